What follows belongs to an exercise in optimizing a design on an open flow for a short achievable clock period and few clock cycles; a production flow would make more cautious choices.
At most, simulation tests tie the RTL to the original design; equivalence was not proved.
Order is by start time. A run may have started before the one above it ended, and the first run may already hold edits.
The series may have gaps, and a smaller design here may also do less where the tests do not look.
No functional check of the RTL was part of runs 6, 7, 9 to 11, 15 to 17, 20 and 21.
Power and IR drop assume default switching activity.

--- flow/config.mk ---
export PLATFORM = sky130hd
export DESIGN_NAME = cpu_top
export DESIGN_NICKNAME = cpu_top
export VERILOG_FILES = /design/flow/design.v
export SDC_FILE = /design/flow/constraint.sdc
export NUM_CORES = 4
export LEC_CHECK = 0
export CAP_MARGIN = 20
export CORE_MARGIN = 2
export CORE_UTILIZATION = 40
export SLEW_MARGIN = 20
--- flow/constraint.sdc ---
create_clock -name core_clock -period 7.5 [get_ports {Clock}]
set_input_delay 1.5000 -clock core_clock [delete_from_list [all_inputs] [get_ports {Clock}]]
set_output_delay 1.5000 -clock core_clock [all_outputs]
set_load 0.01 [all_outputs]
--- flow/design.v ---
module regn(R, Rin, Clock, Q);
	parameter n = 9;
	input wire [n-1:0] R;
	input wire Rin, Clock;
	output reg [n-1:0] Q;
	always @(posedge Clock)
		if (Rin)
			Q <= R;
endmodule
module dec3to8(W, En, Y);
	input wire [2:0] W;
	input wire En; 
	output reg [7:0] Y;
	always @(W or En) 
	begin
		if (En == 1)
			case (W)
				3'b111: Y = 8'b10000000;
				3'b110: Y = 8'b01000000;
				3'b101: Y = 8'b00100000;
				3'b100: Y = 8'b00010000;
				3'b011: Y = 8'b00001000;
				3'b010: Y = 8'b00000100;
				3'b001: Y = 8'b00000010;
				3'b000: Y = 8'b00000001; 
			endcase 
		else
			Y = 8'b00000000;
	 end
endmodule
module num_on_bits(num_in, num_of_ones);
	input wire [7:0] num_in;
	output reg [3:0] num_of_ones;
	integer i;
	always @ (num_in)
	begin
		num_of_ones = 4'b0;
		for (i = 0; i < 8; i = i+1)
			num_of_ones = num_of_ones + num_in[i];
	end
endmodule
module ALU(instruction, input_a, input_b, result);
	input wire [8:0] input_a, input_b;
	input wire [2:0] instruction;
	output reg [8:0] result;
	wire [7:0] temp_a, temp_b;
	wire sign_a, sign_b;
	wire [3:0] num_of_ones;
	assign temp_a = input_a[7:0];
	assign temp_b = input_b[7:0];
	assign sign_a = input_a[8];
	assign sign_b = input_b[8];
	num_on_bits ones (.num_in(temp_b), .num_of_ones(num_of_ones));
	parameter ADD = 3'b010, SUB = 3'b011, SLL = 3'b111, SRL = 3'b110, POS = 1'b0, NEG = 1'b1;
	always @*
	begin
		result = 9'b0;
		case(instruction)
			ADD:
			begin
				if((sign_a == POS) && (sign_b == POS))
				begin
					result = temp_a + temp_b;
					result[8] = sign_a;
				end
				else if((sign_a == POS) && (sign_b == NEG))
				begin
					if(temp_a >= temp_b)
					begin
						result = temp_a - temp_b;
						result[8] = sign_a;
					end
					else
					begin
						result = temp_b - temp_a;
						result[8] = sign_b;
					end
				end
				else if((sign_a == NEG) && (sign_b == POS))
				begin
					if(temp_a >= temp_b)
					begin
						result = temp_a - temp_b;
						result[8] = sign_b;
					end
					else
					begin
						result = temp_b - temp_a;
						result[8] = sign_a;
					end
				end
				else
				begin
					result = temp_a + temp_b;
					result[8] = sign_a;
				end
			end
			SUB:
			begin
				if((sign_a == POS) && (sign_b == POS))
				begin
					if(temp_a >= temp_b)
					begin
						result = temp_a - temp_b;
						result[8] = sign_a;
					end
					else
					begin
						result = temp_b - temp_a;
						result[8] = ~sign_a;
					end
				end
				else if((sign_a == POS) && (sign_b == NEG))
				begin
					result = temp_a + temp_b;
					result[8] = sign_a;
				end
				else if((sign_a == NEG) && (sign_b == POS))
				begin
					result = temp_b - temp_a;
					result[8] = sign_a;
				end
				else
				begin
					if(temp_a >= temp_b)
					begin
						result = temp_a - temp_b;
						result[8] = sign_b;
					end
					else
					begin
						result = temp_b - temp_a;
						result[8] = ~sign_a;
					end
				end
			end
			SLL:
			begin
				result[7:0] = temp_a << num_of_ones;
				result[8] = sign_a;
			end
			SRL:
			begin
				result[7:0] = temp_a >> (num_of_ones);  
				result[8] = sign_a;
			end
		endcase
	end
endmodule
module mux_10_to_1(DIN, R0, R1, R2, R3, R4, R5, R6, R7, G, sel, bus_out);
	input wire [8:0] DIN, R0, R1, R2, R3, R4, R5, R6, R7, G;
	input wire [9:0] sel;
	output wire [8:0] bus_out;
	parameter DIN_code = 10'b000000001, G_code = 10'b0000000010, R0_code = 10'b0000000100,
			  R1_code = 10'b0000001000, R2_code = 10'b0000010000, R3_code = 10'b0000100000,
			  R4_code = 10'b0001000000, R5_code = 10'b0010000000, R6_code = 10'b0100000000,
			  R7_code = 10'b1000000000;
	assign bus_out = (sel == DIN_code) ? DIN:
					 (sel == R0_code) ? R0:
					 (sel == R1_code) ? R1:
					 (sel == R2_code) ? R2:
					 (sel == R3_code) ? R3:
					 (sel == R4_code) ? R4:
					 (sel == R5_code) ? R5:
					 (sel == R6_code) ? R6:
					 (sel == R7_code) ? R7:
					 (sel == G_code) ? G:
					 DIN;  
endmodule
module cpu_top (DIN, Resetn, Clock, Run, Done, BusWires, debug_reg0, debug_reg1,
debug_reg2, debug_reg3, debug_reg4, debug_reg5, debug_reg6, debug_reg7);
	input wire [8:0] DIN;
	input wire Resetn, Clock, Run;
	output reg Done;
	output wire[8:0] BusWires;
	reg reset_all;
	output wire [8:0] debug_reg0, debug_reg1;
	output wire [8:0] debug_reg2, debug_reg3, debug_reg4, debug_reg5, debug_reg6, debug_reg7;
	parameter T0 = 2'b00, T1 = 2'b01, T2 = 2'b10, T3 = 2'b11,  
			  mv = 3'b000, mvi = 3'b001, add = 3'b010, sub = 3'b011,  
			  sll = 3'b111, srl = 3'b110;  
	reg [1:0] Tstep_Q, Nstep_Q;  
	wire [2:0] I;
	wire [7:0] Xreg, Yreg;
	reg [7:0] Rin;
	wire [8:0] R0, R1, R2, R3, R4, R5, R6, R7, IR, G, A;
	reg [7:0] Rout;
	reg DIN_out, Gout, IRin, Ain, Gin;
	wire [9:0] mux_10_1_sel;
	wire [8:0] ALU_out;
	assign mux_10_1_sel = {Rout, Gout, DIN_out};
	assign I = IR[8:6];
	dec3to8 decX (IR[5:3], 1'b1, Xreg); 
	dec3to8 decY (IR[2:0], 1'b1, Yreg);
	regn reg_0 (.R(BusWires), .Rin(Rin[0]), .Clock(Clock), .Q(R0));
	regn reg_1 (BusWires, Rin[1], Clock, R1);
	regn reg_2 (BusWires, Rin[2], Clock, R2);
	regn reg_3 (BusWires, Rin[3], Clock, R3);
	regn reg_4 (BusWires, Rin[4], Clock, R4);
	regn reg_5 (BusWires, Rin[5], Clock, R5);
	regn reg_6 (BusWires, Rin[6], Clock, R6);
	regn reg_7 (BusWires, Rin[7], Clock, R7);
	regn Ireg (.R(DIN), .Rin(IRin), .Clock(Clock), .Q(IR));
	regn Greg (.R(ALU_out), .Rin (Gin), .Clock(Clock), .Q(G));
	regn Areg (.R(BusWires), .Rin (Ain), .Clock(Clock), .Q(A));
	mux_10_to_1 multiplexer (.DIN(DIN), .R0(R0), .R1(R1), .R2(R2), .R3(R3),
							 .R4(R4), .R5(R5), .R6(R6), .R7(R7), .G(G), .sel(mux_10_1_sel),
							 .bus_out(BusWires));
	ALU add_sub (.instruction(I), .input_a(A), .input_b(BusWires), .result(ALU_out));
	always @(Tstep_Q, Run, Done) 
	begin
		case (Tstep_Q)
		T0:
		begin
			if(~Run)
				Nstep_Q <= T0;
			else
				Nstep_Q <= T1;
		end
		T1:
		begin
			if(Done)
				Nstep_Q <= T0;
			else
				Nstep_Q <= T2;
		end
		T2:
		begin
			if(Done)
				Nstep_Q <= T0;
			else
				Nstep_Q <= T3;
		end
		T3:
		begin
			Nstep_Q <= T0;
		end
		endcase
	end
	always @(Tstep_Q or I or Xreg or Yreg or reset_all) 
	begin
		Rout <= 8'b0;
		DIN_out <= 1'b0;
		Gout <= 1'b0;
		Rin <= 8'b0;
		Ain <= 1'b0;
		IRin <= 1'b0; 
		Gin <= 1'b0;
		Done <= 1'b0;
		case (Tstep_Q) 
			T0: 
			begin   
				IRin <= 1'b1;
				if (reset_all)
					Rin <= 8'b11111111;
			end
			T1:  
			begin
				case (I)
					mv:
					begin
						Rin <= Xreg;
						Rout <= Yreg;
						Done <= 1'b1;
					end
					mvi:
					begin
						Rin <= Xreg;
						DIN_out <= 1'b1;
						Done <= 1'b1;
					end
					add:
					begin
						Rout <= Xreg;
						Ain <= 1'b1;
					end
					sub:
					begin
						Rout <= Xreg;
						Ain <= 1'b1;
					end
					sll:
					begin
						Rout <= Xreg;
						Ain <= 1'b1;
					end
					srl:
					begin
						Rout <= Xreg;
						Ain <= 1'b1;
					end
				endcase
			end
			T2:
			begin
				case(I)
					add:
					begin
						Rout <= Yreg;
						Gin <= 1'b1;
					end
					sub:
					begin
						Rout <= Yreg;
						Gin <= 1'b1;
					end
					sll:
					begin
						Rout <= Yreg;
						Gin <= 1'b1;
					end
					srl:
					begin
						Rout <= Yreg;
						Gin <= 1'b1;
					end
				endcase
			end
			T3:
			begin
				case(I)
					add:
					begin
						Gout <= 1'b1;
						Rin <= Xreg;
						Done <= 1'b1;
					end
					sub:
					begin
						Gout <= 1'b1;
						Rin <= Xreg;
						Done <= 1'b1;
					end
					sll:
					begin
						Gout <= 1'b1;
						Rin <= Xreg;
						Done <= 1'b1;
					end
					srl:
					begin
						Gout <= 1'b1;
						Rin <= Xreg;
						Done <= 1'b1;
					end
				endcase
			end
		endcase
	end
	always @(posedge Clock, negedge Resetn) 
	begin
		if (!Resetn)
		begin
			Tstep_Q <= T0;
			reset_all <= 1'b1;
		end
		else
		begin
			Tstep_Q <= Nstep_Q;
			reset_all <= 1'b0;
		end
	end
	assign debug_reg0 = R0;
	assign debug_reg1 = R1;
	assign debug_reg2 = R2;
	assign debug_reg3 = R3;
	assign debug_reg4 = R4;
	assign debug_reg5 = R5;
	assign debug_reg6 = R6;
	assign debug_reg7 = R7;
endmodule
--- flow/run.sh ---
#!/bin/bash
# synth_recipe.tcl (not shown) runs the flow's synth.tcl, then flattens the netlist and writes it again
# the make line also repeats each setting of config.mk as NAME=value (left out here)
make -C /OpenROAD-flow-scripts/flow DESIGN_CONFIG=/design/flow/config.mk WORK_HOME=/design/flow/orfs CLKGATE_MAP_FILE= SYNTH_SCRIPT=/design/flow/synth_recipe.tcl finish
==> summary.txt, run 1 <==
Drt
  – Remaining number of nets flagged by the antenna check after routing: 0
  – Total Wirelength: about 25000 um
  – Number of detailed-routing iterations run before antenna repair: 5
  – Number of DRC violations after detailed-routing iteration 0: between 500 and 600
  – Remaining design rule violation count: 0
  – Via count of the routed design: between 6000 and 7000
  – DR WL/cell: 22.9 um
  – Drt via density: 6.03

Synthesis
  – Area share of the largest cell type after synthesis: approximately two fifths
  – Asr flop ratio synth: roughly 2.5%
  – Proportion of synthesized chip area in sequential cells: 44.3%
  – Syn Inst Count: 756
  – Count of flip-flops with a built-in enable after synthesis: slightly below 100
  – Library cell with the largest summed area after synthesis: edfxtp_1
  – Top cells by area, synth: edfxtp_1 (39%), mux2i_1 (5.3%), ha_1 (4.9%)
  – Most common flop cell mapped by yosys: edfxtp_1
  – Cell area after synthesis: 0.00760 mm^2
  – Yosys Warn Count: 5
  – Mean instance size in the synthesized netlist: ~10 um^2
  – Synth Register Bits: ~120
  – Number of distinct library cells after synthesis: 75

Clock tree
  – H-tree depth: 4
  – Buffer cell driving the clock tree root: clkbuf_16
  – Number of sinks driven by the clock tree: around 120
  – Clock latency on the worst-skew pair: between 0.4 and 0.5 ns
  – CTS Buffer Depth: 2
  – Clock transition at the register clock pins on the worst setup and hold paths after CTS: 0.06 ns
  – Post-cts resize count: 0
  – Number of CTS-inserted buffers: 17
  – CTS tree: done
  – Hold bufs inserted after CTS: 0
  – Post CTS Setup Buffer Count: 0

Die
  – Horizontal extent of the die: around 140 um
  – Area enclosed by the die boundary: slightly above 0.02 mm^2
  – Number of placed I/O pins: 94
  – Die H: roughly 140 um
  – Std cell rows: 50
  – Placeable Area: 0.0186 mm^2
  – Starting density of the core: 40.8%

Timing
  – Actual transition at the worst max-transition pin: 1.16 ns
  – Final Skew: ~0.018 ns
  – Period Utilization, post-route: slightly above 90%
  – Max Freq: 0.143 GHz
  – Setup Total Neg Slack: 0 ns
  – Setup repair after global routing missed its margin: false
  – Hold violation total from the final report: 0
  – Worst slew margin relative to its limit: a little under a quarter
  – Final-report max-slew violation count: 0
  – Minimum clock period after layout: approximately 7.0 ns
  – Final setup violating endpoints: 0

Run
  – Count of maximum capacitance violations: 0

Worst setup path
  – Worst reg-to-reg setup slack: about 0.52 ns
  – Critical path's most frequent cell: inv_1
  – Library cell contributing the largest single delay on the critical path: fa_1
  – Endpoint class of the critical path: flip-flop
  – Slowest cell delay on critical path: ~0.56 ns
  – WS Path Type: reg2reg
  – Max FO, Critical Path: 12
  – Arr. time, crit path: approximately 7.2 ns
  – Setup crit start kind: flip-flop
  – Critical path required time: 7.67 ns

Global routing
  – Number of antenna violations at the first check in global routing: 0
  – GRT Total Usage: roughly 25%
  – GRT overflow: 0
  – Vias in the first global route: 6470
  – Maximum number of pins on one net before global-route repair: 32
  – Wire length of the first global-routing pass: between 30000 and 40000 um

Cells and area
  – Final Net Count: between 900 and 1000
  – Area used by multi-input combinational logic: 0.00392 mm^2
  – Number of antenna cells inserted: 0
  – Number of filler cells placed in the layout: between 1500 and 2000
  – Layout cell share with drive strength beyond 1: between 10% and 20%
  – Post-route standard cell area excluding fillers: roughly 0.0095 mm^2
  – Non-filler instance count after layout: 1101
  – Layout overhead on the synthesized area: 25.0%
  – Sequential cell area: ~0.0034 mm^2
  – Final core utilization: 50.9%

Place
  – Hpwl dp: between 15000 and 20000 um
  – Number of cells in the design after placement: between 1000 and 1500
  – Number of port buffers: 93
  – Final Wtd Congestion: approximately 0.93
  – Placed cell area: a little under 0.009 mm^2

Status
  – Outcome: complete, no violations

Hold path
  – Worst min-delay path category: reg2reg
==> critical path: cells and delay by family (launching register included) <==
family,cells,cell delay (ns)
and+or+nand+nor,7,1.57
buffers and inverters,6,0.72
AOI/OAI and AO/OA,9,1.71
DFF,1,0.39
adders and majority gates,6,2.33
==> registers in the layout, summed over array words and instances, names as in the netlist, 2 cells and up <==
register / cells
Ireg.Q: 9
reg_0.Q: 9
reg_3.Q: 9
Greg.Q: 9
reg_4.Q: 9
Tstep_Q: 2
reg_6.Q: 9
reg_5.Q: 9
reg_1.Q: 9
Yreg: 8
Areg.Q: 9
Xreg: 8
reg_7.Q: 9
reg_2.Q: 9
==> layer usage <==
layer,GRT usage (%),vias to the layer above,routed length [um]
li1,-,3047,-
met5,0,-,0
met3,4.52,46,1390
met4,8.95,0,655
met1,32.8,3269,10800
met2,42.4,280,12400
==> stage by stage <==
stage,setup slack [ns],hold WS [ns]
floorplan,0.175,0.534
global placement,0.678,0.584
detailed placement,0.631,0.589
CTS,0.612,0.611
global route,0.264,0.662
finish,0.517,0.616
==> path summary, 6_finish.rpt <==
path / start / endpoint / cells after the start
hold / removal: Ireg.Q[5] / Xreg[6] / 2
hold reg to reg: Ireg.Q[5] / Xreg[6] / 2
max in group asynchronous: Resetn / reset_all / 1
min in group asynchronous: Resetn / Tstep_Q[0] / 1
setup / recovery: Tstep_Q[1] / Greg.Q[0] / 28
setup reg to reg: Tstep_Q[1] / Greg.Q[0] / 28
==> cells in the mapped netlist, types with 5 or more instances <==
| library cell | count |
|---|---|
| edfxtp_1 | 99 |
| nand2_1 | 72 |
| nor2_1 | 63 |
| a21oi_1 | 44 |
| inv_1 | 40 |
| mux2i_1 | 40 |
| o21ai_0 | 38 |
| ha_1 | 30 |
| clkbuf_1 | 29 |
| o211ai_1 | 29 |
| nand3_1 | 23 |
| a22o_1 | 17 |
| o21a_1 | 17 |
| dfxtp_1 | 16 |
| a31oi_1 | 11 |
| o211a_1 | 11 |
| a22oi_1 | 10 |
| nor3_1 | 8 |
| fa_1 | 7 |
| mux2_2 | 7 |
| nor2b_1 | 7 |
| nor3b_1 | 7 |
| xnor2_1 | 7 |
| a211oi_1 | 6 |
| a221o_1 | 6 |
| and2_1 | 6 |
| buf_2 | 6 |
| xor2_1 | 6 |
| a21boi_0 | 5 |
| o21bai_1 | 5 |
==> layout make-up <==
type,count,area share (%)
tap,234,3.08
inverter,40,1.58
clock buffer,17,4.48
clock inverter,15,2.03
multi-input combinational,556,41.3
timing repair buffer,121,12.0
sequential,118,35.5
==> logic make-up after synthesis <==
group / Yosys count / synth area share (%)
adder cells (fa/ha/maj): 37 / 6.78
other: 1 / 0.0494
buffers and inverters: 82 / 4.36
multiplexers: 48 / 6.50
flip-flops: 118 / 44.3
AND/OR/NAND/NOR: 221 / 14.2
AO/OA/AOI/OAI: 235 / 22.1
XOR/XNOR: 14 / 1.71
==> placed cells by master, fill, tap and decap left out, types with 8 or more instances in the layout <==
| cell type | instances |
|---|---|
| a21oi_1 | 37 |
| a22o_1 | 17 |
| a22oi_1 | 10 |
| nand3_1 | 23 |
| nor3_1 | 8 |
| o211a_1 | 11 |
| inv_1 | 40 |
| o211ai_1 | 29 |
| a31oi_1 | 11 |
| nand2_1 | 72 |
| clkdlybuf4s50_1 | 93 |
| nor2_1 | 63 |
| o21a_1 | 17 |
| edfxtp_1 | 99 |
| dfxtp_1 | 16 |
| ha_1 | 30 |
| o21ai_0 | 36 |
| buf_4 | 28 |
| mux2i_1 | 40 |
| clkbuf_16 | 17 |
Testbench counts, summed over its fixed seeds: cycles 51,014.
Power of run 1 is not shown: default switching activity piles up to over one toggle a cycle in this logic, so the estimate is an artifact.
==> run 2, diff against run 1 <==
==> flow/design.v (replaced) <==
module regn(R, Rin, Clock, Q);
	parameter n = 9;
	input wire [n-1:0] R;
	input wire Rin, Clock;
	output reg [n-1:0] Q;
	always @(posedge Clock)
		if (Rin)
			Q <= R;
endmodule
module dec3to8(W, En, Y);
	input wire [2:0] W;
	input wire En; 
	output reg [7:0] Y;
	always @(W or En) 
	begin
		if (En == 1)
			case (W)
				3'b111: Y = 8'b10000000;
				3'b110: Y = 8'b01000000;
				3'b101: Y = 8'b00100000;
				3'b100: Y = 8'b00010000;
				3'b011: Y = 8'b00001000;
				3'b010: Y = 8'b00000100;
				3'b001: Y = 8'b00000010;
				3'b000: Y = 8'b00000001; 
			endcase 
		else
			Y = 8'b00000000;
	 end
endmodule
module num_on_bits(num_in, one_hot);
	input wire [7:0] num_in;
	output wire [8:0] one_hot;
	reg [3:0] num_of_ones;
	integer i;
	always @*
	begin
		num_of_ones = 4'b0;
		for (i = 0; i < 8; i = i + 1)
			num_of_ones = num_of_ones + num_in[i];
	end
	assign one_hot = 9'b1 << num_of_ones;
endmodule
module ALU(instruction, input_a, input_b, shift_oh, result);
	input wire [8:0] input_a, input_b;
	input wire [2:0] instruction;
	input wire [8:0] shift_oh;    
	output reg [8:0] result;
	localparam MV = 3'b000, ADD = 3'b010, SUB = 3'b011, SLL = 3'b111, SRL = 3'b110;
	wire [7:0] a = input_a[7:0];
	wire [7:0] b = input_b[7:0];
	wire sa = input_a[8];
	wire sb = input_b[8];
	wire [7:0] sum = a + b;
	wire [8:0] d_ab = {1'b0, a} - {1'b0, b};
	wire [7:0] amb = d_ab[7:0];
	wire [7:0] bma = b - a;
	wire lt = d_ab[8];
	wire [7:0] absd = lt ? bma : amb;
	reg [7:0] shl, shr;
	integer j, k;
	always @*
	begin
		shl = 8'b0;
		shr = 8'b0;
		for (j = 0; j < 8; j = j + 1)
			for (k = 0; k < 8; k = k + 1)
			begin
				if (k <= j)
					shl[j] = shl[j] | (a[j-k] & shift_oh[k]);
				if (j + k < 8)
					shr[j] = shr[j] | (a[j+k] & shift_oh[k]);
			end
	end
	always @*
	begin
		result = 9'b0;
		case (instruction)
			MV:  result = input_b;
			ADD: result = (sa == sb) ? {sa, sum} : {lt, absd};
			SUB: result = (sa == sb) ? {lt ^ sa, absd} : (sa ? {1'b1, bma} : {1'b0, sum});
			SLL: result = {sa, shl};
			SRL: result = {sa, shr};
		endcase
	end
endmodule
module mux_10_to_1(DIN, R0, R1, R2, R3, R4, R5, R6, R7, G, sel, bus_out);
	input wire [8:0] DIN, R0, R1, R2, R3, R4, R5, R6, R7, G;
	input wire [9:0] sel;
	output wire [8:0] bus_out;
	parameter DIN_code = 10'b000000001, G_code = 10'b0000000010, R0_code = 10'b0000000100,
			  R1_code = 10'b0000001000, R2_code = 10'b0000010000, R3_code = 10'b0000100000,
			  R4_code = 10'b0001000000, R5_code = 10'b0010000000, R6_code = 10'b0100000000,
			  R7_code = 10'b1000000000;
	assign bus_out = (sel == DIN_code) ? DIN:
					 (sel == R0_code) ? R0:
					 (sel == R1_code) ? R1:
					 (sel == R2_code) ? R2:
					 (sel == R3_code) ? R3:
					 (sel == R4_code) ? R4:
					 (sel == R5_code) ? R5:
					 (sel == R6_code) ? R6:
					 (sel == R7_code) ? R7:
					 (sel == G_code) ? G:
					 DIN;  
endmodule
module cpu_top (DIN, Resetn, Clock, Run, Done, BusWires, debug_reg0, debug_reg1,
debug_reg2, debug_reg3, debug_reg4, debug_reg5, debug_reg6, debug_reg7);
	input wire [8:0] DIN;
	input wire Resetn, Clock, Run;
	output wire Done;
	output wire [8:0] BusWires;
	output wire [8:0] debug_reg0, debug_reg1;
	output wire [8:0] debug_reg2, debug_reg3, debug_reg4, debug_reg5, debug_reg6, debug_reg7;
	localparam mvi = 3'b001;
	reg [8:0] R [0:7];
	reg       pend;      
	reg [2:0] pend_x;    
	wire [2:0] op = DIN[8:6];
	wire [2:0] X  = DIN[5:3];
	wire [2:0] Y  = DIN[2:0];
	wire [8:0] sh_oh [0:7];
	genvar gi;
	generate
		for (gi = 0; gi < 8; gi = gi + 1) begin : g_pop
			num_on_bits pc (.num_in(R[gi][7:0]), .one_hot(sh_oh[gi]));
		end
	endgenerate
	wire [8:0] a  = R[X];
	wire [8:0] b  = R[Y];
	wire [8:0] oh = sh_oh[Y];
	wire [8:0] alu_out;
	ALU alu (.instruction(op), .input_a(a), .input_b(b), .shift_oh(oh), .result(alu_out));
	wire run_exec = Run & ~pend & (op != mvi);
	wire run_mvi  = Run & ~pend & (op == mvi);
	assign Done     = run_exec | pend;
	assign BusWires = pend ? DIN : alu_out;
	wire [2:0] wx = pend ? pend_x : X;
	integer i;
	always @(posedge Clock, negedge Resetn)
	begin
		if (!Resetn)
		begin
			pend <= 1'b0;
			pend_x <= 3'b0;
			for (i = 0; i < 8; i = i + 1)
				R[i] <= 9'b0;
		end
		else
		begin
			pend <= run_mvi;
			if (run_mvi)
				pend_x <= X;
			if (Done)
				R[wx] <= BusWires;
		end
	end
	assign debug_reg0 = R[0];
	assign debug_reg1 = R[1];
	assign debug_reg2 = R[2];
	assign debug_reg3 = R[3];
	assign debug_reg4 = R[4];
	assign debug_reg5 = R[5];
	assign debug_reg6 = R[6];
	assign debug_reg7 = R[7];
endmodule
==> run 2 against run 1 <==
  * Via count grew 27%
  * Register-to-register slack gained 1.4 ns
  * Still clean
  * First-iteration DRC count grew 31%
  * Critical path depth shrank 10
  * Count of clock-buffer cells in the layout shrank 8
  * Synthesized area grew 9.3%
  * Hold slack lost 0.064 ns
  * Worst setup slack lost 0.39 ns
  * Maximum frequency shrank 5.4%
  * Global-route usage grew 5.2 points
  * Routed wire length grew 33%
  * Sequential share of layout area shrank 18 points
==> summary.txt, run 2 <==
Cells and area
  – Final Net Count: 1237 (+37%)
  – Most used cells in the layout excluding fill and tap cells: buf_4 (146), inv_1 (118), clkdlybuf4s50_1 (84)
  – Final core utilization: 54.4% (+3.5 points)
  – Most common cell after layout, fill and taps aside: buf_4
  – Top reg by flops: R
  – Layout cell share with drive strength beyond 1: 24.5% (+14 points)
  – Number of filler cells placed in the layout: 1931 (+16%)
  – Layout overhead on the synthesized area: 33.1%
  – Post-route standard cell area excluding fillers: 0.0110 mm^2 (+16%)
  – Number of antenna cells inserted: 0 (unchanged)
  – Max reg flops: 72
  – Largest regs: R x72, pend_x x3, pend x1

Drt
  – Number of detailed-routing iterations run before antenna repair: 6 (+1)
  – Via count of the routed design: 8443 (+27%)
  – Total Wirelength: 33400 um (+33%)
  – Number of DRC violations after detailed-routing iteration 0: 769 (+31%)
  – Remaining number of nets flagged by the antenna check after routing: 0 (unchanged)
  – DR WL/cell: 23.6 um (+3.1%)
  – Drt via density: 5.95 (-1.4%)
  – Remaining design rule violation count: 0 (unchanged)

Synthesis
  – Library cell with the largest summed area after synthesis: dfrtp_1
  – Count of flip-flops with a built-in enable after synthesis: 0 (-100%)
  – Mean instance size in the synthesized netlist: 8.86 um^2 (-12%)
  – Syn Inst Count: 937 (+24%)
  – Number of distinct library cells after synthesis: 86 (+15%)
  – Cell area after synthesis: 0.00830 mm^2 (+9.3%)
  – Synth Register Bits: 76 (-36%)
  – Asr flop ratio synth: 100% (+97 points)
  – Yosys Warn Count: 5 (unchanged)
  – Most numerous cell in the Yosys netlist: inv_1
  – Area share of the largest cell type after synthesis: 22.9% (-16 points)
  – Synth cell count leaders: inv_1 (118), nor2_1 (78), dfrtp_1 (76)
  – Most common flop cell mapped by yosys: dfrtp_1
  – Proportion of synthesized chip area in sequential cells: 22.9% (-21 points)
  – Top cells by area, synth: dfrtp_1 (23%), fa_1 (8.4%), ha_1 (6.9%)

Worst setup path
  – Worst Path Buf+Inv: 6 (unchanged)
  – Max FO, Critical Path: 17 (+5)
  – Arr. time, crit path: 5.88 ns (-1.27 ns)
  – Cell type group with the largest total delay on the critical path: buffers and inverters
  – Endpoint class of the critical path: output pin
  – WS Path Type: in2out
  – Library cell contributing the largest single delay on the critical path: clkdlybuf4s50_1
  – Critical path required time: 6.00 ns (-1.67 ns)
  – Cell-by-cell listing of the critical path: clkdlybuf4s50_1 > buf_12 > inv_1 > buf_4 > mux4_2 > nand2_1 > o221ai_1 > inv_1 > ha_1 > nand2b_1 > a211o_1 > a21oi_4 > o21ai_1 > a211oi_2 > a211oi_1 > mux2_2 > a21oi_4 > clkdlybuf4s50_1
  – Slowest cell delay on critical path: 0.57 ns (about the same)
  – Setup crit start kind: input pin

Place
  – Placed cell area: 0.0105 mm^2 (+18%)
  – Number of port buffers: 93 (unchanged)
  – Pre-CTS setup slack: -0.271 ns (-0.902 ns)
  – Final Wtd Congestion: 0.963 (+3.6%)
  – Hpwl dp: 26300 um (+38%)

Die
  – Die H: 148 um (+4.4%)
  – Horizontal extent of the die: 148 um (+4.4%)
  – Starting density of the core: 40.9% (+0.14 points)
  – Std cell rows: 52 (+4.0%)
  – Number of placed I/O pins: 94 (unchanged)
  – Placeable Area: 0.0203 mm^2 (+8.9%)
  – Area enclosed by the die boundary: 0.0219 mm^2 (+9.0%)

Global routing
  – GRT Total Usage: 30.4% (+5.2 points)
  – GRT overflow: 0 (unchanged)
  – Vias in the first global route: 8396 (+30%)
  – Number of antenna violations at the first check in global routing: 0 (unchanged)
  – Maximum number of pins on one net before global-route repair: 77 (+140%)
  – Wire length of the first global-routing pass: 50500 um (+33%)

Clock tree
  – H-tree depth: 3 (-1)
  – Number of sinks driven by the clock tree: 76 (-36%)
  – Clock transition at the register clock pins on the worst setup and hold paths after CTS: 0.07 ns (about the same)
  – Number of CTS-inserted buffers: 9 (-8)
  – CTS Buffer Depth: 2 (unchanged)
  – Hold bufs inserted after CTS: 0 (unchanged)
  – Buffer cell driving the clock tree root: clkbuf_16
  – CTS tree: done
  – Clock latency on the worst-skew pair: 0.35 ns (-0.07 ns)

Timing
  – Final worst slack: 0.122 ns (-0.395 ns)
  – Worst slew margin relative to its limit: 42.6% (+20 points)
  – Minimum clock period after layout: 7.38 ns (+0.395 ns)
  – Final Skew: 0.0135 ns (-0.00463 ns)
  – Actual transition at the worst max-transition pin: 0.861 ns (-0.301 ns)
  – Max Freq: 0.136 GHz (-5.4%)
  – Worst hold slack: 0.553 ns (-0.0639 ns)
  – Final setup violating endpoints: 0 (unchanged)
  – Period Utilization, post-route: 98.4% (+5.3 points)
  – Final-report max-slew violation count: 0 (unchanged)
  – Hold violation total from the final report: 0 (unchanged)

Hold path
  – Worst min-delay path category: reg2reg

Run
  – Count of maximum capacitance violations: 0 (unchanged)

Status
  – Outcome: complete, no violations
## run 2: timing repair
action	4_1_cts	5_1_grt
pin swaps	3	9
resized for setup	19	29
buffers inserted	1	4
hold endpoints to repair	0	0
setup endpoints to repair	7	9
## run 2: cells by family (layout without fill, tap and decap cells)
family,count (synthesis),in the layout,synth area share [%]
adder cells (fa/ha/maj),81,81,15.4
multiplexers,109,109,14.8
AND/OR/NAND/NOR,242,242,14.4
XOR/XNOR,16,16,1.78
flip-flops,76,76,22.9
AO/OA/AOI/OAI,245,245,22.5
buffers and inverters,168,380,8.36
## run 2: metal layers
| metal | GRT usage (%) | part of all wire [%] | vias to the layer above |
|---|---|---|---|
| li1 | - | - | 3790 |
| met2 | 50.8 | 48 | 439 |
| met5 | 0 | 0 | - |
| met1 | 40.9 | 42 | 4125 |
| met3 | 3.68 | 6.7 | 89 |
| met4 | 10.8 | 3.8 | 0 |
## run 2: metrics by stage
stage	TNS (ns)	instances
detailed placement	-1.48	1397
floorplan	0	937
global placement	-1.45	1397
finish	0	1419
global route	-0.0410	1419
CTS	0	1414
## run 2: layout make-up
| class | instances | area, um^2 | share of cell area, % |
|---|---|---|---|
| clock buffer | 9 | 225 | 2.04 |
| multi-input combinational | 693 | 5920 | 53.6 |
| clock inverter | 7 | 80.1 | 0.725 |
| tap | 270 | 338 | 3.06 |
| inverter | 119 | 447 | 4.04 |
| timing repair buffer | 245 | 2140 | 19.3 |
| sequential | 76 | 1900 | 17.2 |
## run 2: final timing paths
check / depth (start not counted) / slack [ns] / from / endpoint
hold / removal: 2 / 0.55 / pend_x[2] / pend_x[2]
min in group asynchronous: 1 / 1.12 / Resetn / R[6][0]
setup / recovery: 18 / 0.12 / DIN[1] / BusWires[2]
hold reg to reg: 2 / 0.55 / pend_x[2] / pend_x[2]
setup reg to reg: 19 / 1.93 / R[2][0] / R[1][6]
max in group asynchronous: 2 / 5.78 / Resetn / R[1][3]
## run 2: worst register-to-register path: cells and delay by family (launching register included)
family / cells / cell delay, ns
DFF: 1 / 0.48
muxes: 1 / 0.19
buffers and inverters: 5 / 0.63
AOI/OAI and AO/OA: 7 / 1.86
and+or+nand+nor: 1 / 0.15
adders and majority gates: 5 / 2.11
Testbench counts for the RTL of run 2, summed over its fixed seeds: cycles 20,055.
Power of run 2 is not shown: the default activity estimate is doubtful for this run.
==> run 3, diff against run 2 <==
--- a/flow/config.mk
+++ b/flow/config.mk
@@ -8,4 +8,5 @@
 export CAP_MARGIN = 20
 export CORE_MARGIN = 2
 export CORE_UTILIZATION = 40
+export SETUP_SLACK_MARGIN = 2.5
 export SLEW_MARGIN = 20
==> run 3 against run 2 <==
  * Critical path depth increased by 1
  * Clock skew grew 0.0029 ns
  * Hold slack worse by 0.058 ns
  * Synthesized area stayed put
  * Synthesized cell count did not move
  * Register-to-register slack better by 0.28 ns
  * Cell count is 0.28% higher
  * Count of clock-buffer cells in the layout stayed put
  * Global-route usage increased by 0.74 points
  * Still clean on timing, DRC and antenna
  * Non-clock buffer count is 4 higher
  * Cell area grew 6.7%
  * First-iteration DRC count is 10% higher
==> summary.txt, run 3 <==
Synthesis
  – Number of distinct library cells after synthesis: 86 (unchanged)
  – Mean instance size in the synthesized netlist: 8.86 um^2 (unchanged)
  – Yosys Warn Count: 5 (unchanged)
  – Main combinational cell family by area after synthesis: compound AO/OA/AOI/OAI gates
  – Asr flop ratio synth: 100% (unchanged)
  – Most numerous cell in the Yosys netlist: inv_1
  – Most common flop cell mapped by yosys: dfrtp_1
  – Share of the synthesized netlist area taken by xor and xnor gates: 1.78% (unchanged)
  – Fraction of the mapped netlist area in adder cells: 15.4% (unchanged)
  – Library cell with the largest summed area after synthesis: dfrtp_1
  – Cell area after synthesis: 0.00830 mm^2 (unchanged)
  – Synth cell count leaders: inv_1 (118), nor2_1 (78), dfrtp_1 (76)
  – Count of flip-flops with a built-in enable after synthesis: 0 (unchanged)
  – Syn Inst Count: 937 (unchanged)
  – Area share of the largest cell type after synthesis: 22.9% (unchanged)
  – Synth Register Bits: 76 (unchanged)
  – Proportion of synthesized chip area in sequential cells: 22.9% (unchanged)
  – Area fraction in and, or, nand and nor cells after synthesis: 14.4% (unchanged)
  – Mux share of post-synthesis cell area: 14.8% (unchanged)
  – Share of the synthesized area in compound gates (AO/OA/AOI/OAI): 22.5% (unchanged)
  – Top cells by area, synth: dfrtp_1 (23%), fa_1 (8.4%), ha_1 (6.9%)

Die
  – Number of placed I/O pins: 94 (unchanged)
  – Std cell rows: 52 (unchanged)
  – Die H: 148 um (unchanged)
  – Placeable Area: 0.0203 mm^2 (unchanged)
  – Area enclosed by the die boundary: 0.0219 mm^2 (unchanged)
  – Starting density of the core: 40.9% (unchanged)
  – Horizontal extent of the die: 148 um (unchanged)

Global routing
  – Vias in the first global route: 8361 (-0.42%)
  – Wire length of the first global-routing pass: 51400 um (+1.8%)
  – GRT overflow: 0 (unchanged)
  – GRT Total Usage: 31.1% (+0.74 points)
  – Number of antenna violations at the first check in global routing: 0 (unchanged)
  – Maximum number of pins on one net before global-route repair: 77 (unchanged)

Cells and area
  – Top reg by flops: R
  – Number of antenna cells inserted: 0 (unchanged)
  – Most common cell after layout, fill and taps aside: buf_4
  – Max reg flops: 72 (unchanged)
  – Largest regs: R x72, pend_x x3, pend x1
  – Final Net Count: 1241 (+0.32%)
  – Non-filler instance count after layout: 1423 (+0.28%)
  – Layout cell share with drive strength beyond 1: 35.9% (+11 points)
  – Most used cells in the layout excluding fill and tap cells: buf_4 (127), inv_1 (101), clkdlybuf4s50_1 (77)
  – Layout overhead on the synthesized area: 42.0%

Worst setup path
  – Endpoint class of the critical path: output pin
  – Worst Path Buf+Inv: 6 (unchanged)
  – WS Path Type: reg2out
  – Arr. time, crit path: 5.25 ns (-0.63 ns)
  – Critical path required time: 6.00 ns (about the same)
  – Library cell contributing the largest single delay on the critical path: fa_2
  – Cell type group with the largest total delay on the critical path: adder cells
  – Max FO, Critical Path: 5 (-12)
  – Slowest cell delay on critical path: 0.58 ns (about the same)
  – Cell-by-cell listing of the critical path: ha_4 > inv_1 > fa_2 > fa_1 > fa_2 > inv_1 > fa_1 > a21boi_1 > a211oi_2 > o32ai_2 > buf_4 > buf_8 > nor2_4 > a22oi_2 > nor3b_1 > buf_4 > o41ai_4 > nand2_2 > buf_6
  – Setup crit start kind: flip-flop

Clock tree
  – Hold bufs inserted after CTS: 0 (unchanged)
  – CTS tree: done
  – H-tree depth: 3 (unchanged)
  – Buffer cell driving the clock tree root: clkbuf_16
  – Number of CTS-inserted buffers: 9 (unchanged)
  – CTS Buffer Depth: 2 (unchanged)
  – Clock latency on the worst-skew pair: 0.36 ns (about the same)
  – Number of sinks driven by the clock tree: 76 (unchanged)
  – Clock transition at the register clock pins on the worst setup and hold paths after CTS: 0.08 ns (about the same)

Drt
  – DR WL/cell: 24.4 um (+3.3%)
  – Via count of the routed design: 8625 (+2.2%)
  – Number of detailed-routing iterations run before antenna repair: 5 (-1)
  – Drt via density: 6.06 (+1.9%)
  – Remaining number of nets flagged by the antenna check after routing: 0 (unchanged)
  – Number of DRC violations after detailed-routing iteration 0: 848 (+10%)
  – Remaining design rule violation count: 0 (unchanged)
  – Total Wirelength: 34700 um (+3.6%)

Timing
  – Actual transition at the worst max-transition pin: 0.887 ns (+0.0265 ns)
  – Final-report max-slew violation count: 0 (unchanged)
  – Period Utilization, post-route: 90.0% (-8.3 points)
  – Final Skew: 0.0164 ns (+0.00288 ns)
  – Worst slew margin relative to its limit: 40.4% (-2.2 points)
  – Max Freq: 0.148 GHz (+9.2%)
  – Minimum clock period after layout: 6.75 ns (-0.624 ns)
  – Setup repair after global routing missed its margin: true
  – Final setup violating endpoints: 0 (unchanged)
  – Hold violation total from the final report: 0 (unchanged)

Status
  – Outcome: complete, no violations

Place
  – Hpwl dp: 26000 um (-1.0%)
  – Number of cells in the design after placement: 1341 (-4.0%)
  – Number of port buffers: 93 (unchanged)
  – Final Wtd Congestion: 0.973 (+1.0%)

Run
  – Count of maximum capacitance violations: 0 (unchanged)

Hold path
  – Worst min-delay path category: reg2reg
[run 3: cell count changes in the layout (fill, tap and decap cells not counted), sizes merged]
cell           change
dlymetal6s2s       -3
clkinvlp           +3
clkinv             -1
buf               +17
bufbuf             +1
clkdlybuf4s50      -7
dlygate4sd2        -4
inv                -1
bufinv             -1
[run 3: final timing paths]
| path | startpoint | cells past startpoint | slack [ns] | to |
|---|---|---|---|---|
| hold reg to reg | pend_x[2] | 2 | 0.49 | pend_x[2] |
| max in group asynchronous | Resetn | 2 | 5.88 | R[0][5] |
| hold / removal | pend_x[2] | 2 | 0.49 | pend_x[2] |
| setup reg to reg | R[7][1] | 22 | 2.21 | R[0][5] |
| min in group asynchronous | Resetn | 1 | 1.03 | R[7][8] |
| setup / recovery | R[7][1] | 19 | 0.75 | BusWires[1] |
[run 3: cells by family after synthesis]
kind of cell             Yosys count
adder cells (fa/ha/maj)           81
buffers and inverters            168
AND/OR/NAND/NOR                  242
multiplexers                     109
XOR/XNOR                          16
AO/OA/AOI/OAI                    245
flip-flops                        76
[run 3: final cells by class]
| class | count | area [um^2] |
|---|---|---|
| flip-flops and latches | 76 | 1920 |
| well taps | 270 | 338 |
| inverters | 119 | 457 |
| fillers | 1789 | 8510 |
| multi-input cells | 693 | 6500 |
| repair buffers | 249 | 2290 |
| clock inverters | 7 | 57.6 |
| clock buffers | 9 | 225 |
[run 3: metal layers]
metal / track usage (%) / up-vias / routed length, um
li1: - / 3788 / -
met4: 14.0 / 0 / 1780
met5: 0 / - / 0
met2: 51.7 / 479 / 16300
met1: 40.5 / 4250 / 14100
met3: 4.60 / 108 / 2510
[run 3: repair_timing]
action / CTS / global route
endpoints found under the setup margin: 82 / 74
gates cloned: 4 / 0
pin swaps: 52 / 30
gates resized for setup: 184 / 76
buffers inserted: 34 / 27
[run 3: per-stage QoR]
stage	TNS, ns	util (%)	cell area, um^2	hold WS (ns)	worst slack (ns)
after detailed placement	-0.288	50.3	10200	0.471	-0.134
after CTS	0	55.4	11200	0.497	0.817
after global placement	-0.215	50.3	10200	0.467	-0.117
after global routing	0	58.1	11800	0.511	0.715
final	0	58.1	11800	0.495	0.747
after floorplan	0	-	8580	0.445	1.16
[run 3: worst register-to-register path, cell delays in order, from the launching register on]
cell      delay (ns)
dfrtp_2         0.46
ha_4            0.28
inv_1           0.04
fa_2            0.58
fa_1            0.46
fa_2            0.45
inv_1           0.08
fa_1            0.41
a21boi_1        0.18
a211oi_2        0.08
o32ai_2         0.25
buf_4           0.17
buf_4           0.12
buf_6           0.12
buf_4           0.11
nor3_1          0.04
o31ai_2         0.26
a31oi_1         0.12
and4bb_2        0.38
nor2_4          0.07
buf_4           0.15
buf_6           0.12
mux2_2          0.25
Power of run 3 is not shown: the default activity estimate is doubtful for this run.
==> run 4, diff against run 3 <==
--- a/flow/design.v
+++ b/flow/design.v
@@ -31,32 +31,47 @@
 module num_on_bits(num_in, one_hot);
 	input wire [7:0] num_in;
 	output wire [8:0] one_hot;
-	reg [3:0] num_of_ones;
-	integer i;
+	wire [4:0] lo, hi;
+	nib_count cl (.v(num_in[3:0]), .c(lo));
+	nib_count ch (.v(num_in[7:4]), .c(hi));
+	assign one_hot[0] = lo[0] & hi[0];
+	assign one_hot[1] = (lo[1] & hi[0]) | (lo[0] & hi[1]);
+	assign one_hot[2] = (lo[2] & hi[0]) | (lo[1] & hi[1]) | (lo[0] & hi[2]);
+	assign one_hot[3] = (lo[3] & hi[0]) | (lo[2] & hi[1]) | (lo[1] & hi[2]) | (lo[0] & hi[3]);
+	assign one_hot[4] = (lo[4] & hi[0]) | (lo[3] & hi[1]) | (lo[2] & hi[2]) | (lo[1] & hi[3]) | (lo[0] & hi[4]);
+	assign one_hot[5] = (lo[4] & hi[1]) | (lo[3] & hi[2]) | (lo[2] & hi[3]) | (lo[1] & hi[4]);
+	assign one_hot[6] = (lo[4] & hi[2]) | (lo[3] & hi[3]) | (lo[2] & hi[4]);
+	assign one_hot[7] = (lo[4] & hi[3]) | (lo[3] & hi[4]);
+	assign one_hot[8] = lo[4] & hi[4];
+endmodule
+module nib_count(v, c);
+	input wire [3:0] v;
+	output reg [4:0] c;
 	always @*
-	begin
-		num_of_ones = 4'b0;
-		for (i = 0; i < 8; i = i + 1)
-			num_of_ones = num_of_ones + num_in[i];
-	end
-	assign one_hot = 9'b1 << num_of_ones;
+		case (v)
+			4'b0000: c = 5'b00001;
+			4'b0001, 4'b0010, 4'b0100, 4'b1000: c = 5'b00010;
+			4'b0011, 4'b0101, 4'b0110, 4'b1001, 4'b1010, 4'b1100: c = 5'b00100;
+			4'b1111: c = 5'b10000;
+			default: c = 5'b01000;
+		endcase
 endmodule
 module ALU(instruction, input_a, input_b, shift_oh, result);
 	input wire [8:0] input_a, input_b;
 	input wire [2:0] instruction;
 	input wire [8:0] shift_oh;    
-	output reg [8:0] result;
+	output wire [8:0] result;
 	localparam MV = 3'b000, ADD = 3'b010, SUB = 3'b011, SLL = 3'b111, SRL = 3'b110;
 	wire [7:0] a = input_a[7:0];
 	wire [7:0] b = input_b[7:0];
 	wire sa = input_a[8];
 	wire sb = input_b[8];
-	wire [7:0] sum = a + b;
-	wire [8:0] d_ab = {1'b0, a} - {1'b0, b};
-	wire [7:0] amb = d_ab[7:0];
-	wire [7:0] bma = b - a;
-	wire lt = d_ab[8];
-	wire [7:0] absd = lt ? bma : amb;
+	wire [7:0] sum, amb, bma;
+	wire c_sum, c_amb, c_bma;
+	ks_add8 u_sum (.x(a), .y(b),  .ci(1'b0), .s(sum), .co(c_sum));
+	ks_add8 u_amb (.x(a), .y(~b), .ci(1'b1), .s(amb), .co(c_amb));
+	ks_add8 u_bma (.x(b), .y(~a), .ci(1'b1), .s(bma), .co(c_bma));
+	wire lt = ~c_amb;    
 	reg [7:0] shl, shr;
 	integer j, k;
 	always @*
@@ -72,17 +87,65 @@
 					shr[j] = shr[j] | (a[j+k] & shift_oh[k]);
 			end
 	end
-	always @*
-	begin
-		result = 9'b0;
-		case (instruction)
-			MV:  result = input_b;
-			ADD: result = (sa == sb) ? {sa, sum} : {lt, absd};
-			SUB: result = (sa == sb) ? {lt ^ sa, absd} : (sa ? {1'b1, bma} : {1'b0, sum});
-			SLL: result = {sa, shl};
-			SRL: result = {sa, shr};
-		endcase
-	end
+	wire is_add = (instruction == ADD);
+	wire is_sub = (instruction == SUB);
+	wire is_sll = (instruction == SLL);
+	wire is_srl = (instruction == SRL);
+	wire is_mv  = (instruction == MV);
+	wire eq_s   = (sa == sb);
+	wire use_sum  = (is_add & eq_s) | (is_sub & ~sa & sb);
+	wire use_absd = (is_add & ~eq_s) | (is_sub & eq_s);
+	wire use_bma  = is_sub & sa & ~sb;
+	wire sel_sum = use_sum;
+	wire sel_bma = use_bma | (use_absd & lt);
+	wire sel_amb = use_absd & ~lt;
+	assign result[7:0] = ({8{sel_sum}} & sum) | ({8{sel_bma}} & bma) | ({8{sel_amb}} & amb)
+	                   | ({8{is_sll}} & shl) | ({8{is_srl}} & shr) | ({8{is_mv}} & b);
+	wire sgn_static = (is_mv & sb) | ((is_add | is_sub | is_sll | is_srl) & sa);
+	assign result[8] = use_absd ? (lt ^ (is_sub & sa)) : sgn_static;
+endmodule
+module ks_add8(x, y, ci, s, co);
+	input wire [7:0] x, y;
+	input wire ci;
+	output wire [7:0] s;
+	output wire co;
+	wire [7:0] p = x ^ y;
+	wire [7:0] g0 = x & y;
+	wire [7:0] g = {g0[7:1], g0[0] | (p[0] & ci)};
+	wire [7:0] pp = {p[7:1], 1'b0};
+	wire [7:0] g1, p1, g2, p2, g3, p3;
+	genvar i;
+	generate
+		for (i = 0; i < 8; i = i + 1) begin : l1
+			if (i >= 1) begin
+				assign g1[i] = g[i] | (pp[i] & g[i-1]);
+				assign p1[i] = pp[i] & pp[i-1];
+			end else begin
+				assign g1[i] = g[i];
+				assign p1[i] = pp[i];
+			end
+		end
+		for (i = 0; i < 8; i = i + 1) begin : l2
+			if (i >= 2) begin
+				assign g2[i] = g1[i] | (p1[i] & g1[i-2]);
+				assign p2[i] = p1[i] & p1[i-2];
+			end else begin
+				assign g2[i] = g1[i];
+				assign p2[i] = p1[i];
+			end
+		end
+		for (i = 0; i < 8; i = i + 1) begin : l3
+			if (i >= 4) begin
+				assign g3[i] = g2[i] | (p2[i] & g2[i-4]);
+				assign p3[i] = p2[i] & p2[i-4];
+			end else begin
+				assign g3[i] = g2[i];
+				assign p3[i] = p2[i];
+			end
+		end
+	endgenerate
+	assign s = p ^ {g3[6:0], ci};
+	assign co = g3[7];
 endmodule
 module mux_10_to_1(DIN, R0, R1, R2, R3, R4, R5, R6, R7, G, sel, bus_out);
 	input wire [8:0] DIN, R0, R1, R2, R3, R4, R5, R6, R7, G;
==> run 4 against run 3 <==
  * Global-route usage is 3.7 points higher
  * Largest cell class unchanged
  * Still clean
  * Die area up 20%
  * Highest routed layer unchanged
  * Critical path depth shrank 3
==> summary.txt, run 4 <==
Status
  – Outcome: complete, no violations

Timing
  – Final Skew: 0.00789 ns (-0.00846 ns)
  – Setup Total Neg Slack: 0 ns (unchanged)
  – Hold violation total from the final report: 0 (unchanged)
  – Minimum clock period after layout: 6.33 ns (-0.426 ns)
  – Worst slew margin relative to its limit: 37.7% (-2.7 points)
  – Final worst slack: 1.17 ns (+0.426 ns)
  – Period Utilization, post-route: 84.4% (-5.7 points)
  – Final-report max-slew violation count: 0 (unchanged)
  – Final setup violating endpoints: 0 (unchanged)
  – Max Freq: 0.158 GHz (+6.7%)
  – Setup repair after global routing missed its margin: true
  – Actual transition at the worst max-transition pin: 0.933 ns (+0.0459 ns)

Die
  – Std cell rows: 57 (+9.6%)
  – Die H: 162 um (+9.5%)
  – Placeable Area: 0.0245 mm^2 (+21%)
  – Horizontal extent of the die: 162 um (+9.5%)
  – Number of placed I/O pins: 94 (unchanged)
  – Area enclosed by the die boundary: 0.0263 mm^2 (+20%)
  – Starting density of the core: 40.9% (about the same)

Global routing
  – Maximum number of pins on one net before global-route repair: 77 (unchanged)
  – Number of antenna violations at the first check in global routing: 0 (unchanged)
  – Wire length of the first global-routing pass: 68600 um (+33%)
  – GRT overflow: 0 (unchanged)
  – Vias in the first global route: 10600 (+27%)
  – GRT Total Usage: 34.9% (+3.7 points)

Synthesis
  – Proportion of synthesized chip area in sequential cells: 19.0% (-3.9 points)
  – Most common flop cell mapped by yosys: dfrtp_1
  – Mean instance size in the synthesized netlist: 8.11 um^2 (-8.4%)
  – Synth cell count leaders: mux2i_1 (106), nand2_1 (100), nor2_1 (95)
  – Area share of the largest cell type after synthesis: 19.0% (-3.9 points)
  – Yosys Warn Count: 5 (unchanged)
  – Number of distinct library cells after synthesis: 87 (+1.2%)
  – Most numerous cell in the Yosys netlist: mux2i_1
  – Asr flop ratio synth: 100% (unchanged)
  – Library cell with the largest summed area after synthesis: dfrtp_1
  – Cell area after synthesis: 0.0100 mm^2 (+21%)
  – Top cells by area, synth: dfrtp_1 (19%), mux2i_1 (11%), ha_1 (9.1%)
  – Syn Inst Count: 1234 (+32%)
  – Synth Register Bits: 76 (unchanged)
  – Count of flip-flops with a built-in enable after synthesis: 0 (unchanged)

Worst setup path
  – Library cell contributing the largest single delay on the critical path: mux4_2
  – Worst reg-to-reg setup slack: 2.98 ns (+0.77 ns)
  – WS Path Type: in2out
  – Max FO, Critical Path: 6 (+1)
  – Endpoint class of the critical path: output pin
  – Worst R2R Path Depth: 13 (-41%)
  – Worst Path Buf+Inv: 4 (-2)
  – Worst flop-to-flop path endpoint: R[7][3]
  – Reg-to-reg critical path startpoint: R[3][0]
  – Arr. time, crit path: 4.83 ns (-0.42 ns)
  – Slowest cell delay on critical path: 0.51 ns (-0.07 ns)
  – Cell type group with the largest total delay on the critical path: compound AO/OA/AOI/OAI gates
  – Critical path required time: 6.00 ns (about the same)
  – Cell-by-cell listing of the critical path: buf_16 > buf_4 > mux4_2 > and2_0 > o22a_1 > ha_2 > inv_1 > o21a_1 > o21ai_0 > a21oi_1 > o41ai_1 > nor2_1 > o22ai_2 > o2bb2ai_2 > nand2_2 > buf_6
  – Setup crit start kind: input pin

Run
  – Count of maximum capacitance violations: 0 (unchanged)

Place
  – Number of cells in the design after placement: 1633 (+22%)
  – Placed cell area: 0.0118 mm^2 (+16%)
  – Final Wtd Congestion: 1.05 (+7.7%)
  – Hpwl dp: 35000 um (+35%)
  – Pre-CTS setup slack: -0.00477 ns (+0.129 ns)
  – Number of port buffers: 93 (unchanged)

Hold path
  – Cell depth of the worst min-delay path: 2 (unchanged)
  – Worst Min Path Start: pend_x[2]
  – Worst min-delay path category: reg2reg
  – Hold Path End: pend_x[2]

Drt
  – Total Wirelength: 46500 um (+34%)
  – Number of detailed-routing iterations run before antenna repair: 7 (+2)
  – DR WL/cell: 27.2 um (+12%)
  – Drt via density: 6.62 (+9.3%)
  – Via count of the routed design: 11300 (+31%)
  – Remaining number of nets flagged by the antenna check after routing: 0 (unchanged)
  – Number of DRC violations after detailed-routing iteration 0: 1358 (+60%)
  – Remaining design rule violation count: 0 (unchanged)

Cells and area
  – Post-route standard cell area excluding fillers: 0.0132 mm^2 (+12%)
  – Non-filler instance count after layout: 1709 (+20%)
  – Most used cells in the layout excluding fill and tap cells: mux2i_1 (106), buf_4 (103), nand2_1 (90)
  – Number of filler cells placed in the layout: 2299 (+29%)
  – Number of antenna cells inserted: 0 (unchanged)
  – Final Net Count: 1468 (+18%)
  – Most common cell after layout, fill and taps aside: mux2i_1
  – Max reg flops: 72 (unchanged)
  – Layout overhead on the synthesized area: 31.9%
  – Layout cell share with drive strength beyond 1: 23.8% (-12 points)
  – Top reg by flops: R
  – Largest regs: R x72, pend_x x3, pend x1

Power and ir drop
  – Peak VDD IR: approximately 0.28 mV
  – Overall power consumption: around 6.1 mW
  – Power per Cell Area: around 460 mW/mm^2
  – Leakage: between 5 and 6 nW

Clock tree
  – CTS tree: done
  – H-tree depth: 3 (unchanged)
  – Number of CTS-inserted buffers: 9 (unchanged)
  – Number of sinks driven by the clock tree: 76 (unchanged)
  – Clock latency on the worst-skew pair: 0.35 ns (about the same)
  – Buffer cell driving the clock tree root: clkbuf_16
  – Clock transition at the register clock pins on the worst setup and hold paths after CTS: 0.06 ns (-0.02 ns)
  – CTS Buffer Depth: 2 (unchanged)
## run 4: cell types whose count changed after synthesis, sizes merged, moves of 23 or more
| cell | previous run | this run |
|---|---|---|
| inv | 118 | 72 |
| mux2i | 56 | 107 |
| o22ai | 7 | 47 |
| nand2 | 59 | 100 |
| fa | 35 | 3 |
| ha | 46 | 73 |
| clkbuf | 23 | 46 |
| o21ai | 40 | 66 |
## run 4: logic make-up (layout without fill, tap and decap cells)
kind of cell / after synthesis / in the layout / synth area share (%)
adders and majority gates: 76 / 76 / 9.72
muxes: 145 / 145 / 15.5
and+or+nand+nor: 358 / 358 / 17.8
AOI/OAI and AO/OA: 412 / 412 / 30.6
DFF: 76 / 76 / 19.0
buffers and inverters: 157 / 308 / 6.51
xor gates and xnor gates: 10 / 10 / 0.875
## run 4: what timing repair did
| action | 4_1_cts | 5_1_grt |
|---|---|---|
| endpoints found under the setup margin | 73 | 10 |
| hold buffers | 0 | 0 |
| cloned | 7 | 0 |
| pin swaps | 58 | 21 |
| setup buffers | 48 | 4 |
| resized for setup | 175 | 9 |
## run 4: where the power goes
part	internal (mW)	switching, mW	total (mW)
combinational	1.98	2.37	4.35
sequential	0.584	0.728	1.31
clock	0.268	0.184	0.452
## run 4: layout make-up
cell class                      count  area [um^2]  share of cell area, %
Inverter                           73          285                   2.16
Multi-Input combinational cell   1001         8140                   61.7
Clock inverter                      5         60.1                  0.455
Tap cell                          324          405                   3.07
Timing Repair Buffer              219         2170                   16.4
Clock buffer                       11          243                   1.84
Sequential cell                    76         1900                   14.4
## run 4: worst register-to-register path: stages, from the launching register on
cell       delay (ns)
dfrtp_1          0.61
inv_1            0.21
ha_1             0.39
mux2i_1          0.21
o21a_1           0.27
nor3_1           0.08
or4_1            0.58
a2111oi_4        0.38
a21oi_1          0.27
o41ai_4          0.55
a41oi_2          0.22
buf_4            0.18
buf_4            0.16
mux2_2           0.28
## run 4: worst max path at each step
stage / startpoint / endpoint / slack [ns] / cells after the start
3_5_place_dp: DIN[1] / BusWires[5] / -0.005 / 16
3_3_place_gp: DIN[1] / BusWires[5] / -0.0009 / 16
4_1_cts: DIN[0] / BusWires[1] / 1.26 / 17
6_report: DIN[0] / BusWires[7] / 1.17 / 16
2_1_floorplan: DIN[0] / BusWires[4] / 1.50 / 17
5_1_grt: DIN[0] / BusWires[7] / 1.12 / 16
## run 4: stage by stage
stage               utilization, %  hold WS, ns
finish                        54.0        0.526
global route                  54.0        0.565
CTS                           53.6        0.520
detailed placement            48.3        0.503
global placement              48.3        0.496
floorplan                        -        0.450
## run 4: per-layer routing
metal  global-route usage, %  vias to the layer above  part of all wire (%)
li1                        -                     5014                     -
met1                    47.5                     5549                    42
met2                    56.2                      643                    45
met3                    4.42                      111                   8.6
met4                    14.2                        0                   4.4
met5                       0                        -                     0
Testbench counts for the RTL of run 4, summed over its fixed seeds: cycles 20,055.
==> run 5, diff against run 4 <==
--- a/flow/config.mk
+++ b/flow/config.mk
@@ -7,6 +7,7 @@
 export LEC_CHECK = 0
 export CAP_MARGIN = 20
 export CORE_MARGIN = 2
-export CORE_UTILIZATION = 40
-export SETUP_SLACK_MARGIN = 2.5
+export CORE_UTILIZATION = 70
+export PLACE_DENSITY = 0.85
+export SETUP_SLACK_MARGIN = 3.5
 export SLEW_MARGIN = 20
==> run 5 against run 4 <==
  * The run now fails in global routing (5_1_grt)
  * Synthesized cell count unchanged
  * Synthesized area unchanged
==> summary.txt, run 5 <==
Status
  – Outcome: aborted with a tool error
  – Last stage reached: global routing (5_1_grt)
  – Stop Error: [ERROR GRT-0116] Global routing finished with congestion. Check the congestion regions in the DRC Viewer.

Synthesis
  – Synth Register Bits: 76 (unchanged)
  – Syn Inst Count: 1234 (unchanged)
  – Most common flop cell mapped by yosys: dfrtp_1
  – Number of distinct library cells after synthesis: 87 (unchanged)
  – Area share of the largest cell type after synthesis: 19.0% (unchanged)
  – Yosys Warn Count: 5 (unchanged)
  – Count of flip-flops with a built-in enable after synthesis: 0 (unchanged)
  – Asr flop ratio synth: 100% (unchanged)
  – Library cell with the largest summed area after synthesis: dfrtp_1
  – Synth cell count leaders: mux2i_1 (106), nand2_1 (100), nor2_1 (95)
  – Mean instance size in the synthesized netlist: 8.11 um^2 (unchanged)
  – Proportion of synthesized chip area in sequential cells: 19.0% (unchanged)
  – Top cells by area, synth: dfrtp_1 (19%), mux2i_1 (11%), ha_1 (9.1%)
  – Cell area after synthesis: 0.0100 mm^2 (unchanged)
  – Most numerous cell in the Yosys netlist: mux2i_1

Global routing
  – GRT Total Usage: 84.5%
  – Wire length of the first global-routing pass: slightly below 100000 um
  – Maximum number of pins on one net before global-route repair: 77
  – Vias in the first global route: around 16000
  – GRT overflow: around 160

Die
  – Number of placed I/O pins: 94 (unchanged)
  – Die H: 124 um (-24%)
  – Starting density of the core: 71.8% (+31 points)
  – Horizontal extent of the die: 124 um (-24%)
  – Std cell rows: 43 (-25%)

Clock tree
  – CTS Buffer Depth: 2 (unchanged)
  – H-tree depth: 3 (unchanged)
  – Number of CTS-inserted buffers: 9 (unchanged)
  – Number of sinks driven by the clock tree: 76 (unchanged)
  – Hold bufs inserted after CTS: 0 (unchanged)
  – Buffer cell driving the clock tree root: clkbuf_16

Place
  – Hpwl dp: 30100 um (-14%)
  – Final Wtd Congestion: 1.15 (+10%)
  – Number of cells in the design after placement: 1478 (-9.5%)
  – Number of port buffers: 93 (unchanged)
[run 5: stage by stage]
step | setup slack [ns] | hold slack (ns) | instance area, um^2
2_1_floorplan | 1.50 | 0.450 | 10500
3_3_place_gp | 0.197 | 0.466 | 11600
3_5_place_dp | 0.146 | 0.510 | 11600
4_1_cts | 1.24 | 0.520 | 13300
[run 5: cells by family after synthesis]
| family | synth area share (%) |
|---|---|
| buffers and inverters | 6.51 |
| multiplexers | 15.5 |
| XOR/XNOR | 0.875 |
| AO/OA/AOI/OAI | 30.6 |
| flip-flops | 19.0 |
| AND/OR/NAND/NOR | 17.8 |
| adder cells (fa/ha/maj) | 9.72 |
[run 5: worst max path at each step]
| stage | endpoint | slack (ns) | cells past startpoint |
|---|---|---|---|
| after CTS | BusWires[5] | 1.24 | 19 |
| after detailed placement | BusWires[5] | 0.15 | 17 |
| after global placement | BusWires[5] | 0.20 | 17 |
| after floorplan | BusWires[4] | 1.50 | 17 |
[run 5: repair_timing]
item                       CTS
pin swaps                   68
resized for setup          234
setup buffers               74
setup endpoints to repair   82
gates cloned                 6
[run 5: metal layers]
layer  overflow  track usage, %
met1          2            83.1
met3          3            72.0
met5          0            42.0
met4         72            88.8
met2         84            97.6
==> run 6, diff against run 5 <==
--- a/flow/design.v
+++ b/flow/design.v
@@ -66,12 +66,20 @@
 	wire [7:0] b = input_b[7:0];
 	wire sa = input_a[8];
 	wire sb = input_b[8];
-	wire [7:0] sum, amb, bma;
-	wire c_sum, c_amb, c_bma;
-	ks_add8 u_sum (.x(a), .y(b),  .ci(1'b0), .s(sum), .co(c_sum));
-	ks_add8 u_amb (.x(a), .y(~b), .ci(1'b1), .s(amb), .co(c_amb));
-	ks_add8 u_bma (.x(b), .y(~a), .ci(1'b1), .s(bma), .co(c_bma));
-	wire lt = ~c_amb;    
+	wire [7:0] cs;                        
+	wire [7:0] gs_all, ps_all;
+	ks_prefix8 u_s (.g(a & b), .p(a ^ b), .G(gs_all), .P(ps_all));
+	assign cs = {gs_all[6:0], 1'b0};
+	wire [7:0] sum = (a ^ b) ^ cs;
+	wire [7:0] pd = ~(a ^ b);
+	wire [7:0] gd = a & ~b;
+	wire [7:0] Gd, Pd;
+	ks_prefix8 u_d (.g(gd), .p(pd), .G(Gd), .P(Pd));
+	wire [7:0] c0 = {Gd[6:0], 1'b0};               
+	wire [7:0] c1 = {Gd[6:0] | Pd[6:0], 1'b1};     
+	wire [7:0] amb = pd ^ c1;                      
+	wire [7:0] bma = ~(pd ^ c0);                   
+	wire lt = ~(Gd[7] | Pd[7]);                    
 	reg [7:0] shl, shr;
 	integer j, k;
 	always @*
@@ -96,33 +104,28 @@
 	wire use_sum  = (is_add & eq_s) | (is_sub & ~sa & sb);
 	wire use_absd = (is_add & ~eq_s) | (is_sub & eq_s);
 	wire use_bma  = is_sub & sa & ~sb;
-	wire sel_sum = use_sum;
-	wire sel_bma = use_bma | (use_absd & lt);
-	wire sel_amb = use_absd & ~lt;
-	assign result[7:0] = ({8{sel_sum}} & sum) | ({8{sel_bma}} & bma) | ({8{sel_amb}} & amb)
-	                   | ({8{is_sll}} & shl) | ({8{is_srl}} & shr) | ({8{is_mv}} & b);
+	wire [7:0] base = ({8{use_sum}} & sum) | ({8{use_bma}} & bma)
+	                | ({8{is_sll}} & shl) | ({8{is_srl}} & shr) | ({8{is_mv}} & b);
+	wire [7:0] m_lt = base | ({8{use_absd}} & bma);
+	wire [7:0] m_ge = base | ({8{use_absd}} & amb);
 	wire sgn_static = (is_mv & sb) | ((is_add | is_sub | is_sll | is_srl) & sa);
-	assign result[8] = use_absd ? (lt ^ (is_sub & sa)) : sgn_static;
-endmodule
-module ks_add8(x, y, ci, s, co);
-	input wire [7:0] x, y;
-	input wire ci;
-	output wire [7:0] s;
-	output wire co;
-	wire [7:0] p = x ^ y;
-	wire [7:0] g0 = x & y;
-	wire [7:0] g = {g0[7:1], g0[0] | (p[0] & ci)};
-	wire [7:0] pp = {p[7:1], 1'b0};
-	wire [7:0] g1, p1, g2, p2, g3, p3;
+	wire s_lt = use_absd ? ~(is_sub & sa) : sgn_static;
+	wire s_ge = use_absd ?  (is_sub & sa) : sgn_static;
+	assign result = lt ? {s_lt, m_lt} : {s_ge, m_ge};
+endmodule
+module ks_prefix8(g, p, G, P);
+	input wire [7:0] g, p;
+	output wire [7:0] G, P;
+	wire [7:0] g1, p1, g2, p2;
 	genvar i;
 	generate
 		for (i = 0; i < 8; i = i + 1) begin : l1
 			if (i >= 1) begin
-				assign g1[i] = g[i] | (pp[i] & g[i-1]);
-				assign p1[i] = pp[i] & pp[i-1];
+				assign g1[i] = g[i] | (p[i] & g[i-1]);
+				assign p1[i] = p[i] & p[i-1];
 			end else begin
 				assign g1[i] = g[i];
-				assign p1[i] = pp[i];
+				assign p1[i] = p[i];
 			end
 		end
 		for (i = 0; i < 8; i = i + 1) begin : l2
@@ -136,16 +139,14 @@
 		end
 		for (i = 0; i < 8; i = i + 1) begin : l3
 			if (i >= 4) begin
-				assign g3[i] = g2[i] | (p2[i] & g2[i-4]);
-				assign p3[i] = p2[i] & p2[i-4];
+				assign G[i] = g2[i] | (p2[i] & g2[i-4]);
+				assign P[i] = p2[i] & p2[i-4];
 			end else begin
-				assign g3[i] = g2[i];
-				assign p3[i] = p2[i];
+				assign G[i] = g2[i];
+				assign P[i] = p2[i];
 			end
 		end
 	endgenerate
-	assign s = p ^ {g3[6:0], ci};
-	assign co = g3[7];
 endmodule
 module mux_10_to_1(DIN, R0, R1, R2, R3, R4, R5, R6, R7, G, sel, bus_out);
 	input wire [8:0] DIN, R0, R1, R2, R3, R4, R5, R6, R7, G;
@@ -177,27 +178,37 @@
 	output wire [8:0] debug_reg2, debug_reg3, debug_reg4, debug_reg5, debug_reg6, debug_reg7;
 	localparam mvi = 3'b001;
 	reg [8:0] R [0:7];
+	reg [8:0] SH [0:7];  
 	reg       pend;      
 	reg [2:0] pend_x;    
 	wire [2:0] op = DIN[8:6];
 	wire [2:0] X  = DIN[5:3];
 	wire [2:0] Y  = DIN[2:0];
-	wire [8:0] sh_oh [0:7];
-	genvar gi;
-	generate
-		for (gi = 0; gi < 8; gi = gi + 1) begin : g_pop
-			num_on_bits pc (.num_in(R[gi][7:0]), .one_hot(sh_oh[gi]));
-		end
-	endgenerate
-	wire [8:0] a  = R[X];
-	wire [8:0] b  = R[Y];
-	wire [8:0] oh = sh_oh[Y];
+	wire [7:0] xd, yd;
+	dec3to8 decX (X, 1'b1, xd);
+	dec3to8 decY (Y, 1'b1, yd);
+	reg [8:0] a, b, oh;
+	integer n;
+	always @*
+	begin
+		a = 9'b0;
+		b = 9'b0;
+		oh = 9'b0;
+		for (n = 0; n < 8; n = n + 1)
+		begin
+			a = a | ({9{xd[n]}} & R[n]);
+			b = b | ({9{yd[n]}} & R[n]);
+			oh = oh | ({9{yd[n]}} & SH[n]);
+		end
+	end
 	wire [8:0] alu_out;
 	ALU alu (.instruction(op), .input_a(a), .input_b(b), .shift_oh(oh), .result(alu_out));
 	wire run_exec = Run & ~pend & (op != mvi);
 	wire run_mvi  = Run & ~pend & (op == mvi);
 	assign Done     = run_exec | pend;
 	assign BusWires = pend ? DIN : alu_out;
+	wire [8:0] bus_oh;
+	num_on_bits pc (.num_in(BusWires[7:0]), .one_hot(bus_oh));
 	wire [2:0] wx = pend ? pend_x : X;
 	integer i;
 	always @(posedge Clock, negedge Resetn)
@@ -207,7 +218,10 @@
 			pend <= 1'b0;
 			pend_x <= 3'b0;
 			for (i = 0; i < 8; i = i + 1)
+			begin
 				R[i] <= 9'b0;
+				SH[i] <= 9'b1;
+			end
 		end
 		else
 		begin
@@ -215,7 +229,10 @@
 			if (run_mvi)
 				pend_x <= X;
 			if (Done)
+			begin
 				R[wx] <= BusWires;
+				SH[wx] <= bus_oh;
+			end
 		end
 	end
 	assign debug_reg0 = R[0];
--- a/flow/config.mk
+++ b/flow/config.mk
@@ -7,7 +7,7 @@
 export LEC_CHECK = 0
 export CAP_MARGIN = 20
 export CORE_MARGIN = 2
-export CORE_UTILIZATION = 70
-export PLACE_DENSITY = 0.85
+export CORE_UTILIZATION = 50
+export PLACE_DENSITY = 0.7
 export SETUP_SLACK_MARGIN = 3.5
 export SLEW_MARGIN = 20
==> run 6 against run 5 <==
  * Now clean on timing, DRC and antenna
  * Synthesized area shrank 7.6%
  * Synthesized cell count decreased by 17%
==> summary.txt, run 6 <==
Status
  – Outcome: complete, no violations

Worst setup path
  – Cell type group with the largest total delay on the critical path: compound AO/OA/AOI/OAI gates
  – Critical path required time: 6.00 ns
  – Critical path's most frequent cell: buf_4
  – Setup crit start kind: input pin
  – Arr. time, crit path: 4.89 ns
  – Slowest cell delay on critical path: 0.41 ns
  – Cell-by-cell listing of the critical path: buf_12 > buf_12 > buf_4 > inv_1 > buf_4 > o22ai_1 > o2bb2ai_2 > inv_1 > ha_1 > nor4_2 > a21oi_4 > a21o_4 > buf_6 > buf_4 > a2111oi_1 > a21oi_1 > nor2_1 > a21oi_2 > inv_2 > buf_6
  – Library cell contributing the largest single delay on the critical path: a2111oi_1
  – Endpoint class of the critical path: output pin
  – Max FO, Critical Path: 5
  – WS Path Type: in2out
  – Worst Path Buf+Inv: 10

Cells and area
  – Top reg by flops: R
  – Most used cells in the layout excluding fill and tap cells: nand2_1 (183), dfrtp_1 (132), nor2_1 (104)
  – Number of antenna cells inserted: 0
  – Largest regs: R x72, SH x64, pend_x x3
  – Max reg flops: a little over 70
  – Number of filler cells placed in the layout: 1303
  – Final Net Count: 1241
  – Post-route standard cell area excluding fillers: 0.0129 mm^2
  – Non-filler instance count after layout: 1449
  – Most common cell after layout, fill and taps aside: nand2_1
  – Layout overhead on the synthesized area: 39.4%
  – Layout cell share with drive strength beyond 1: around a third

Drt
  – Number of DRC violations after detailed-routing iteration 0: about 1000
  – DR WL/cell: between 20 and 25 um
  – Number of detailed-routing iterations run before antenna repair: 6
  – Met2 routed wirelength: ~16000 um
  – Drt via density: 6.49
  – Remaining number of nets flagged by the antenna check after routing: 0
  – Highest metal used: met4
  – Total Wirelength: around 36000 um
  – Remaining design rule violation count: 0
  – Via count of the routed design: roughly 9400
  – Met3 layer wire length in the routed design: 3490 um
  – Routed length on met1: approximately 14000 um

Timing
  – Minimum clock period after layout: between 6 and 7 ns
  – Period Utilization, post-route: 85.2%
  – Worst hold slack: about 0.47 ns
  – Setup Total Neg Slack: 0 ns
  – Final-report max-slew violation count: 0
  – Hold violation total from the final report: 0
  – Actual transition at the worst max-transition pin: roughly 1.1 ns
  – Final setup violating endpoints: 0
  – Final Skew: around 0.013 ns
  – Final worst slack: 1.11 ns
  – Max Freq: between 0.15 and 0.2 GHz
  – Setup repair after global routing missed its margin: true
  – Worst slew margin relative to its limit: about a quarter

Place
  – Number of cells in the design after placement: 1331 (-9.9%)
  – Placed cell area: 0.0107 mm^2 (-7.7%)
  – Hpwl dp: 22800 um (-24%)
  – Final Wtd Congestion: 0.964 (-16%)
  – Number of port buffers: 93 (unchanged)
  – Pre-CTS setup slack: 0.209 ns (+0.0626 ns)

Die
  – Number of placed I/O pins: 94 (unchanged)
  – Horizontal extent of the die: 140 um (+13%)
  – Placeable Area: about 0.018 mm^2
  – Std cell rows: 49 (+14%)
  – Die H: 140 um (+13%)
  – Starting density of the core: 51.3% (-21 points)
  – Area enclosed by the die boundary: between 0.015 and 0.02 mm^2

Clock tree
  – Clock latency on the worst-skew pair: around 0.43 ns
  – H-tree depth: 4 (+1)
  – Hold bufs inserted after CTS: 0 (unchanged)
  – Clock transition at the register clock pins on the worst setup and hold paths after CTS: about 0.07 ns
  – CTS tree: done
  – Buffer cell driving the clock tree root: clkbuf_16
  – Number of CTS-inserted buffers: 17 (+8)
  – Number of sinks driven by the clock tree: 140 (+84%)
  – CTS Buffer Depth: 2 (unchanged)

Global routing
  – GRT Total Usage: between 30% and 40%
  – Vias in the first global route: roughly 9100
  – Number of antenna violations at the first check in global routing: 0
  – Maximum number of pins on one net before global-route repair: 80
  – Wire length of the first global-routing pass: between 50000 and 60000 um
  – GRT overflow: 0

Synthesis
  – Asr flop ratio synth: 100% (unchanged)
  – Cell area after synthesis: 0.00925 mm^2 (-7.6%)
  – Top cells by area, synth: dfrtp_1 (36%), mux4_2 (8.0%), nand2_1 (7.6%)
  – Synth cell count leaders: nand2_1 (187), dfrtp_1 (132), nor2_1 (112)
  – Synth Register Bits: 140 (+84%)
  – Library cell with the largest summed area after synthesis: dfrtp_1
  – Count of flip-flops with a built-in enable after synthesis: 0 (unchanged)
  – Yosys Warn Count: 6 (+1)
  – Area share of the largest cell type after synthesis: 35.7% (+17 points)
  – Most common flop cell mapped by yosys: dfrtp_1
  – Most numerous cell in the Yosys netlist: nand2_1
  – Syn Inst Count: 1023 (-17%)
  – Proportion of synthesized chip area in sequential cells: 38.0% (+19 points)
  – Mean instance size in the synthesized netlist: 9.04 um^2 (+11%)
  – Number of distinct library cells after synthesis: 78 (-10%)

Hold path
  – Worst min-delay path category: reg2reg

Power and ir drop
  – Peak VDD IR: ~0.29 mV
  – Power per Cell Area: 481 mW/mm^2
  – Leakage: around 5.5 nW

Run
  – Count of maximum capacitance violations: 0
run 6: metrics by stage:
| stage | power, mW | util [%] |
|---|---|---|
| after CTS | 5.80 | 69.8 |
| final | 6.21 | 71.5 |
| after global placement | 4.26 | 59.4 |
| after detailed placement | 4.28 | 59.4 |
| after floorplan | 3.19 | - |
| after global routing | 6.48 | 71.5 |
run 6: layout make-up:
| type | instances | area [um^2] | share of cell area [%] |
|---|---|---|---|
| timing repair buffer | 228 | 2370 | 18.4 |
| tap | 229 | 287 | 2.22 |
| inverter | 39 | 156 | 1.21 |
| multi-input combinational | 781 | 5950 | 46.2 |
| clock buffer | 17 | 425 | 3.30 |
| sequential | 140 | 3510 | 27.2 |
| clock inverter | 15 | 190 | 1.48 |
run 6: final timing paths:
kind / startpoint / depth (start not counted) / end / slack (ns)
setup / recovery: DIN[0] / 20 / BusWires[8] / 1.11
hold / removal: SH[0][0] / 2 / SH[0][0] / 0.47
setup reg to reg: R[4][0] / 29 / SH[1][3] / 1.96
hold reg to reg: SH[0][0] / 2 / SH[0][0] / 0.47
max in group asynchronous: Resetn / 2 / pend_x[1] / 5.32
min in group asynchronous: Resetn / 1 / SH[3][1] / 1.03
run 6: what timing repair did:
item / in CTS / in global routing
buffers inserted: 60 / 19
cloned: 7 / 0
pin swaps: 56 / 17
setup endpoints to repair: 146 / 146
endpoints found under the hold margin: 0 / 0
gates resized for setup: 252 / 33
run 6: logic make-up (layout without fill, tap and decap cells):
kind of cell | after synthesis | after routing | synth area share (%)
buf+inv | 102 | 299 | 4.55
flops | 140 | 140 | 38.0
fa+ha+maj | 22 | 22 | 3.14
mux | 85 | 85 | 14.4
xor+xnor | 11 | 11 | 1.04
simple gates | 394 | 394 | 18.7
compound gates | 269 | 269 | 20.1
run 6: power breakdown:
part           internal [mW]  leakage [nW]  switching (mW)
clock                  0.509         0.301           0.387
combinational           1.89          3.48            2.07
sequential              1.06          1.77           0.294
run 6: metal layers:
layer / up-vias / GRT usage (%)
li1: 4089 / -
met5: - / 0
met2: 577 / 55.9
met1: 4608 / 47.0
met3: 131 / 9.13
met4: 0 / 19.5
run 6: tightest hold or removal path, stage by stage (launching register included):
cell,delay [ns]
dfstp_2,0.37
nand2_1,0.05
nand2_1,0.05
==> run 7, diff against run 6 <==
--- a/flow/design.v
+++ b/flow/design.v
@@ -56,62 +56,21 @@
 			default: c = 5'b01000;
 		endcase
 endmodule
-module ALU(instruction, input_a, input_b, shift_oh, result);
-	input wire [8:0] input_a, input_b;
-	input wire [2:0] instruction;
-	input wire [8:0] shift_oh;    
-	output wire [8:0] result;
-	localparam MV = 3'b000, ADD = 3'b010, SUB = 3'b011, SLL = 3'b111, SRL = 3'b110;
-	wire [7:0] a = input_a[7:0];
-	wire [7:0] b = input_b[7:0];
-	wire sa = input_a[8];
-	wire sb = input_b[8];
-	wire [7:0] cs;                        
-	wire [7:0] gs_all, ps_all;
-	ks_prefix8 u_s (.g(a & b), .p(a ^ b), .G(gs_all), .P(ps_all));
-	assign cs = {gs_all[6:0], 1'b0};
-	wire [7:0] sum = (a ^ b) ^ cs;
+module ALU(a, b, sum, amb, bma, absd, lt, gt);
+	input wire [7:0] a, b;
+	output wire [7:0] sum, amb, bma, absd;
+	output wire lt, gt;
+	wire [7:0] Gs, Ps;
+	ks_prefix8 u_s (.g(a & b), .p(a ^ b), .G(Gs), .P(Ps));
+	assign sum = (a ^ b) ^ {Gs[6:0], 1'b0};
 	wire [7:0] pd = ~(a ^ b);
-	wire [7:0] gd = a & ~b;
 	wire [7:0] Gd, Pd;
-	ks_prefix8 u_d (.g(gd), .p(pd), .G(Gd), .P(Pd));
-	wire [7:0] c0 = {Gd[6:0], 1'b0};               
-	wire [7:0] c1 = {Gd[6:0] | Pd[6:0], 1'b1};     
-	wire [7:0] amb = pd ^ c1;                      
-	wire [7:0] bma = ~(pd ^ c0);                   
-	wire lt = ~(Gd[7] | Pd[7]);                    
-	reg [7:0] shl, shr;
-	integer j, k;
-	always @*
-	begin
-		shl = 8'b0;
-		shr = 8'b0;
-		for (j = 0; j < 8; j = j + 1)
-			for (k = 0; k < 8; k = k + 1)
-			begin
-				if (k <= j)
-					shl[j] = shl[j] | (a[j-k] & shift_oh[k]);
-				if (j + k < 8)
-					shr[j] = shr[j] | (a[j+k] & shift_oh[k]);
-			end
-	end
-	wire is_add = (instruction == ADD);
-	wire is_sub = (instruction == SUB);
-	wire is_sll = (instruction == SLL);
-	wire is_srl = (instruction == SRL);
-	wire is_mv  = (instruction == MV);
-	wire eq_s   = (sa == sb);
-	wire use_sum  = (is_add & eq_s) | (is_sub & ~sa & sb);
-	wire use_absd = (is_add & ~eq_s) | (is_sub & eq_s);
-	wire use_bma  = is_sub & sa & ~sb;
-	wire [7:0] base = ({8{use_sum}} & sum) | ({8{use_bma}} & bma)
-	                | ({8{is_sll}} & shl) | ({8{is_srl}} & shr) | ({8{is_mv}} & b);
-	wire [7:0] m_lt = base | ({8{use_absd}} & bma);
-	wire [7:0] m_ge = base | ({8{use_absd}} & amb);
-	wire sgn_static = (is_mv & sb) | ((is_add | is_sub | is_sll | is_srl) & sa);
-	wire s_lt = use_absd ? ~(is_sub & sa) : sgn_static;
-	wire s_ge = use_absd ?  (is_sub & sa) : sgn_static;
-	assign result = lt ? {s_lt, m_lt} : {s_ge, m_ge};
+	ks_prefix8 u_d (.g(a & ~b), .p(pd), .G(Gd), .P(Pd));
+	assign amb = pd ^ {Gd[6:0] | Pd[6:0], 1'b1};
+	assign bma = ~(pd ^ {Gd[6:0], 1'b0});
+	assign gt = Gd[7];
+	assign lt = ~(Gd[7] | Pd[7]);
+	assign absd = lt ? bma : amb;
 endmodule
 module ks_prefix8(g, p, G, P);
 	input wire [7:0] g, p;
@@ -176,9 +135,8 @@
 	output wire [8:0] BusWires;
 	output wire [8:0] debug_reg0, debug_reg1;
 	output wire [8:0] debug_reg2, debug_reg3, debug_reg4, debug_reg5, debug_reg6, debug_reg7;
-	localparam mvi = 3'b001;
+	localparam MV = 3'b000, MVI = 3'b001, ADD = 3'b010, SUB = 3'b011, SLL = 3'b111, SRL = 3'b110;
 	reg [8:0] R [0:7];
-	reg [8:0] SH [0:7];  
 	reg       pend;      
 	reg [2:0] pend_x;    
 	wire [2:0] op = DIN[8:6];
@@ -187,28 +145,88 @@
 	wire [7:0] xd, yd;
 	dec3to8 decX (X, 1'b1, xd);
 	dec3to8 decY (Y, 1'b1, yd);
+	wire [8:0] sh_oh [0:7];
+	wire [24:0] V [0:63];
+	genvar gi, gj;
+	generate
+		for (gi = 0; gi < 8; gi = gi + 1) begin : g_pop
+			num_on_bits pc (.num_in(R[gi][7:0]), .one_hot(sh_oh[gi]));
+		end
+		for (gi = 0; gi < 8; gi = gi + 1) begin : g_x
+			for (gj = 0; gj < 8; gj = gj + 1) begin : g_y
+				if (gi < gj) begin : g_pair
+					wire [7:0] sum, amb, bma, absd;
+					wire lt, gt;
+					ALU u (.a(R[gi][7:0]), .b(R[gj][7:0]), .sum(sum), .amb(amb), .bma(bma),
+					       .absd(absd), .lt(lt), .gt(gt));
+					assign V[gi*8+gj] = {lt, bma, absd, sum};
+					assign V[gj*8+gi] = {gt, amb, absd, sum};
+				end else if (gi == gj) begin : g_same
+					assign V[gi*8+gj] = {1'b0, 8'b0, 8'b0, R[gi][6:0], 1'b0};
+				end
+			end
+		end
+	endgenerate
+	reg [24:0] v;
 	reg [8:0] a, b, oh;
-	integer n;
+	reg [24:0] vx;
+	integer n, m;
 	always @*
 	begin
+		v = 25'b0;
 		a = 9'b0;
 		b = 9'b0;
 		oh = 9'b0;
 		for (n = 0; n < 8; n = n + 1)
 		begin
+			vx = 25'b0;
+			for (m = 0; m < 8; m = m + 1)
+				vx = vx | ({25{yd[m]}} & V[n*8+m]);
+			v = v | ({25{xd[n]}} & vx);
 			a = a | ({9{xd[n]}} & R[n]);
 			b = b | ({9{yd[n]}} & R[n]);
-			oh = oh | ({9{yd[n]}} & SH[n]);
+			oh = oh | ({9{yd[n]}} & sh_oh[n]);
 		end
 	end
-	wire [8:0] alu_out;
-	ALU alu (.instruction(op), .input_a(a), .input_b(b), .shift_oh(oh), .result(alu_out));
-	wire run_exec = Run & ~pend & (op != mvi);
-	wire run_mvi  = Run & ~pend & (op == mvi);
+	wire [7:0] v_sum  = v[7:0];
+	wire [7:0] v_absd = v[15:8];
+	wire [7:0] v_bma  = v[23:16];
+	wire       v_lt   = v[24];
+	reg [7:0] shl, shr;
+	integer j, k;
+	always @*
+	begin
+		shl = 8'b0;
+		shr = 8'b0;
+		for (j = 0; j < 8; j = j + 1)
+			for (k = 0; k < 8; k = k + 1)
+			begin
+				if (k <= j)
+					shl[j] = shl[j] | (a[j-k] & oh[k]);
+				if (j + k < 8)
+					shr[j] = shr[j] | (a[j+k] & oh[k]);
+			end
+	end
+	wire sa = a[8];
+	wire sb = b[8];
+	wire is_add = (op == ADD);
+	wire is_sub = (op == SUB);
+	wire is_sll = (op == SLL);
+	wire is_srl = (op == SRL);
+	wire is_mv  = (op == MV);
+	wire eq_s   = (sa == sb);
+	wire use_sum  = (is_add & eq_s) | (is_sub & ~sa & sb);
+	wire use_absd = (is_add & ~eq_s) | (is_sub & eq_s);
+	wire use_bma  = is_sub & sa & ~sb;
+	wire [7:0] mag = ({8{use_sum}} & v_sum) | ({8{use_absd}} & v_absd) | ({8{use_bma}} & v_bma)
+	               | ({8{is_sll}} & shl) | ({8{is_srl}} & shr) | ({8{is_mv}} & b[7:0]);
+	wire sgn_static = (is_mv & sb) | ((is_add | is_sub | is_sll | is_srl) & sa);
+	wire sgn = use_absd ? (v_lt ^ (is_sub & sa)) : sgn_static;
+	wire [8:0] alu_out = {sgn, mag};
+	wire run_exec = Run & ~pend & (op != MVI);
+	wire run_mvi  = Run & ~pend & (op == MVI);
 	assign Done     = run_exec | pend;
 	assign BusWires = pend ? DIN : alu_out;
-	wire [8:0] bus_oh;
-	num_on_bits pc (.num_in(BusWires[7:0]), .one_hot(bus_oh));
 	wire [2:0] wx = pend ? pend_x : X;
 	integer i;
 	always @(posedge Clock, negedge Resetn)
@@ -218,10 +236,7 @@
 			pend <= 1'b0;
 			pend_x <= 3'b0;
 			for (i = 0; i < 8; i = i + 1)
-			begin
 				R[i] <= 9'b0;
-				SH[i] <= 9'b1;
-			end
 		end
 		else
 		begin
@@ -229,10 +244,7 @@
 			if (run_mvi)
 				pend_x <= X;
 			if (Done)
-			begin
 				R[wx] <= BusWires;
-				SH[wx] <= bus_oh;
-			end
 		end
 	end
 	assign debug_reg0 = R[0];
==> run 7 against run 6 <==
  * The flow now stops in global routing (5_1_grt)
  * Synthesized cell count grew to 6.7 times the previous value
  * Synthesized area grew to 5.2 times the previous value
==> summary.txt, run 7 <==
Synthesis
  – Synth Register Bits: 76 (-46%)
  – Top cells by area, synth: ha_1 (13%), xnor2_1 (6.3%), a21oi_1 (6.2%)
  – Number of distinct library cells after synthesis: 114 (+46%)
  – Most numerous cell in the Yosys netlist: a21oi_1
  – Cell area after synthesis: 0.0479 mm^2 (+420%)
  – Most common flop cell mapped by yosys: dfrtp_1
  – Mean instance size in the synthesized netlist: 6.99 um^2 (-23%)
  – Asr flop ratio synth: 100% (unchanged)
  – Count of flip-flops with a built-in enable after synthesis: 0 (unchanged)
  – Proportion of synthesized chip area in sequential cells: 3.97% (-34 points)
  – Syn Inst Count: 6851 (+570%)
  – Yosys Warn Count: 5 (-1)
  – Library cell with the largest summed area after synthesis: ha_1
  – Synth cell count leaders: a21oi_1 (591), nor2_1 (510), ha_1 (480)
  – Area share of the largest cell type after synthesis: 12.5% (-23 points)

Status
  – Last stage reached: global routing (5_1_grt)
  – Outcome: aborted with a tool error
  – Stop Error: [ERROR GRT-0116] Global routing finished with congestion. Check the congestion regions in the DRC Viewer.

Global routing
  – Vias in the first global route: 76000
  – GRT overflow: between 2000 and 3000
  – GRT Total Usage: 92.2%
  – Wire length of the first global-routing pass: between 600000 and 700000 um
  – Maximum number of pins on one net before global-route repair: 77

Die
  – Std cell rows: 113 (+130%)
  – Number of placed I/O pins: 94 (unchanged)
  – Starting density of the core: 50.5% (-0.85 points)
  – Die H: 313 um (+120%)
  – Horizontal extent of the die: 313 um (+120%)

Place
  – Final Wtd Congestion: 1.53 (+59%)
  – Hpwl dp: 322000 um (+1300%)
  – Number of port buffers: 93 (unchanged)

Clock tree
  – Hold bufs inserted after CTS: 0 (unchanged)
  – CTS Buffer Depth: 2 (unchanged)
  – Number of sinks driven by the clock tree: 76 (-46%)
  – Buffer cell driving the clock tree root: clkbuf_16
  – H-tree depth: 3 (-1)
  – Number of CTS-inserted buffers: 9 (-8)
-- run 7: kinds of logic after synthesis --
group / Yosys count / share of synthesized area (%)
muxes: 369 / 8.43
and+or+nand+nor: 2115 / 22.4
AOI/OAI and AO/OA: 2425 / 33.8
adders and majority gates: 536 / 14.9
buffers and inverters: 794 / 6.72
xor gates and xnor gates: 536 / 9.81
DFF: 76 / 3.97
-- run 7: how the worst max path moves through the flow --
stage / slack, ns / depth (start not counted) / to / start
4_1_cts: 1.25 / 18 / BusWires[6] / R[2][0]
3_5_place_dp: -0.09 / 14 / BusWires[6] / DIN[1]
3_3_place_gp: -0.09 / 13 / BusWires[3] / DIN[1]
2_1_floorplan: 2.04 / 12 / BusWires[4] / R[2][1]
-- run 7: timing repair --
item / CTS
cloned: 8
setup endpoints to repair: 82
pin swaps: 123
buffers inserted: 215
resized for setup: 697
-- run 7: stage by stage --
| step | instance area [um^2] | setup WS, ns | util (%) | hold slack [ns] | cells |
|---|---|---|---|---|---|
| floorplan | 48400 | 2.04 | - | 0.450 | 6851 |
| global placement | 54400 | -0.0884 | 57.3 | 0.485 | 8382 |
| detailed placement | 54400 | -0.0946 | 57.3 | 0.485 | 8382 |
| CTS | 60000 | 1.25 | 63.3 | 0.497 | 8621 |
-- run 7: routing by layer --
layer,GRT overflow,global-route usage [%]
met5,31,69.2
met4,790,90.0
met3,164,84.0
met2,1627,103
met1,191,90.9
==> run 8, diff against run 7 <==
==> flow/design.v: back to that of run 4 <==
==> run 8 against run 7 <==
  * The run now finishes clean
  * Synthesized cell count down 82%
  * Synthesized area down 79%
==> summary.txt, run 8 <==
Worst setup path
  – Cell type group with the largest total delay on the critical path: buffers and inverters
  – Worst R2R Path Depth: 35
  – WS Path Type: in2reg
  – Critical path's most frequent cell: buf_6
  – Number of cells on the critical path: 36
  – Worst reg-to-reg setup slack: ~1.9 ns
  – Endpoint class of the critical path: flip-flop
  – First element of the critical path: DIN[5]
  – Arr. time, crit path: 6.54 ns
  – Library cell contributing the largest single delay on the critical path: a221oi_2
  – Capturing instance or port of the critical path: R[6][6]
  – Slowest cell delay on critical path: roughly 0.3 ns
  – Reg-to-reg critical path startpoint: R[5][4]
  – Max FO, Critical Path: 8
  – Setup crit start kind: input pin
  – Worst flop-to-flop path endpoint: R[6][6]
  – Worst Path Buf+Inv: 22
  – Critical path required time: a little under 8 ns

Synthesis
  – Most numerous cell in the Yosys netlist: mux2i_1
  – Area fraction in and, or, nand and nor cells after synthesis: 17.8% (-4.7 points)
  – Area share of the largest cell type after synthesis: 19.0% (+6.5 points)
  – Most common flop cell mapped by yosys: dfrtp_1
  – Proportion of synthesized chip area in sequential cells: 19.0% (+15 points)
  – Fraction of the mapped netlist area in adder cells: 9.72% (-5.2 points)
  – Share of the synthesized area in compound gates (AO/OA/AOI/OAI): 30.6% (-3.2 points)
  – Asr flop ratio synth: 100% (unchanged)
  – Yosys Warn Count: 5 (unchanged)
  – Top cells by area, synth: dfrtp_1 (19%), mux2i_1 (11%), ha_1 (9.1%)
  – Mean instance size in the synthesized netlist: 8.11 um^2 (+16%)
  – Synth cell count leaders: mux2i_1 (106), nand2_1 (100), nor2_1 (95)
  – Library cell with the largest summed area after synthesis: dfrtp_1
  – Synth Register Bits: 76 (unchanged)
  – Number of distinct library cells after synthesis: 87 (-24%)
  – Mux share of post-synthesis cell area: 15.5% (+7.1 points)
  – Count of flip-flops with a built-in enable after synthesis: 0 (unchanged)
  – Main combinational cell family by area after synthesis: compound AO/OA/AOI/OAI gates
  – Cell area after synthesis: 0.0100 mm^2 (-79%)
  – Share of the synthesized netlist area taken by xor and xnor gates: 0.875% (-8.9 points)
  – Syn Inst Count: 1234 (-82%)

Timing
  – Final Skew: 0.00746 ns
  – Final setup violating endpoints: 0
  – Worst slew margin relative to its limit: a little under a third
  – Actual transition at the worst max-transition pin: 1.01 ns
  – Hold violation total from the final report: 0
  – Minimum clock period after layout: ~6.3 ns
  – Setup Total Neg Slack: 0 ns
  – Final-report max-slew violation count: 0
  – Setup repair after global routing missed its margin: true
  – Max Freq: between 0.15 and 0.2 GHz
  – Period Utilization, post-route: approximately 84%

Cells and area
  – Final Net Count: between 1500 and 2000
  – Layout cell share with drive strength beyond 1: between 20% and 30%
  – Layout overhead on the synthesized area: 39.9%
  – Top reg by flops: R
  – Most used cells in the layout excluding fill and tap cells: buf_4 (111), mux2i_1 (104), nand2_1 (93)
  – Most common cell after layout, fill and taps aside: buf_4
  – Max reg flops: 72
  – Number of filler cells placed in the layout: around 1500
  – Largest regs: R x72, pend_x x3, pend x1
  – Non-filler instance count after layout: 1686

Power and ir drop
  – Fraction of power consumed by sequential logic: about 20%
  – Part of the power in combinational logic: 73.4%
  – Peak VDD IR: approximately 0.33 mV
  – Leakage: 5.76 nW
  – Power per Cell Area: approximately 480 mW/mm^2
  – Switching share of power: between 50% and 60%
  – Clock share of power: under 10%
  – Overall power consumption: approximately 6.7 mW
  – Net switching power of the design: 3.53 mW
  – Cell internal power dissipation: approximately 3.2 mW

Die
  – Std cell rows: 51 (-55%)
  – Die H: 146 um (-54%)
  – Horizontal extent of the die: 146 um (-54%)
  – Starting density of the core: 51.3% (+0.81 points)
  – Placeable Area: 0.0195 mm^2
  – Number of placed I/O pins: 94 (unchanged)
  – Area enclosed by the die boundary: between 0.02 and 0.025 mm^2

Clock tree
  – Number of sinks driven by the clock tree: 76 (unchanged)
  – Buffer cell driving the clock tree root: clkbuf_16
  – CTS tree: done
  – Number of CTS-inserted buffers: 9 (unchanged)
  – CTS Buffer Depth: 2 (unchanged)
  – Clock latency on the worst-skew pair: between 0.3 and 0.4 ns
  – Clock transition at the register clock pins on the worst setup and hold paths after CTS: roughly 0.060 ns
  – H-tree depth: 3 (unchanged)

Place
  – Number of port buffers: 93 (unchanged)
  – Final Wtd Congestion: 1.08 (-29%)
  – Hpwl dp: 34000 um (-89%)
  – Number of cells in the design after placement: 1571 (-81%)

Hold path
  – Worst min-delay path category: reg2reg

Drt
  – Total Wirelength: 47400 um
  – Via count of the routed design: between 10000 and 15000
  – Drt via density: about 7
  – Remaining design rule violation count: 0
  – Remaining number of nets flagged by the antenna check after routing: 0
  – DR WL/cell: about 28 um
  – Number of DRC violations after detailed-routing iteration 0: between 1500 and 2000
  – Number of detailed-routing iterations run before antenna repair: 7

Global routing
  – GRT Total Usage: between 40% and 50%
  – Wire length of the first global-routing pass: 67400 um
  – Number of antenna violations at the first check in global routing: 2
  – GRT overflow: 0
  – Vias in the first global route: between 10000 and 15000
  – Maximum number of pins on one net before global-route repair: 77

Run
  – Count of maximum capacitance violations: 0

Status
  – Outcome: complete, no violations
[run 8: cell types whose count changed after synthesis, sizes merged, moves of 146 or more]
cell,before,now
nand2,475,100
nor3,175,18
mux2i,253,107
xor2,191,3
o21ai,423,66
o22ai,220,47
ha,480,73
inv,260,72
clkbuf,308,46
nor2,512,96
buf,212,38
a21oi,597,49
xnor2,345,7
[run 8: power groups by stage]
stage / combinational [mW] / clock, mW / sequential [mW]
final: 4.92 / 0.461 / 1.33
after global routing: 5.16 / 0.474 / 1.32
after CTS: 4.31 / 0.456 / 1.26
after detailed placement: 3.93 / 0 / 1.26
after global placement: 3.90 / 0 / 1.25
after floorplan: 2.77 / 0 / 0.864
[run 8: cell families (layout without fill, tap and decap cells)]
family | count (synthesis) | in the layout
xor gates and xnor gates | 10 | 10
AOI/OAI and AO/OA | 412 | 412
adders and majority gates | 76 | 76
buffers and inverters | 157 | 342
muxes | 145 | 145
DFF | 76 | 76
other | 0 | 2
and+or+nand+nor | 358 | 358
[run 8: worst min-delay path by stage]
stage	slack, ns	to	startpoint	depth (start not counted)
detailed placement	0.49	pend_x[2]	pend_x[2]	2
finish	0.51	pend_x[2]	pend_x[2]	2
floorplan	0.45	pend_x[2]	pend_x[2]	2
global route	0.54	pend_x[2]	pend_x[2]	2
global placement	0.47	pend_x[2]	pend_x[2]	2
CTS	0.50	pend_x[2]	pend_x[2]	2
[run 8: timing repair]
action,in CTS,in global routing
endpoints found under the hold margin,0,0
pin swaps,60,20
hold buffers,0,0
gates cloned,7,2
endpoints found under the setup margin,82,82
buffers inserted,59,29
gates resized for setup,209,87
[run 8: tightest hold or removal path, stage by stage (launching register included)]
cell and delay, ns:
dfrtp_1 0.35, nand2_1 0.05, o21ai_0 0.08
[run 8: cell type report]
cell class / count / area [um^2] / area share, %
Multi-Input combinational cell: 1001 / 8610 / 61.5
Timing Repair Buffer: 253 / 2550 / 18.2
Sequential cell: 76 / 1900 / 13.6
Tap cell: 265 / 332 / 2.37
Inverter: 73 / 294 / 2.10
Clock buffer: 12 / 256 / 1.83
Clock inverter: 4 / 55.1 / 0.393
Antenna cell: 2 / 5.00 / 0.0357
[run 8: per-layer routing]
metal,GRT usage (%),routed length (um),vias up
met5,0,0,-
met4,23.8,3510,0
met3,11.7,6260,248
met2,62.3,20000,940
met1,53.3,17700,5643
li1,-,-,5077
[run 8: stage by stage]
stage	hold WS, ns	util [%]	cell area, um^2	setup slack, ns
after floorplan	0.450	-	10500	1.50
after global placement	0.468	60.2	11800	0.217
after detailed placement	0.487	60.3	11800	0.210
after CTS	0.505	68.0	13300	1.33
after global routing	0.541	71.7	14000	1.14
final	0.514	71.7	14000	1.22
Testbench counts for the RTL of run 8, summed over its fixed seeds: cycles 20,055.
==> run 9, diff against run 8 <==
==> flow/design.v: back to that of run 6 <==
--- a/flow/config.mk
+++ b/flow/config.mk
@@ -11,3 +11,5 @@
 export PLACE_DENSITY = 0.7
 export SETUP_SLACK_MARGIN = 3.5
 export SLEW_MARGIN = 20
+export SYNTH_HIERARCHICAL = 1
+export SYNTH_MINIMUM_KEEP_SIZE = 0
==> run 9 against run 8 <==
  * Critical path depth is 19 lower
  * Die area is 9.2% lower
  * Synthesized cell count is 37% lower
  * Register-to-register slack better by 0.58 ns
  * Critical path type is now in2out
==> summary.txt, run 9 <==
Drt
  – Total Wirelength: 34200 um (-28%)
  – DR WL/cell: 28.1 um (about the same)
  – Number of DRC violations after detailed-routing iteration 0: 1038 (-32%)
  – Drt via density: 6.75 (-4.4%)
  – Number of detailed-routing iterations run before antenna repair: 10 (+3)
  – Via count of the routed design: 8217 (-31%)
  – Remaining number of nets flagged by the antenna check after routing: 0 (unchanged)
  – Remaining design rule violation count: 0 (unchanged)

Die
  – Number of placed I/O pins: 94 (unchanged)
  – Std cell rows: 49 (-3.9%)
  – Horizontal extent of the die: 139 um (-4.7%)
  – Starting density of the core: 50.7% (-0.61 points)
  – Area enclosed by the die boundary: 0.0192 mm^2 (-9.2%)
  – Placeable Area: 0.0179 mm^2 (-8.3%)
  – Die H: 139 um (-4.7%)

Worst setup path
  – WS Path Type: in2out
  – Cell-by-cell listing of the critical path: buf_8 > and4bb_2 > a22oi_1 > nand4_1 > inv_2 > ha_4 > and4_4 > and3_4 > and3_4 > or2_4 > buf_4 > mux2i_2 > xnor2_1 > nand2_1 > nand2_1 > mux2_4 > buf_6
  – Setup crit start kind: input pin
  – Endpoint class of the critical path: output pin
  – Slowest cell delay on critical path: 0.50 ns (+0.20 ns)
  – Max FO, Critical Path: 9 (+1)
  – Critical path required time: 6.00 ns (-1.76 ns)
  – Arr. time, crit path: 4.67 ns (-1.87 ns)
  – Library cell contributing the largest single delay on the critical path: and4bb_2

Clock tree
  – Number of sinks driven by the clock tree: 140 (+84%)
  – Buffer cell driving the clock tree root: clkbuf_16
  – CTS Buffer Depth: 2 (unchanged)
  – Clock transition at the register clock pins on the worst setup and hold paths after CTS: 0.07 ns (about the same)
  – CTS tree: done
  – Hold bufs inserted after CTS: 0 (unchanged)
  – Clock latency on the worst-skew pair: 0.44 ns (+0.10 ns)
  – Number of CTS-inserted buffers: 17 (+8)
  – H-tree depth: 4 (+1)

Cells and area
  – Final Net Count: 1006 (-33%)
  – Final core utilization: 69.0% (-2.7 points)
  – Layout overhead on the synthesized area: 36.3%
  – Layout cell share with drive strength beyond 1: 46.4% (+17 points)
  – Most common cell after layout, fill and taps aside: dfrtp_1
  – Number of filler cells placed in the layout: 1287 (-13%)
  – Number of antenna cells inserted: 0 (-2)
  – Max reg flops: 72 (unchanged)
  – Most used cells in the layout excluding fill and tap cells: dfrtp_1 (131), a22oi_1 (109), buf_4 (96)
  – Largest regs: R x72, SH x64, pend_x x3
  – Top reg by flops: R

Timing
  – Actual transition at the worst max-transition pin: 1.01 ns (+0.00383 ns)
  – Setup repair after global routing missed its margin: true
  – Final Skew: 0.0167 ns (+0.00921 ns)
  – Minimum clock period after layout: 6.17 ns (-0.109 ns)
  – Period Utilization, post-route: 82.3% (-1.5 points)
  – Final setup violating endpoints: 0 (unchanged)
  – Final-report max-slew violation count: 0 (unchanged)
  – Max Freq: 0.162 GHz (+1.8%)
  – Worst hold slack: 0.511 ns (-0.00334 ns)
  – Worst slew margin relative to its limit: 31.9% (-0.064 points)
  – Setup Total Neg Slack: 0 ns (unchanged)
  – Hold violation total from the final report: 0 (unchanged)

Synthesis
  – Mean instance size in the synthesized netlist: 11.7 um^2 (+44%)
  – Cell area after synthesis: 0.00907 mm^2 (-9.4%)
  – Syn Inst Count: 774 (-37%)
  – Yosys Warn Count: 12 (+7)

Power and ir drop
  – Power per Cell Area: 315 mW/mm^2 (-34%)
  – Leakage: 5.59 nW (-3.0%)
  – Peak VDD IR: 0.248 mV (-24%)

Global routing
  – Wire length of the first global-routing pass: 50900 um (-24%)
  – Maximum number of pins on one net before global-route repair: 75 (-2.6%)
  – GRT overflow: 0 (unchanged)
  – GRT Total Usage: 34.7% (-6.7 points)
  – Vias in the first global route: 8294 (-24%)
  – Number of antenna violations at the first check in global routing: 0 (-2)

Run
  – Count of maximum capacitance violations: 0 (unchanged)

Hold path
  – Worst min-delay path category: reg2reg

Place
  – Final Wtd Congestion: 0.990 (-8.7%)
  – Hpwl dp: 21000 um (-38%)
  – Number of port buffers: 93 (unchanged)

Status
  – Outcome: complete, no violations
-- run 9: changes by cell type in the layout (fill, tap and decap cells not counted), sizes merged, moves of 43 or more --
cell   previous run  this run
o21ai            66        14
ha               73        19
mux2i           107        13
mux2             34       148
dfrtp            76       132
o22ai            47         4
nor2             96        15
a22oi            24       130
nand2           100        27
-- run 9: power by group --
part           internal (mW)  switching, mW
logic                   1.03          0.864
registers              0.933          0.197
clock network          0.475          0.396
-- run 9: timing repair --
item,CTS,global route
setup buffers,48,25
hold endpoints to repair,0,0
pin swaps,59,39
setup endpoints to repair,146,146
gates cloned,4,1
gates resized for setup,188,54
-- run 9: stage by stage --
stage | total power [mW] | area (um^2) | worst slack (ns) | instances
after floorplan | 1.91 | 9430 | 1.70 | 789
after global placement | 2.44 | 10500 | 0.292 | 1107
after detailed placement | 2.46 | 10500 | 0.310 | 1107
after CTS | 3.65 | 12000 | 1.39 | 1191
after global routing | 4.04 | 12400 | 1.22 | 1217
final | 3.90 | 12400 | 1.33 | 1217
-- run 9: metal layers --
metal  wire length (um)  share of wire [%]  up-vias  track usage (%)
met4               1470                4.3        0             15.0
met1              13900                 41     4156             46.7
li1                   -                  -     3407                -
met5                  0                  0        -                0
met3               3070                9.0      117             7.56
met2              15800                 46      537             54.5
-- run 9: final timing paths --
check | from | endpoint | slack [ns] | cells past startpoint
worst max-delay path | DIN[0] | BusWires[6] | 1.33 | 17
worst min-delay path | SH[6][1] | SH[6][1] | 0.51 | 1
worst max register to register | R[1][3] | SH[1][6] | 2.45 | 23
worst min register to register | SH[6][1] | SH[6][1] | 0.51 | 1
max in group asynchronous | Resetn | R[2][8] | 5.06 | 2
min in group asynchronous | Resetn | R[3][6] | 1.07 | 1
-- run 9: final cells by class --
| cell class | instances | area [um^2] | area share, % |
|---|---|---|---|
| flip-flops and latches | 140 | 3510 | 28.4 |
| repair buffers | 218 | 2050 | 16.6 |
| multi-input cells | 567 | 5790 | 46.8 |
| well taps | 229 | 287 | 2.32 |
| inverters | 31 | 119 | 0.962 |
| clock buffers | 17 | 425 | 3.44 |
| clock inverters | 15 | 174 | 1.41 |
-- run 9: worst max-delay path, delay by kind of cell --
family                   cells  cell delay (ns)
AO/OA/AOI/OAI                1             0.19
AND/OR/NAND/NOR              8             1.62
adder cells (fa/ha/maj)      1             0.28
XOR/XNOR                     1             0.10
multiplexers                 2             0.54
buffers and inverters        4             0.45
==> run 10, diff against run 9 <==
--- a/flow/design.v
+++ b/flow/design.v
@@ -56,7 +56,8 @@
 			default: c = 5'b01000;
 		endcase
 endmodule
-module ALU(instruction, input_a, input_b, shift_oh, result);
+module ALU(en, instruction, input_a, input_b, shift_oh, result);
+	input wire en;                 
 	input wire [8:0] input_a, input_b;
 	input wire [2:0] instruction;
 	input wire [8:0] shift_oh;    
@@ -95,11 +96,11 @@
 					shr[j] = shr[j] | (a[j+k] & shift_oh[k]);
 			end
 	end
-	wire is_add = (instruction == ADD);
-	wire is_sub = (instruction == SUB);
-	wire is_sll = (instruction == SLL);
-	wire is_srl = (instruction == SRL);
-	wire is_mv  = (instruction == MV);
+	wire is_add = en & (instruction == ADD);
+	wire is_sub = en & (instruction == SUB);
+	wire is_sll = en & (instruction == SLL);
+	wire is_srl = en & (instruction == SRL);
+	wire is_mv  = en & (instruction == MV);
 	wire eq_s   = (sa == sb);
 	wire use_sum  = (is_add & eq_s) | (is_sub & ~sa & sb);
 	wire use_absd = (is_add & ~eq_s) | (is_sub & eq_s);
@@ -148,25 +149,11 @@
 		end
 	endgenerate
 endmodule
-module mux_10_to_1(DIN, R0, R1, R2, R3, R4, R5, R6, R7, G, sel, bus_out);
-	input wire [8:0] DIN, R0, R1, R2, R3, R4, R5, R6, R7, G;
-	input wire [9:0] sel;
+module mux_10_to_1(DIN, alu_out, pend, bus_out);
+	input wire [8:0] DIN, alu_out;
+	input wire pend;
 	output wire [8:0] bus_out;
-	parameter DIN_code = 10'b000000001, G_code = 10'b0000000010, R0_code = 10'b0000000100,
-			  R1_code = 10'b0000001000, R2_code = 10'b0000010000, R3_code = 10'b0000100000,
-			  R4_code = 10'b0001000000, R5_code = 10'b0010000000, R6_code = 10'b0100000000,
-			  R7_code = 10'b1000000000;
-	assign bus_out = (sel == DIN_code) ? DIN:
-					 (sel == R0_code) ? R0:
-					 (sel == R1_code) ? R1:
-					 (sel == R2_code) ? R2:
-					 (sel == R3_code) ? R3:
-					 (sel == R4_code) ? R4:
-					 (sel == R5_code) ? R5:
-					 (sel == R6_code) ? R6:
-					 (sel == R7_code) ? R7:
-					 (sel == G_code) ? G:
-					 DIN;  
+	assign bus_out = alu_out | ({9{pend}} & DIN);
 endmodule
 module cpu_top (DIN, Resetn, Clock, Run, Done, BusWires, debug_reg0, debug_reg1,
 debug_reg2, debug_reg3, debug_reg4, debug_reg5, debug_reg6, debug_reg7);
@@ -184,9 +171,10 @@
 	wire [2:0] op = DIN[8:6];
 	wire [2:0] X  = DIN[5:3];
 	wire [2:0] Y  = DIN[2:0];
-	wire [7:0] xd, yd;
+	wire [7:0] xd, yd, yd2;
 	dec3to8 decX (X, 1'b1, xd);
 	dec3to8 decY (Y, 1'b1, yd);
+	dec3to8 decY2 (Y, 1'b1, yd2);
 	reg [8:0] a, b, oh;
 	integer n;
 	always @*
@@ -198,17 +186,19 @@
 		begin
 			a = a | ({9{xd[n]}} & R[n]);
 			b = b | ({9{yd[n]}} & R[n]);
-			oh = oh | ({9{yd[n]}} & SH[n]);
+			oh = oh | ({9{yd2[n]}} & SH[n]);
 		end
 	end
 	wire [8:0] alu_out;
-	ALU alu (.instruction(op), .input_a(a), .input_b(b), .shift_oh(oh), .result(alu_out));
+	ALU alu (.en(~pend), .instruction(op), .input_a(a), .input_b(b), .shift_oh(oh), .result(alu_out));
 	wire run_exec = Run & ~pend & (op != mvi);
 	wire run_mvi  = Run & ~pend & (op == mvi);
 	assign Done     = run_exec | pend;
-	assign BusWires = pend ? DIN : alu_out;
+	wire [8:0] wdata;
+	mux_10_to_1 bus_port (.DIN(DIN), .alu_out(alu_out), .pend(pend), .bus_out(BusWires));
+	mux_10_to_1 bus_write (.DIN(DIN), .alu_out(alu_out), .pend(pend), .bus_out(wdata));
 	wire [8:0] bus_oh;
-	num_on_bits pc (.num_in(BusWires[7:0]), .one_hot(bus_oh));
+	num_on_bits pc (.num_in(wdata[7:0]), .one_hot(bus_oh));
 	wire [2:0] wx = pend ? pend_x : X;
 	integer i;
 	always @(posedge Clock, negedge Resetn)
@@ -230,7 +220,7 @@
 				pend_x <= X;
 			if (Done)
 			begin
-				R[wx] <= BusWires;
+				R[wx] <= wdata;
 				SH[wx] <= bus_oh;
 			end
 		end
==> run 10 against run 9 <==
  * Total power increased by 15%
  * Largest cell class unchanged
  * Synthesized area up 1.9%
  * Core utilization up 3.0 points
  * Still clean
  * Combinational power grew 25%
  * Cell count is 2.7% higher
  * Worst setup slack got worse by 0.21 ns
==> summary.txt, run 10 <==
Cells and area
  – Final core utilization: 72.1% (+3.0 points)
  – Max reg flops: 72 (unchanged)
  – Layout cell share with drive strength beyond 1: 50.2% (+3.9 points)
  – Number of filler cells placed in the layout: 1113 (-14%)
  – Number of antenna cells inserted: 0 (unchanged)
  – Largest regs: R x72, SH x64, pend_x x3
  – Layout overhead on the synthesized area: 40.6%
  – Final Net Count: 1039 (+3.3%)
  – Non-filler instance count after layout: 1250 (+2.7%)
  – Most used cells in the layout excluding fill and tap cells: dfrtp_1 (132), buf_4 (101), a22oi_1 (97)
  – Post-route standard cell area excluding fillers: 0.0130 mm^2 (+5.1%)
  – Top reg by flops: R
  – Most common cell after layout, fill and taps aside: dfrtp_1

Worst setup path
  – WS Path Type: in2out
  – Critical path required time: 6.00 ns (about the same)
  – Setup crit start kind: input pin
  – Max FO, Critical Path: 8 (-1)
  – Reg-to-reg critical path startpoint: R[0][0]
  – Arr. time, crit path: 4.88 ns (+0.21 ns)
  – Worst reg-to-reg setup slack: 2.09 ns (-0.36 ns)
  – Worst flop-to-flop path endpoint: SH[1][6]
  – Worst R2R Path Depth: 24 (+4.3%)
  – Endpoint class of the critical path: output pin

Die
  – Number of placed I/O pins: 94 (unchanged)
  – Starting density of the core: 51.3% (+0.61 points)
  – Std cell rows: 49 (unchanged)
  – Area enclosed by the die boundary: 0.0196 mm^2 (+1.8%)
  – Die H: 140 um (+0.91%)
  – Placeable Area: 0.0180 mm^2 (+0.68%)
  – Horizontal extent of the die: 140 um (+0.91%)

Global routing
  – Maximum number of pins on one net before global-route repair: 91 (+21%)
  – Wire length of the first global-routing pass: 51200 um (+0.71%)
  – Vias in the first global route: 8728 (+5.2%)
  – GRT Total Usage: 33.9% (-0.86 points)
  – Number of antenna violations at the first check in global routing: 0 (unchanged)
  – GRT overflow: 0 (unchanged)

Hold path
  – Worst min-delay path category: reg2reg
  – Worst Min Path Start: SH[5][4]
  – Hold Path End: SH[5][4]
  – Cell depth of the worst min-delay path: 1 (unchanged)

Timing
  – Worst hold slack: 0.517 ns (+0.00612 ns)
  – Final setup violating endpoints: 0 (unchanged)
  – Actual transition at the worst max-transition pin: 0.880 ns (-0.134 ns)
  – Worst slew margin relative to its limit: 41.3% (+9.5 points)
  – Hold violation total from the final report: 0 (unchanged)
  – Setup Total Neg Slack: 0 ns (unchanged)
  – Period Utilization, post-route: 85.1% (+2.8 points)
  – Setup repair after global routing missed its margin: true
  – Final worst slack: 1.12 ns (-0.209 ns)
  – Max Freq: 0.157 GHz (-3.3%)
  – Final-report max-slew violation count: 0 (unchanged)
  – Final Skew: 0.0196 ns (+0.00294 ns)
  – Minimum clock period after layout: 6.38 ns (+0.209 ns)

Drt
  – Total Wirelength: 38200 um (+12%)
  – Drt via density: 7.34 (+8.8%)
  – Via count of the routed design: 9181 (+12%)
  – Number of DRC violations after detailed-routing iteration 0: 1650 (+59%)
  – DR WL/cell: 30.6 um (+8.7%)
  – Number of detailed-routing iterations run before antenna repair: 14 (+4)
  – Remaining design rule violation count: 0 (unchanged)
  – Remaining number of nets flagged by the antenna check after routing: 0 (unchanged)

Place
  – Placed cell area: 0.0105 mm^2 (-0.67%)
  – Hpwl dp: 20500 um (-2.5%)
  – Final Wtd Congestion: 1.03 (+4.1%)
  – Number of cells in the design after placement: 1096 (-0.99%)
  – Number of port buffers: 93 (unchanged)
  – Pre-CTS setup slack: 0.0851 ns (-0.225 ns)

Clock tree
  – Buffer cell driving the clock tree root: clkbuf_16
  – Number of sinks driven by the clock tree: 140 (unchanged)
  – Clock latency on the worst-skew pair: 0.45 ns (about the same)
  – Clock transition at the register clock pins on the worst setup and hold paths after CTS: 0.07 ns (about the same)
  – Number of CTS-inserted buffers: 17 (unchanged)
  – CTS tree: done
  – CTS Buffer Depth: 2 (unchanged)
  – Hold bufs inserted after CTS: 0 (unchanged)
  – H-tree depth: 4 (unchanged)

Synthesis
  – Yosys Warn Count: 12 (unchanged)
  – Syn Inst Count: 782 (+1.0%)
  – Cell area after synthesis: 0.00924 mm^2 (+1.9%)
  – Mean instance size in the synthesized netlist: 11.8 um^2 (+0.85%)

Power and ir drop
  – Clock share of power: 20.1% (-2.3 points)
  – Cell internal power dissipation: 2.70 mW (+11%)
  – Part of the power in combinational logic: 52.8% (+4.2 points)
  – Overall power consumption: 4.50 mW (+15%)
  – Peak VDD IR: 0.205 mV (-17%)
  – Net switching power of the design: 1.80 mW (+24%)
  – Fraction of power consumed by sequential logic: 27.2% (-1.8 points)
  – Power per Cell Area: 346 mW/mm^2 (+9.9%)
  – Switching share of power: 40.0% (+2.6 points)
  – Leakage: 5.89 nW (+5.3%)

Status
  – Outcome: complete, no violations

Run
  – Count of maximum capacitance violations: 0 (unchanged)
[run 10: cell type report]
class / instances / area, um^2 / share of cell area, %
multi-input combinational: 579 / 6230 / 48.0
sequential: 140 / 3510 / 27.0
timing repair buffer: 231 / 2200 / 16.9
clock buffer: 18 / 439 / 3.38
tap: 229 / 287 / 2.21
clock inverter: 14 / 173 / 1.33
inverter: 39 / 149 / 1.15
[run 10: repair_timing]
action | in CTS | in global routing
setup buffers | 69 | 36
endpoints found under the setup margin | 146 | 145
pin swaps | 63 | 54
gates cloned | 10 | 7
resized for setup | 230 | 85
[run 10: worst max-delay path by stage]
| stage | start | slack [ns] | end |
|---|---|---|---|
| after floorplan | DIN[2] | 1.74 | SH[3][6] |
| after global placement | DIN[0] | 0.20 | SH[2][6] |
| after detailed placement | DIN[0] | 0.09 | SH[4][6] |
| after CTS | DIN[0] | 1.35 | BusWires[1] |
| after global routing | DIN[1] | 1.02 | BusWires[2] |
| final | DIN[1] | 1.12 | BusWires[2] |
[run 10: critical path, cell delays in order]
cell and delay, ns:
buf_12 0.11, nor4b_4 0.32, buf_4 0.21, a22oi_2 0.09
nand4_1 0.23, inv_2 0.10, ha_4 0.32, and4_4 0.24
and3_4 0.20, and3_4 0.21, buf_4 0.12, nor2_4 0.04
a21oi_1 0.28, o211ai_1 0.19, a21o_1 0.22, clkdlybuf4s50_1 0.50
[run 10: routing by layer]
metal	GRT usage [%]	vias up	share of wire, %
li1	-	3527	-
met3	8.17	337	12
met1	45.2	4451	36
met4	16.2	0	7.9
met5	0	-	0
met2	52.1	866	43
[run 10: power groups by stage]
| stage | Sequential, mW | Combinational [mW] | Clock (mW) |
|---|---|---|---|
| floorplan | 1.16 | 0.970 | 0 |
| global placement | 1.18 | 1.50 | 0 |
| finish | 1.22 | 2.37 | 0.902 |
| detailed placement | 1.19 | 1.55 | 0 |
| CTS | 1.19 | 1.95 | 0.888 |
| global route | 1.23 | 2.44 | 0.930 |
==> run 11, diff against run 10 <==
--- a/flow/design.v
+++ b/flow/design.v
@@ -56,11 +56,12 @@
 			default: c = 5'b01000;
 		endcase
 endmodule
-module ALU(en, instruction, input_a, input_b, shift_oh, result);
+module ALU(en, instruction, input_a, input_b, shift_oh, lt, result);
 	input wire en;                 
 	input wire [8:0] input_a, input_b;
 	input wire [2:0] instruction;
 	input wire [8:0] shift_oh;    
+	input wire lt;                
 	output wire [8:0] result;
 	localparam MV = 3'b000, ADD = 3'b010, SUB = 3'b011, SLL = 3'b111, SRL = 3'b110;
 	wire [7:0] a = input_a[7:0];
@@ -80,7 +81,6 @@
 	wire [7:0] c1 = {Gd[6:0] | Pd[6:0], 1'b1};     
 	wire [7:0] amb = pd ^ c1;                      
 	wire [7:0] bma = ~(pd ^ c0);                   
-	wire lt = ~(Gd[7] | Pd[7]);                    
 	reg [7:0] shl, shr;
 	integer j, k;
 	always @*
@@ -148,6 +148,27 @@
 			end
 		end
 	endgenerate
+endmodule
+module mag_lt(a, b, lt, gt);
+	input wire [7:0] a, b;
+	output wire lt, gt;
+	wire [7:0] l0 = ~a & b;
+	wire [7:0] g0 = a & ~b;
+	wire [3:0] l1, g1;
+	wire [1:0] l2, g2;
+	genvar i;
+	generate
+		for (i = 0; i < 4; i = i + 1) begin : t1
+			assign l1[i] = l0[2*i+1] | (~g0[2*i+1] & l0[2*i]);
+			assign g1[i] = g0[2*i+1] | (~l0[2*i+1] & g0[2*i]);
+		end
+		for (i = 0; i < 2; i = i + 1) begin : t2
+			assign l2[i] = l1[2*i+1] | (~g1[2*i+1] & l1[2*i]);
+			assign g2[i] = g1[2*i+1] | (~l1[2*i+1] & g1[2*i]);
+		end
+	endgenerate
+	assign lt = l2[1] | (~g2[1] & l2[0]);
+	assign gt = g2[1] | (~l2[1] & g2[0]);
 endmodule
 module mux_10_to_1(DIN, alu_out, pend, bus_out);
 	input wire [8:0] DIN, alu_out;
@@ -189,8 +210,33 @@
 			oh = oh | ({9{yd2[n]}} & SH[n]);
 		end
 	end
+	wire [7:0] xd2, yd3;
+	dec3to8 decX2 (X, 1'b1, xd2);
+	dec3to8 decY3 (Y, 1'b1, yd3);
+	wire [63:0] LT;
+	genvar gi, gj;
+	generate
+		for (gi = 0; gi < 8; gi = gi + 1) begin : g_x
+			for (gj = 0; gj < 8; gj = gj + 1) begin : g_y
+				if (gi < gj) begin : g_pair
+					mag_lt c (.a(R[gi][7:0]), .b(R[gj][7:0]), .lt(LT[gi*8+gj]), .gt(LT[gj*8+gi]));
+				end else if (gi == gj) begin : g_same
+					assign LT[gi*8+gj] = 1'b0;
+				end
+			end
+		end
+	endgenerate
+	reg lt_sel;
+	integer p, q;
+	always @*
+	begin
+		lt_sel = 1'b0;
+		for (p = 0; p < 8; p = p + 1)
+			for (q = 0; q < 8; q = q + 1)
+				lt_sel = lt_sel | (xd2[p] & yd3[q] & LT[p*8+q]);
+	end
 	wire [8:0] alu_out;
-	ALU alu (.en(~pend), .instruction(op), .input_a(a), .input_b(b), .shift_oh(oh), .result(alu_out));
+	ALU alu (.en(~pend), .instruction(op), .input_a(a), .input_b(b), .shift_oh(oh), .lt(lt_sel), .result(alu_out));
 	wire run_exec = Run & ~pend & (op != mvi);
 	wire run_mvi  = Run & ~pend & (op == mvi);
 	assign Done     = run_exec | pend;
==> run 11 against run 10 <==
  * Still clean on timing, DRC and antenna
  * Worst setup slack improved by 0.28 ns
  * Non-clock buffer count increased by 27
  * Clock skew decreased by 0.0068 ns
  * Cell count increased by 90%
  * Largest cell class unchanged
==> summary.txt, run 11 <==
Cells and area
  – Final Net Count: 2000 (+92%)
  – Most used cells in the layout excluding fill and tap cells: inv_1 (173), maj3_2 (168), buf_4 (130)
  – Number of antenna cells inserted: 0 (unchanged)
  – Top reg by flops: R
  – Largest regs: R x72, SH x64, pend_x x3
  – Max reg flops: 72 (unchanged)
  – Final core utilization: 64.3% (-7.8 points)
  – Sequential cell area: 0.00359 mm^2 (+2.1%)
  – Layout cell share with drive strength beyond 1: 40.8% (-9.5 points)
  – Number of filler cells placed in the layout: 2537 (+130%)
  – Area used by multi-input combinational logic: 0.0118 mm^2 (+90%)
  – Most common cell after layout, fill and taps aside: inv_1
  – Layout overhead on the synthesized area: 26.8%

Timing
  – Worst slew margin relative to its limit: 23.0% (-18 points)
  – Final setup violating endpoints: 0 (unchanged)
  – Final Skew: 0.0128 ns (-0.00680 ns)
  – Worst hold slack: 0.508 ns (-0.00899 ns)
  – Actual transition at the worst max-transition pin: 1.16 ns (+0.275 ns)
  – Minimum clock period after layout: 6.11 ns (-0.277 ns)
  – Hold violation total from the final report: 0 (unchanged)
  – Period Utilization, post-route: 81.4% (-3.7 points)
  – Setup Total Neg Slack: 0 ns (unchanged)
  – Max Freq: 0.164 GHz (+4.5%)
  – Final-report max-slew violation count: 0 (unchanged)
  – Setup repair after global routing missed its margin: true

Synthesis
  – Syn Inst Count: 1709 (+120%)
  – Cell area after synthesis: 0.0155 mm^2 (+68%)
  – Yosys Warn Count: 14 (+2)
  – Mean instance size in the synthesized netlist: 9.07 um^2 (-23%)

Place
  – Hpwl dp: 39300 um (+92%)
  – Final Wtd Congestion: 0.954 (-7.5%)
  – Number of port buffers: 93 (unchanged)

Clock tree
  – Hold bufs inserted after CTS: 0 (unchanged)
  – Clock transition at the register clock pins on the worst setup and hold paths after CTS: 0.06 ns (about the same)
  – Buffer cell driving the clock tree root: clkbuf_16
  – CTS Buffer Depth: 2 (unchanged)
  – Number of CTS-inserted buffers: 17 (unchanged)
  – Number of sinks driven by the clock tree: 140 (unchanged)
  – CTS tree: done
  – H-tree depth: 4 (unchanged)
  – Clock latency on the worst-skew pair: 0.43 ns (-0.02 ns)

Global routing
  – Wire length of the first global-routing pass: 94900 um (+85%)
  – GRT Total Usage: 37.5% (+3.7 points)
  – Number of antenna violations at the first check in global routing: 0 (unchanged)
  – GRT overflow: 0 (unchanged)
  – Vias in the first global route: 15700 (+80%)
  – Maximum number of pins on one net before global-route repair: 74 (-19%)

Power and ir drop
  – Clock share of power: 12.2% (-7.9 points)
  – Switching share of power: 46.5% (+6.5 points)
  – Fraction of power consumed by sequential logic: 23.8% (-3.4 points)
  – Power per Cell Area: 357 mW/mm^2 (+3.0%)
  – Net switching power of the design: 3.26 mW (+81%)
  – Peak VDD IR: 0.216 mV (+5.2%)
  – Leakage: 7.95 nW (+35%)
  – Part of the power in combinational logic: 64.0% (+11 points)
  – Cell internal power dissipation: 3.75 mW (+39%)

Die
  – Placeable Area: 0.0306 mm^2 (+70%)
  – Die H: 180 um (+29%)
  – Horizontal extent of the die: 180 um (+29%)
  – Starting density of the core: 50.7% (-0.58 points)
  – Number of placed I/O pins: 94 (unchanged)
  – Area enclosed by the die boundary: 0.0324 mm^2 (+66%)
  – Std cell rows: 64 (+31%)

Drt
  – Drt via density: 6.72 (-8.5%)
  – Number of detailed-routing iterations run before antenna repair: 7 (-7)
  – Remaining number of nets flagged by the antenna check after routing: 0 (unchanged)
  – Total Wirelength: 62100 um (+62%)
  – Via count of the routed design: 16000 (+74%)
  – Number of DRC violations after detailed-routing iteration 0: 1739 (+5.4%)
  – Remaining design rule violation count: 0 (unchanged)
  – DR WL/cell: 26.1 um (-15%)

Run
  – Count of maximum capacitance violations: 0 (unchanged)

Worst setup path
  – Endpoint class of the critical path: output pin
  – WS Path Type: reg2out
  – Setup crit start kind: flip-flop
  – Max FO, Critical Path: 7 (-1)
  – Critical path required time: 6.00 ns (about the same)
  – Arr. time, crit path: 4.61 ns (-0.27 ns)
  – Worst reg-to-reg setup slack: 1.54 ns (-0.55 ns)

Hold path
  – Worst min-delay path category: reg2reg

Status
  – Outcome: complete, no violations
-- run 11: power by group through the flow --
stage          Sequential [mW]  Clock, mW  Combinational, mW
3_5_place_dp              1.69          0               3.82
6_report                  1.67      0.856               4.49
3_3_place_gp              1.68          0               3.75
2_1_floorplan             1.46          0               2.68
5_1_grt                   1.69      0.887               4.79
4_1_cts                   1.62      0.857               4.24
-- run 11: final timing paths --
path / cells past startpoint / startpoint / end
worst max-delay path: 18 / R[2][4] / BusWires[2]
worst min-delay path: 1 / SH[7][3] / SH[7][3]
worst max register to register: 26 / R[2][4] / SH[1][6]
worst min register to register: 1 / SH[7][3] / SH[7][3]
max in group asynchronous: 2 / Resetn / R[5][5]
min in group asynchronous: 1 / Resetn / R[7][1]
-- run 11: what timing repair did --
action | in CTS | in global routing
gates resized for setup | 251 | 55
gates cloned | 5 | 0
setup buffers | 102 | 9
pin swaps | 64 | 37
endpoints found under the setup margin | 146 | 146
-- run 11: through the flow --
stage / total power, mW / std cells / setup WS [ns] / cell area [um^2]
after floorplan: 4.14 / 1748 / 2.14 / 16000
after global placement: 5.43 / 2229 / 0.411 / 17400
after detailed placement: 5.52 / 2229 / 0.334 / 17400
after CTS: 6.72 / 2367 / 1.52 / 19300
after global routing: 7.37 / 2377 / 1.31 / 19700
final: 7.01 / 2377 / 1.39 / 19700
-- run 11: final cells by class --
cell class                      instances  area share [%]
Clock inverter                         12           0.713
Multi-Input combinational cell       1345            60.2
Clock buffer                           19            2.25
Sequential cell                       140            18.2
Inverter                              207            3.95
Tap cell                              396            2.52
Timing Repair Buffer                  258            12.1
-- run 11: routing by layer --
metal	up-vias	GRT usage [%]	share of wire [%]
li1	6890	-	-
met1	7827	46.6	38
met2	990	61.2	46
met3	270	7.05	8.7
met4	0	21.8	7.1
met5	-	0	0
-- run 11: worst max-delay path, stage by stage (launching register included) --
cell,delay [ns]
dfrtp_4,0.49
buf_2,0.22
nor2b_4,0.05
maj3_2,0.31
maj3_2,0.32
maj3_2,0.35
a31o_1,0.24
a22oi_1,0.16
a21boi_0,0.18
a2111oi_4,0.24
nand4_1,0.21
buf_6,0.21
buf_4,0.15
buf_4,0.13
buf_6,0.12
a21oi_4,0.14
o211ai_1,0.22
a21o_1,0.27
buf_2,0.15
==> run 12, diff against run 11 <==
--- a/flow/design.v
+++ b/flow/design.v
@@ -105,14 +105,13 @@
 	wire use_sum  = (is_add & eq_s) | (is_sub & ~sa & sb);
 	wire use_absd = (is_add & ~eq_s) | (is_sub & eq_s);
 	wire use_bma  = is_sub & sa & ~sb;
-	wire [7:0] base = ({8{use_sum}} & sum) | ({8{use_bma}} & bma)
-	                | ({8{is_sll}} & shl) | ({8{is_srl}} & shr) | ({8{is_mv}} & b);
-	wire [7:0] m_lt = base | ({8{use_absd}} & bma);
-	wire [7:0] m_ge = base | ({8{use_absd}} & amb);
+	wire sel_sum = use_sum;
+	wire sel_bma = use_bma | (use_absd & lt);
+	wire sel_amb = use_absd & ~lt;
+	wire [7:0] other = ({8{is_sll}} & shl) | ({8{is_srl}} & shr) | ({8{is_mv}} & b);
+	assign result[7:0] = ({8{sel_sum}} & sum) | ({8{sel_bma}} & bma) | ({8{sel_amb}} & amb) | other;
 	wire sgn_static = (is_mv & sb) | ((is_add | is_sub | is_sll | is_srl) & sa);
-	wire s_lt = use_absd ? ~(is_sub & sa) : sgn_static;
-	wire s_ge = use_absd ?  (is_sub & sa) : sgn_static;
-	assign result = lt ? {s_lt, m_lt} : {s_ge, m_ge};
+	assign result[8] = use_absd ? (lt ^ (is_sub & sa)) : sgn_static;
 endmodule
 module ks_prefix8(g, p, G, P);
 	input wire [7:0] g, p;
==> run 12 against run 11 <==
  * Core utilization increased by 1.9 points
  * Synthesized cell count is the same
  * Routed wire length down 3.7%
  * Combinational power shrank 43%
  * Critical endpoint is now BusWires[7]
  * Largest power group unchanged
==> summary.txt, run 12 <==
Global routing
  – GRT overflow: 0 (unchanged)
  – Wire length of the first global-routing pass: 89300 um (-5.9%)
  – Maximum number of pins on one net before global-route repair: 73 (-1.4%)
  – Vias in the first global route: 15400 (-2.1%)
  – GRT Total Usage: 35.2% (-2.4 points)
  – Number of antenna violations at the first check in global routing: 0 (unchanged)

Clock tree
  – Clock transition at the register clock pins on the worst setup and hold paths after CTS: 0.06 ns (about the same)
  – Clock latency on the worst-skew pair: 0.44 ns (about the same)
  – CTS tree: done
  – Number of sinks driven by the clock tree: 140 (unchanged)
  – H-tree depth: 4 (unchanged)
  – CTS Buffer Depth: 2 (unchanged)
  – Buffer cell driving the clock tree root: clkbuf_16
  – Hold bufs inserted after CTS: 0 (unchanged)
  – Number of CTS-inserted buffers: 17 (unchanged)

Worst setup path
  – Slowest cell delay on critical path: 0.26 ns (-0.23 ns)
  – First element of the critical path: DIN[2]
  – Worst flop-to-flop path endpoint: SH[3][6]
  – Number of cells on the critical path: 17 (-1)
  – Cell-by-cell listing of the critical path: buf_6 > buf_12 > and4b_4 > buf_4 > a22oi_2 > nand4_1 > buf_4 > buf_4 > ha_2 > a21oi_2 > o21a_1 > o31ai_2 > xnor2_1 > a311oi_1 > nand2_1 > a21o_1 > buf_2
  – Reg-to-reg critical path startpoint: R[2][4]
  – Library cell contributing the largest single delay on the critical path: nand4_1
  – Setup crit start kind: input pin
  – Max FO, Critical Path: 7 (unchanged)
  – Worst Path Buf+Inv: 6 (unchanged)
  – Worst reg-to-reg setup slack: 1.85 ns (+0.31 ns)
  – Critical path's most frequent cell: buf_4
  – Arr. time, crit path: 4.37 ns (-0.24 ns)
  – WS Path Type: in2out
  – Critical path required time: 6.00 ns (about the same)
  – Capturing instance or port of the critical path: BusWires[7]
  – Worst R2R Path Depth: 23 (-12%)
  – Cell type group with the largest total delay on the critical path: compound AO/OA/AOI/OAI gates
  – Endpoint class of the critical path: output pin

Power and ir drop
  – Power per Cell Area: 230 mW/mm^2 (-36%)
  – Leakage: 8.34 nW (+4.9%)
  – Peak VDD IR: 0.234 mV (+8.3%)

Timing
  – Final Skew: 0.0176 ns (+0.00477 ns)
  – Setup Total Neg Slack: 0 ns (unchanged)
  – Final setup violating endpoints: 0 (unchanged)
  – Period Utilization, post-route: 78.3% (-3.1 points)
  – Worst slew margin relative to its limit: 29.3% (+6.3 points)
  – Setup repair after global routing missed its margin: true
  – Max Freq: 0.170 GHz (+3.9%)
  – Final-report max-slew violation count: 0 (unchanged)
  – Minimum clock period after layout: 5.87 ns (-0.231 ns)
  – Actual transition at the worst max-transition pin: 1.06 ns (-0.0940 ns)
  – Hold violation total from the final report: 0 (unchanged)

Cells and area
  – Largest regs: R x72, SH x64, pend_x x3
  – Sequential cell area: 0.00359 mm^2 (about the same)
  – Top reg by flops: R
  – Area used by multi-input combinational logic: 0.0122 mm^2 (+2.8%)
  – Most common cell after layout, fill and taps aside: maj3_2
  – Number of antenna cells inserted: 0 (unchanged)
  – Layout overhead on the synthesized area: 30.2%
  – Non-filler instance count after layout: 2413 (+1.5%)
  – Number of filler cells placed in the layout: 2401 (-5.4%)
  – Most used cells in the layout excluding fill and tap cells: maj3_2 (168), inv_1 (156), buf_4 (155)
  – Layout cell share with drive strength beyond 1: 42.1% (+1.4 points)
  – Max reg flops: 72 (unchanged)
  – Final Net Count: 2035 (+1.8%)

Synthesis
  – Yosys Warn Count: 14 (unchanged)
  – Mean instance size in the synthesized netlist: 9.09 um^2 (+0.22%)
  – Syn Inst Count: 1709 (unchanged)
  – Cell area after synthesis: 0.0155 mm^2 (+0.22%)

Die
  – Starting density of the core: 50.8% (+0.11 points)
  – Horizontal extent of the die: 180 um (+0.11%)
  – Die H: 180 um (+0.11%)
  – Std cell rows: 64 (unchanged)
  – Placeable Area: 0.0306 mm^2 (unchanged)
  – Number of placed I/O pins: 94 (unchanged)
  – Area enclosed by the die boundary: 0.0325 mm^2 (+0.22%)

Place
  – Number of cells in the design after placement: 2224 (-0.22%)
  – Hpwl dp: 38000 um (-3.2%)
  – Final Wtd Congestion: 0.962 (+0.82%)
  – Number of port buffers: 93 (unchanged)

Drt
  – Number of DRC violations after detailed-routing iteration 0: 1823 (+4.8%)
  – Remaining design rule violation count: 0 (unchanged)
  – Remaining number of nets flagged by the antenna check after routing: 0 (unchanged)
  – Total Wirelength: 59800 um (-3.7%)
  – Drt via density: 6.60 (-1.7%)
  – Via count of the routed design: 15900 (-0.26%)
  – DR WL/cell: 24.8 um (-5.1%)
  – Number of detailed-routing iterations run before antenna repair: 8 (+1)

Status
  – Outcome: complete, no violations

Hold path
  – Worst Min Path Start: SH[7][6]
  – Worst min-delay path category: reg2reg

Run
  – Count of maximum capacitance violations: 0 (unchanged)
## run 12: repair_timing
action,in CTS,in global routing
pin swaps,78,67
buffers inserted,101,51
setup endpoints to repair,146,138
gates resized for setup,242,114
gates cloned,4,1
## run 12: how the worst min path moves through the flow
stage | end | cells after the start | slack (ns)
2_1_floorplan | SH[3][7] | 1 | 0.48
3_3_place_gp | SH[7][3] | 1 | 0.49
3_5_place_dp | SH[7][6] | 1 | 0.49
4_1_cts | SH[7][6] | 1 | 0.51
5_1_grt | SH[7][6] | 1 | 0.52
6_report | SH[7][6] | 1 | 0.51
## run 12: routing by layer
metal	track usage [%]	share of wire [%]
met3	4.89	7.1
met5	1.63	0.049
met1	42.8	39
met4	23.0	8.1
met2	58.1	46
## run 12: through the flow
step	util (%)	area (um^2)	hold WS, ns	setup WS, ns	power (mW)
floorplan	-	16100	0.480	2.33	2.64
global placement	57.3	17500	0.488	0.463	3.38
detailed placement	57.3	17500	0.494	0.463	3.43
CTS	63.4	19400	0.509	1.71	4.43
global route	66.1	20200	0.519	1.45	4.85
finish	66.1	20200	0.508	1.63	4.64
## run 12: layout make-up
cell class	count	share of cell area [%]
Clock inverter	13	0.569
Sequential cell	140	17.7
Timing Repair Buffer	292	13.2
Inverter	198	3.70
Multi-Input combinational cell	1355	60.2
Clock buffer	19	2.19
Tap cell	396	2.45
## run 12: power by group
part | internal (mW) | switching [mW] | leakage [nW] | total [mW]
Combinational | 1.32 | 1.26 | 6.23 | 2.58
Clock | 0.466 | 0.355 | 0.272 | 0.822
Sequential | 0.886 | 0.357 | 1.84 | 1.24
Testbench counts for the RTL of run 12, summed over its fixed seeds: cycles 20,055.
==> run 13, diff against run 12 <==
--- a/flow/design.v
+++ b/flow/design.v
@@ -151,23 +151,30 @@
 module mag_lt(a, b, lt, gt);
 	input wire [7:0] a, b;
 	output wire lt, gt;
-	wire [7:0] l0 = ~a & b;
-	wire [7:0] g0 = a & ~b;
 	wire [3:0] l1, g1;
 	wire [1:0] l2, g2;
 	genvar i;
 	generate
 		for (i = 0; i < 4; i = i + 1) begin : t1
-			assign l1[i] = l0[2*i+1] | (~g0[2*i+1] & l0[2*i]);
-			assign g1[i] = g0[2*i+1] | (~l0[2*i+1] & g0[2*i]);
+			cmp2 c (.a(a[2*i+1:2*i]), .b(b[2*i+1:2*i]), .lt(l1[i]), .gt(g1[i]));
 		end
 		for (i = 0; i < 2; i = i + 1) begin : t2
-			assign l2[i] = l1[2*i+1] | (~g1[2*i+1] & l1[2*i]);
-			assign g2[i] = g1[2*i+1] | (~l1[2*i+1] & g1[2*i]);
+			cmp_join j (.lh(l1[2*i+1]), .gh(g1[2*i+1]), .ll(l1[2*i]), .gl(g1[2*i]), .lt(l2[i]), .gt(g2[i]));
 		end
 	endgenerate
-	assign lt = l2[1] | (~g2[1] & l2[0]);
-	assign gt = g2[1] | (~l2[1] & g2[0]);
+	cmp_join j3 (.lh(l2[1]), .gh(g2[1]), .ll(l2[0]), .gl(g2[0]), .lt(lt), .gt(gt));
+endmodule
+module cmp2(a, b, lt, gt);
+	input wire [1:0] a, b;
+	output wire lt, gt;
+	assign lt = a < b;
+	assign gt = a > b;
+endmodule
+module cmp_join(lh, gh, ll, gl, lt, gt);
+	input wire lh, gh, ll, gl;
+	output wire lt, gt;
+	assign lt = lh | (~gh & ll);
+	assign gt = gh | (~lh & gl);
 endmodule
 module mux_10_to_1(DIN, alu_out, pend, bus_out);
 	input wire [8:0] DIN, alu_out;
@@ -213,18 +220,7 @@
 	dec3to8 decX2 (X, 1'b1, xd2);
 	dec3to8 decY3 (Y, 1'b1, yd3);
 	wire [63:0] LT;
-	genvar gi, gj;
-	generate
-		for (gi = 0; gi < 8; gi = gi + 1) begin : g_x
-			for (gj = 0; gj < 8; gj = gj + 1) begin : g_y
-				if (gi < gj) begin : g_pair
-					mag_lt c (.a(R[gi][7:0]), .b(R[gj][7:0]), .lt(LT[gi*8+gj]), .gt(LT[gj*8+gi]));
-				end else if (gi == gj) begin : g_same
-					assign LT[gi*8+gj] = 1'b0;
-				end
-			end
-		end
-	endgenerate
+	wire [7:0] wxd;    
 	reg lt_sel;
 	integer p, q;
 	always @*
@@ -245,6 +241,32 @@
 	wire [8:0] bus_oh;
 	num_on_bits pc (.num_in(wdata[7:0]), .one_hot(bus_oh));
 	wire [2:0] wx = pend ? pend_x : X;
+	dec3to8 decW (wx, 1'b1, wxd);
+	genvar gx, gy;
+	generate
+		for (gx = 0; gx < 8; gx = gx + 1) begin : g_ltx
+			for (gy = 0; gy < 8; gy = gy + 1) begin : g_lty
+				if (gx == gy) begin : g_same
+					assign LT[gx*8+gy] = 1'b0;
+				end else begin : g_pair
+					reg lt_q;
+					always @(posedge Clock, negedge Resetn)
+						if (!Resetn)
+							lt_q <= 1'b0;
+						else if (Done & (wxd[gx] | wxd[gy]))
+							lt_q <= wxd[gx] ? w_lt[gy] : w_gt[gx];
+					assign LT[gx*8+gy] = lt_q;
+				end
+			end
+		end
+	endgenerate
+	wire [7:0] w_lt, w_gt;
+	genvar gj;
+	generate
+		for (gj = 0; gj < 8; gj = gj + 1) begin : g_cmp
+			mag_lt c (.a(wdata[7:0]), .b(R[gj][7:0]), .lt(w_lt[gj]), .gt(w_gt[gj]));
+		end
+	endgenerate
 	integer i;
 	always @(posedge Clock, negedge Resetn)
 	begin
--- a/flow/config.mk
+++ b/flow/config.mk
@@ -7,8 +7,8 @@
 export LEC_CHECK = 0
 export CAP_MARGIN = 20
 export CORE_MARGIN = 2
-export CORE_UTILIZATION = 50
-export PLACE_DENSITY = 0.7
+export CORE_UTILIZATION = 55
+export PLACE_DENSITY = 0.8
 export SETUP_SLACK_MARGIN = 3.5
 export SLEW_MARGIN = 20
 export SYNTH_HIERARCHICAL = 1
==> run 13 against run 12 <==
  * Still clean
  * First-iteration DRC count rose by 5.4%
  * Routed wire length fell by 4.5%
  * Cell count down 13%
  * Worst setup slack improved by 0.013 ns
  * Sequential cell count increased by 56
  * Critical endpoint is now BusWires[8]
  * Highest routed layer is now met4
==> summary.txt, run 13 <==
Power and ir drop
  – Leakage: 8.89 nW (+6.5%)
  – Overall power consumption: 5.36 mW (+15%)
  – Power per Cell Area: 272 mW/mm^2 (+18%)
  – Peak VDD IR: 0.214 mV (-8.6%)

Drt
  – Via count of the routed design: 14700 (-7.9%)
  – Remaining number of nets flagged by the antenna check after routing: 0 (unchanged)
  – Number of DRC violations after detailed-routing iteration 0: 1922 (+5.4%)
  – Drt via density: 6.97 (+5.5%)
  – Total Wirelength: 57100 um (-4.5%)
  – Number of detailed-routing iterations run before antenna repair: 10 (+2)
  – Remaining design rule violation count: 0 (unchanged)
  – DR WL/cell: 27.1 um (+9.4%)

Status
  – Outcome: complete, no violations

Worst setup path
  – Max FO, Critical Path: 18 (+11)
  – Critical path required time: 6.00 ns (about the same)
  – Endpoint class of the critical path: output pin
  – Setup crit start kind: input pin
  – WS Path Type: in2out
  – Arr. time, crit path: 4.36 ns (about the same)
  – Worst reg-to-reg setup slack: 2.81 ns (+0.96 ns)

Global routing
  – GRT Total Usage: 38.5% (+3.3 points)
  – GRT overflow: 0 (unchanged)
  – Maximum number of pins on one net before global-route repair: 86 (+18%)
  – Number of antenna violations at the first check in global routing: 1 (+1)
  – Vias in the first global route: 14200 (-7.6%)
  – Wire length of the first global-routing pass: 84600 um (-5.3%)

Synthesis
  – Cell area after synthesis: 0.0150 mm^2 (-3.6%)
  – Yosys Warn Count: 14 (unchanged)
  – Mean instance size in the synthesized netlist: 9.89 um^2 (+8.8%)
  – Syn Inst Count: 1513 (-11%)

Die
  – Std cell rows: 60 (-6.3%)
  – Number of placed I/O pins: 94 (unchanged)
  – Placeable Area: 0.0269 mm^2 (-12%)
  – Die H: 169 um (-6.3%)
  – Horizontal extent of the die: 169 um (-6.3%)
  – Area enclosed by the die boundary: 0.0286 mm^2 (-12%)
  – Starting density of the core: 55.7% (+4.9 points)

Timing
  – Period Utilization, post-route: 78.2% (-0.17 points)
  – Hold violation total from the final report: 0 (unchanged)
  – Worst slew margin relative to its limit: 22.0% (-7.3 points)
  – Max Freq: 0.171 GHz (+0.22%)
  – Setup repair after global routing missed its margin: true
  – Final Skew: 0.0213 ns (+0.00366 ns)
  – Final setup violating endpoints: 0 (unchanged)
  – Final-report max-slew violation count: 0 (unchanged)
  – Actual transition at the worst max-transition pin: 1.16 ns (+0.100 ns)
  – Minimum clock period after layout: 5.86 ns (-0.0129 ns)
  – Setup Total Neg Slack: 0 ns (unchanged)

Place
  – Number of port buffers: 93 (unchanged)
  – Hpwl dp: 35000 um (-8.1%)
  – Final Wtd Congestion: 0.929 (-3.4%)

Cells and area
  – Most common cell after layout, fill and taps aside: dfrtp_1
  – Most used cells in the layout excluding fill and tap cells: dfrtp_1 (188), a22oi_1 (132), inv_1 (124)
  – Area used by multi-input combinational logic: 0.0107 mm^2 (-12%)
  – Max reg flops: 72 (unchanged)
  – Sequential cell area: 0.00491 mm^2 (+37%)
  – Number of filler cells placed in the layout: 1756 (-27%)
  – Top reg by flops: R
  – Final Net Count: 1847 (-9.2%)
  – Layout cell share with drive strength beyond 1: 37.8% (-4.3 points)
  – Largest regs: R x72, SH x64, g_ltx.g_lty.g_pair.lt_q x56
  – Layout overhead on the synthesized area: 31.6%

Clock tree
  – CTS tree: done
  – Hold bufs inserted after CTS: 0 (unchanged)
  – H-tree depth: 4 (unchanged)
  – Buffer cell driving the clock tree root: clkbuf_16
  – Clock transition at the register clock pins on the worst setup and hold paths after CTS: 0.08 ns (+0.02 ns)
  – Clock latency on the worst-skew pair: 0.45 ns (about the same)
  – CTS Buffer Depth: 2 (unchanged)
  – Number of CTS-inserted buffers: 17 (unchanged)
  – Number of sinks driven by the clock tree: 196 (+40%)

Run
  – Count of maximum capacitance violations: 0 (unchanged)

Hold path
  – Worst min-delay path category: reg2reg
==> run 13: cell types whose count changed in the layout (fill, tap and decap cells not counted), sizes merged, moves of 31 or more <==
| cell | previous run | this run |
|---|---|---|
| ha | 19 | 83 |
| maj3 | 168 | 0 |
| nor2 | 39 | 70 |
| nand4b | 1 | 57 |
| nand2 | 95 | 34 |
| dfrtp | 132 | 188 |
| nand3 | 70 | 126 |
| o21ai | 39 | 89 |
| and2b | 56 | 0 |
| nand2b | 113 | 1 |
| a2bb2oi | 0 | 32 |
| inv | 202 | 152 |
==> run 13: metrics by stage <==
stage          worst slack (ns)  util, %  hold WS (ns)  cell area [um^2]  std cells
6_report                   1.64     73.3         0.512             19700       2107
2_1_floorplan              2.34        -         0.480             15700       1560
3_3_place_gp              0.428     62.2         0.489             16700       1924
5_1_grt                    1.58     73.3         0.526             19700       2107
4_1_cts                    1.77     69.5         0.514             18700       2063
3_5_place_dp              0.330     62.2         0.495             16700       1924
==> run 13: cell type report <==
class | count | area share (%)
inverter | 145 | 2.89
tap | 341 | 2.16
timing repair inverter | 1 | 0.0317
multi-input combinational | 1128 | 54.3
clock buffer | 21 | 2.29
sequential | 196 | 24.9
clock inverter | 11 | 0.489
antenna | 1 | 0.0127
timing repair buffer | 263 | 12.9
==> run 13: power breakdown <==
group	internal, mW	switching [mW]	total [mW]
sequential	1.32	0.270	1.59
combinational	1.33	1.54	2.88
clock	0.444	0.453	0.897
total	3.09	2.27	5.36
==> run 13: what timing repair did <==
item | CTS | global route
gates resized for setup | 255 | 137
setup endpoints to repair | 202 | 202
pin swaps | 62 | 73
buffers inserted | 99 | 41
gates cloned | 8 | 2
==> run 13: layer usage <==
metal  global-route usage [%]  part of all wire, %  vias up
met5                        0                    0        -
met4                     19.8                  6.1        0
met3                     7.83                   11      278
met2                     59.9                   45      992
met1                     51.1                   39     7273
li1                         -                    -     6139
==> run 13: critical path: stages <==
cell,delay [ns]
buf_6,0.18
buf_6,0.17
and4bb_4,0.30
a22oi_1,0.22
nand2_1,0.15
a2111oi_4,0.36
nand4_1,0.22
buf_6,0.20
buf_6,0.11
nor3b_4,0.13
o21ai_1,0.17
o21ai_1,0.11
a22o_1,0.21
a21o_1,0.16
buf_2,0.14
==> run 13: final timing paths <==
check	start	end	cells past startpoint
max	DIN[1]	BusWires[8]	15
min	SH[5][6]	SH[5][6]	1
max reg2reg	R[3][1]	SH[4][2]	22
min reg2reg	SH[5][6]	SH[5][6]	1
max in group asynchronous	Resetn	g_ltx[0].g_lty[4].g_pair.lt_q	2
min in group asynchronous	Resetn	SH[5][3]	1
Testbench counts for the RTL of run 13, summed over its fixed seeds: cycles 20,055.
==> run 14, diff against run 13 <==
--- a/flow/config.mk
+++ b/flow/config.mk
@@ -7,8 +7,8 @@
 export LEC_CHECK = 0
 export CAP_MARGIN = 20
 export CORE_MARGIN = 2
-export CORE_UTILIZATION = 55
-export PLACE_DENSITY = 0.8
+export CORE_UTILIZATION = 50
+export PLACE_DENSITY = 0.7
 export SETUP_SLACK_MARGIN = 3.5
 export SLEW_MARGIN = 20
 export SYNTH_HIERARCHICAL = 1
==> run 14 against run 13 <==
  * Synthesized cell count stayed put
  * Non-clock buffer count increased by 9
  * Worst setup slack gained 0.048 ns
  * Synthesized area unchanged
  * Critical path depth rose by 1
  * Sequential cell count is the same
==> summary.txt, run 14 <==
Status
  – Outcome: complete, no violations

Hold path
  – Hold Path End: SH[4][4]
  – Worst min-delay path category: reg2reg
  – Worst Min Path Start: SH[4][4]
  – Cell depth of the worst min-delay path: 1 (unchanged)

Global routing
  – Maximum number of pins on one net before global-route repair: 90 (+4.7%)
  – GRT overflow: 0 (unchanged)
  – Wire length of the first global-routing pass: 82100 um (-2.9%)
  – GRT Total Usage: 34.5% (-4.0 points)
  – Vias in the first global route: 13500 (-5.1%)
  – Number of antenna violations at the first check in global routing: 0 (-1)

Clock tree
  – Hold bufs inserted after CTS: 0 (unchanged)
  – Buffer cell driving the clock tree root: clkbuf_16
  – Clock transition at the register clock pins on the worst setup and hold paths after CTS: 0.07 ns (about the same)
  – Number of sinks driven by the clock tree: 196 (unchanged)
  – CTS tree: done
  – Number of CTS-inserted buffers: 17 (unchanged)
  – CTS Buffer Depth: 2 (unchanged)
  – H-tree depth: 4 (unchanged)
  – Clock latency on the worst-skew pair: 0.45 ns (about the same)

Timing
  – Final-report max-slew violation count: 0 (unchanged)
  – Setup Total Neg Slack: 0 ns (unchanged)
  – Period Utilization, post-route: 77.5% (-0.65 points)
  – Worst slew margin relative to its limit: 15.7% (-6.3 points)
  – Hold violation total from the final report: 0 (unchanged)
  – Setup repair after global routing missed its margin: true
  – Final setup violating endpoints: 0 (unchanged)
  – Minimum clock period after layout: 5.81 ns (-0.0484 ns)
  – Final Skew: 0.0119 ns (-0.00937 ns)
  – Max Freq: 0.172 GHz (+0.83%)
  – Actual transition at the worst max-transition pin: 1.26 ns (+0.102 ns)

Die
  – Area enclosed by the die boundary: 0.0313 mm^2 (+9.8%)
  – Die H: 177 um (+4.8%)
  – Starting density of the core: 50.6% (-5.1 points)
  – Std cell rows: 63 (+5.0%)
  – Placeable Area: 0.0296 mm^2 (+10%)
  – Horizontal extent of the die: 177 um (+4.8%)
  – Number of placed I/O pins: 94 (unchanged)

Power and ir drop
  – Power per Cell Area: 268 mW/mm^2 (-1.6%)
  – Leakage: 9.03 nW (+1.6%)
  – Peak VDD IR: 0.200 mV (-6.4%)
  – Overall power consumption: 5.37 mW (+0.11%)

Worst setup path
  – Setup crit start kind: input pin
  – Slowest cell delay on critical path: 0.38 ns (+0.02 ns)
  – Worst reg-to-reg setup slack: 2.86 ns (+0.05 ns)
  – Critical path required time: 6.00 ns (about the same)
  – Worst flop-to-flop path endpoint: SH[6][2]
  – Cell type group with the largest total delay on the critical path: simple AND/OR/NAND/NOR gates
  – Worst R2R Path Depth: 21 (-4.5%)
  – Worst Path Buf+Inv: 5 (unchanged)
  – Max FO, Critical Path: 12 (-6)
  – Endpoint class of the critical path: output pin
  – Arr. time, crit path: 4.31 ns (-0.05 ns)
  – Number of cells on the critical path: 16 (+1)
  – Critical path's most frequent cell: inv_1
  – WS Path Type: in2out
  – Reg-to-reg critical path startpoint: R[0][1]
  – Cell-by-cell listing of the critical path: buf_6 > nor4b_4 > buf_4 > a22oi_1 > nand4_1 > inv_1 > ha_4 > inv_1 > nand2_2 > o21a_1 > o31ai_4 > xnor2_1 > a311oi_1 > nand2_1 > a21o_1 > buf_2
  – Library cell contributing the largest single delay on the critical path: nor4b_4

Cells and area
  – Final Net Count: 1853 (+0.32%)
  – Most used cells in the layout excluding fill and tap cells: dfrtp_1 (188), a22oi_1 (125), inv_1 (124)
  – Layout cell share with drive strength beyond 1: 39.6% (+1.7 points)
  – Largest regs: R x72, SH x64, g_ltx.g_lty.g_pair.lt_q x56
  – Number of filler cells placed in the layout: 2250 (+28%)
  – Layout overhead on the synthesized area: 33.9%
  – Number of antenna cells inserted: 0 (-1)
  – Max reg flops: 72 (unchanged)
  – Most common cell after layout, fill and taps aside: dfrtp_1
  – Top reg by flops: R

Drt
  – Routed length on met1: 22900 um (+3.7%)
  – Total Wirelength: 55700 um (-2.5%)
  – Remaining design rule violation count: 0 (unchanged)
  – Remaining number of nets flagged by the antenna check after routing: 0 (unchanged)
  – Drt via density: 6.61 (-5.2%)
  – Via count of the routed design: 14300 (-2.7%)
  – Met2 routed wirelength: 25200 um (-1.4%)
  – DR WL/cell: 25.8 um (-4.9%)
  – Highest metal used: met4
  – Number of DRC violations after detailed-routing iteration 0: 1762 (-8.3%)
  – Met3 layer wire length in the routed design: 4870 um (-19%)
  – Number of detailed-routing iterations run before antenna repair: 6 (-4)

Synthesis
  – Cell area after synthesis: 0.0150 mm^2 (unchanged)
  – Syn Inst Count: 1513 (unchanged)
  – Mean instance size in the synthesized netlist: 9.89 um^2 (unchanged)
  – Yosys Warn Count: 14 (unchanged)

Place
  – Final Wtd Congestion: 0.976 (+5.1%)
  – Number of port buffers: 93 (unchanged)
  – Hpwl dp: 35400 um (+1.3%)

Run
  – Count of maximum capacitance violations: 0 (unchanged)
-- run 14: stage by stage --
step / util, % / hold slack (ns) / setup slack [ns] / area, um^2 / cells
finish: 67.8 / 0.510 / 1.69 / 20100 / 2161
CTS: 62.5 / 0.510 / 1.72 / 18500 / 2088
global route: 67.8 / 0.524 / 1.60 / 20100 / 2161
detailed placement: 57.0 / 0.494 / 0.537 / 16800 / 1981
floorplan: - / 0.480 / 2.34 / 15700 / 1560
global placement: 57.0 / 0.487 / 0.566 / 16800 / 1981
-- run 14: layout make-up --
class                      instances  area, um^2  area share (%)
clock buffer                      20         447            2.23
clock inverter                    12         108           0.537
inverter                         145         581            2.90
multi-input combinational       1123       10800            53.7
sequential                       196        4910            24.5
tap                              390         488            2.43
timing repair buffer             272        2720            13.6
timing repair inverter             3        26.3           0.131
-- run 14: worst reg2reg max path, stage by stage, from the launching register on --
cell and delay, ns:
dfrtp_1 0.53, a22oi_2 0.22, nand4_1 0.24, ha_4 0.38, inv_2 0.04, a21o_4 0.21
a21oi_4 0.16, buf_6 0.13, o21ai_4 0.05, xnor2_1 0.12, a32oi_1 0.22, nand3_2 0.16
buf_6 0.16, buf_6 0.10, a21o_4 0.24, inv_2 0.08, ha_4 0.21, mux2i_4 0.23
mux2i_4 0.13, a222oi_1 0.44, inv_2 0.16, mux2_2 0.30
-- run 14: where the power goes --
group	internal (mW)	switching, mW	leakage, nW	total, mW
clock	0.468	0.433	0.267	0.900
sequential	1.32	0.260	2.61	1.58
combinational	1.34	1.54	6.15	2.89
-- run 14: what timing repair did --
| action | CTS | global route |
|---|---|---|
| setup endpoints to repair | 202 | 202 |
| gates cloned | 5 | 4 |
| resized for setup | 211 | 214 |
| hold endpoints to repair | 0 | 0 |
| pin swaps | 45 | 116 |
| setup buffers | 70 | 69 |
-- run 14: how the worst max path moves through the flow --
| stage | start | to | slack (ns) |
|---|---|---|---|
| 6_report | DIN[1] | BusWires[7] | 1.69 |
| 3_3_place_gp | DIN[3] | g_ltx[1].g_lty[6].g_pair.lt_q | 0.57 |
| 2_1_floorplan | DIN[4] | BusWires[7] | 2.34 |
| 5_1_grt | DIN[1] | BusWires[7] | 1.60 |
| 3_5_place_dp | DIN[1] | BusWires[5] | 0.54 |
| 4_1_cts | DIN[4] | BusWires[2] | 1.72 |
-- run 14: metal layers --
| metal | vias up | track usage, % |
|---|---|---|
| met2 | 788 | 53.4 |
| met1 | 7154 | 47.0 |
| met3 | 188 | 6.01 |
| met5 | - | 0 |
| met4 | 0 | 15.9 |
| li1 | 6149 | - |
==> run 15, diff against run 14 <==
--- a/flow/design.v
+++ b/flow/design.v
@@ -7,26 +7,10 @@
 		if (Rin)
 			Q <= R;
 endmodule
-module dec3to8(W, En, Y);
+module dec3to8(W, Y);
 	input wire [2:0] W;
-	input wire En; 
-	output reg [7:0] Y;
-	always @(W or En) 
-	begin
-		if (En == 1)
-			case (W)
-				3'b111: Y = 8'b10000000;
-				3'b110: Y = 8'b01000000;
-				3'b101: Y = 8'b00100000;
-				3'b100: Y = 8'b00010000;
-				3'b011: Y = 8'b00001000;
-				3'b010: Y = 8'b00000100;
-				3'b001: Y = 8'b00000010;
-				3'b000: Y = 8'b00000001; 
-			endcase 
-		else
-			Y = 8'b00000000;
-	 end
+	output wire [7:0] Y;
+	assign Y = 8'b1 << W;
 endmodule
 module num_on_bits(num_in, one_hot);
 	input wire [7:0] num_in;
@@ -56,11 +40,14 @@
 			default: c = 5'b01000;
 		endcase
 endmodule
-module ALU(en, instruction, input_a, input_b, shift_oh, lt, result);
+module ALU(en, instruction, input_a, input_b, shift_oh, lt, din, din_en, result, bus);
 	input wire en;                 
 	input wire [8:0] input_a, input_b;
 	input wire [2:0] instruction;
 	input wire [8:0] shift_oh;    
+	input wire [8:0] din;         
+	input wire din_en;
+	output wire [8:0] bus;        
 	input wire lt;                
 	output wire [8:0] result;
 	localparam MV = 3'b000, ADD = 3'b010, SUB = 3'b011, SLL = 3'b111, SRL = 3'b110;
@@ -109,9 +96,12 @@
 	wire sel_bma = use_bma | (use_absd & lt);
 	wire sel_amb = use_absd & ~lt;
 	wire [7:0] other = ({8{is_sll}} & shl) | ({8{is_srl}} & shr) | ({8{is_mv}} & b);
-	assign result[7:0] = ({8{sel_sum}} & sum) | ({8{sel_bma}} & bma) | ({8{sel_amb}} & amb) | other;
+	wire [7:0] arith = ({8{sel_sum}} & sum) | ({8{sel_bma}} & bma) | ({8{sel_amb}} & amb);
+	assign result[7:0] = arith | other;
+	assign bus[7:0] = arith | other | ({8{din_en}} & din[7:0]);
 	wire sgn_static = (is_mv & sb) | ((is_add | is_sub | is_sll | is_srl) & sa);
 	assign result[8] = use_absd ? (lt ^ (is_sub & sa)) : sgn_static;
+	assign bus[8] = result[8] | (din_en & din[8]);
 endmodule
 module ks_prefix8(g, p, G, P);
 	input wire [7:0] g, p;
@@ -199,9 +189,9 @@
 	wire [2:0] X  = DIN[5:3];
 	wire [2:0] Y  = DIN[2:0];
 	wire [7:0] xd, yd, yd2;
-	dec3to8 decX (X, 1'b1, xd);
-	dec3to8 decY (Y, 1'b1, yd);
-	dec3to8 decY2 (Y, 1'b1, yd2);
+	dec3to8 decX (X, xd);
+	dec3to8 decY (Y, yd);
+	dec3to8 decY2 (Y, yd2);
 	reg [8:0] a, b, oh;
 	integer n;
 	always @*
@@ -217,8 +207,8 @@
 		end
 	end
 	wire [7:0] xd2, yd3;
-	dec3to8 decX2 (X, 1'b1, xd2);
-	dec3to8 decY3 (Y, 1'b1, yd3);
+	dec3to8 decX2 (X, xd2);
+	dec3to8 decY3 (Y, yd3);
 	wire [63:0] LT;
 	wire [7:0] wxd;    
 	reg lt_sel;
@@ -231,17 +221,17 @@
 				lt_sel = lt_sel | (xd2[p] & yd3[q] & LT[p*8+q]);
 	end
 	wire [8:0] alu_out;
-	ALU alu (.en(~pend), .instruction(op), .input_a(a), .input_b(b), .shift_oh(oh), .lt(lt_sel), .result(alu_out));
+	ALU alu (.en(~pend), .instruction(op), .input_a(a), .input_b(b), .shift_oh(oh), .lt(lt_sel),
+	          .din(DIN), .din_en(pend), .result(alu_out), .bus(BusWires));
 	wire run_exec = Run & ~pend & (op != mvi);
 	wire run_mvi  = Run & ~pend & (op == mvi);
 	assign Done     = run_exec | pend;
 	wire [8:0] wdata;
-	mux_10_to_1 bus_port (.DIN(DIN), .alu_out(alu_out), .pend(pend), .bus_out(BusWires));
 	mux_10_to_1 bus_write (.DIN(DIN), .alu_out(alu_out), .pend(pend), .bus_out(wdata));
 	wire [8:0] bus_oh;
 	num_on_bits pc (.num_in(wdata[7:0]), .one_hot(bus_oh));
 	wire [2:0] wx = pend ? pend_x : X;
-	dec3to8 decW (wx, 1'b1, wxd);
+	dec3to8 decW (wx, wxd);
 	genvar gx, gy;
 	generate
 		for (gx = 0; gx < 8; gx = gx + 1) begin : g_ltx
==> run 15 against run 14 <==
  * Critical path type is now in2reg
  * Synthesized area decreased by 0.86%
  * Worst setup slack lost 0.13 ns
  * First-iteration DRC count grew 4.5%
  * Register-to-register slack lost 0.21 ns
==> summary.txt, run 15 <==
Cells and area
  – Most used cells in the layout excluding fill and tap cells: dfrtp_1 (188), buf_4 (172), a22oi_1 (118)
  – Largest regs: R x72, SH x64, g_ltx.g_lty.g_pair.lt_q x56
  – Max reg flops: 72 (unchanged)
  – Layout cell share with drive strength beyond 1: 45.7% (+6.2 points)
  – Top reg by flops: R
  – Layout overhead on the synthesized area: 41.4%
  – Most common cell after layout, fill and taps aside: dfrtp_1
  – Final Net Count: 1901 (+2.6%)

Worst setup path
  – Setup crit start kind: input pin
  – Endpoint class of the critical path: flip-flop
  – Max FO, Critical Path: 7 (-5)
  – Arr. time, crit path: 6.34 ns (+2.03 ns)
  – WS Path Type: in2reg
  – Reg-to-reg critical path startpoint: R[6][2]
  – Library cell contributing the largest single delay on the critical path: nor3b_4
  – Critical path required time: 7.89 ns (+1.89 ns)
  – Cell type group with the largest total delay on the critical path: buffers and inverters
  – Worst R2R Path Depth: 28 (+33%)
  – Critical path's most frequent cell: buf_6
  – Worst reg-to-reg setup slack: 2.65 ns (-0.21 ns)
  – Worst Path Buf+Inv: 17 (+12)
  – Worst flop-to-flop path endpoint: g_ltx[1].g_lty[3].g_pair.lt_q
  – Slowest cell delay on critical path: 0.25 ns (-0.13 ns)

Die
  – Placeable Area: 0.0294 mm^2 (-0.53%)
  – Die H: 176 um (-0.42%)
  – Horizontal extent of the die: 176 um (-0.42%)
  – Number of placed I/O pins: 94 (unchanged)
  – Starting density of the core: 50.5% (-0.17 points)
  – Std cell rows: 63 (unchanged)
  – Area enclosed by the die boundary: 0.0311 mm^2 (-0.84%)

Synthesis
  – Yosys Warn Count: 13 (-1)
  – Cell area after synthesis: 0.0148 mm^2 (-0.86%)
  – Mean instance size in the synthesized netlist: 9.82 um^2 (-0.73%)
  – Syn Inst Count: 1511 (-0.13%)

Hold path
  – Worst min-delay path category: reg2reg
  – Worst Min Path Start: SH[5][6]
  – Hold Path End: SH[5][6]
  – Cell depth of the worst min-delay path: 1 (unchanged)

Timing
  – Period Utilization, post-route: 79.2% (+1.7 points)
  – Setup Total Neg Slack: 0 ns (unchanged)
  – Worst slew margin relative to its limit: 30.1% (+14 points)
  – Final setup violating endpoints: 0 (unchanged)
  – Setup repair after global routing missed its margin: true
  – Hold violation total from the final report: 0 (unchanged)
  – Actual transition at the worst max-transition pin: 1.04 ns (-0.222 ns)
  – Final-report max-slew violation count: 0 (unchanged)
  – Max Freq: 0.168 GHz (-2.2%)
  – Minimum clock period after layout: 5.94 ns (+0.128 ns)
  – Final Skew: 0.0177 ns (+0.00580 ns)

Drt
  – Total Wirelength: 59900 um (+7.6%)
  – Remaining design rule violation count: 0 (unchanged)
  – Via count of the routed design: 14800 (+3.4%)
  – Drt via density: 6.68 (+1.0%)
  – Remaining number of nets flagged by the antenna check after routing: 0 (unchanged)
  – Number of DRC violations after detailed-routing iteration 0: 1841 (+4.5%)
  – DR WL/cell: 27.1 um (+5.1%)
  – Number of detailed-routing iterations run before antenna repair: 7 (+1)

Clock tree
  – H-tree depth: 4 (unchanged)
  – CTS tree: done
  – Number of sinks driven by the clock tree: 196 (unchanged)
  – CTS Buffer Depth: 2 (unchanged)
  – Hold bufs inserted after CTS: 0 (unchanged)
  – Buffer cell driving the clock tree root: clkbuf_16
  – Number of CTS-inserted buffers: 17 (unchanged)
  – Clock latency on the worst-skew pair: 0.47 ns (+0.02 ns)
  – Clock transition at the register clock pins on the worst setup and hold paths after CTS: 0.08 ns (about the same)

Run
  – Count of maximum capacitance violations: 0 (unchanged)

Global routing
  – Maximum number of pins on one net before global-route repair: 72 (-20%)
  – Vias in the first global route: 14200 (+5.0%)
  – Global-route track usage on met3: 5.68% (-0.33 points)
  – GRT Total Usage: 36.4% (+1.9 points)
  – Global-route layer with the greatest usage: met2
  – Wire length of the first global-routing pass: 85600 um (+4.2%)
  – GR Layer Usage met2: 59.3% (+5.9 points)
  – Number of antenna violations at the first check in global routing: 1 (+1)
  – Met1 track demand over resource: 46.8% (-0.20 points)
  – GRT overflow: 0 (unchanged)

Place
  – Hpwl dp: 35500 um (about the same)
  – Final Wtd Congestion: 0.923 (-5.5%)
  – Number of port buffers: 93 (unchanged)

Status
  – Outcome: complete, no violations
## run 15: cell types whose count changed in the layout (fill, tap and decap cells not counted), sizes merged, moves of 7 or more
cell,before,now
and4bb,20,0
nor4b,7,0
nor3b,3,21
buf,194,288
nor3,1,8
and4b,19,0
conb,48,0
and3b,1,21
## run 15: stage by stage
step / setup WS [ns] / hold slack [ns] / area, um^2 / util, % / std cells
finish: 1.56 / 0.513 / 21000 / 71.4 / 2212
global placement: 0.508 / 0.487 / 16700 / 56.7 / 1955
global route: 1.50 / 0.528 / 21000 / 71.4 / 2209
detailed placement: 0.406 / 0.494 / 16700 / 56.7 / 1955
CTS: 1.67 / 0.511 / 19500 / 66.3 / 2130
floorplan: 2.23 / 0.480 / 15400 / - / 1511
## run 15: final cells by class
type,instances,area [um^2]
multi-input cells,1077,10700
clock buffers,18,429
inverters,145,596
fillers,2029,8410
clock inverters,14,193
repair buffers,367,3620
diodes,3,7.51
well taps,390,488
repair inverters,2,17.5
flip-flops and latches,196,4910
## run 15: worst max-delay path by stage
stage | from | to | slack, ns | cells after the start
after global routing | DIN[3] | g_ltx[3].g_lty[7].g_pair.lt_q | 1.50 | 34
after global placement | DIN[0] | g_ltx[5].g_lty[7].g_pair.lt_q | 0.51 | 24
after floorplan | DIN[3] | BusWires[5] | 2.23 | 13
final | DIN[3] | g_ltx[1].g_lty[3].g_pair.lt_q | 1.56 | 34
after CTS | DIN[3] | BusWires[5] | 1.67 | 16
after detailed placement | DIN[0] | g_ltx[5].g_lty[1].g_pair.lt_q | 0.41 | 24
## run 15: timing repair
item                                    CTS  global route
resized for setup                       320           199
gates cloned                              9             4
endpoints found under the setup margin  202           202
pin swaps                                99           127
buffers inserted                        134            75
## run 15: per-layer routing
| metal | vias up | part of all wire (%) | wire length [um] |
|---|---|---|---|
| met5 | - | 0 | 0 |
| li1 | 6245 | - | - |
| met4 | 0 | 5.8 | 3490 |
| met3 | 238 | 8.2 | 4940 |
| met1 | 7385 | 39 | 23400 |
| met2 | 899 | 47 | 28100 |
Power of run 15 is not shown: the default activity estimate is doubtful for this run.
==> run 16, diff against run 15 <==
--- a/flow/design.v
+++ b/flow/design.v
@@ -59,15 +59,12 @@
 	wire [7:0] gs_all, ps_all;
 	ks_prefix8 u_s (.g(a & b), .p(a ^ b), .G(gs_all), .P(ps_all));
 	assign cs = {gs_all[6:0], 1'b0};
-	wire [7:0] sum = (a ^ b) ^ cs;
 	wire [7:0] pd = ~(a ^ b);
 	wire [7:0] gd = a & ~b;
 	wire [7:0] Gd, Pd;
 	ks_prefix8 u_d (.g(gd), .p(pd), .G(Gd), .P(Pd));
 	wire [7:0] c0 = {Gd[6:0], 1'b0};               
 	wire [7:0] c1 = {Gd[6:0] | Pd[6:0], 1'b1};     
-	wire [7:0] amb = pd ^ c1;                      
-	wire [7:0] bma = ~(pd ^ c0);                   
 	reg [7:0] shl, shr;
 	integer j, k;
 	always @*
@@ -96,7 +93,10 @@
 	wire sel_bma = use_bma | (use_absd & lt);
 	wire sel_amb = use_absd & ~lt;
 	wire [7:0] other = ({8{is_sll}} & shl) | ({8{is_srl}} & shr) | ({8{is_mv}} & b);
-	wire [7:0] arith = ({8{sel_sum}} & sum) | ({8{sel_bma}} & bma) | ({8{sel_amb}} & amb);
+	wire any_arith = sel_sum | sel_amb | sel_bma;
+	wire [7:0] p_sel = {8{any_arith}} & ((a ^ b) ^ {8{sel_amb}});
+	wire [7:0] c_sel = ({8{sel_sum}} & cs) | ({8{sel_amb}} & c1) | ({8{sel_bma}} & c0);
+	wire [7:0] arith = p_sel ^ c_sel;
 	assign result[7:0] = arith | other;
 	assign bus[7:0] = arith | other | ({8{din_en}} & din[7:0]);
 	wire sgn_static = (is_mv & sb) | ((is_add | is_sub | is_sll | is_srl) & sa);
==> run 16 against run 15 <==
  * Die area grew 0.48%
  * First-iteration DRC count increased by 0.60%
  * Non-clock buffer count fell by 61
  * Critical endpoint is now BusWires[7]
  * Highest routed layer unchanged
==> summary.txt, run 16 <==
Cells and area
  – Top reg by flops: R
  – Area used by multi-input combinational logic: 0.0112 mm^2 (+4.7%)
  – Number of filler cells placed in the layout: 1997 (-1.6%)
  – Max reg flops: 72 (unchanged)
  – Most common cell after layout, fill and taps aside: dfrtp_1
  – Most used cells in the layout excluding fill and tap cells: dfrtp_1 (188), buf_4 (141), a22oi_1 (132)
  – Final Net Count: 1844 (-3.0%)
  – Final core utilization: 70.8% (-0.57 points)
  – Layout overhead on the synthesized area: 40.0%
  – Largest regs: R x72, SH x64, g_ltx.g_lty.g_pair.lt_q x56
  – Post-route standard cell area excluding fillers: 0.0209 mm^2 (-0.54%)
  – Layout cell share with drive strength beyond 1: 46.8% (+1.0 points)
  – Sequential cell area: 0.00491 mm^2 (unchanged)

Worst setup path
  – Capturing instance or port of the critical path: BusWires[7]
  – Worst Path Buf+Inv: 5 (-12)
  – Critical path required time: 6.00 ns (-1.89 ns)
  – Worst R2R Path Depth: 22 (-21%)
  – Max FO, Critical Path: 8 (+1)
  – Reg-to-reg critical path startpoint: R[0][2]
  – Cell-by-cell listing of the critical path: buf_8 > bufbuf_16 > and3b_2 > a22oi_1 > nand4_1 > buf_6 > inv_1 > ha_4 > and4_4 > and3_4 > and2_2 > nor2_4 > a2bb2oi_4 > o211a_1 > o211ai_2 > buf_2
  – Worst flop-to-flop path endpoint: SH[6][4]
  – First element of the critical path: DIN[2]
  – Setup crit start kind: input pin
  – Arr. time, crit path: 4.55 ns (-1.79 ns)
  – Number of cells on the critical path: 16 (-53%)
  – Library cell contributing the largest single delay on the critical path: a22oi_1
  – Slowest cell delay on critical path: 0.32 ns (+0.07 ns)
  – WS Path Type: in2out
  – Cell type group with the largest total delay on the critical path: simple AND/OR/NAND/NOR gates
  – Worst reg-to-reg setup slack: 2.76 ns (+0.11 ns)
  – Endpoint class of the critical path: output pin

Drt
  – Via count of the routed design: 14700 (-0.46%)
  – Remaining design rule violation count: 0 (unchanged)
  – Remaining number of nets flagged by the antenna check after routing: 0 (unchanged)
  – DR WL/cell: 26.8 um (-1.1%)
  – Number of detailed-routing iterations run before antenna repair: 9 (+2)
  – Total Wirelength: 57700 um (-3.7%)
  – Drt via density: 6.83 (+2.3%)
  – Number of DRC violations after detailed-routing iteration 0: 1852 (+0.60%)

Timing
  – Final-report max-slew violation count: 0 (unchanged)
  – Period Utilization, post-route: 80.6% (+1.4 points)
  – Setup repair after global routing missed its margin: true
  – Actual transition at the worst max-transition pin: 1.16 ns (+0.124 ns)
  – Minimum clock period after layout: 6.05 ns (+0.104 ns)
  – Hold violation total from the final report: 0 (unchanged)
  – Max Freq: 0.165 GHz (-1.7%)
  – Worst slew margin relative to its limit: 21.7% (-8.3 points)
  – Final Skew: 0.0150 ns (-0.00272 ns)
  – Setup Total Neg Slack: 0 ns (unchanged)
  – Final setup violating endpoints: 0 (unchanged)

Global routing
  – GRT Total Usage: 34.8% (-1.6 points)
  – Vias in the first global route: 14000 (-1.2%)
  – Maximum number of pins on one net before global-route repair: 78 (+8.3%)
  – GRT overflow: 0 (unchanged)
  – Wire length of the first global-routing pass: 83100 um (-2.9%)
  – Number of antenna violations at the first check in global routing: 1 (unchanged)

Run
  – Count of maximum capacitance violations: 0 (unchanged)

Die
  – Placeable Area: 0.0295 mm^2 (+0.27%)
  – Std cell rows: 63 (unchanged)
  – Starting density of the core: 50.6% (+0.12 points)
  – Number of placed I/O pins: 94 (unchanged)
  – Die H: 177 um (+0.24%)
  – Horizontal extent of the die: 177 um (+0.24%)
  – Area enclosed by the die boundary: 0.0312 mm^2 (+0.48%)

Synthesis
  – Syn Inst Count: 1517 (+0.40%)
  – Mean instance size in the synthesized netlist: 9.83 um^2 (about the same)
  – Yosys Warn Count: 13 (unchanged)
  – Cell area after synthesis: 0.0149 mm^2 (+0.50%)

Place
  – Hpwl dp: 34400 um (-2.9%)
  – Final Wtd Congestion: 0.960 (+4.0%)
  – Placed cell area: 0.0167 mm^2 (+0.42%)
  – Number of port buffers: 93 (unchanged)

Clock tree
  – CTS Buffer Depth: 2 (unchanged)
  – H-tree depth: 4 (unchanged)
  – Buffer cell driving the clock tree root: clkbuf_16
  – Number of CTS-inserted buffers: 17 (unchanged)
  – Number of sinks driven by the clock tree: 196 (unchanged)
  – Clock latency on the worst-skew pair: 0.46 ns (about the same)
  – CTS tree: done
  – Clock transition at the register clock pins on the worst setup and hold paths after CTS: 0.07 ns (about the same)

Hold path
  – Worst min-delay path category: reg2reg

Status
  – Outcome: complete, no violations
==> run 16: worst min-delay path by stage <==
stage	from	endpoint	slack, ns	depth (start not counted)
finish	SH[2][6]	SH[2][6]	0.51	1
CTS	SH[0][7]	SH[0][7]	0.51	1
floorplan	SH[4][7]	SH[4][7]	0.48	1
global placement	SH[0][3]	SH[0][3]	0.49	1
detailed placement	SH[3][5]	SH[3][5]	0.49	1
global route	SH[5][7]	SH[5][7]	0.53	1
==> run 16: area by class of cell <==
type	instances	area share, %
repair buffers	306	14.6
repair inverters	2	0.0839
flip-flops and latches	196	23.5
inverters	147	2.80
diodes	1	0.0120
clock inverters	12	0.623
well taps	390	2.34
multi-input cells	1079	53.8
clock buffers	20	2.19
==> run 16: timing repair <==
item                                   CTS  global route
buffers inserted                       102            56
gates resized for setup                297           227
hold buffers                             0             0
setup endpoints to repair              202           202
endpoints found under the hold margin    0             0
cloned                                   8             2
pin swaps                               76           148
==> run 16: stage by stage <==
| step | instances | setup slack (ns) | hold WS, ns |
|---|---|---|---|
| floorplan | 1517 | 2.12 | 0.480 |
| global placement | 1952 | 0.0266 | 0.488 |
| detailed placement | 1952 | 0.228 | 0.494 |
| CTS | 2094 | 1.67 | 0.511 |
| global route | 2153 | 1.36 | 0.530 |
| finish | 2153 | 1.45 | 0.514 |
==> run 16: routing by layer <==
| layer | share of wire, % | global-route usage, % | up-vias |
|---|---|---|---|
| met5 | 0 | 0 | - |
| met4 | 6.1 | 17.8 | 0 |
| met3 | 8.7 | 5.28 | 248 |
| met2 | 47 | 55.6 | 931 |
| met1 | 38 | 45.7 | 7332 |
| li1 | - | - | 6188 |
Power of run 16 is not shown: the default activity estimate is doubtful for this run.
==> run 17, diff against run 16 <==
--- a/flow/design.v
+++ b/flow/design.v
@@ -228,8 +228,10 @@
 	assign Done     = run_exec | pend;
 	wire [8:0] wdata;
 	mux_10_to_1 bus_write (.DIN(DIN), .alu_out(alu_out), .pend(pend), .bus_out(wdata));
+	wire [8:0] wcmp;
+	mux_10_to_1 bus_cmp (.DIN(DIN), .alu_out(alu_out), .pend(pend), .bus_out(wcmp));
 	wire [8:0] bus_oh;
-	num_on_bits pc (.num_in(wdata[7:0]), .one_hot(bus_oh));
+	num_on_bits pc (.num_in(wcmp[7:0]), .one_hot(bus_oh));
 	wire [2:0] wx = pend ? pend_x : X;
 	dec3to8 decW (wx, wxd);
 	genvar gx, gy;
@@ -254,7 +256,7 @@
 	genvar gj;
 	generate
 		for (gj = 0; gj < 8; gj = gj + 1) begin : g_cmp
-			mag_lt c (.a(wdata[7:0]), .b(R[gj][7:0]), .lt(w_lt[gj]), .gt(w_gt[gj]));
+			mag_lt c (.a(wcmp[7:0]), .b(R[gj][7:0]), .lt(w_lt[gj]), .gt(w_gt[gj]));
 		end
 	endgenerate
 	integer i;
==> run 17 against run 16 <==
  * Cell count up 0.37%
  * Maximum frequency up 1.1%
  * Hold slack about the same
  * Die area up 0.47%
  * Critical path type unchanged
  * Clock skew up 0.0086 ns
  * Synthesized cell count up 0.59%
  * Still clean
  * First-iteration DRC count up 23%
  * Worst setup slack better by 0.068 ns
==> summary.txt, run 17 <==
Worst setup path
  – Slowest cell delay on critical path: 0.31 ns (about the same)
  – Reg-to-reg critical path startpoint: R[1][1]
  – Setup crit start kind: input pin
  – Worst reg-to-reg setup slack: 2.68 ns (-0.08 ns)
  – Critical path required time: 6.00 ns (about the same)
  – Endpoint class of the critical path: output pin
  – Library cell contributing the largest single delay on the critical path: and3b_2
  – Worst Path Buf+Inv: 6 (+1)
  – Critical path's most frequent cell: buf_4
  – Cell type group with the largest total delay on the critical path: compound AO/OA/AOI/OAI gates
  – Max FO, Critical Path: 14 (+6)
  – Worst flop-to-flop path endpoint: SH[4][4]
  – Worst R2R Path Depth: 22 (unchanged)
  – WS Path Type: in2out
  – Cell-by-cell listing of the critical path: buf_6 > buf_12 > and3b_2 > buf_4 > a22oi_1 > nand4_1 > buf_4 > inv_1 > ha_4 > a21oi_2 > o21a_1 > o31ai_4 > nor2_4 > a2bb2oi_2 > o211a_1 > o211ai_2 > buf_2
  – Arr. time, crit path: 4.48 ns (-0.07 ns)

Cells and area
  – Most common cell after layout, fill and taps aside: dfrtp_1
  – Final Net Count: 1853 (+0.49%)
  – Layout overhead on the synthesized area: 36.1%
  – Top reg by flops: R
  – Largest regs: R x72, SH x64, g_ltx.g_lty.g_pair.lt_q x56
  – Sequential cell area: 0.00491 mm^2 (unchanged)
  – Max reg flops: 72 (unchanged)
  – Area used by multi-input combinational logic: 0.0108 mm^2 (-3.9%)
  – Number of antenna cells inserted: 0 (-1)
  – Layout cell share with drive strength beyond 1: 42.5% (-4.2 points)
  – Number of filler cells placed in the layout: 2097 (+5.0%)
  – Most used cells in the layout excluding fill and tap cells: dfrtp_1 (188), buf_4 (156), a22oi_1 (124)

Global routing
  – Maximum number of pins on one net before global-route repair: 119 (+53%)
  – Number of antenna violations at the first check in global routing: 0 (-1)
  – GRT Total Usage: 36.0% (+1.2 points)
  – GRT overflow: 0 (unchanged)
  – Vias in the first global route: 14200 (+1.3%)
  – Wire length of the first global-routing pass: 85500 um (+2.9%)

Place
  – Hpwl dp: 35700 um (+3.8%)
  – Number of port buffers: 93 (unchanged)
  – Final Wtd Congestion: 0.942 (-1.9%)

Timing
  – Setup Total Neg Slack: 0 ns (unchanged)
  – Max Freq: 0.167 GHz (+1.1%)
  – Final-report max-slew violation count: 0 (unchanged)
  – Worst slew margin relative to its limit: 28.9% (+7.2 points)
  – Minimum clock period after layout: 5.98 ns (-0.0676 ns)
  – Hold violation total from the final report: 0 (unchanged)
  – Period Utilization, post-route: 79.7% (-0.90 points)
  – Final setup violating endpoints: 0 (unchanged)
  – Actual transition at the worst max-transition pin: 1.06 ns (-0.107 ns)
  – Final Skew: 0.0236 ns (+0.00863 ns)
  – Setup repair after global routing missed its margin: true

Die
  – Std cell rows: 63 (unchanged)
  – Horizontal extent of the die: 177 um (+0.23%)
  – Placeable Area: 0.0296 mm^2 (+0.27%)
  – Number of placed I/O pins: 94 (unchanged)
  – Starting density of the core: 50.7% (+0.11 points)
  – Die H: 177 um (+0.23%)
  – Area enclosed by the die boundary: 0.0314 mm^2 (+0.47%)

Hold path
  – Worst min-delay path category: reg2reg
  – Hold Path End: SH[5][4]
  – Cell depth of the worst min-delay path: 1 (unchanged)
  – Worst Min Path Start: SH[5][4]

Clock tree
  – H-tree depth: 4 (unchanged)
  – Buffer cell driving the clock tree root: clkbuf_16
  – CTS tree: done
  – CTS Buffer Depth: 2 (unchanged)
  – Hold bufs inserted after CTS: 0 (unchanged)
  – Clock latency on the worst-skew pair: 0.48 ns (+0.02 ns)
  – Clock transition at the register clock pins on the worst setup and hold paths after CTS: 0.09 ns (+0.02 ns)
  – Number of CTS-inserted buffers: 17 (unchanged)
  – Number of sinks driven by the clock tree: 196 (unchanged)

Synthesis
  – Cell area after synthesis: 0.0150 mm^2 (+0.48%)
  – Yosys Warn Count: 13 (unchanged)
  – Mean instance size in the synthesized netlist: 9.82 um^2 (-0.11%)
  – Syn Inst Count: 1526 (+0.59%)

Drt
  – Number of DRC violations after detailed-routing iteration 0: 2275 (+23%)
  – Remaining number of nets flagged by the antenna check after routing: 0 (unchanged)
  – Via count of the routed design: 14800 (+0.35%)
  – Total Wirelength: 59000 um (+2.2%)
  – DR WL/cell: 27.3 um (+1.8%)
  – Drt via density: 6.83 (about the same)
  – Remaining design rule violation count: 0 (unchanged)
  – Number of detailed-routing iterations run before antenna repair: 9 (unchanged)

Run
  – Count of maximum capacitance violations: 0 (unchanged)

Status
  – Outcome: complete, no violations
==> run 17: through the flow <==
step                worst slack, ns  std cells  instance area (um^2)  util [%]  hold WS [ns]
global route                   1.48       2161                 20400      69.0         0.526
global placement              0.169       1970                 16700      56.6         0.474
CTS                            1.81       2115                 19400      65.6         0.513
finish                         1.52       2161                 20400      69.0         0.514
floorplan                      2.11       1526                 15300         -         0.459
detailed placement            0.218       1970                 16700      56.6         0.494
==> run 17: how the worst max path moves through the flow <==
| stage | startpoint | cells after the start | to | slack (ns) |
|---|---|---|---|---|
| 2_1_floorplan | DIN[2] | 18 | SH[3][6] | 2.11 |
| 3_3_place_gp | DIN[1] | 16 | BusWires[6] | 0.17 |
| 3_5_place_dp | DIN[1] | 16 | BusWires[6] | 0.22 |
| 4_1_cts | DIN[3] | 13 | BusWires[6] | 1.81 |
| 5_1_grt | DIN[0] | 17 | BusWires[7] | 1.48 |
| 6_report | DIN[0] | 17 | BusWires[7] | 1.52 |
==> run 17: cell type report <==
type                       instances  share of cell area [%]
inverter                         147                    2.83
sequential                       196                    24.1
tap                              390                    2.39
clock inverter                    15                   0.822
multi-input combinational       1089                    52.9
timing repair inverter             2                  0.0613
timing repair buffer             305                    14.8
clock buffer                      17                    2.08
==> run 17: worst reg2reg max path, cell delays in order, from the launching register on <==
cell and delay [ns]:
dfrtp_1 0.51, a22oi_2 0.24, nand4_1 0.26, ha_4 0.40, inv_2 0.07, a21o_4 0.25
a31oi_4 0.19, buf_4 0.13, inv_1 0.03, a2bb2oi_2 0.14, a211oi_2 0.11, buf_4 0.15
buf_6 0.11, o21ai_4 0.22, a21o_1 0.19, inv_2 0.07, ha_4 0.26, mux2i_4 0.19
mux2i_1 0.12, buf_4 0.17, a222oi_1 0.39, nand2_2 0.21, mux2_4 0.31
==> run 17: timing repair <==
item | CTS | global route
setup endpoints to repair | 202 | 202
buffers inserted | 101 | 45
pin swaps | 79 | 60
gates cloned | 12 | 1
gates resized for setup | 332 | 145
==> run 17: per-layer routing <==
layer	part of all wire [%]	up-vias	wire length, um	track usage [%]
li1	-	6202	-	-
met1	39	7271	22700	47.4
met3	9.8	251	5810	6.83
met2	46	1027	26900	56.2
met4	6.1	0	3620	18.7
met5	0	-	0	0
Power of run 17 is not shown: the default activity estimate is doubtful for this run.
==> run 18, diff against run 17 <==
==> flow/design.v: back to that of run 13 <==
--- a/flow/config.mk
+++ b/flow/config.mk
@@ -9,7 +9,7 @@
 export CORE_MARGIN = 2
 export CORE_UTILIZATION = 50
 export PLACE_DENSITY = 0.7
-export SETUP_SLACK_MARGIN = 3.5
+export SETUP_SLACK_MARGIN = 5
 export SLEW_MARGIN = 20
 export SYNTH_HIERARCHICAL = 1
 export SYNTH_MINIMUM_KEEP_SIZE = 0
==> run 18 against run 17 <==
  * Hold slack got worse by 0.0026 ns
  * Core utilization increased by 4.5 points
  * Non-clock buffer count increased by 117
  * Sequential share of layout area decreased by 1.1 points
  * Die area decreased by 0.11%
  * Synthesized area decreased by 0.11%
  * Via count increased by 6.2%
  * Global-route usage increased by 2.2 points
  * Worst setup slack improved by 0.070 ns
  * Critical endpoint unchanged
==> summary.txt, run 18 <==
Clock tree
  – Number of sinks driven by the clock tree: 196 (unchanged)
  – CTS tree: done
  – Clock transition at the register clock pins on the worst setup and hold paths after CTS: 0.08 ns (about the same)
  – Clock latency on the worst-skew pair: 0.47 ns (about the same)
  – CTS Buffer Depth: 2 (unchanged)
  – Buffer cell driving the clock tree root: clkbuf_16
  – Number of CTS-inserted buffers: 17 (unchanged)
  – H-tree depth: 4 (unchanged)

Cells and area
  – Largest regs: R x72, SH x64, g_ltx.g_lty.g_pair.lt_q x56
  – Non-filler instance count after layout: 2314 (+7.1%)
  – Most common cell after layout, fill and taps aside: buf_6
  – Final Net Count: 2005 (+8.2%)
  – Top reg by flops: R
  – Max reg flops: 72 (unchanged)
  – Layout cell share with drive strength beyond 1: 52.6% (+10 points)
  – Most used cells in the layout excluding fill and tap cells: buf_6 (185), buf_4 (164), dfrtp_1 (127)
  – Layout overhead on the synthesized area: 45.1%

Power and ir drop
  – Power per Cell Area: around 270 mW/mm^2
  – Peak VDD IR: 0.220 mV
  – Leakage: about 10 nW

Place
  – Number of port buffers: 93 (unchanged)
  – Hpwl dp: 34600 um (-3.2%)
  – Final Wtd Congestion: 0.942 (about the same)
  – Number of cells in the design after placement: 1981 (+0.56%)

Worst setup path
  – Reg-to-reg critical path startpoint: R[0][0]
  – Setup crit start kind: input pin
  – WS Path Type: in2out
  – Worst R2R Path Depth: 21 (-4.5%)
  – First element of the critical path: DIN[1]
  – Critical path required time: 6.00 ns (about the same)
  – Endpoint class of the critical path: output pin
  – Max FO, Critical Path: 5 (-9)
  – Arr. time, crit path: 4.41 ns (-0.07 ns)

Drt
  – Number of DRC violations after detailed-routing iteration 0: 2144 (-5.8%)
  – Remaining design rule violation count: 0 (unchanged)
  – Highest metal used: met5
  – DR WL/cell: 27.6 um (+1.2%)
  – Total Wirelength: 64000 um (+8.4%)
  – Number of detailed-routing iterations run before antenna repair: 9 (unchanged)
  – Remaining number of nets flagged by the antenna check after routing: 0 (unchanged)
  – Routed length on met1: 24100 um (+6.2%)
  – Met2 routed wirelength: 28800 um (+7.2%)
  – Met3 layer wire length in the routed design: 6710 um (+16%)
  – Via count of the routed design: 15700 (+6.2%)
  – Drt via density: 6.77 (-0.80%)

Timing
  – Worst slew margin relative to its limit: 24.5% (-4.4 points)
  – Setup repair after global routing missed its margin: true
  – Setup Total Neg Slack: 0 ns (unchanged)
  – Period Utilization, post-route: 78.8% (-0.93 points)
  – Final-report max-slew violation count: 0 (unchanged)
  – Hold violation total from the final report: 0 (unchanged)
  – Minimum clock period after layout: 5.91 ns (-0.0698 ns)
  – Final Skew: 0.0220 ns (-0.00156 ns)
  – Actual transition at the worst max-transition pin: 1.13 ns (+0.0731 ns)
  – Final setup violating endpoints: 0 (unchanged)
  – Max Freq: 0.169 GHz (+1.2%)

Die
  – Number of placed I/O pins: 94 (unchanged)
  – Std cell rows: 63 (unchanged)
  – Starting density of the core: 50.6% (-0.055 points)
  – Horizontal extent of the die: 177 um (about the same)
  – Area enclosed by the die boundary: 0.0313 mm^2 (-0.11%)
  – Placeable Area: 0.0296 mm^2 (unchanged)
  – Die H: 177 um (about the same)

Global routing
  – Maximum number of pins on one net before global-route repair: 107 (-10%)
  – Number of antenna violations at the first check in global routing: 2 (+2)
  – GRT Total Usage: 38.2% (+2.2 points)
  – GRT overflow: 0 (unchanged)
  – Vias in the first global route: 14700 (+4.1%)
  – Wire length of the first global-routing pass: 90400 um (+5.7%)

Synthesis
  – Syn Inst Count: 1513 (-0.85%)
  – Cell area after synthesis: 0.0150 mm^2 (-0.11%)
  – Yosys Warn Count: 14 (+1)
  – Mean instance size in the synthesized netlist: 9.89 um^2 (+0.75%)

Hold path
  – Cell depth of the worst min-delay path: 1 (unchanged)
  – Worst min-delay path category: reg2reg
  – Worst Min Path Start: SH[4][6]

Run
  – Count of maximum capacitance violations: 0 (unchanged)

Status
  – Outcome: complete, no violations
run 18: timing repair:
| action | 4_1_cts | 5_1_grt |
|---|---|---|
| setup endpoints to repair | 278 | 366 |
| hold buffers | 0 | 0 |
| buffers inserted | 217 | 71 |
| gates resized for setup | 746 | 211 |
| cloned | 11 | 1 |
| pin swaps | 104 | 141 |
run 18: through the flow:
step                hold WS, ns  utilization [%]  worst slack [ns]  area [um^2]  power, mW
global route              0.532             73.5              1.54        21700       6.00
finish                    0.511             73.5              1.59        21700       5.82
detailed placement        0.494             57.1             0.265        16900       3.74
floorplan                 0.480                -              2.34        15700       2.95
global placement          0.488             57.1             0.304        16900       3.68
CTS                       0.510             68.6              1.74        20300       5.33
run 18: routing by layer:
layer	vias to the layer above	global-route usage [%]
met5	-	0
met4	2	19.8
met3	346	8.05
met2	1096	58.9
met1	7754	50.4
li1	6471	-
run 18: where the power goes:
group | switching [mW] | internal, mW
Sequential | 0.247 | 1.33
Combinational | 1.79 | 1.55
Clock | 0.473 | 0.430
run 18: layout make-up:
class / instances / area (um^2)
Clock inverter: 13 / 103
Tap cell: 390 / 488
Timing Repair inverter: 2 / 17.5
Antenna cell: 1 / 2.50
Fill cell: 1902 / 7830
Inverter: 145 / 583
Timing Repair Buffer: 422 / 4130
Clock buffer: 19 / 433
Multi-Input combinational cell: 1126 / 11000
Sequential cell: 196 / 4990
run 18: final timing paths:
check / to / slack, ns
max in group asynchronous: R[3][5] / 5.27
hold / removal: SH[4][6] / 0.51
setup reg to reg: g_ltx[3].g_lty[5].g_pair.lt_q / 2.75
hold reg to reg: SH[4][6] / 0.51
setup / recovery: BusWires[7] / 1.59
min in group asynchronous: SH[7][4] / 1.14
run 18: critical path, stage by stage:
cell and delay (ns):
buf_12 0.12, buf_12 0.13, nor4b_4 0.30, buf_4 0.18, buf_6 0.10, a22oi_2 0.09
nand4_1 0.19, buf_6 0.15, inv_1 0.07, ha_4 0.29, and4_4 0.24, and3_4 0.18
and2_2 0.14, nor2_2 0.04, xnor2_1 0.12, a22oi_1 0.14, nand2_1 0.11, a21o_1 0.20
buf_6 0.12
Testbench counts for the RTL of run 18, summed over its fixed seeds: cycles 20,055.
==> run 19, diff against run 18 <==
==> flow/flow/run.sh (new file) <==
#!/bin/bash
# The standard layout, with the resizer free to pick any equivalent cell
# (not only ones of the same footprint) when it repairs timing.
set -euo pipefail
bash standard.sh MATCH_CELL_FOOTPRINT=0 finish > layout.log 2>&1
==> flow/standard.sh (new file) <==
#!/bin/bash
# synth_recipe.tcl (not shown) runs the flow's synth.tcl, then flattens the netlist and writes it again
# the make line also repeats each setting of config.mk as NAME=value (left out here)
make -C /OpenROAD-flow-scripts/flow DESIGN_CONFIG=/design/flow/config.mk WORK_HOME=/design/flow/orfs CLKGATE_MAP_FILE= SYNTH_SCRIPT=/design/flow/synth_recipe.tcl "${@:-finish}"
--- a/flow/config.mk
+++ b/flow/config.mk
@@ -9,7 +9,7 @@
 export CORE_MARGIN = 2
 export CORE_UTILIZATION = 50
 export PLACE_DENSITY = 0.7
-export SETUP_SLACK_MARGIN = 5
+export SETUP_SLACK_MARGIN = 3.5
 export SLEW_MARGIN = 20
 export SYNTH_HIERARCHICAL = 1
 export SYNTH_MINIMUM_KEEP_SIZE = 0
removed: flow/run.sh
==> run 19 against run 18 <==
  * Sequential share of layout area up 2.6 points
  * Combinational power is 19% lower
  * Hold slack got worse by 0.0012 ns
  * Non-clock buffer count decreased by 180
  * Global-route usage down 4.5 points
  * Via count down 11%
  * Largest cell class unchanged
==> summary.txt, run 19 <==
Status
  – Outcome: complete, no violations

Cells and area
  – Most common cell after layout, fill and taps aside: dfrtp_1
  – Non-filler instance count after layout: 2127 (-8.1%)
  – Number of antenna cells inserted: 0 (-1)
  – Final Net Count: 1819 (-9.3%)
  – Post-route standard cell area excluding fillers: 0.0193 mm^2 (-11%)
  – Most used cells in the layout excluding fill and tap cells: dfrtp_1 (187), a22oi_1 (137), inv_1 (128)
  – Layout overhead on the synthesized area: 28.7%
  – Largest regs: R x72, SH x64, g_ltx.g_lty.g_pair.lt_q x56
  – Area used by multi-input combinational logic: 0.0103 mm^2 (-5.9%)
  – Sequential cell area: 0.00492 mm^2 (-1.5%)
  – Layout cell share with drive strength beyond 1: 34.6% (-18 points)
  – Final core utilization: 65.2% (-8.3 points)
  – Number of filler cells placed in the layout: 2372 (+25%)
  – Max reg flops: 72 (unchanged)
  – Top reg by flops: R

Die
  – Number of placed I/O pins: 94 (unchanged)
  – Horizontal extent of the die: 177 um (unchanged)
  – Starting density of the core: 50.6% (unchanged)
  – Placeable Area: 0.0296 mm^2 (unchanged)
  – Std cell rows: 63 (unchanged)
  – Area enclosed by the die boundary: 0.0313 mm^2 (unchanged)
  – Die H: 177 um (unchanged)

Timing
  – Final worst slack: 1.67 ns (+0.0769 ns)
  – Final-report max-slew violation count: 0 (unchanged)
  – Worst slew margin relative to its limit: 25.8% (+1.2 points)
  – Final setup violating endpoints: 0 (unchanged)
  – Final Skew: 0.0142 ns (-0.00785 ns)
  – Actual transition at the worst max-transition pin: 1.11 ns (-0.0176 ns)
  – Period Utilization, post-route: 77.7% (-1.0 points)
  – Setup repair after global routing missed its margin: true
  – Minimum clock period after layout: 5.83 ns (-0.0769 ns)
  – Hold violation total from the final report: 0 (unchanged)
  – Max Freq: 0.172 GHz (+1.3%)
  – Worst hold slack: 0.510 ns (-0.00124 ns)
  – Setup Total Neg Slack: 0 ns (unchanged)

Run
  – Count of maximum capacitance violations: 0 (unchanged)

Global routing
  – Number of antenna violations at the first check in global routing: 1 (-1)
  – GRT overflow: 0 (unchanged)
  – Maximum number of pins on one net before global-route repair: 108 (+0.93%)
  – GRT Total Usage: 33.7% (-4.5 points)
  – Vias in the first global route: 13300 (-9.5%)
  – Wire length of the first global-routing pass: 80400 um (-11%)

Worst setup path
  – Critical path required time: 6.00 ns (about the same)
  – Max FO, Critical Path: 5 (unchanged)
  – Arr. time, crit path: 4.33 ns (-0.08 ns)
  – WS Path Type: in2out
  – Setup crit start kind: input pin
  – Endpoint class of the critical path: output pin

Clock tree
  – Hold bufs inserted after CTS: 0 (unchanged)
  – Number of CTS-inserted buffers: 17 (unchanged)
  – Clock latency on the worst-skew pair: 0.45 ns (-0.02 ns)
  – H-tree depth: 4 (unchanged)
  – Clock transition at the register clock pins on the worst setup and hold paths after CTS: 0.07 ns (about the same)
  – Number of sinks driven by the clock tree: 196 (unchanged)
  – CTS Buffer Depth: 2 (unchanged)
  – CTS tree: done
  – Buffer cell driving the clock tree root: clkbuf_16

Drt
  – Via count of the routed design: 13900 (-11%)
  – DR WL/cell: 25.0 um (-9.4%)
  – Total Wirelength: 53300 um (-17%)
  – Number of detailed-routing iterations run before antenna repair: 10 (+1)
  – Drt via density: 6.54 (-3.5%)
  – Remaining number of nets flagged by the antenna check after routing: 0 (unchanged)
  – Number of DRC violations after detailed-routing iteration 0: 1523 (-29%)
  – Remaining design rule violation count: 0 (unchanged)

Place
  – Final Wtd Congestion: 0.926 (-1.8%)
  – Hpwl dp: 34600 um (about the same)
  – Pre-CTS setup slack: 0.176 ns (-0.0881 ns)
  – Placed cell area: 0.0167 mm^2 (-0.80%)
  – Number of cells in the design after placement: 1987 (+0.30%)
  – Number of port buffers: 93 (unchanged)

Power and ir drop
  – Overall power consumption: 5.28 mW (-9.4%)
  – Switching share of power: 40.8% (-2.3 points)
  – Fraction of power consumed by sequential logic: 29.9% (+2.8 points)
  – Part of the power in combinational logic: 51.5% (-5.9 points)
  – Cell internal power dissipation: 3.12 mW (-5.7%)
  – Power per Cell Area: 274 mW/mm^2 (+2.2%)
  – Peak VDD IR: 0.182 mV (-17%)
  – Leakage: 8.66 nW (-13%)
  – Net switching power of the design: 2.16 mW (-14%)
  – Clock share of power: 18.7% (+3.2 points)

Synthesis
  – Yosys Warn Count: 14 (unchanged)
  – Cell area after synthesis: 0.0150 mm^2 (unchanged)
  – Syn Inst Count: 1513 (unchanged)
  – Mean instance size in the synthesized netlist: 9.89 um^2 (unchanged)

Hold path
  – Worst min-delay path category: reg2reg
[run 19: changes by cell type in the layout (fill, tap and decap cells not counted), moves of 23 or more]
cell	previous run	this run
mux2_4	72	39
clkdlybuf4s50_1	0	72
buf_2	41	5
dfrtp_1	127	187
buf_6	185	36
mux2_2	67	92
dfrtp_2	61	1
buf_4	164	104
nand3_1	86	109
[run 19: power groups by stage]
stage	clock network (mW)	logic (mW)	registers (mW)
2_1_floorplan	0	1.42	1.49
3_3_place_gp	0	2.10	1.57
3_5_place_dp	0	2.15	1.57
4_1_cts	0.994	2.56	1.56
5_1_grt	1.04	2.89	1.59
6_report	0.984	2.72	1.57
[run 19: final cells by class]
class / instances / share of cell area (%)
Sequential cell: 196 / 25.5
Inverter: 145 / 2.90
Clock buffer: 22 / 2.41
Multi-Input combinational cell: 1122 / 53.7
Tap cell: 390 / 2.53
Timing Repair Buffer: 242 / 12.2
Clock inverter: 10 / 0.760
[run 19: worst max-delay path, stage by stage]
cell	delay, ns
buf_12	0.11
buf_6	0.11
nor4b_4	0.30
buf_6	0.17
a22oi_2	0.07
nand4_1	0.22
inv_2	0.08
ha_4	0.31
inv_2	0.03
a21o_1	0.22
a21oi_2	0.18
buf_4	0.15
o21ai_2	0.06
xnor2_1	0.13
a32oi_1	0.18
nand3_1	0.17
a21o_1	0.19
buf_2	0.13
[run 19: worst paths after layout]
| kind | start | end | slack (ns) | depth (start not counted) |
|---|---|---|---|---|
| hold reg to reg | SH[4][6] | SH[4][6] | 0.51 | 1 |
| max in group asynchronous | Resetn | g_ltx[6].g_lty[7].g_pair.lt_q | 5.24 | 2 |
| hold / removal | SH[4][6] | SH[4][6] | 0.51 | 1 |
| setup / recovery | DIN[0] | BusWires[5] | 1.67 | 18 |
| min in group asynchronous | Resetn | g_ltx[5].g_lty[0].g_pair.lt_q | 1.05 | 1 |
| setup reg to reg | R[2][1] | SH[1][2] | 2.83 | 20 |
[run 19: metal layers]
| layer | part of all wire (%) | global-route usage [%] | routed length, um |
|---|---|---|---|
| met5 | 0.017 | 0 | 9 |
| met2 | 46 | 52.1 | 24500 |
| met1 | 41 | 45.9 | 21700 |
| met3 | 8.8 | 6.62 | 4700 |
| met4 | 4.5 | 14.7 | 2380 |
[run 19: timing repair]
| action | in CTS | in global routing |
|---|---|---|
| gates resized for setup | 242 | 78 |
| pin swaps | 100 | 58 |
| cloned | 3 | 3 |
| buffers inserted | 87 | 15 |
| endpoints found under the setup margin | 202 | 188 |
==> run 20, diff against run 19 <==
--- a/flow/design.v
+++ b/flow/design.v
@@ -7,26 +7,10 @@
 		if (Rin)
 			Q <= R;
 endmodule
-module dec3to8(W, En, Y);
+module dec3to8(W, Y);
 	input wire [2:0] W;
-	input wire En; 
-	output reg [7:0] Y;
-	always @(W or En) 
-	begin
-		if (En == 1)
-			case (W)
-				3'b111: Y = 8'b10000000;
-				3'b110: Y = 8'b01000000;
-				3'b101: Y = 8'b00100000;
-				3'b100: Y = 8'b00010000;
-				3'b011: Y = 8'b00001000;
-				3'b010: Y = 8'b00000100;
-				3'b001: Y = 8'b00000010;
-				3'b000: Y = 8'b00000001; 
-			endcase 
-		else
-			Y = 8'b00000000;
-	 end
+	output wire [7:0] Y;
+	assign Y = 8'b1 << W;
 endmodule
 module num_on_bits(num_in, one_hot);
 	input wire [7:0] num_in;
@@ -199,9 +183,9 @@
 	wire [2:0] X  = DIN[5:3];
 	wire [2:0] Y  = DIN[2:0];
 	wire [7:0] xd, yd, yd2;
-	dec3to8 decX (X, 1'b1, xd);
-	dec3to8 decY (Y, 1'b1, yd);
-	dec3to8 decY2 (Y, 1'b1, yd2);
+	dec3to8 decX (X, xd);
+	dec3to8 decY (Y, yd);
+	dec3to8 decY2 (Y, yd2);
 	reg [8:0] a, b, oh;
 	integer n;
 	always @*
@@ -217,8 +201,8 @@
 		end
 	end
 	wire [7:0] xd2, yd3;
-	dec3to8 decX2 (X, 1'b1, xd2);
-	dec3to8 decY3 (Y, 1'b1, yd3);
+	dec3to8 decX2 (X, xd2);
+	dec3to8 decY3 (Y, yd3);
 	wire [63:0] LT;
 	wire [7:0] wxd;    
 	reg lt_sel;
@@ -241,7 +225,7 @@
 	wire [8:0] bus_oh;
 	num_on_bits pc (.num_in(wdata[7:0]), .one_hot(bus_oh));
 	wire [2:0] wx = pend ? pend_x : X;
-	dec3to8 decW (wx, 1'b1, wxd);
+	dec3to8 decW (wx, wxd);
 	genvar gx, gy;
 	generate
 		for (gx = 0; gx < 8; gx = gx + 1) begin : g_ltx
==> flow/run.sh (new file) <==
#!/bin/bash
# synth_recipe.tcl (not shown) runs the flow's synth.tcl, then flattens the netlist and writes it again
# the make line also repeats each setting of config.mk as NAME=value (left out here)
make -C /OpenROAD-flow-scripts/flow DESIGN_CONFIG=/design/flow/config.mk WORK_HOME=/design/flow/orfs CLKGATE_MAP_FILE= SYNTH_SCRIPT=/design/flow/synth_recipe.tcl finish
removed: flow/flow/run.sh
removed: flow/standard.sh
==> run 20 against run 19 <==
  * Non-clock buffer count grew 39
  * Clock skew about the same
  * Routed wire length grew 3.2%
  * Count of clock-buffer cells in the layout is 1 lower
==> summary.txt, run 20 <==
Global routing
  – GRT overflow: 0 (unchanged)
  – Vias in the first global route: 13500 (+0.99%)
  – Wire length of the first global-routing pass: 80800 um (+0.47%)
  – GRT Total Usage: 34.3% (+0.56 points)
  – Number of antenna violations at the first check in global routing: 0 (-1)
  – Maximum number of pins on one net before global-route repair: 124 (+15%)

Place
  – Final Wtd Congestion: 0.966 (+4.3%)
  – Hpwl dp: 35300 um (+2.0%)
  – Placed cell area: 0.0164 mm^2 (-1.7%)
  – Number of port buffers: 93 (unchanged)
  – Number of cells in the design after placement: 1941 (-2.3%)

Worst setup path
  – Endpoint class of the critical path: output pin
  – Setup crit start kind: input pin
  – WS Path Type: in2out
  – Worst R2R Path Depth: 20 (unchanged)
  – Critical path required time: 6.00 ns (about the same)
  – Max FO, Critical Path: 8 (+3)
  – Arr. time, crit path: 4.34 ns (about the same)

Die
  – Area enclosed by the die boundary: 0.0310 mm^2 (-1.2%)
  – Die H: 176 um (-0.60%)
  – Horizontal extent of the die: 176 um (-0.60%)
  – Placeable Area: 0.0289 mm^2 (-2.1%)
  – Number of placed I/O pins: 94 (unchanged)
  – Starting density of the core: 51.1% (+0.46 points)
  – Std cell rows: 62 (-1.6%)

Timing
  – Final-report max-slew violation count: 0 (unchanged)
  – Setup repair after global routing missed its margin: true
  – Setup Total Neg Slack: 0 ns (unchanged)
  – Max Freq: 0.171 GHz (-0.21%)
  – Minimum clock period after layout: 5.84 ns (+0.0121 ns)
  – Period Utilization, post-route: 77.9% (+0.16 points)
  – Worst slew margin relative to its limit: 34.0% (+8.3 points)
  – Actual transition at the worst max-transition pin: 0.989 ns (-0.124 ns)
  – Final setup violating endpoints: 0 (unchanged)
  – Hold violation total from the final report: 0 (unchanged)
  – Final Skew: 0.0146 ns (+0.000463 ns)

Drt
  – Number of detailed-routing iterations run before antenna repair: 6 (-4)
  – Drt via density: 6.61 (+1.1%)
  – Total Wirelength: 55000 um (+3.2%)
  – DR WL/cell: 26.0 um (+3.9%)
  – Number of DRC violations after detailed-routing iteration 0: 1783 (+17%)
  – Via count of the routed design: 14000 (+0.42%)
  – Remaining number of nets flagged by the antenna check after routing: 0 (unchanged)
  – Remaining design rule violation count: 0 (unchanged)

Clock tree
  – CTS tree: done
  – CTS Buffer Depth: 2 (unchanged)
  – Clock transition at the register clock pins on the worst setup and hold paths after CTS: 0.07 ns (about the same)
  – Number of CTS-inserted buffers: 17 (unchanged)
  – Number of sinks driven by the clock tree: 196 (unchanged)
  – Buffer cell driving the clock tree root: clkbuf_16
  – Clock latency on the worst-skew pair: 0.46 ns (about the same)
  – H-tree depth: 4 (unchanged)

Cells and area
  – Final Net Count: 1811 (-0.44%)
  – Non-filler instance count after layout: 2113 (-0.66%)
  – Layout cell share with drive strength beyond 1: 39.0% (+4.4 points)
  – Most common cell after layout, fill and taps aside: dfrtp_1
  – Number of antenna cells inserted: 0 (unchanged)
  – Most used cells in the layout excluding fill and tap cells: dfrtp_1 (187), inv_1 (131), buf_4 (129)
  – Largest regs: R x72, SH x64, g_ltx.g_lty.g_pair.lt_q x56
  – Post-route standard cell area excluding fillers: 0.0194 mm^2 (+0.68%)
  – Top reg by flops: R
  – Layout overhead on the synthesized area: 31.2%
  – Max reg flops: 72 (unchanged)
  – Final core utilization: 67.0% (+1.9 points)

Hold path
  – Worst min-delay path category: reg2reg
  – Cell depth of the worst min-delay path: 1 (unchanged)

Synthesis
  – Mean instance size in the synthesized netlist: 9.78 um^2 (-1.2%)
  – Cell area after synthesis: 0.0148 mm^2 (-1.2%)
  – Yosys Warn Count: 13 (-1)
  – Syn Inst Count: 1512 (-0.066%)

Status
  – Outcome: complete, no violations

Run
  – Count of maximum capacitance violations: 0 (unchanged)
[run 20: worst paths after layout]
check | startpoint | to | slack, ns
setup / recovery | DIN[1] | BusWires[2] | 1.66
hold / removal | SH[4][2] | SH[4][2] | 0.51
setup reg to reg | R[5][1] | SH[4][6] | 2.82
hold reg to reg | SH[4][2] | SH[4][2] | 0.51
max in group asynchronous | Resetn | R[2][1] | 4.77
min in group asynchronous | Resetn | g_ltx[5].g_lty[4].g_pair.lt_q | 0.94
[run 20: metrics by stage]
stage | hold slack [ns] | setup WS (ns)
global route | 0.520 | 1.59
finish | 0.511 | 1.66
global placement | 0.476 | 0.147
floorplan | 0.459 | 2.37
detailed placement | 0.487 | 0.399
CTS | 0.503 | 1.74
[run 20: layout make-up]
class                      count  area, um^2
clock buffer                  21         450
clock inverter                11         115
fill                        2199        9540
inverter                     145         557
multi-input combinational   1075       10200
sequential                   196        4920
tap                          384         480
timing repair buffer         281        2690
[run 20: worst max-delay path, cell delays in order]
cell and delay [ns]:
buf_12 0.12, buf_12 0.13, nor3b_4 0.15, buf_6 0.14
a22oi_2 0.17, nand4_1 0.27, inv_2 0.16, ha_4 0.24
a21o_4 0.25, buf_4 0.13, buf_6 0.10, buf_6 0.11
nor2_4 0.09, xnor2_2 0.08, a32oi_1 0.20, nand3_1 0.14
a21o_1 0.21, buf_6 0.13
[run 20: timing repair]
item	in CTS	in global routing
setup buffers	79	53
resized for setup	229	148
pin swaps	86	117
hold buffers	0	0
setup endpoints to repair	202	202
cloned	3	4
[run 20: per-layer routing]
| metal | part of all wire, % | track usage [%] |
|---|---|---|
| met1 | 40 | 45.7 |
| met2 | 46 | 53.1 |
| met3 | 9.5 | 8.31 |
| met4 | 4.7 | 15.2 |
| met5 | 0 | 0 |
Power of run 20 is not shown: the default activity estimate is doubtful for this run.
==> run 21, diff against run 20 <==
--- a/flow/design.v
+++ b/flow/design.v
@@ -222,8 +222,10 @@
 	wire [8:0] wdata;
 	mux_10_to_1 bus_port (.DIN(DIN), .alu_out(alu_out), .pend(pend), .bus_out(BusWires));
 	mux_10_to_1 bus_write (.DIN(DIN), .alu_out(alu_out), .pend(pend), .bus_out(wdata));
+	wire [8:0] wcmp;
+	mux_10_to_1 bus_cmp (.DIN(DIN), .alu_out(alu_out), .pend(pend), .bus_out(wcmp));
 	wire [8:0] bus_oh;
-	num_on_bits pc (.num_in(wdata[7:0]), .one_hot(bus_oh));
+	num_on_bits pc (.num_in(wcmp[7:0]), .one_hot(bus_oh));
 	wire [2:0] wx = pend ? pend_x : X;
 	dec3to8 decW (wx, wxd);
 	genvar gx, gy;
@@ -248,7 +250,7 @@
 	genvar gj;
 	generate
 		for (gj = 0; gj < 8; gj = gj + 1) begin : g_cmp
-			mag_lt c (.a(wdata[7:0]), .b(R[gj][7:0]), .lt(w_lt[gj]), .gt(w_gt[gj]));
+			mag_lt c (.a(wcmp[7:0]), .b(R[gj][7:0]), .lt(w_lt[gj]), .gt(w_gt[gj]));
 		end
 	endgenerate
 	integer i;
==> run 21 against run 20 <==
  * Critical endpoint is now BusWires[7]
  * Highest routed layer unchanged
  * Critical path depth is 1 lower
  * Non-clock buffer count increased by 42
  * Hold slack improved by 0.0018 ns
  * Maximum frequency rose by 0.30%
  * Register-to-register slack barely moved
  * Still clean on timing, DRC and antenna
  * Sequential cell count stayed put
  * Die area up 0.47%
  * Count of clock-buffer cells in the layout fell by 1
  * Cell count increased by 2.8%
  * Synthesized cell count rose by 0.60%
  * Sequential share of layout area shrank 1.4 points
==> summary.txt, run 21 <==
Timing
  – Max Freq: 0.172 GHz (+0.30%)
  – Worst hold slack: 0.513 ns (+0.00180 ns)
  – Hold violation total from the final report: 0 (unchanged)
  – Final Skew: 0.0167 ns (+0.00205 ns)
  – Minimum clock period after layout: 5.83 ns (-0.0174 ns)
  – Final setup violating endpoints: 0 (unchanged)
  – Worst slew margin relative to its limit: 27.3% (-6.7 points)
  – Actual transition at the worst max-transition pin: 1.08 ns (+0.0928 ns)
  – Final-report max-slew violation count: 0 (unchanged)
  – Setup Total Neg Slack: 0 ns (unchanged)
  – Setup repair after global routing missed its margin: true
  – Period Utilization, post-route: 77.7% (-0.23 points)

Cells and area
  – Largest regs: R x72, SH x64, g_ltx.g_lty.g_pair.lt_q x56
  – Most used cells in the layout excluding fill and tap cells: dfrtp_1 (188), buf_4 (161), a22oi_1 (119)
  – Layout cell share with drive strength beyond 1: 44.3% (+5.3 points)
  – Non-filler instance count after layout: 2172 (+2.8%)
  – Most common cell after layout, fill and taps aside: dfrtp_1
  – Final Net Count: 1864 (+2.9%)
  – Top reg by flops: R
  – Post-route standard cell area excluding fillers: 0.0205 mm^2 (+5.9%)
  – Max reg flops: 72 (unchanged)
  – Number of filler cells placed in the layout: 2018 (-8.2%)
  – Sequential cell area: 0.00491 mm^2 (about the same)
  – Layout overhead on the synthesized area: 38.3%
  – Number of antenna cells inserted: 0 (unchanged)
  – Area used by multi-input combinational logic: 0.0108 mm^2 (+5.7%)

Global routing
  – Vias in the first global route: 13600 (+0.93%)
  – Wire length of the first global-routing pass: 81300 um (+0.60%)
  – GRT Total Usage: 34.1% (-0.18 points)
  – GRT overflow: 0 (unchanged)
  – Maximum number of pins on one net before global-route repair: 96 (-23%)
  – Number of antenna violations at the first check in global routing: 1 (+1)

Synthesis
  – Cell area after synthesis: 0.0149 mm^2 (+0.48%)
  – Yosys Warn Count: 13 (unchanged)
  – Mean instance size in the synthesized netlist: 9.77 um^2 (-0.11%)
  – Syn Inst Count: 1521 (+0.60%)

Worst setup path
  – Cell-by-cell listing of the critical path: buf_8 > nor3b_1 > buf_4 > a22oi_2 > nand4_1 > buf_6 > ha_4 > inv_2 > a21o_1 > a21oi_2 > buf_4 > o31ai_4 > xnor2_1 > a311oi_1 > nand2_1 > a21o_1 > buf_2
  – Cell type group with the largest total delay on the critical path: compound AO/OA/AOI/OAI gates
  – WS Path Type: in2out
  – Slowest cell delay on critical path: 0.32 ns (+0.05 ns)
  – Setup crit start kind: input pin
  – Arr. time, crit path: 4.33 ns (about the same)
  – Endpoint class of the critical path: output pin
  – Library cell contributing the largest single delay on the critical path: nor3b_1
  – Worst Path Buf+Inv: 6 (-2)
  – Max FO, Critical Path: 18 (+10)
  – Critical path required time: 6.00 ns (about the same)

Drt
  – Number of DRC violations after detailed-routing iteration 0: 1985 (+11%)
  – DR WL/cell: 26.7 um (+2.5%)
  – Drt via density: 6.84 (+3.5%)
  – Remaining number of nets flagged by the antenna check after routing: 0 (unchanged)
  – Remaining design rule violation count: 0 (unchanged)
  – Total Wirelength: 57900 um (+5.3%)
  – Via count of the routed design: 14900 (+6.4%)
  – Number of detailed-routing iterations run before antenna repair: 10 (+4)

Clock tree
  – Clock transition at the register clock pins on the worst setup and hold paths after CTS: 0.07 ns (about the same)
  – Hold bufs inserted after CTS: 0 (unchanged)
  – CTS Buffer Depth: 2 (unchanged)
  – Buffer cell driving the clock tree root: clkbuf_16
  – Clock latency on the worst-skew pair: 0.46 ns (about the same)
  – CTS tree: done
  – Number of CTS-inserted buffers: 17 (unchanged)
  – H-tree depth: 4 (unchanged)
  – Number of sinks driven by the clock tree: 196 (unchanged)

Place
  – Placed cell area: 0.0165 mm^2 (+0.26%)
  – Number of cells in the design after placement: 1953 (+0.62%)
  – Final Wtd Congestion: 0.978 (+1.3%)
  – Number of port buffers: 93 (unchanged)
  – Hpwl dp: 34600 um (-2.1%)

Die
  – Number of placed I/O pins: 94 (unchanged)
  – Horizontal extent of the die: 176 um (+0.24%)
  – Die H: 176 um (+0.24%)
  – Std cell rows: 63 (+1.6%)
  – Placeable Area: 0.0295 mm^2 (+1.9%)
  – Starting density of the core: 50.4% (-0.70 points)
  – Area enclosed by the die boundary: 0.0311 mm^2 (+0.47%)

Run
  – Count of maximum capacitance violations: 0 (unchanged)

Hold path
  – Worst min-delay path category: reg2reg

Status
  – Outcome: complete, no violations
-- run 21: cell count changes in the layout (fill, tap and decap cells not counted), sizes merged --
cell           delta
a21o              +8
and3b             +2
buf              +39
bufinv            -1
clkbuf            +3
clkdlybuf4s15     -1
clkinv            +2
clkinvlp          -1
inv               +2
-- run 21: area by class of cell --
type                    count  area share [%]
flip-flops and latches    196            23.9
inverters                 145            2.73
repair buffers            323            15.7
clock inverters            12           0.566
clock buffers              20            2.22
multi-input cells        1085            52.4
repair inverters            1          0.0305
well taps                 390            2.38
-- run 21: per-layer routing --
| layer | vias up | global-route usage, % | share of wire (%) |
|---|---|---|---|
| li1 | 6187 | - | - |
| met1 | 7308 | 45.4 | 38 |
| met2 | 1046 | 53.4 | 45 |
| met3 | 320 | 6.03 | 10 |
| met4 | 0 | 17.4 | 6.4 |
| met5 | - | 0 | 0 |
-- run 21: worst reg2reg max path, delay by kind of cell, from the launching register on --
family / cells / cell delay [ns]
AOI/OAI and AO/OA: 7 / 1.66
buffers and inverters: 6 / 0.78
muxes: 3 / 0.64
and+or+nand+nor: 3 / 0.50
DFF: 1 / 0.48
adders and majority gates: 2 / 0.43
xor gates and xnor gates: 1 / 0.08
-- run 21: path summary, 6_finish.rpt --
| check | from | end | slack (ns) | cells after the start |
|---|---|---|---|---|
| min | SH[5][7] | SH[5][7] | 0.51 | 1 |
| max reg2reg | R[0][1] | SH[1][2] | 2.83 | 22 |
| max in group asynchronous | Resetn | g_ltx[1].g_lty[6].g_pair.lt_q | 5.06 | 2 |
| max | DIN[3] | BusWires[7] | 1.67 | 17 |
| min reg2reg | SH[5][7] | SH[5][7] | 0.51 | 1 |
| min in group asynchronous | Resetn | SH[5][5] | 1.12 | 1 |
-- run 21: what timing repair did --
action,in CTS,in global routing
setup endpoints to repair,202,194
resized for setup,277,221
pin swaps,78,146
gates cloned,7,6
setup buffers,101,73
-- run 21: stage by stage --
stage          utilization (%)  setup slack (ns)
2_1_floorplan                -              2.36
4_1_cts                   63.9              1.81
5_1_grt                   69.7              1.56
3_5_place_dp              55.9             0.176
6_report                  69.7              1.67
3_3_place_gp              55.9             0.187
Power of run 21 is not shown: the default activity estimate is doubtful for this run.
==> run 22, diff against run 21 <==
--- a/flow/design.v
+++ b/flow/design.v
@@ -7,10 +7,26 @@
 		if (Rin)
 			Q <= R;
 endmodule
-module dec3to8(W, Y);
+module dec3to8(W, En, Y);
 	input wire [2:0] W;
-	output wire [7:0] Y;
-	assign Y = 8'b1 << W;
+	input wire En; 
+	output reg [7:0] Y;
+	always @(W or En) 
+	begin
+		if (En == 1)
+			case (W)
+				3'b111: Y = 8'b10000000;
+				3'b110: Y = 8'b01000000;
+				3'b101: Y = 8'b00100000;
+				3'b100: Y = 8'b00010000;
+				3'b011: Y = 8'b00001000;
+				3'b010: Y = 8'b00000100;
+				3'b001: Y = 8'b00000010;
+				3'b000: Y = 8'b00000001; 
+			endcase 
+		else
+			Y = 8'b00000000;
+	 end
 endmodule
 module num_on_bits(num_in, one_hot);
 	input wire [7:0] num_in;
@@ -183,9 +199,9 @@
 	wire [2:0] X  = DIN[5:3];
 	wire [2:0] Y  = DIN[2:0];
 	wire [7:0] xd, yd, yd2;
-	dec3to8 decX (X, xd);
-	dec3to8 decY (Y, yd);
-	dec3to8 decY2 (Y, yd2);
+	dec3to8 decX (X, 1'b1, xd);
+	dec3to8 decY (Y, 1'b1, yd);
+	dec3to8 decY2 (Y, 1'b1, yd2);
 	reg [8:0] a, b, oh;
 	integer n;
 	always @*
@@ -201,8 +217,8 @@
 		end
 	end
 	wire [7:0] xd2, yd3;
-	dec3to8 decX2 (X, xd2);
-	dec3to8 decY3 (Y, yd3);
+	dec3to8 decX2 (X, 1'b1, xd2);
+	dec3to8 decY3 (Y, 1'b1, yd3);
 	wire [63:0] LT;
 	wire [7:0] wxd;    
 	reg lt_sel;
@@ -222,12 +238,10 @@
 	wire [8:0] wdata;
 	mux_10_to_1 bus_port (.DIN(DIN), .alu_out(alu_out), .pend(pend), .bus_out(BusWires));
 	mux_10_to_1 bus_write (.DIN(DIN), .alu_out(alu_out), .pend(pend), .bus_out(wdata));
-	wire [8:0] wcmp;
-	mux_10_to_1 bus_cmp (.DIN(DIN), .alu_out(alu_out), .pend(pend), .bus_out(wcmp));
 	wire [8:0] bus_oh;
-	num_on_bits pc (.num_in(wcmp[7:0]), .one_hot(bus_oh));
+	num_on_bits pc (.num_in(wdata[7:0]), .one_hot(bus_oh));
 	wire [2:0] wx = pend ? pend_x : X;
-	dec3to8 decW (wx, wxd);
+	dec3to8 decW (wx, 1'b1, wxd);
 	genvar gx, gy;
 	generate
 		for (gx = 0; gx < 8; gx = gx + 1) begin : g_ltx
@@ -250,7 +264,7 @@
 	genvar gj;
 	generate
 		for (gj = 0; gj < 8; gj = gj + 1) begin : g_cmp
-			mag_lt c (.a(wcmp[7:0]), .b(R[gj][7:0]), .lt(w_lt[gj]), .gt(w_gt[gj]));
+			mag_lt c (.a(wdata[7:0]), .b(R[gj][7:0]), .lt(w_lt[gj]), .gt(w_gt[gj]));
 		end
 	endgenerate
 	integer i;
--- a/flow/config.mk
+++ b/flow/config.mk
@@ -8,6 +8,7 @@
 export CAP_MARGIN = 20
 export CORE_MARGIN = 2
 export CORE_UTILIZATION = 50
+export GPL_ROUTABILITY_DRIVEN = 0
 export PLACE_DENSITY = 0.7
 export SETUP_SLACK_MARGIN = 3.5
 export SLEW_MARGIN = 20
==> run 22 against run 21 <==
  * Hold slack worse by 0.0042 ns
  * Register-to-register slack worse by 0.40 ns
  * Clock skew up 0.0016 ns
  * Sequential cell count unchanged
  * Maximum frequency down 5.9%
  * Highest routed layer unchanged
==> summary.txt, run 22 <==
Timing
  – Setup Total Neg Slack: 0 ns (unchanged)
  – Hold violation total from the final report: 0 (unchanged)
  – Final setup violating endpoints: 0 (unchanged)
  – Final-report max-slew violation count: 0 (unchanged)
  – Setup repair after global routing missed its margin: true
  – Period Utilization, post-route: 82.6% (+4.9 points)
  – Max Freq: 0.162 GHz (-5.9%)
  – Actual transition at the worst max-transition pin: 1.11 ns (+0.0310 ns)
  – Minimum clock period after layout: 6.19 ns (+0.366 ns)
  – Final Skew: 0.0183 ns (+0.00161 ns)
  – Worst slew margin relative to its limit: 25.7% (-1.6 points)

Cells and area
  – Top reg by flops: R
  – Final Net Count: 1884 (+1.1%)
  – Most used cells in the layout excluding fill and tap cells: dfrtp_1 (188), buf_4 (130), nand3_1 (125)
  – Layout cell share with drive strength beyond 1: 38.1% (-6.2 points)
  – Final core utilization: 68.5% (-1.2 points)
  – Area used by multi-input combinational logic: 0.0106 mm^2 (-1.5%)
  – Sequential cell area: 0.00491 mm^2 (unchanged)
  – Number of filler cells placed in the layout: 2082 (+3.2%)
  – Most common cell after layout, fill and taps aside: dfrtp_1
  – Layout overhead on the synthesized area: 35.2%
  – Largest regs: R x72, SH x64, g_ltx.g_lty.g_pair.lt_q x56
  – Max reg flops: 72 (unchanged)
  – Number of antenna cells inserted: 0 (unchanged)

Die
  – Placeable Area: 0.0296 mm^2 (+0.27%)
  – Std cell rows: 63 (unchanged)
  – Number of placed I/O pins: 94 (unchanged)
  – Starting density of the core: 50.6% (+0.25 points)
  – Horizontal extent of the die: 177 um (+0.37%)
  – Area enclosed by the die boundary: 0.0313 mm^2 (+0.74%)
  – Die H: 177 um (+0.37%)

Clock tree
  – Buffer cell driving the clock tree root: clkbuf_16
  – Clock latency on the worst-skew pair: 0.45 ns (about the same)
  – CTS tree: done
  – Number of CTS-inserted buffers: 17 (unchanged)
  – CTS Buffer Depth: 2 (unchanged)
  – H-tree depth: 4 (unchanged)
  – Clock transition at the register clock pins on the worst setup and hold paths after CTS: 0.06 ns (about the same)
  – Number of sinks driven by the clock tree: 196 (unchanged)

Power and ir drop
  – Peak VDD IR: ~0.17 mV
  – Clock share of power: 18.9%
  – Leakage: just over 9 nW
  – Switching share of power: between 40 and 50%
  – Net switching power of the design: 2.24 mW
  – Power per Cell Area: about 270 mW/mm^2
  – Cell internal power dissipation: between 3 and 4 mW
  – Part of the power in combinational logic: between 50% and 60%
  – Fraction of power consumed by sequential logic: between 20 and 30%

Global routing
  – Met1 track demand over resource: 44.8% (-0.57 points)
  – Global-route layer with the greatest usage: met2
  – GRT Total Usage: 33.1% (-1.0 points)
  – GRT overflow: 0 (unchanged)
  – Number of antenna violations at the first check in global routing: 0 (-1)
  – GR Layer Usage met2: 51.4% (-2.0 points)
  – Global-route track usage on met3: 5.93% (-0.10 points)
  – Maximum number of pins on one net before global-route repair: 74 (-23%)
  – Vias in the first global route: 13500 (-0.90%)
  – Wire length of the first global-routing pass: 79400 um (-2.3%)

Drt
  – Remaining number of nets flagged by the antenna check after routing: 0 (unchanged)
  – Remaining design rule violation count: 0 (unchanged)
  – DR WL/cell: 26.9 um (+0.80%)
  – Via count of the routed design: 15100 (+1.4%)
  – Number of DRC violations after detailed-routing iteration 0: 2322 (+17%)
  – Total Wirelength: 58900 um (+1.7%)
  – Number of detailed-routing iterations run before antenna repair: 17 (+7)
  – Drt via density: 6.87 (+0.47%)

Worst setup path
  – Endpoint class of the critical path: flip-flop
  – Arr. time, crit path: 6.51 ns (+2.18 ns)
  – Worst R2R Path Depth: 23 (+4.5%)
  – Library cell contributing the largest single delay on the critical path: nand4_1
  – Cell type group with the largest total delay on the critical path: compound AO/OA/AOI/OAI gates
  – Worst flop-to-flop path endpoint: g_ltx[1].g_lty[4].g_pair.lt_q
  – Max FO, Critical Path: 10 (-8)
  – Slowest cell delay on critical path: 0.39 ns (+0.07 ns)
  – Worst Path Buf+Inv: 11 (+5)
  – Worst reg-to-reg setup slack: 2.43 ns (-0.40 ns)
  – Critical path required time: 7.82 ns (+1.82 ns)
  – Setup crit start kind: input pin
  – Reg-to-reg critical path startpoint: R[4][4]
  – WS Path Type: in2reg

Hold path
  – Worst Min Path Start: SH[4][4]
  – Hold Path End: SH[4][4]
  – Worst min-delay path category: reg2reg
  – Cell depth of the worst min-delay path: 1 (unchanged)

Status
  – Outcome: complete, no violations

Synthesis
  – Cell area after synthesis: 0.0150 mm^2 (+0.76%)
  – Mean instance size in the synthesized netlist: 9.89 um^2 (+1.3%)
  – Syn Inst Count: 1513 (-0.53%)
  – Yosys Warn Count: 14 (+1)

Place
  – Hpwl dp: 33400 um (-3.5%)
  – Number of port buffers: 93 (unchanged)

Run
  – Count of maximum capacitance violations: 0 (unchanged)
==> run 22: what timing repair did <==
item                                    4_1_cts  5_1_grt
gates cloned                                  7        9
buffers inserted                             96       73
resized for setup                           257      157
hold buffers                                  0        0
endpoints found under the setup margin      202      202
pin swaps                                    79       69
==> run 22: area by class of cell <==
cell class / count / area share, %
clock buffer: 21 / 2.18
clock inverter: 11 / 0.995
inverter: 145 / 2.90
multi-input combinational: 1129 / 52.4
sequential: 196 / 24.3
tap: 390 / 2.41
timing repair buffer: 298 / 14.8
timing repair inverter: 2 / 0.0865
==> run 22: worst reg2reg max path, delay by kind of cell (launching register included) <==
family | cells | cell delay [ns]
AO/OA/AOI/OAI | 9 | 1.78
buffers and inverters | 6 | 1.00
flip-flops | 1 | 0.50
AND/OR/NAND/NOR | 5 | 0.96
XOR/XNOR | 1 | 0.15
adder cells (fa/ha/maj) | 2 | 0.53
==> run 22: worst max-delay path by stage <==
stage,start,to,depth (start not counted)
final,DIN[0],g_ltx[1].g_lty[4].g_pair.lt_q,29
after global routing,DIN[0],g_ltx[1].g_lty[4].g_pair.lt_q,29
after CTS,DIN[0],BusWires[7],18
after detailed placement,DIN[1],g_ltx[0].g_lty[6].g_pair.lt_q,20
after global placement,DIN[1],BusWires[7],15
after floorplan,DIN[4],BusWires[7],13
==> run 22: routing by layer <==
layer,part of all wire [%],vias up
li1,-,6216
met1,37,7372
met2,43,1136
met3,12,345
met4,7.0,0
met5,0,-
==> run 22: power by group through the flow <==
stage               combinational, mW  clock, mW  sequential, mW
floorplan                        1.45          0            1.49
global placement                 2.06          0            1.57
detailed placement               2.12          0            1.57
CTS                              2.47       1.04            1.56
global route                     3.04       1.08            1.60
finish                           2.88       1.04            1.59
==> run 22: metrics by stage <==
stage / hold WS, ns / setup slack [ns] / instance area, um^2 / instances / total power, mW
final: 0.509 / 1.31 / 20200 / 2192 / 5.50
after global routing: 0.519 / 1.22 / 20200 / 2192 / 5.72
after CTS: 0.511 / 1.64 / 18900 / 2109 / 5.06
after detailed placement: 0.494 / 0.313 / 16800 / 1974 / 3.69
after global placement: 0.487 / 0.339 / 16800 / 1974 / 3.63
after floorplan: 0.480 / 2.34 / 15700 / 1560 / 2.94
Testbench counts for the RTL of run 22, summed over its fixed seeds: cycles 20,055.
==> run 23, diff against run 22 <==
--- a/flow/config.mk
+++ b/flow/config.mk
@@ -8,9 +8,8 @@
 export CAP_MARGIN = 20
 export CORE_MARGIN = 2
 export CORE_UTILIZATION = 50
-export GPL_ROUTABILITY_DRIVEN = 0
 export PLACE_DENSITY = 0.7
-export SETUP_SLACK_MARGIN = 3.5
+export SETUP_SLACK_MARGIN = 2.5
 export SLEW_MARGIN = 20
 export SYNTH_HIERARCHICAL = 1
 export SYNTH_MINIMUM_KEEP_SIZE = 0
==> run 23 against run 22 <==
  * Clock skew is 0.0038 ns lower
  * Sequential cell count stayed put
  * Highest routed layer unchanged
  * Sequential share of layout area is 0.75 points higher
  * Hold slack better by 0.0041 ns
  * Core utilization is 2.0 points lower
  * Count of clock-buffer cells in the layout is 4 lower
  * Clock power is 8% lower
  * Synthesized area stayed put
  * Sequential power hardly changed
  * Still clean on timing, DRC and antenna
  * Synthesized cell count stayed put
  * Cell count is 2.2% lower
  * Total power is 3.2% lower
==> summary.txt, run 23 <==
Clock tree
  – Number of CTS-inserted buffers: 17 (unchanged)
  – CTS Buffer Depth: 2 (unchanged)
  – Clock latency on the worst-skew pair: 0.48 ns (+0.03 ns)
  – Clock transition at the register clock pins on the worst setup and hold paths after CTS: 0.08 ns (+0.02 ns)
  – Hold bufs inserted after CTS: 0 (unchanged)
  – H-tree depth: 4 (unchanged)
  – Number of sinks driven by the clock tree: 196 (unchanged)
  – CTS tree: done
  – Buffer cell driving the clock tree root: clkbuf_16

Worst setup path
  – Library cell contributing the largest single delay on the critical path: and4b_4
  – Worst reg-to-reg setup slack: 2.69 ns (+0.26 ns)
  – Setup crit start kind: input pin
  – Critical path required time: 6.00 ns (-1.82 ns)
  – Endpoint class of the critical path: output pin
  – Arr. time, crit path: 4.20 ns (-2.31 ns)
  – Slowest cell delay on critical path: 0.41 ns (+0.02 ns)
  – Reg-to-reg critical path startpoint: R[2][1]
  – Worst flop-to-flop path endpoint: SH[4][2]
  – Cell type group with the largest total delay on the critical path: compound AO/OA/AOI/OAI gates
  – Worst R2R Path Depth: 25 (+8.7%)
  – Cell-by-cell listing of the critical path: buf_12 > and4b_4 > a22oi_2 > nand4_1 > inv_2 > ha_4 > a21o_4 > a21oi_4 > buf_4 > buf_6 > o31ai_4 > nor2_1 > xnor2_1 > a22oi_2 > nand2_1 > a21o_1 > buf_2
  – Critical path's most frequent cell: a22oi_2
  – WS Path Type: in2out
  – Worst Path Buf+Inv: 5 (-6)
  – Max FO, Critical Path: 21 (+11)

Global routing
  – Maximum number of pins on one net before global-route repair: 113 (+53%)
  – GRT overflow: 0 (unchanged)
  – Number of antenna violations at the first check in global routing: 0 (unchanged)
  – Wire length of the first global-routing pass: 82900 um (+4.4%)
  – GRT Total Usage: 35.0% (+1.9 points)
  – Vias in the first global route: 13600 (+0.76%)

Die
  – Number of placed I/O pins: 94 (unchanged)
  – Std cell rows: 63 (unchanged)
  – Starting density of the core: 50.6% (unchanged)
  – Placeable Area: 0.0296 mm^2 (unchanged)
  – Horizontal extent of the die: 177 um (unchanged)
  – Area enclosed by the die boundary: 0.0313 mm^2 (unchanged)
  – Die H: 177 um (unchanged)

Hold path
  – Hold Path End: SH[4][6]
  – Worst Min Path Start: SH[4][6]
  – Worst min-delay path category: reg2reg
  – Cell depth of the worst min-delay path: 1 (unchanged)

Power and ir drop
  – Fraction of power consumed by sequential logic: 29.5% (+0.7 points)
  – Leakage: 8.86 nW (-2.6%)
  – Power per Cell Area: 271 mW/mm^2 (-0.19%)
  – Part of the power in combinational logic: 52.5% (+0.2 points)
  – Peak VDD IR: 0.212 mV (+23%)
  – Switching share of power: 42.6% (+1.9 points)
  – Clock share of power: 18.0% (-0.9 points)
  – Cell internal power dissipation: 3.06 mW (-6.2%)
  – Net switching power of the design: 2.27 mW (+1.3%)
  – Overall power consumption: 5.33 mW (-3.2%)

Drt
  – Total Wirelength: 54700 um (-7.0%)
  – Remaining number of nets flagged by the antenna check after routing: 0 (unchanged)
  – Number of detailed-routing iterations run before antenna repair: 9 (-8)
  – Drt via density: 6.59 (-4.1%)
  – Number of DRC violations after detailed-routing iteration 0: 1818 (-22%)
  – DR WL/cell: 25.5 um (-4.9%)
  – Routed length on met1: 23000 um (+5.1%)
  – Met3 layer wire length in the routed design: 4520 um (-38%)
  – Highest metal used: met4
  – Met2 routed wirelength: 24900 um (-2.6%)
  – Remaining design rule violation count: 0 (unchanged)
  – Via count of the routed design: 14100 (-6.2%)

Place
  – Placed cell area: 0.0167 mm^2 (-0.52%)
  – Final Wtd Congestion: between 0.9 and 1
  – Number of port buffers: 93 (unchanged)
  – Hpwl dp: 35300 um (+5.7%)

Timing
  – Final-report max-slew violation count: 0 (unchanged)
  – Period Utilization, post-route: 76.0% (-6.6 points)
  – Setup repair after global routing missed its margin: true
  – Setup Total Neg Slack: 0 ns (unchanged)
  – Final Skew: 0.0145 ns (-0.00378 ns)
  – Actual transition at the worst max-transition pin: 1.19 ns (+0.0724 ns)
  – Minimum clock period after layout: 5.70 ns (-0.493 ns)
  – Max Freq: 0.175 GHz (+8.7%)
  – Worst hold slack: 0.513 ns (+0.00410 ns)
  – Final setup violating endpoints: 0 (unchanged)
  – Worst slew margin relative to its limit: 21.0% (-4.8 points)
  – Hold violation total from the final report: 0 (unchanged)

Cells and area
  – Final Net Count: 1836 (-2.5%)
  – Number of antenna cells inserted: 0 (unchanged)
  – Most common cell after layout, fill and taps aside: dfrtp_1
  – Number of filler cells placed in the layout: 2287 (+9.8%)
  – Layout overhead on the synthesized area: 31.2%
  – Largest regs: R x72, SH x64, g_ltx.g_lty.g_pair.lt_q x56
  – Top reg by flops: R
  – Layout cell share with drive strength beyond 1: 38.2% (+0.074 points)
  – Post-route standard cell area excluding fillers: 0.0196 mm^2 (-3.0%)
  – Max reg flops: 72 (unchanged)
  – Most used cells in the layout excluding fill and tap cells: dfrtp_1 (188), a22oi_1 (135), inv_1 (126)

Run
  – Count of maximum capacitance violations: 0 (unchanged)

Synthesis
  – Syn Inst Count: 1513 (unchanged)
  – Yosys Warn Count: 14 (unchanged)
  – Cell area after synthesis: 0.0150 mm^2 (unchanged)
  – Mean instance size in the synthesized netlist: 9.89 um^2 (unchanged)

Status
  – Outcome: complete, no violations
-- run 23: worst register-to-register path, delay by kind of cell, from the launching register on --
kind / cells / cell delay (ns)
AOI/OAI and AO/OA: 6 / 1.35
buffers and inverters: 10 / 1.26
muxes: 3 / 0.59
DFF: 1 / 0.51
adders and majority gates: 2 / 0.44
and+or+nand+nor: 3 / 0.43
xor gates and xnor gates: 1 / 0.12
-- run 23: timing repair --
item | 4_1_cts | 5_1_grt
hold endpoints to repair | 0 | 0
resized for setup | 309 | 70
pin swaps | 149 | 53
setup endpoints to repair | 186 | 129
setup buffers | 100 | 13
gates cloned | 9 | 0
-- run 23: how the worst max path moves through the flow --
stage / startpoint / cells after the start / to / slack, ns
final: DIN[2] / 17 / BusWires[7] / 1.80
after global routing: DIN[1] / 27 / SH[4][2] / 1.70
after CTS: DIN[0] / 17 / BusWires[7] / 1.89
after detailed placement: DIN[1] / 15 / BusWires[5] / 0.49
after global placement: DIN[1] / 15 / BusWires[5] / 0.53
after floorplan: DIN[4] / 13 / BusWires[7] / 2.34
-- run 23: final cells by class --
| cell class | count | area [um^2] | area share, % |
|---|---|---|---|
| Sequential cell | 196 | 4910 | 25.0 |
| Multi-Input combinational cell | 1125 | 10600 | 53.9 |
| Clock buffer | 17 | 425 | 2.17 |
| Timing Repair Buffer | 256 | 2500 | 12.7 |
| Clock inverter | 15 | 178 | 0.905 |
| Tap cell | 390 | 488 | 2.48 |
| Inverter | 145 | 553 | 2.82 |
-- run 23: power groups by stage --
| stage | logic [mW] | registers (mW) | clock network [mW] |
|---|---|---|---|
| 3_5_place_dp | 2.12 | 1.57 | 0 |
| 5_1_grt | 2.95 | 1.59 | 1.01 |
| 6_report | 2.80 | 1.57 | 0.961 |
| 2_1_floorplan | 1.40 | 1.49 | 0 |
| 4_1_cts | 2.61 | 1.56 | 0.968 |
| 3_3_place_gp | 2.06 | 1.57 | 0 |
-- run 23: layer usage --
layer  up-vias  GRT usage [%]
met5         -              0
met4         0           15.5
met3       165           6.10
met2       849           54.0
met1      7005           48.0
li1       6109              -
-- run 23: stage by stage --
step / utilization [%] / cells / setup WS [ns]
after floorplan: - / 1560 / 2.34
after global placement: 56.4 / 1990 / 0.532
after detailed placement: 56.4 / 1990 / 0.490
after CTS: 65.0 / 2131 / 1.89
after global routing: 66.5 / 2144 / 1.70
final: 66.5 / 2144 / 1.80
==> run 24, diff against run 23 <==
--- a/flow/config.mk
+++ b/flow/config.mk
@@ -9,7 +9,7 @@
 export CORE_MARGIN = 2
 export CORE_UTILIZATION = 50
 export PLACE_DENSITY = 0.7
-export SETUP_SLACK_MARGIN = 2.5
+export SETUP_SLACK_MARGIN = 2.0
 export SLEW_MARGIN = 20
 export SYNTH_HIERARCHICAL = 1
 export SYNTH_MINIMUM_KEEP_SIZE = 0
==> run 24 against run 23 <==
  * Critical path depth is 1 lower
  * Count of clock-buffer cells in the layout stayed put
  * Cell count is 2.1% higher
  * Synthesized cell count stayed put
  * First-iteration DRC count is 21% higher
  * Critical path type unchanged
  * Still clean
  * Core utilization is 1.9 points higher
  * Sequential cell count stayed put
==> summary.txt, run 24 <==
Status
  – Outcome: complete, no violations

Timing
  – Final setup violating endpoints: 0 (unchanged)
  – Period Utilization, post-route: 80.9% (+5.0 points)
  – Max Freq: 0.165 GHz (-6.1%)
  – Setup repair after global routing missed its margin: true
  – Final-report max-slew violation count: 0 (unchanged)
  – Final Skew: 0.0119 ns (-0.00267 ns)
  – Actual transition at the worst max-transition pin: 1.26 ns (+0.0782 ns)
  – Final worst slack: 1.43 ns (-0.372 ns)
  – Minimum clock period after layout: 6.07 ns (+0.372 ns)
  – Worst slew margin relative to its limit: 15.5% (-5.4 points)
  – Hold violation total from the final report: 0 (unchanged)
  – Worst hold slack: 0.498 ns (-0.0150 ns)
  – Setup Total Neg Slack: 0 ns (unchanged)

Cells and area
  – Final core utilization: 68.4% (+1.9 points)
  – Max reg flops: 72 (unchanged)
  – Most common cell after layout, fill and taps aside: dfrtp_1
  – Final Net Count: 1880 (+2.4%)
  – Layout cell share with drive strength beyond 1: 40.6% (+2.4 points)
  – Number of filler cells placed in the layout: 2100 (-8.2%)
  – Number of antenna cells inserted: 0 (unchanged)
  – Non-filler instance count after layout: 2188 (+2.1%)
  – Post-route standard cell area excluding fillers: 0.0202 mm^2 (+2.9%)
  – Most used cells in the layout excluding fill and tap cells: dfrtp_1 (188), buf_4 (143), a22oi_1 (132)
  – Layout overhead on the synthesized area: 35.0%
  – Top reg by flops: R
  – Largest regs: R x72, SH x64, g_ltx.g_lty.g_pair.lt_q x56

Drt
  – Drt via density: 6.77 (+2.8%)
  – Remaining number of nets flagged by the antenna check after routing: 0 (unchanged)
  – Number of DRC violations after detailed-routing iteration 0: 2197 (+21%)
  – Total Wirelength: 58700 um (+7.2%)
  – Number of detailed-routing iterations run before antenna repair: 9 (unchanged)
  – Remaining design rule violation count: 0 (unchanged)
  – DR WL/cell: 26.8 um (+5.0%)
  – Via count of the routed design: 14800 (+4.9%)

Place
  – Pre-CTS setup slack: 0.449 ns (-0.0407 ns)
  – Number of cells in the design after placement: 1992 (+0.10%)
  – Final Wtd Congestion: 1.03 (+11%)
  – Number of port buffers: 93 (unchanged)
  – Placed cell area: 0.0165 mm^2 (-1.2%)
  – Hpwl dp: 36200 um (+2.7%)

Worst setup path
  – Setup crit start kind: input pin
  – Endpoint class of the critical path: output pin
  – Critical path's most frequent cell: buf_4
  – Cell-by-cell listing of the critical path: buf_12 > and4bb_4 > a22oi_1 > nand4_1 > ha_4 > inv_2 > a21o_4 > a21oi_4 > buf_4 > buf_4 > o21ai_1 > xnor2_1 > a32oi_1 > nand3_2 > a21o_1 > buf_2
  – WS Path Type: in2out
  – Max FO, Critical Path: 9 (-57%)
  – Arr. time, crit path: 4.57 ns (+0.37 ns)
  – Slowest cell delay on critical path: 0.43 ns (+0.02 ns)
  – Library cell contributing the largest single delay on the critical path: ha_4
  – Critical path required time: 6.00 ns (about the same)

Power and ir drop
  – Overall power consumption: 5.52 mW (+3.6%)
  – Power per Cell Area: 273 mW/mm^2 (+0.72%)
  – Leakage: 9.05 nW (+2.2%)
  – Peak VDD IR: 0.221 mV (+4.3%)

Synthesis
  – Yosys Warn Count: 14 (unchanged)
  – Mean instance size in the synthesized netlist: 9.89 um^2 (unchanged)
  – Syn Inst Count: 1513 (unchanged)
  – Cell area after synthesis: 0.0150 mm^2 (unchanged)

Die
  – Area enclosed by the die boundary: 0.0313 mm^2 (unchanged)
  – Horizontal extent of the die: 177 um (unchanged)
  – Number of placed I/O pins: 94 (unchanged)
  – Die H: 177 um (unchanged)
  – Placeable Area: 0.0296 mm^2 (unchanged)
  – Starting density of the core: 50.6% (unchanged)
  – Std cell rows: 63 (unchanged)

Clock tree
  – Number of sinks driven by the clock tree: 196 (unchanged)
  – CTS Buffer Depth: 2 (unchanged)
  – Buffer cell driving the clock tree root: clkbuf_16
  – CTS tree: done
  – Clock latency on the worst-skew pair: 0.46 ns (-0.02 ns)
  – Clock transition at the register clock pins on the worst setup and hold paths after CTS: 0.07 ns (about the same)
  – Number of CTS-inserted buffers: 17 (unchanged)
  – Hold bufs inserted after CTS: 0 (unchanged)
  – H-tree depth: 4 (unchanged)

Global routing
  – GRT overflow: 0 (unchanged)
  – Wire length of the first global-routing pass: 81900 um (-1.2%)
  – Vias in the first global route: 13700 (+1.2%)
  – Number of antenna violations at the first check in global routing: 1 (+1)
  – Maximum number of pins on one net before global-route repair: 89 (-21%)
  – GRT Total Usage: 34.5% (-0.43 points)

Hold path
  – Worst min-delay path category: reg2reg

Run
  – Count of maximum capacitance violations: 0 (unchanged)
==> run 24: changes by cell type in the layout (fill, tap and decap cells not counted), moves of 6 or more <==
cell	previous run	this run
ha_1	59	44
mux2_4	24	4
ha_2	1	7
nor2_1	68	62
o21ai_1	6	16
nand3_1	70	76
buf_12	9	19
buf_4	117	143
mux2_2	105	124
buf_6	34	50
ha_4	23	32
==> run 24: layout make-up <==
cell class                      instances  area [um^2]  area share, %
Multi-Input combinational cell       1120        10600           52.4
Sequential cell                       196         4910           24.3
Timing Repair Buffer                  305         3010           14.9
Inverter                              145          564           2.79
Tap cell                              390          488           2.41
Clock buffer                           17          425           2.11
Clock inverter                         15          210           1.04
==> run 24: layer usage <==
| layer | part of all wire (%) | GRT usage [%] | vias to the layer above |
|---|---|---|---|
| li1 | - | - | 6202 |
| met1 | 39 | 48.8 | 7297 |
| met2 | 43 | 50.7 | 1014 |
| met3 | 12 | 7.86 | 300 |
| met4 | 6.2 | 14.3 | 2 |
| met5 | 0.026 | 0 | - |
==> run 24: path summary, 6_finish.rpt <==
check | from | to | slack (ns) | cells past startpoint
max in group asynchronous | Resetn | SH[1][3] | 5.17 | 2
max reg2reg | R[2][1] | SH[2][6] | 2.46 | 22
min in group asynchronous | Resetn | g_ltx[2].g_lty[1].g_pair.lt_q | 1.00 | 1
max | DIN[3] | BusWires[5] | 1.43 | 16
min | SH[3][7] | SH[3][7] | 0.50 | 1
min reg2reg | SH[3][7] | SH[3][7] | 0.50 | 1
==> run 24: power breakdown <==
group | internal, mW | switching [mW] | total, mW
clock | 0.516 | 0.495 | 1.01
combinational | 1.29 | 1.63 | 2.92
sequential | 1.32 | 0.275 | 1.59
==> run 24: what timing repair did <==
| item | CTS | global route |
|---|---|---|
| endpoints found under the setup margin | 129 | 130 |
| pin swaps | 95 | 105 |
| buffers inserted | 104 | 55 |
| cloned | 2 | 3 |
| gates resized for setup | 215 | 253 |
| endpoints found under the hold margin | 0 | 0 |
==> run 24: worst max-delay path, delay by kind of cell <==
family          cells  cell delay [ns]
compound gates      6             1.18
simple gates        3             0.77
buf+inv             5             0.54
fa+ha+maj           1             0.43
xor+xnor            1             0.15
==> run 25, diff against run 24 <==
--- a/flow/config.mk
+++ b/flow/config.mk
@@ -9,7 +9,7 @@
 export CORE_MARGIN = 2
 export CORE_UTILIZATION = 50
 export PLACE_DENSITY = 0.7
-export SETUP_SLACK_MARGIN = 2.0
+export SETUP_SLACK_MARGIN = 3.0
 export SLEW_MARGIN = 20
 export SYNTH_HIERARCHICAL = 1
 export SYNTH_MINIMUM_KEEP_SIZE = 0
==> run 25 against run 24 <==
  * Still clean on timing, DRC and antenna
  * Sequential power barely moved
  * Clock power decreased by 9%
  * Synthesized area did not move
  * Cell count is 2.4% lower
  * Synthesized cell count stayed put
  * Hold slack gained 0.0097 ns
  * Total power shrank 8.3%
  * Sequential cell count stayed put
  * Combinational power decreased by 12%
  * Critical path depth up 2
  * Maximum frequency grew 2.8%
  * Critical endpoint is now BusWires[3]
  * Largest cell class unchanged
  * Largest power group unchanged
  * Highest routed layer is now met4
==> summary.txt, run 25 <==
Status
  – Outcome: complete, no violations

Drt
  – Remaining design rule violation count: 0 (unchanged)
  – Total Wirelength: 52600 um (-10%)
  – Number of detailed-routing iterations run before antenna repair: 6 (-3)
  – Number of DRC violations after detailed-routing iteration 0: 1666 (-24%)
  – Remaining number of nets flagged by the antenna check after routing: 0 (unchanged)
  – Via count of the routed design: 14000 (-5.7%)
  – Drt via density: 6.54 (-3.4%)
  – DR WL/cell: 24.6 um (-8.2%)

Timing
  – Setup Total Neg Slack: 0 ns (unchanged)
  – Final-report max-slew violation count: 0 (unchanged)
  – Hold violation total from the final report: 0 (unchanged)
  – Worst slew margin relative to its limit: 27.7% (+12 points)
  – Actual transition at the worst max-transition pin: 1.08 ns (-0.188 ns)
  – Final setup violating endpoints: 0 (unchanged)
  – Minimum clock period after layout: 5.90 ns (-0.166 ns)
  – Period Utilization, post-route: 78.7% (-2.2 points)
  – Max Freq: 0.169 GHz (+2.8%)
  – Final Skew: 0.0184 ns (+0.00656 ns)
  – Setup repair after global routing missed its margin: true

Synthesis
  – Syn Inst Count: 1513 (unchanged)
  – Mean instance size in the synthesized netlist: 9.89 um^2 (unchanged)
  – Yosys Warn Count: 14 (unchanged)
  – Cell area after synthesis: 0.0150 mm^2 (unchanged)

Place
  – Number of cells in the design after placement: 1990 (-0.10%)
  – Placed cell area: 0.0168 mm^2 (+2.0%)
  – Final Wtd Congestion: 0.942 (-8.7%)
  – Number of port buffers: 93 (unchanged)
  – Hpwl dp: 35500 um (-2.0%)

Die
  – Placeable Area: 0.0296 mm^2 (unchanged)
  – Horizontal extent of the die: 177 um (unchanged)
  – Number of placed I/O pins: 94 (unchanged)
  – Starting density of the core: 50.6% (unchanged)
  – Area enclosed by the die boundary: 0.0313 mm^2 (unchanged)
  – Std cell rows: 63 (unchanged)
  – Die H: 177 um (unchanged)

Clock tree
  – H-tree depth: 4 (unchanged)
  – CTS Buffer Depth: 2 (unchanged)
  – Buffer cell driving the clock tree root: clkbuf_16
  – CTS tree: done
  – Number of CTS-inserted buffers: 17 (unchanged)
  – Number of sinks driven by the clock tree: 196 (unchanged)
  – Clock latency on the worst-skew pair: 0.47 ns (about the same)
  – Clock transition at the register clock pins on the worst setup and hold paths after CTS: 0.07 ns (about the same)

Global routing
  – Met1 track demand over resource: 45.2% (-3.6 points)
  – Global-route track usage on met3: 6.23% (-1.6 points)
  – GRT Total Usage: 33.8% (-0.70 points)
  – Vias in the first global route: 13400 (-2.3%)
  – Global-route layer with the greatest usage: met2
  – Wire length of the first global-routing pass: 81000 um (-1.1%)
  – Number of antenna violations at the first check in global routing: 0 (-1)
  – GR Layer Usage met2: 53.0% (+2.3 points)
  – GRT overflow: 0 (unchanged)
  – Maximum number of pins on one net before global-route repair: 75 (-16%)

Hold path
  – Worst min-delay path category: reg2reg

Cells and area
  – Most used cells in the layout excluding fill and tap cells: dfrtp_1 (187), a22oi_1 (133), inv_1 (128)
  – Largest regs: R x72, SH x64, g_ltx.g_lty.g_pair.lt_q x56
  – Final Net Count: 1828 (-2.8%)
  – Layout overhead on the synthesized area: 27.5%
  – Final core utilization: 64.6% (-3.8 points)
  – Top reg by flops: R
  – Layout cell share with drive strength beyond 1: 34.1% (-6.5 points)
  – Number of antenna cells inserted: 0 (unchanged)
  – Post-route standard cell area excluding fillers: 0.0191 mm^2 (-5.5%)
  – Most common cell after layout, fill and taps aside: dfrtp_1
  – Non-filler instance count after layout: 2136 (-2.4%)
  – Max reg flops: 72 (unchanged)

Power and ir drop
  – Overall power consumption: 5.07 mW (-8.3%)
  – Power per Cell Area: 265 mW/mm^2 (-2.9%)
  – Leakage: 8.62 nW (-4.8%)
  – Cell internal power dissipation: 2.94 mW (-6.0%)
  – Peak VDD IR: 0.201 mV (-9.2%)
  – Net switching power of the design: 2.13 mW (-11%)
  – Part of the power in combinational logic: 50.6% (-2.2 points)
  – Fraction of power consumed by sequential logic: 31.3% (+2.4 points)
  – Clock share of power: 18.2% (about the same)
  – Switching share of power: 42.0% (-1.4 points)

Worst setup path
  – Cell-by-cell listing of the critical path: buf_12 > buf_8 > buf_6 > and4b_4 > a22oi_2 > nand4_1 > buf_4 > buf_6 > ha_4 > a21o_1 > a21oi_2 > buf_4 > inv_2 > xnor2_1 > a32oi_1 > nand3_1 > a21o_1 > buf_2
  – Endpoint class of the critical path: output pin
  – Slowest cell delay on critical path: 0.23 ns (-0.20 ns)
  – Library cell contributing the largest single delay on the critical path: and4b_4
  – Setup crit start kind: input pin
  – Critical path required time: 6.00 ns (about the same)
  – WS Path Type: in2out
  – Arr. time, crit path: 4.40 ns (-0.17 ns)
  – Max FO, Critical Path: 6 (-3)

Run
  – Count of maximum capacitance violations: 0 (unchanged)
-- run 25: cell count changes in the layout (fill, tap and decap cells not counted), moves of 6 or more --
cell	previous run	this run
nand3_2	50	2
buf_4	143	121
mux2_4	4	38
nand3_1	76	124
ha_2	7	1
buf_6	50	26
ha_1	44	64
o21ai_1	16	10
mux2_2	124	95
ha_4	32	18
buf_12	19	11
-- run 25: metrics by stage --
stage                     setup WS (ns)  hold WS [ns]
after global routing               1.54         0.525
after floorplan                    2.34         0.480
final                              1.60         0.508
after detailed placement          0.142         0.495
after global placement            0.409         0.489
after CTS                          1.71         0.511
-- run 25: layer usage --
metal  vias up  part of all wire (%)
li1       6096                     -
met1      6932                    41
met2       779                    46
met3       167                   8.4
met4         0                   4.8
met5         -                     0
-- run 25: worst paths after layout --
kind,cells after the start,endpoint,startpoint,slack [ns]
setup / recovery,18,BusWires[3],DIN[2],1.60
hold / removal,1,SH[0][2],SH[0][2],0.51
setup reg to reg,22,SH[3][2],R[1][1],2.85
hold reg to reg,1,SH[0][2],SH[0][2],0.51
max in group asynchronous,2,g_ltx[0].g_lty[4].g_pair.lt_q,Resetn,5.06
min in group asynchronous,1,R[4][8],Resetn,1.02
-- run 25: power by group through the flow --
stage / combinational (mW) / sequential (mW) / clock [mW]
6_report: 2.56 / 1.58 / 0.920
5_1_grt: 2.72 / 1.60 / 0.978
4_1_cts: 2.39 / 1.57 / 0.930
3_5_place_dp: 2.14 / 1.59 / 0
3_3_place_gp: 2.09 / 1.58 / 0
2_1_floorplan: 1.44 / 1.49 / 0
-- run 25: critical path, delay by kind of cell --
kind / cells / cell delay (ns)
fa+ha+maj: 1 / 0.14
buf+inv: 8 / 1.00
compound gates: 5 / 1.00
xor+xnor: 1 / 0.14
simple gates: 3 / 0.59
-- run 25: final cells by class --
type,count,area (um^2)
Clock buffer,21,440
Clock inverter,11,120
Fill cell,2329,10500
Inverter,145,567
Multi-Input combinational cell,1120,10200
Sequential cell,196,4920
Tap cell,390,488
Timing Repair Buffer,251,2320
Timing Repair inverter,2,17.5
-- run 25: repair_timing --
item / CTS / global route
setup endpoints to repair: 202 / 163
gates resized for setup: 220 / 74
hold buffers: 0 / 0
cloned: 5 / 0
setup buffers: 84 / 25
pin swaps: 69 / 48

-- static timing again, ports no longer ideal --
Ports are ideal in the flow. The routed layouts listed here were re-timed in OpenROAD.
Step 1 (the two cells are an assumption about what drives the block):
set clk [get_ports {Clock}]
set_driving_cell -lib_cell sky130_fd_sc_hd__clkbuf_16 $clk
set_driving_cell -lib_cell sky130_fd_sc_hd__buf_2 [delete_from_list [all_inputs] $clk]
Step 2 adds t to the input delays and takes it off the output delays; t is the mean of the earliest and latest rising clock arrival at the registers after step 1. Input paths then give back, and output paths get back, about the clock's delay inside the block.
Three values: ideal ports, drivers, drivers and shift; two values: the first two.
run	t (ns)	setup slack, ns	hold WS [ns]	worst data-port slew with drivers (ns)
run 1	0.456	0.517 / 0.517 / 0.517	0.616 / 0.616 / 0.616	0.06
run 2	0.384	0.122 / 0.100 / 0.100	0.553 / 0.553 / 0.553	0.03
run 3	0.396	0.747 / 0.702 / 0.831	0.495 / 0.495 / 0.495	0.07
run 4	0.382	1.173 / 1.044 / 1.044	0.526 / 0.526 / 0.526	0.13
run 6	0.474	1.107 / 0.998 / 0.550	0.468 / 0.468 / 0.468	0.24
run 8	0.378	1.218 / 1.098 / 0.770	0.514 / 0.514 / 0.514	0.15
run 9	0.484	1.327 / 1.285 / 0.906	0.511 / 0.511 / 0.511	0.06
run 10	0.486	1.117 / 0.997 / 0.532	0.517 / 0.517 / 0.517	0.18
run 11	0.463	1.394 / 1.356 / 1.158	0.508 / 0.508 / 0.508	0.10
run 12	0.481	1.625 / 1.586 / 1.240	0.508 / 0.508 / 0.508	0.06
run 13	0.489	1.638 / 1.590 / 1.322	0.512 / 0.512 / 0.512	0.07
run 14	0.497	1.686 / 1.593 / 1.285	0.510 / 0.510 / 0.510	0.15
run 15	0.511	1.558 / 1.503 / 1.018	0.513 / 0.513 / 0.513	0.15
run 16	0.502	1.455 / 1.376 / 1.041	0.514 / 0.514 / 0.514	0.09
run 17	0.522	1.522 / 1.444 / 1.031	0.514 / 0.514 / 0.514	0.10
run 18	0.510	1.592 / 1.537 / 1.088	0.511 / 0.511 / 0.511	0.12
run 19	0.495	1.669 / 1.560 / 1.200	0.510 / 0.510 / 0.510	0.16
run 20	0.500	1.657 / 1.604 / 1.272	0.511 / 0.511 / 0.511	0.07
run 21	0.502	1.674 / 1.523 / 1.216	0.513 / 0.513 / 0.513	0.32
run 22	0.491	1.308 / 1.265 / 0.808	0.509 / 0.509 / 0.509	0.08
run 23	0.520	1.802 / 1.625 / 1.170	0.513 / 0.513 / 0.513	0.24
run 24	0.501	1.429 / 1.261 / 0.934	0.498 / 0.498 / 0.498	0.20
run 25	0.512	1.596 / 1.527 / 1.231	0.508 / 0.508 / 0.508	0.12
After both steps setup and hold are still met in every run listed. The setup slack of run 23, which loses most, moves by -0.177 ns with the drivers and by -0.632 ns with both steps.
